Source: an optimization exercise on an open RTL-to-GDS flow (aim: small area). Production flows keep margins and buffers that such runs may drop.
RTL that was checked went through simulation tests only; none was proved equivalent to the original.
The runs stand in the order in which they began. Some may have run side by side, so a run need not build on the results above it, and the first need not be the original design.
The series may have gaps, and a smaller design here may also do less where the tests do not look.
For runs 3 and 4, only the layout was checked, not whether the RTL still works.
Power and IR drop assume default switching activity.

==> flow/design.v <==
`timescale 1ns/1ps
module alu (
    input wire [18:0] a,
    input wire [18:0] b,
    input wire [2:0] alu_op,
    output reg zero,
    output reg [18:0] result
);
localparam ADD=3'b000;
localparam SUB=3'b001;
localparam MUL=3'b010;
localparam DIV=3'b011;
localparam AND=3'b100;
localparam OR=3'b101;
localparam XOR=3'b110;
localparam NOT=3'b111;
always @(*) begin
    case (alu_op)
        ADD: result=a+b;
        SUB: result=a-b;
        MUL: result=a*b;
        DIV: result= (b==0) ?19'd0:(a/b);
        AND: result=a&b;
        OR: result =a|b;
        XOR: result =a^b;
        NOT: result=~a;
        default: result = 19'd0;
    endcase
    zero=(result==19'd0);
end
endmodule  
`timescale 1ns/1ps
module alu_control (
    input wire [1:0] types,
    input wire [2:0] alu_type,
    input wire [1:0] funct2,
    output reg [2:0] alu_op
);
localparam ADD=3'b000;
localparam SUB=3'b001;
localparam MUL=3'b010;
localparam DIV=3'b011;
localparam AND=3'b100;
localparam OR=3'b101;
localparam XOR=3'b110;
localparam NOT=3'b111;
always @(*) begin
    case (types)
        2'b00: begin   
            case (alu_type)
                ADD: alu_op=ADD;
                SUB: alu_op=SUB;
                MUL: alu_op=MUL;
                DIV: alu_op=DIV;
                AND:alu_op=AND;
                OR:alu_op=OR;
                XOR:alu_op=XOR;
                NOT:alu_op=NOT;
                default:alu_op=ADD;
            endcase
        end
        2'b01: begin
            case (funct2)
                2'b00: alu_op = ADD; 
                2'b01: alu_op = SUB; 
                2'b10: alu_op = NOT;
                2'b11: alu_op = ADD;
                default: alu_op = ADD;
            endcase
        end
default: alu_op = ADD; 
    endcase
end
endmodule 
`timescale 1ns/1ps
module branch (
    input wire [1:0] types,
    input wire [3:0] opcode,
    input wire [18:0] readdata1,
    input wire [18:0] readdata2,
    input wire [18:0] pc_current,
    input wire [10:0] jump_addr,
    input wire [7:0] branch_addr,
    input wire [18:0] subroutine_pc_next,
    input wire subroutine_pc_src,
    input wire program_end,
    output reg [18:0] pc_next,
    output reg pc_src
);
always @(*) begin
    pc_src=1'b0;
    pc_next=pc_current+19'd1;
    if(!program_end) begin
    if(subroutine_pc_src)begin  
    pc_src=1'b1;
    pc_next=subroutine_pc_next;
    end
    else
        begin
case (types)
    2'b10:begin  
    if(opcode==4'b0011) begin
        pc_src=1'b1;
        pc_next={8'd0,jump_addr};
    end
    end
    2'b11: begin  
        if(opcode==4'b0100) begin
            if(branch_addr[0]==1'b0) begin
                if(readdata1==readdata2) begin
                    pc_src=1'b1;
                    pc_next={12'd0,branch_addr[7:1]};
                end
            end else if(branch_addr[0]==1'b1) begin
                if(readdata1!=readdata2) begin
                    pc_src=1'b1;
                    pc_next={12'd0,branch_addr[7:1]};
                end
            end
        end
    end
    default: begin
        pc_src=1'b0;
    end
endcase
        end
    end
    else
        begin
            pc_src=1'b0;
            pc_next=pc_current;  
        end
end
endmodule  
`timescale 1ns/1ps
module control (
    input wire [3:0] opcode,
    input wire program_end,
 output reg alu_use,
    output reg regwrite,
    output reg jump_en,
    output reg branch_en,
    output reg call_en,
    output reg ret_en,
    output reg mem_read,
    output reg mem_write,
    output reg encr_en,
    output reg decr_en,
    output reg fft_en
);
always @(*) begin
regwrite = 1'b0;
 alu_use=1'b0;
jump_en=1'b0;
branch_en=1'b0;
ret_en=1'b0;
call_en=1'b0;
mem_read=1'b0;
mem_write=1'b0;
encr_en=1'b0;
decr_en=1'b0;
fft_en=1'b0;
if(!program_end) begin
    case (opcode)
        4'b0001: begin  
            regwrite=1'b1;
            alu_use=1'b1;
        end
        4'b0010: begin  
            regwrite=1'b1;
            alu_use=1'b1;
        end
        4'b0011: begin  
            jump_en=1'b1;
        end
        4'b0100: begin  
            branch_en=1'b1;
        end
        4'b0101: begin  
            regwrite=1'b1;  
            mem_read=1'b1;
        end
        4'b0110: begin  
            mem_write=1'b1;
        end
        4'b0111: begin  
            call_en=1'b1;
        end
        4'b1000: begin  
           ret_en=1'b1;
        end
    4'b1001: begin  
        mem_read=1'b1;
        mem_write=1'b1;
        encr_en=1'b1;
    end
    4'b1010: begin  
        mem_read=1'b1;
        mem_write=1'b1;
        decr_en=1'b1;
    end
    4'b1011: begin  
        mem_read=1'b1;
        mem_write=1'b1;
        fft_en=1'b1;
    end
         default: begin
            regwrite = 1'b0;
            alu_use  = 1'b0;
        end
    endcase
end
end
endmodule  
`timescale 1ns/1ps
module data_memory (
    input wire clk,
    input wire reset,
    input wire [3:0] addr,
    input wire [18:0] write_data,
    input wire mem_write,
    input wire mem_read,
    output reg [18:0] read_data
);
reg [18:0] data_mem [0:15];
integer i;
always @(posedge clk or posedge reset) begin
    if (reset) begin
        for (i = 0; i < 16; i = i + 1) begin
            data_mem[i] <= 19'd0;
        end
        data_mem[0] <= 19'd5;
        data_mem[1] <= 19'b0011010001010110110;
        data_mem[2] <= 19'd0;
        data_mem[3] <= 19'd0;
        data_mem[4] <= 19'd3;
    end else if (mem_write) begin
        data_mem[addr] <= write_data;
    end
end
always @(*) begin
    if (mem_read) begin
        read_data = data_mem[addr];
    end else begin
        read_data = 19'd0;
    end
end
endmodule
`timescale 1ns/1ps
module encrdecr (
    input wire [18:0] a,
    input wire encr_en,
    input wire decr_en,
    output reg [18:0] result
);
parameter [18:0] key = 19'h1A2B3;
always @(*) begin
    result = 19'd0; 
    if (encr_en) begin
        result = a ^ key;
    end
    else if (decr_en) begin
        result = a ^ key; 
    end
end
endmodule
`timescale 1ns/1ps
module fft (
    input wire [18:0] a,
    input wire fft_en,
    output reg [18:0] fft_result
);
reg signed [18:0] real_part;
reg signed [18:0] temp_calc;
reg [2:0] freq_bin;
always @(*) begin
    fft_result = 19'd0;
    real_part = 19'd0;
    temp_calc = 19'd0;
    freq_bin = 3'd0;
    if(fft_en) begin
        real_part = $signed(a);
        freq_bin = real_part[2:0];
        case (freq_bin)
            3'b000: begin
                fft_result = real_part;
            end
            3'b001: begin
                temp_calc = (real_part * 707) / 1000;
                fft_result = temp_calc[18:0];
            end
            3'b010: begin
                fft_result = real_part;
            end
            3'b011: begin
                temp_calc = (real_part * 707) / 1000;
                fft_result = temp_calc[18:0];
            end
            3'b100: begin
                fft_result = ~real_part;
            end
            3'b101: begin
                temp_calc = (real_part * 707) / 1000;
                fft_result = ~temp_calc[18:0];
            end
            3'b110: begin
                fft_result = real_part;
            end
            3'b111: begin
                temp_calc = (real_part * 707) / 1000;
                fft_result = ~temp_calc[18:0];
            end
            default: begin
                fft_result = real_part;
            end
        endcase
        if(fft_result[18] == 1'b1) begin
            fft_result = ~fft_result + 1'b1;
        end
    end
    else begin
        fft_result = 19'd1;
    end
end
endmodule  
`timescale 1ns/1ps
module instr_parser (
    input wire [18:0] instr,
    output reg [3:0] opcode,
    output reg  [3:0] rs1,
    output reg  [3:0] rs2,
    output reg  [3:0] rd,
    output reg [1:0] funct2,
    output reg [2:0] alu_type,
    output reg [10:0] jump_addr,
    output reg [7:0] branch_addr,
    output reg [7:0] mem_addr,
    output reg [10:0] call_addr
);
always @(*) begin
    opcode =instr[18:15];
rs1=4'd0;
rs2=4'd0;
rd=4'd0;
alu_type=3'd0;
funct2=2'd0;
jump_addr=11'd0;
call_addr=11'd0;
branch_addr=8'd0;
mem_addr=8'd0;
case (opcode)
    4'b0001: begin  
rs1=instr[14:11];
rs2=instr[10:7];
rd=instr[6:3];
alu_type=instr[2:0];
    end
    4'b0010: begin 
rs1=instr[14:11];
funct2=instr[10:9];
rd=instr[6:3];
    end
    4'b0011: begin 
    jump_addr=instr[10:0];
    end
    4'b0100: begin 
rs1=instr[14:11];
rs2=instr[10:7];
branch_addr=instr[7:0];
    end
    4'b0101: begin  
rd=instr[14:11];
mem_addr=instr[7:0];
    end
     4'b0110: begin  
rs1=instr[14:11];
mem_addr=instr[7:0];
    end
     4'b0111: begin  
        call_addr=instr[10:0];
    end
    4'b1000: begin  
    end
    4'b1001: begin  
        rs1=instr[14:11];
mem_addr=instr[7:0];
    end
    4'b1010: begin  
rs1=instr[14:11];
mem_addr=instr[7:0];
    end
    4'b1011: begin  
       rs1=instr[14:11];
mem_addr=instr[7:0]; 
    end
    default: begin
rs1=instr[14:11];
rs2=instr[10:7];
rd=instr[6:3];
alu_type=instr[2:0];
    end
endcase
end
endmodule  
`timescale 1ns/1ps
module pc (
    input wire clk,
    input wire reset,
    input wire [18:0] pc_in,
    output reg [18:0] pc_out
);
always @(posedge clk or posedge reset) begin
    if (reset) begin
        pc_out <= 19'd0;
    end else begin
        pc_out <= pc_in;
    end
end
endmodule
`timescale 1ns/1ps
module register_file (
    input wire clk,
    input wire reset,
    input wire [3:0] rs1,
    input wire [3:0] rs2,
    input wire [3:0] rd,
    input wire [18:0] write_data,
    input wire regwrite,
    output wire [18:0] readdata1,
    output wire [18:0] readdata2
);
reg [18:0] mem [0:15];
integer i;
always @(posedge clk or posedge reset) begin
    if (reset) begin
        for (i = 0; i < 16; i = i + 1) begin
            mem[i] <= 19'd0;
        end
    end else if (regwrite) begin
        if (rd != 4'd0) begin  
            mem[rd] <= write_data;
        end
    end
end
assign readdata1 = (rs1 == 4'd0) ? 19'd0 : mem[rs1];
assign readdata2 = (rs2 == 4'd0) ? 19'd0 : mem[rs2];
endmodule
`timescale 1ns/1ps
module stack (
    input wire clk,
    input wire reset,
    input wire [18:0] push_data,
    input wire push,
    input wire pop,
    output reg [18:0] pop_data,
    output reg [3:0] sp,
    output wire stack_empty,
    output wire stack_full
);
integer i;
reg [18:0] stack_mem [0:15];
always @(posedge clk or posedge reset) begin
    if(reset) begin
        sp <= 4'd15;
        for(i = 0; i < 16; i = i + 1) begin
            stack_mem[i] <= 19'd0;
        end
    end
    else begin
        if(push && !stack_full) begin
            sp <= sp - 4'd1;
            stack_mem[sp - 4'd1] <= push_data;
        end
        else if(pop && !stack_empty) begin
            sp <= sp + 4'd1;
        end
    end
end
always @(*) begin
    if (!stack_empty) begin
        pop_data = stack_mem[sp];
    end
    else
        pop_data = 19'd0;
end
assign stack_empty = (sp >= 4'd15);
assign stack_full = (sp == 4'd0);
endmodule
`timescale 1ns/1ps
module subroutine (
    input wire clk,
    input wire reset,
    input wire [3:0] opcode,
    input wire [18:0] pc_current,
    input wire [10:0] call_addr,
    input wire call_en,
    input wire ret_en,
    input wire program_end,
    output reg [18:0] pc_next,
    output reg pc_src,   
    output wire [18:0] stack_top,   
    output wire [3:0] sp_out,       
    output wire stack_empty,
    output wire stack_full
);
wire [18:0] pop_data;
reg [18:0] push_data;
reg push, pop;
stack stack_inst (
    .clk(clk),
    .reset(reset),
    .push_data(push_data),
    .push(push),
    .pop(pop),
    .pop_data(pop_data),
    .sp(sp_out),
    .stack_empty(stack_empty),
    .stack_full(stack_full)
);
assign stack_top = pop_data;
always @(*) begin
    pc_src = 1'b0;
    pc_next = pc_current + 19'd1;
    push = 1'b0;
    pop = 1'b0;
    push_data = 19'd0;
    if (!program_end) begin
        if (opcode == 4'b0111 && call_en) begin 
            if (!stack_full) begin
                pc_src = 1'b1;
                pc_next = {8'd0, call_addr}; 
                push = 1'b1;
                push_data = pc_current + 19'd1; 
            end
        end else if (opcode == 4'b1000 && ret_en) begin 
            if (!stack_empty) begin
                pc_src = 1'b1;
                pc_next = pop_data;  
                pop = 1'b1;
            end
        end
    end else begin
        pc_next = pc_current;
    end
end
endmodule
`timescale 1ns/1ps
module type_decode (
    input wire [3:0] opcode,
    output reg [1:0] types
);
always @(*) begin
    case (opcode)
        4'b0001: types = 2'b00;   
        4'b0101: types = 2'b00;   
        4'b0110: types = 2'b00;   
4'b1001: types=2'b00;
4'b1010: types=2'b00;
4'b1011: types=2'b00;
        4'b0010: types = 2'b01;  
        4'b0011: types=2'b10;  
        4'b0111: types=2'b10;  
        4'b1000: types=2'b10;  
        4'b0100:types=2'b11;  
        default: types = 2'b00; 
    endcase
end
endmodule  
`timescale 1ns/1ps
module cpu (
    input wire clk,
    input wire reset,
    input wire [18:0] instr,
    output wire [18:0] pc,
    output wire halted,
    output wire rf_we,
    output wire [3:0] rf_waddr,
    output wire [18:0] rf_wdata,
    output wire dm_we,
    output wire [3:0] dm_waddr,
    output wire [18:0] dm_wdata
);
    wire [18:0] instruction;
    wire [3:0]  opcode, rs1, rs2, rd;
    wire [2:0]  alu_type, alu_op;
    wire [1:0]  funct2, types;
    wire [10:0] jump_addr, call_addr;
    wire [7:0]  branch_addr, mem_addr;
    wire [18:0] readdata1, readdata2, result, alu_b, mem_data, write_data;
    wire regwrite, alu_use, branch_en, jump_en, mem_read, mem_write, call_en, ret_en, pc_src, zero;
    wire [18:0] pc_out_internal, pc_next, pc_in;
    wire [18:0] subroutine_pc_next;
    wire subroutine_pc_src;
    wire [18:0] encr_result,fft_result;
    wire encr_en_out, decr_en_out, fft_en_out;
    wire [18:0] stack_top_out;
    wire [3:0] sp_out;
    wire stack_empty_out, stack_full_out;
    wire [18:0] dm_write_data;
    assign dm_write_data = (encr_en_out || decr_en_out) ? encr_result : ((fft_en_out) ? fft_result : readdata1);
    reg program_end;
pc p1 (
        .clk(clk),
        .reset(reset),
        .pc_in(pc_in),
        .pc_out(pc_out_internal)
    );
    always @(*) begin
        program_end = (pc_out_internal > 19'd31);
    end
    assign instruction = instr;
instr_parser instr_parser1 (
        .instr(instruction),
        .opcode(opcode),
        .rs1(rs1),
        .rs2(rs2),
        .rd(rd),
        .alu_type(alu_type),
        .funct2(funct2),
        .jump_addr(jump_addr),
        .branch_addr(branch_addr),
        .mem_addr(mem_addr),
        .call_addr(call_addr)
    );
    type_decode type_decoder1 (
        .opcode(opcode),
        .types(types)
    );
    alu_control alu_control1 (
        .types(types),
        .alu_type(alu_type),
        .funct2(funct2),
        .alu_op(alu_op)
    );
    register_file register_file1 (
        .clk(clk),
        .reset(reset),
        .rs1(rs1),
        .rs2(rs2),
        .rd(rd),
        .write_data(write_data),
        .regwrite(regwrite && !program_end),
        .readdata1(readdata1),
        .readdata2(readdata2)
    );
    data_memory data_mem1 (
        .clk(clk),
        .reset(reset),
        .addr(mem_addr[3:0]), 
        .write_data(dm_write_data),
        .mem_write(mem_write && !program_end),  
        .mem_read(mem_read),   
        .read_data(mem_data)   
    );
    subroutine subroutine1 (
        .clk(clk),
        .reset(reset),
        .opcode(opcode),
        .pc_current(pc_out_internal),
        .call_addr(call_addr),
        .call_en(call_en),
        .ret_en(ret_en),
        .program_end(program_end),
        .pc_next(subroutine_pc_next),
        .pc_src(subroutine_pc_src),
        .stack_top(stack_top_out),
        .sp_out(sp_out),
        .stack_empty(stack_empty_out),
        .stack_full(stack_full_out)
    );
    assign alu_b = (types == 2'b01 && (funct2 == 2'b00 || funct2 == 2'b01)) ? 19'd1 : readdata2;
    alu alu1 (
        .alu_op(alu_op),
        .a(readdata1),
        .b(alu_b),
        .result(result),
        .zero(zero)
    );
    branch branch1 (
        .types(types),
        .opcode(opcode),
        .readdata1(readdata1),
        .readdata2(readdata2),
        .pc_current(pc_out_internal),
        .jump_addr(jump_addr),
        .branch_addr(branch_addr),
        .subroutine_pc_next(subroutine_pc_next),
        .subroutine_pc_src(subroutine_pc_src),
        .pc_next(pc_next),
        .pc_src(pc_src),
        .program_end(program_end)
    );
    control control1 (
        .opcode(opcode),
        .regwrite(regwrite),
        .alu_use(alu_use),
        .branch_en(branch_en),
        .jump_en(jump_en),
        .mem_read(mem_read),
        .mem_write(mem_write),
        .call_en(call_en),
        .ret_en(ret_en),
        .program_end(program_end),
        .encr_en(encr_en_out),
        .decr_en(decr_en_out),
        .fft_en(fft_en_out)
    );
   encrdecr encrdecr1(
        .a(mem_data),
        .encr_en(encr_en_out),
        .decr_en(decr_en_out),
        .result(encr_result)
    );
fft fft1(
    .a(mem_data),
    .fft_en(fft_en_out),
    .fft_result(fft_result)
);
    assign write_data = (opcode == 4'b0101) ? mem_data : 
                       ((encr_en_out || decr_en_out) ? encr_result : ((fft_en_out) ? fft_result : result));
    assign pc_in = program_end ? pc_out_internal : (pc_src ? pc_next : (pc_out_internal + 19'd1));
    assign pc = pc_out_internal;
    assign halted = program_end;
    assign rf_we = regwrite && !program_end && (rd != 4'd0);
    assign rf_waddr = rd;
    assign rf_wdata = write_data;
    assign dm_we = mem_write && !program_end;
    assign dm_waddr = mem_addr[3:0];
    assign dm_wdata = dm_write_data;
endmodule
==> flow/run.sh <==
#!/bin/bash
# synth_recipe.tcl (not shown) runs the flow's synth.tcl, then flattens the netlist and writes it again
# the make line also repeats each setting of config.mk as NAME=value (left out here)
make -C /OpenROAD-flow-scripts/flow DESIGN_CONFIG=/design/flow/config.mk WORK_HOME=/design/flow/orfs CLKGATE_MAP_FILE= SYNTH_SCRIPT=/design/flow/synth_recipe.tcl finish
==> flow/config.mk <==
export PLATFORM = sky130hd
export DESIGN_NAME = cpu
export DESIGN_NICKNAME = cpu
export VERILOG_FILES = /design/flow/design.v
export SDC_FILE = /design/flow/constraint.sdc
export NUM_CORES = 4
export LEC_CHECK = 0
export CAP_MARGIN = 20
export CORE_MARGIN = 2
export CORE_UTILIZATION = 40
export SLEW_MARGIN = 20
==> flow/constraint.sdc <==
create_clock -name core_clock -period 250.0 [get_ports {clk}]
set_input_delay 50.0000 -clock core_clock [delete_from_list [all_inputs] [get_ports {clk}]]
set_output_delay 50.0000 -clock core_clock [all_outputs]
set_load 0.01 [all_outputs]
==> impl_metrics.py, run 1 <==
metrics = {
    "status": {
        "status": "finished clean",
    },
    "cts": {
        "cts_made_buffers": 96,
        "cts_buffer_depth": 3,
        "cts_tree": "done",
        "postCtsSetupRepairBufs": 0,
        "h-tree-depth": 3,
        "cts_sinks": 915,
        "hold_buffers": 0,
        "insertion_delay_ns": 0.76,
        "clkTransAtPathRegs_ns": 0.06,
        "cts_root_buf": "clkbuf_16",
        "cts_resized": 0,
    },
    "floorplan": {
        "design.die.area_sq_um": 177000,
        "rows": 152,
        "initial_utilization": 0.404,
        "ioPinCount": 89,
        "dieHeight_microns": 421,
        "core_sq_um": 172000,
        "die_w_microns": 421,
    },
    "drt": {
        "drtIter0Drc": 7049,
        "wl_met1_microns": 108000,
        "wire_per_inst_microns": 24.7,
        "detail-route-antenna-nets": 0,
        "drc": 0,
        "wl_microns": 257000,
        "firstDrtPassIters": 10,
        "wl_met2_microns": 115000,
        "via_per_inst": 6.15,
        "dr_wl_met3_microns": 21800,
        "via_count": 64000,
        "highest_layer": "met5",
    },
    "sta": {
        "max_freq_mhz": 6.53,
        "rsz0062_at_grt": "false",
        "fin_crit_sh": 0.612,
        "fin_skew_ns": 0.0686,
        "max_slew_margin": 0.178,
        "setup-violations-final": 0,
        "hold_viol": 0,
        "timing.final.crit_period_ns": 153.04,
        "tightest_slew_ns": 1.22,
        "report.final.slew_viol_count": 0,
        "tns_ns": 0,
    },
    "flow_run": {
        "drv_cap": 0,
    },
    "placed_design": {
        "placedInstanceArea_sq_um": 73400,
        "port_buffers": 88,
        "dpl.hpwl_microns": 181000,
        "place_congestion": 0.986,
    },
    "logic_synthesis": {
        "async_reset_ff_frac": 1.00,
        "synth_xor_area_frac": 0.0362,
        "netlist_instances": 8058,
        "yosys-mux-area-fraction": 0.0328,
        "yosys_warnings": 17,
        "synthAdderAreaFrac": 0.124,
        "syn_avg_cell_area_sq_um": 8.62,
        "synth-edff-count": 0,
        "synth_ff_type": "dfrtp_1",
        "synthSimpleGateAreaFrac": 0.177,
        "synth_top_family_by_area": "compound AO/OA/AOI/OAI gates",
        "synth_area_sq_um": 69500,
        "synth_cell_types": 132,
        "seq_area_frac_synth": 0.330,
        "synth-compound-area-share": 0.248,
        "synth-seq-cells": 915,
    },
    "grt": {
        "grt_max_degree": 177,
        "grt_pass1_wl_microns": 391000,
        "antenna_found_initial": 9,
        "grt_pass1_vias": 61900,
        "grt_overflow": 0,
        "grt_usage": 0.287,
    },
    "final_layout": {
        "fin_nets": 8624,
        "stdcell_area_sq_um": 76900,
        "seq_area_sq_um": 22900,
        "multiInputGateArea_sq_um": 43200,
        "area_growth_pct": 10.7,
        "nFillCells": 16900,
        "drive_gt1_frac": 0.0852,
        "final_util": 0.447,
    },
    "setup_path": {
        "start_kind": "input port",
        "cp_max_fo": 34,
        "crit_top_cell": "o21a_1",
        "required_ns": 200.00,
        "rr_worst_depth": 239,
        "crit_path_end_kind": "primary output",
        "crit_slowest_cell": "a21oi_1",
        "critPathKind": "in -> out",
        "r2r-start": "register_file1.mem[13][12]$_DFFE_PP0P_",
        "crit_arrival_ns": 103.04,
        "reg2reg_to": "register_file1.mem[5][0]$_DFFE_PP0P_",
        "max_stage_delay_ns": 0.80,
        "rrSetupSlack_ns": 198.63,
    },
    "worst_hold_path": {
        "holdPathEnd": "data_mem1.data_mem[1][7]$_DFFE_PP1P_",
        "hp-class": "reg -> reg",
        "holdPathStages": 2,
        "hold_start": "data_mem1.data_mem[1][7]$_DFFE_PP1P_",
    },
}
-- per-stage QoR --
| step | setup WS, ns | hold WS [ns] | std cells |
|---|---|---|---|
| floorplan | 104.20 | 0.442 | 8058 |
| global placement | 99.23 | 0.454 | 10200 |
| detailed placement | 97.81 | 0.457 | 10200 |
| CTS | 97.58 | 0.466 | 10400 |
| global route | 93.09 | 0.486 | 10400 |
| finish | 96.96 | 0.463 | 10400 |
-- state kept, by name, summed over array words and instances, names as in the netlist --
signal and cells:
data_mem1.data_mem 304, subroutine1.stack_inst.stack_mem 303, register_file1.mem 285, p1.pc_out 19
subroutine1.stack_inst.sp 4
-- cell type report --
cell class | count | share of cell area
Timing Repair Buffer | 327 | 0.0359
Tap cell | 2310 | 0.0376
Inverter | 454 | 0.0223
Clock buffer | 142 | 0.0359
Multi-Input combinational cell | 6229 | 0.562
Antenna cell | 3 | 0.0000976
Clock inverter | 36 | 0.00860
Sequential cell | 915 | 0.298
-- routing by layer --
metal  GRT usage  up-vias
met5           0        -
met1       0.384    31500
li1            -    29100
met4       0.127        8
met3      0.0553      652
met2       0.452     2806
-- cell usage after synthesis, drive strengths merged (125+ instances only) --
cell type  number  area (sq um)
nor2          576          2170
a21oi         285          1450
a22oi         252          1910
inv           451          1690
a31oi         140           903
o21a          160          1200
nand3         125           626
o21ai         784          3940
nand2        1089          4090
dfrtp         898         22500
xnor2         217          1930
ha            407          5090
clkbuf        350          1320
and2          268          1680
nor3          200          1020
fa            173          3460
-- layout by cell type (no fill, tap or decap), types with 183 or more instances in the layout --
cell | Yosys | routed
nand2_1 | 1089 | 1083
dfrtp_1 | 898 | 898
o21ai_0 | 632 | 631
nor2_1 | 574 | 566
inv_1 | 446 | 445
ha_1 | 407 | 407
a21oi_1 | 280 | 279
and2_1 | 266 | 265
a22oi_1 | 250 | 250
buf_4 | 23 | 231
xnor2_1 | 213 | 210
nor3_1 | 196 | 183
-- critical path: cells and delay by family --
| family | cells | cell delay, ns |
|---|---|---|
| compound gates | 156 | 29.52 |
| simple gates | 47 | 9.91 |
| fa+ha+maj | 19 | 6.07 |
| mux | 13 | 3.95 |
| buf+inv | 12 | 3.45 |
| xor+xnor | 1 | 0.07 |
-- cell families after synthesis --
| family | after synthesis |
|---|---|
| simple gates | 2658 |
| flops | 915 |
| fa+ha+maj | 584 |
| compound gates | 2510 |
| xor+xnor | 284 |
| mux | 193 |
| buf+inv | 914 |
-- how the worst max path moves through the flow --
stage,startpoint,endpoint,slack [ns]
floorplan,instr[16],rf_wdata[0],104.20
global placement,instr[15],rf_wdata[0],99.23
detailed placement,instr[16],rf_wdata[0],97.81
CTS,instr[16],rf_wdata[0],97.58
global route,instr[16],rf_wdata[0],93.09
finish,instr[16],rf_wdata[0],96.96
Power of run 1 is not shown: default switching activity piles up to over one toggle a cycle in this logic, so the estimate is an artifact.
==> run 2: changes to the inputs <==
==> flow/design.v (replaced) <==
module muldiv(input [18:0] a, input [18:0] b, input div, input mul, output [18:0] p, output [18:0] q);
  wire [18:0] bx = b ^ {19{div}};
  wire [18:0] hz;   
  assign hz[18] = ~b[18];
  assign hz[17] = hz[18] & ~b[17];
  assign hz[16] = hz[17] & ~b[16];
  assign hz[15] = hz[16] & ~b[15];
  assign hz[14] = hz[15] & ~b[14];
  assign hz[13] = hz[14] & ~b[13];
  assign hz[12] = hz[13] & ~b[12];
  assign hz[11] = hz[12] & ~b[11];
  assign hz[10] = hz[11] & ~b[10];
  assign hz[9] = hz[10] & ~b[9];
  assign hz[8] = hz[9] & ~b[8];
  assign hz[7] = hz[8] & ~b[7];
  assign hz[6] = hz[7] & ~b[6];
  assign hz[5] = hz[6] & ~b[5];
  assign hz[4] = hz[5] & ~b[4];
  assign hz[3] = hz[4] & ~b[3];
  assign hz[2] = hz[3] & ~b[2];
  assign hz[1] = hz[2] & ~b[1];
  assign hz[0] = 1'b0;
  wire [0:0] x18, y18, s18, r18; wire [1:0] c18; wire g18 = div | a[18];
  assign x18 = div & a[18];
  assign y18 = bx[0:0] & {1{g18}};
  assign c18[0] = div;
  assign s18[0] = x18[0] ^ y18[0] ^ c18[0];
  assign c18[1] = (x18[0] & y18[0]) | (c18[0] & (x18[0] ^ y18[0]));
  assign q[18] = c18[1] & hz[1];
  assign r18 = (mul | q[18]) ? s18 : x18;
  wire [1:0] x17, y17, s17, r17; wire [2:0] c17; wire g17 = div | a[17];
  assign x17 = {r18[0:0], div & a[17]};
  assign y17 = bx[1:0] & {2{g17}};
  assign c17[0] = div;
  assign s17[0] = x17[0] ^ y17[0] ^ c17[0];
  assign c17[1] = (x17[0] & y17[0]) | (c17[0] & (x17[0] ^ y17[0]));
  assign s17[1] = x17[1] ^ y17[1] ^ c17[1];
  assign c17[2] = (x17[1] & y17[1]) | (c17[1] & (x17[1] ^ y17[1]));
  assign q[17] = c17[2] & hz[2];
  assign r17 = (mul | q[17]) ? s17 : x17;
  wire [2:0] x16, y16, s16, r16; wire [3:0] c16; wire g16 = div | a[16];
  assign x16 = {r17[1:0], div & a[16]};
  assign y16 = bx[2:0] & {3{g16}};
  assign c16[0] = div;
  assign s16[0] = x16[0] ^ y16[0] ^ c16[0];
  assign c16[1] = (x16[0] & y16[0]) | (c16[0] & (x16[0] ^ y16[0]));
  assign s16[1] = x16[1] ^ y16[1] ^ c16[1];
  assign c16[2] = (x16[1] & y16[1]) | (c16[1] & (x16[1] ^ y16[1]));
  assign s16[2] = x16[2] ^ y16[2] ^ c16[2];
  assign c16[3] = (x16[2] & y16[2]) | (c16[2] & (x16[2] ^ y16[2]));
  assign q[16] = c16[3] & hz[3];
  assign r16 = (mul | q[16]) ? s16 : x16;
  wire [3:0] x15, y15, s15, r15; wire [4:0] c15; wire g15 = div | a[15];
  assign x15 = {r16[2:0], div & a[15]};
  assign y15 = bx[3:0] & {4{g15}};
  assign c15[0] = div;
  assign s15[0] = x15[0] ^ y15[0] ^ c15[0];
  assign c15[1] = (x15[0] & y15[0]) | (c15[0] & (x15[0] ^ y15[0]));
  assign s15[1] = x15[1] ^ y15[1] ^ c15[1];
  assign c15[2] = (x15[1] & y15[1]) | (c15[1] & (x15[1] ^ y15[1]));
  assign s15[2] = x15[2] ^ y15[2] ^ c15[2];
  assign c15[3] = (x15[2] & y15[2]) | (c15[2] & (x15[2] ^ y15[2]));
  assign s15[3] = x15[3] ^ y15[3] ^ c15[3];
  assign c15[4] = (x15[3] & y15[3]) | (c15[3] & (x15[3] ^ y15[3]));
  assign q[15] = c15[4] & hz[4];
  assign r15 = (mul | q[15]) ? s15 : x15;
  wire [4:0] x14, y14, s14, r14; wire [5:0] c14; wire g14 = div | a[14];
  assign x14 = {r15[3:0], div & a[14]};
  assign y14 = bx[4:0] & {5{g14}};
  assign c14[0] = div;
  assign s14[0] = x14[0] ^ y14[0] ^ c14[0];
  assign c14[1] = (x14[0] & y14[0]) | (c14[0] & (x14[0] ^ y14[0]));
  assign s14[1] = x14[1] ^ y14[1] ^ c14[1];
  assign c14[2] = (x14[1] & y14[1]) | (c14[1] & (x14[1] ^ y14[1]));
  assign s14[2] = x14[2] ^ y14[2] ^ c14[2];
  assign c14[3] = (x14[2] & y14[2]) | (c14[2] & (x14[2] ^ y14[2]));
  assign s14[3] = x14[3] ^ y14[3] ^ c14[3];
  assign c14[4] = (x14[3] & y14[3]) | (c14[3] & (x14[3] ^ y14[3]));
  assign s14[4] = x14[4] ^ y14[4] ^ c14[4];
  assign c14[5] = (x14[4] & y14[4]) | (c14[4] & (x14[4] ^ y14[4]));
  assign q[14] = c14[5] & hz[5];
  assign r14 = (mul | q[14]) ? s14 : x14;
  wire [5:0] x13, y13, s13, r13; wire [6:0] c13; wire g13 = div | a[13];
  assign x13 = {r14[4:0], div & a[13]};
  assign y13 = bx[5:0] & {6{g13}};
  assign c13[0] = div;
  assign s13[0] = x13[0] ^ y13[0] ^ c13[0];
  assign c13[1] = (x13[0] & y13[0]) | (c13[0] & (x13[0] ^ y13[0]));
  assign s13[1] = x13[1] ^ y13[1] ^ c13[1];
  assign c13[2] = (x13[1] & y13[1]) | (c13[1] & (x13[1] ^ y13[1]));
  assign s13[2] = x13[2] ^ y13[2] ^ c13[2];
  assign c13[3] = (x13[2] & y13[2]) | (c13[2] & (x13[2] ^ y13[2]));
  assign s13[3] = x13[3] ^ y13[3] ^ c13[3];
  assign c13[4] = (x13[3] & y13[3]) | (c13[3] & (x13[3] ^ y13[3]));
  assign s13[4] = x13[4] ^ y13[4] ^ c13[4];
  assign c13[5] = (x13[4] & y13[4]) | (c13[4] & (x13[4] ^ y13[4]));
  assign s13[5] = x13[5] ^ y13[5] ^ c13[5];
  assign c13[6] = (x13[5] & y13[5]) | (c13[5] & (x13[5] ^ y13[5]));
  assign q[13] = c13[6] & hz[6];
  assign r13 = (mul | q[13]) ? s13 : x13;
  wire [6:0] x12, y12, s12, r12; wire [7:0] c12; wire g12 = div | a[12];
  assign x12 = {r13[5:0], div & a[12]};
  assign y12 = bx[6:0] & {7{g12}};
  assign c12[0] = div;
  assign s12[0] = x12[0] ^ y12[0] ^ c12[0];
  assign c12[1] = (x12[0] & y12[0]) | (c12[0] & (x12[0] ^ y12[0]));
  assign s12[1] = x12[1] ^ y12[1] ^ c12[1];
  assign c12[2] = (x12[1] & y12[1]) | (c12[1] & (x12[1] ^ y12[1]));
  assign s12[2] = x12[2] ^ y12[2] ^ c12[2];
  assign c12[3] = (x12[2] & y12[2]) | (c12[2] & (x12[2] ^ y12[2]));
  assign s12[3] = x12[3] ^ y12[3] ^ c12[3];
  assign c12[4] = (x12[3] & y12[3]) | (c12[3] & (x12[3] ^ y12[3]));
  assign s12[4] = x12[4] ^ y12[4] ^ c12[4];
  assign c12[5] = (x12[4] & y12[4]) | (c12[4] & (x12[4] ^ y12[4]));
  assign s12[5] = x12[5] ^ y12[5] ^ c12[5];
  assign c12[6] = (x12[5] & y12[5]) | (c12[5] & (x12[5] ^ y12[5]));
  assign s12[6] = x12[6] ^ y12[6] ^ c12[6];
  assign c12[7] = (x12[6] & y12[6]) | (c12[6] & (x12[6] ^ y12[6]));
  assign q[12] = c12[7] & hz[7];
  assign r12 = (mul | q[12]) ? s12 : x12;
  wire [7:0] x11, y11, s11, r11; wire [8:0] c11; wire g11 = div | a[11];
  assign x11 = {r12[6:0], div & a[11]};
  assign y11 = bx[7:0] & {8{g11}};
  assign c11[0] = div;
  assign s11[0] = x11[0] ^ y11[0] ^ c11[0];
  assign c11[1] = (x11[0] & y11[0]) | (c11[0] & (x11[0] ^ y11[0]));
  assign s11[1] = x11[1] ^ y11[1] ^ c11[1];
  assign c11[2] = (x11[1] & y11[1]) | (c11[1] & (x11[1] ^ y11[1]));
  assign s11[2] = x11[2] ^ y11[2] ^ c11[2];
  assign c11[3] = (x11[2] & y11[2]) | (c11[2] & (x11[2] ^ y11[2]));
  assign s11[3] = x11[3] ^ y11[3] ^ c11[3];
  assign c11[4] = (x11[3] & y11[3]) | (c11[3] & (x11[3] ^ y11[3]));
  assign s11[4] = x11[4] ^ y11[4] ^ c11[4];
  assign c11[5] = (x11[4] & y11[4]) | (c11[4] & (x11[4] ^ y11[4]));
  assign s11[5] = x11[5] ^ y11[5] ^ c11[5];
  assign c11[6] = (x11[5] & y11[5]) | (c11[5] & (x11[5] ^ y11[5]));
  assign s11[6] = x11[6] ^ y11[6] ^ c11[6];
  assign c11[7] = (x11[6] & y11[6]) | (c11[6] & (x11[6] ^ y11[6]));
  assign s11[7] = x11[7] ^ y11[7] ^ c11[7];
  assign c11[8] = (x11[7] & y11[7]) | (c11[7] & (x11[7] ^ y11[7]));
  assign q[11] = c11[8] & hz[8];
  assign r11 = (mul | q[11]) ? s11 : x11;
  wire [8:0] x10, y10, s10, r10; wire [9:0] c10; wire g10 = div | a[10];
  assign x10 = {r11[7:0], div & a[10]};
  assign y10 = bx[8:0] & {9{g10}};
  assign c10[0] = div;
  assign s10[0] = x10[0] ^ y10[0] ^ c10[0];
  assign c10[1] = (x10[0] & y10[0]) | (c10[0] & (x10[0] ^ y10[0]));
  assign s10[1] = x10[1] ^ y10[1] ^ c10[1];
  assign c10[2] = (x10[1] & y10[1]) | (c10[1] & (x10[1] ^ y10[1]));
  assign s10[2] = x10[2] ^ y10[2] ^ c10[2];
  assign c10[3] = (x10[2] & y10[2]) | (c10[2] & (x10[2] ^ y10[2]));
  assign s10[3] = x10[3] ^ y10[3] ^ c10[3];
  assign c10[4] = (x10[3] & y10[3]) | (c10[3] & (x10[3] ^ y10[3]));
  assign s10[4] = x10[4] ^ y10[4] ^ c10[4];
  assign c10[5] = (x10[4] & y10[4]) | (c10[4] & (x10[4] ^ y10[4]));
  assign s10[5] = x10[5] ^ y10[5] ^ c10[5];
  assign c10[6] = (x10[5] & y10[5]) | (c10[5] & (x10[5] ^ y10[5]));
  assign s10[6] = x10[6] ^ y10[6] ^ c10[6];
  assign c10[7] = (x10[6] & y10[6]) | (c10[6] & (x10[6] ^ y10[6]));
  assign s10[7] = x10[7] ^ y10[7] ^ c10[7];
  assign c10[8] = (x10[7] & y10[7]) | (c10[7] & (x10[7] ^ y10[7]));
  assign s10[8] = x10[8] ^ y10[8] ^ c10[8];
  assign c10[9] = (x10[8] & y10[8]) | (c10[8] & (x10[8] ^ y10[8]));
  assign q[10] = c10[9] & hz[9];
  assign r10 = (mul | q[10]) ? s10 : x10;
  wire [9:0] x9, y9, s9, r9; wire [10:0] c9; wire g9 = div | a[9];
  assign x9 = {r10[8:0], div & a[9]};
  assign y9 = bx[9:0] & {10{g9}};
  assign c9[0] = div;
  assign s9[0] = x9[0] ^ y9[0] ^ c9[0];
  assign c9[1] = (x9[0] & y9[0]) | (c9[0] & (x9[0] ^ y9[0]));
  assign s9[1] = x9[1] ^ y9[1] ^ c9[1];
  assign c9[2] = (x9[1] & y9[1]) | (c9[1] & (x9[1] ^ y9[1]));
  assign s9[2] = x9[2] ^ y9[2] ^ c9[2];
  assign c9[3] = (x9[2] & y9[2]) | (c9[2] & (x9[2] ^ y9[2]));
  assign s9[3] = x9[3] ^ y9[3] ^ c9[3];
  assign c9[4] = (x9[3] & y9[3]) | (c9[3] & (x9[3] ^ y9[3]));
  assign s9[4] = x9[4] ^ y9[4] ^ c9[4];
  assign c9[5] = (x9[4] & y9[4]) | (c9[4] & (x9[4] ^ y9[4]));
  assign s9[5] = x9[5] ^ y9[5] ^ c9[5];
  assign c9[6] = (x9[5] & y9[5]) | (c9[5] & (x9[5] ^ y9[5]));
  assign s9[6] = x9[6] ^ y9[6] ^ c9[6];
  assign c9[7] = (x9[6] & y9[6]) | (c9[6] & (x9[6] ^ y9[6]));
  assign s9[7] = x9[7] ^ y9[7] ^ c9[7];
  assign c9[8] = (x9[7] & y9[7]) | (c9[7] & (x9[7] ^ y9[7]));
  assign s9[8] = x9[8] ^ y9[8] ^ c9[8];
  assign c9[9] = (x9[8] & y9[8]) | (c9[8] & (x9[8] ^ y9[8]));
  assign s9[9] = x9[9] ^ y9[9] ^ c9[9];
  assign c9[10] = (x9[9] & y9[9]) | (c9[9] & (x9[9] ^ y9[9]));
  assign q[9] = c9[10] & hz[10];
  assign r9 = (mul | q[9]) ? s9 : x9;
  wire [10:0] x8, y8, s8, r8; wire [11:0] c8; wire g8 = div | a[8];
  assign x8 = {r9[9:0], div & a[8]};
  assign y8 = bx[10:0] & {11{g8}};
  assign c8[0] = div;
  assign s8[0] = x8[0] ^ y8[0] ^ c8[0];
  assign c8[1] = (x8[0] & y8[0]) | (c8[0] & (x8[0] ^ y8[0]));
  assign s8[1] = x8[1] ^ y8[1] ^ c8[1];
  assign c8[2] = (x8[1] & y8[1]) | (c8[1] & (x8[1] ^ y8[1]));
  assign s8[2] = x8[2] ^ y8[2] ^ c8[2];
  assign c8[3] = (x8[2] & y8[2]) | (c8[2] & (x8[2] ^ y8[2]));
  assign s8[3] = x8[3] ^ y8[3] ^ c8[3];
  assign c8[4] = (x8[3] & y8[3]) | (c8[3] & (x8[3] ^ y8[3]));
  assign s8[4] = x8[4] ^ y8[4] ^ c8[4];
  assign c8[5] = (x8[4] & y8[4]) | (c8[4] & (x8[4] ^ y8[4]));
  assign s8[5] = x8[5] ^ y8[5] ^ c8[5];
  assign c8[6] = (x8[5] & y8[5]) | (c8[5] & (x8[5] ^ y8[5]));
  assign s8[6] = x8[6] ^ y8[6] ^ c8[6];
  assign c8[7] = (x8[6] & y8[6]) | (c8[6] & (x8[6] ^ y8[6]));
  assign s8[7] = x8[7] ^ y8[7] ^ c8[7];
  assign c8[8] = (x8[7] & y8[7]) | (c8[7] & (x8[7] ^ y8[7]));
  assign s8[8] = x8[8] ^ y8[8] ^ c8[8];
  assign c8[9] = (x8[8] & y8[8]) | (c8[8] & (x8[8] ^ y8[8]));
  assign s8[9] = x8[9] ^ y8[9] ^ c8[9];
  assign c8[10] = (x8[9] & y8[9]) | (c8[9] & (x8[9] ^ y8[9]));
  assign s8[10] = x8[10] ^ y8[10] ^ c8[10];
  assign c8[11] = (x8[10] & y8[10]) | (c8[10] & (x8[10] ^ y8[10]));
  assign q[8] = c8[11] & hz[11];
  assign r8 = (mul | q[8]) ? s8 : x8;
  wire [11:0] x7, y7, s7, r7; wire [12:0] c7; wire g7 = div | a[7];
  assign x7 = {r8[10:0], div & a[7]};
  assign y7 = bx[11:0] & {12{g7}};
  assign c7[0] = div;
  assign s7[0] = x7[0] ^ y7[0] ^ c7[0];
  assign c7[1] = (x7[0] & y7[0]) | (c7[0] & (x7[0] ^ y7[0]));
  assign s7[1] = x7[1] ^ y7[1] ^ c7[1];
  assign c7[2] = (x7[1] & y7[1]) | (c7[1] & (x7[1] ^ y7[1]));
  assign s7[2] = x7[2] ^ y7[2] ^ c7[2];
  assign c7[3] = (x7[2] & y7[2]) | (c7[2] & (x7[2] ^ y7[2]));
  assign s7[3] = x7[3] ^ y7[3] ^ c7[3];
  assign c7[4] = (x7[3] & y7[3]) | (c7[3] & (x7[3] ^ y7[3]));
  assign s7[4] = x7[4] ^ y7[4] ^ c7[4];
  assign c7[5] = (x7[4] & y7[4]) | (c7[4] & (x7[4] ^ y7[4]));
  assign s7[5] = x7[5] ^ y7[5] ^ c7[5];
  assign c7[6] = (x7[5] & y7[5]) | (c7[5] & (x7[5] ^ y7[5]));
  assign s7[6] = x7[6] ^ y7[6] ^ c7[6];
  assign c7[7] = (x7[6] & y7[6]) | (c7[6] & (x7[6] ^ y7[6]));
  assign s7[7] = x7[7] ^ y7[7] ^ c7[7];
  assign c7[8] = (x7[7] & y7[7]) | (c7[7] & (x7[7] ^ y7[7]));
  assign s7[8] = x7[8] ^ y7[8] ^ c7[8];
  assign c7[9] = (x7[8] & y7[8]) | (c7[8] & (x7[8] ^ y7[8]));
  assign s7[9] = x7[9] ^ y7[9] ^ c7[9];
  assign c7[10] = (x7[9] & y7[9]) | (c7[9] & (x7[9] ^ y7[9]));
  assign s7[10] = x7[10] ^ y7[10] ^ c7[10];
  assign c7[11] = (x7[10] & y7[10]) | (c7[10] & (x7[10] ^ y7[10]));
  assign s7[11] = x7[11] ^ y7[11] ^ c7[11];
  assign c7[12] = (x7[11] & y7[11]) | (c7[11] & (x7[11] ^ y7[11]));
  assign q[7] = c7[12] & hz[12];
  assign r7 = (mul | q[7]) ? s7 : x7;
  wire [12:0] x6, y6, s6, r6; wire [13:0] c6; wire g6 = div | a[6];
  assign x6 = {r7[11:0], div & a[6]};
  assign y6 = bx[12:0] & {13{g6}};
  assign c6[0] = div;
  assign s6[0] = x6[0] ^ y6[0] ^ c6[0];
  assign c6[1] = (x6[0] & y6[0]) | (c6[0] & (x6[0] ^ y6[0]));
  assign s6[1] = x6[1] ^ y6[1] ^ c6[1];
  assign c6[2] = (x6[1] & y6[1]) | (c6[1] & (x6[1] ^ y6[1]));
  assign s6[2] = x6[2] ^ y6[2] ^ c6[2];
  assign c6[3] = (x6[2] & y6[2]) | (c6[2] & (x6[2] ^ y6[2]));
  assign s6[3] = x6[3] ^ y6[3] ^ c6[3];
  assign c6[4] = (x6[3] & y6[3]) | (c6[3] & (x6[3] ^ y6[3]));
  assign s6[4] = x6[4] ^ y6[4] ^ c6[4];
  assign c6[5] = (x6[4] & y6[4]) | (c6[4] & (x6[4] ^ y6[4]));
  assign s6[5] = x6[5] ^ y6[5] ^ c6[5];
  assign c6[6] = (x6[5] & y6[5]) | (c6[5] & (x6[5] ^ y6[5]));
  assign s6[6] = x6[6] ^ y6[6] ^ c6[6];
  assign c6[7] = (x6[6] & y6[6]) | (c6[6] & (x6[6] ^ y6[6]));
  assign s6[7] = x6[7] ^ y6[7] ^ c6[7];
  assign c6[8] = (x6[7] & y6[7]) | (c6[7] & (x6[7] ^ y6[7]));
  assign s6[8] = x6[8] ^ y6[8] ^ c6[8];
  assign c6[9] = (x6[8] & y6[8]) | (c6[8] & (x6[8] ^ y6[8]));
  assign s6[9] = x6[9] ^ y6[9] ^ c6[9];
  assign c6[10] = (x6[9] & y6[9]) | (c6[9] & (x6[9] ^ y6[9]));
  assign s6[10] = x6[10] ^ y6[10] ^ c6[10];
  assign c6[11] = (x6[10] & y6[10]) | (c6[10] & (x6[10] ^ y6[10]));
  assign s6[11] = x6[11] ^ y6[11] ^ c6[11];
  assign c6[12] = (x6[11] & y6[11]) | (c6[11] & (x6[11] ^ y6[11]));
  assign s6[12] = x6[12] ^ y6[12] ^ c6[12];
  assign c6[13] = (x6[12] & y6[12]) | (c6[12] & (x6[12] ^ y6[12]));
  assign q[6] = c6[13] & hz[13];
  assign r6 = (mul | q[6]) ? s6 : x6;
  wire [13:0] x5, y5, s5, r5; wire [14:0] c5; wire g5 = div | a[5];
  assign x5 = {r6[12:0], div & a[5]};
  assign y5 = bx[13:0] & {14{g5}};
  assign c5[0] = div;
  assign s5[0] = x5[0] ^ y5[0] ^ c5[0];
  assign c5[1] = (x5[0] & y5[0]) | (c5[0] & (x5[0] ^ y5[0]));
  assign s5[1] = x5[1] ^ y5[1] ^ c5[1];
  assign c5[2] = (x5[1] & y5[1]) | (c5[1] & (x5[1] ^ y5[1]));
  assign s5[2] = x5[2] ^ y5[2] ^ c5[2];
  assign c5[3] = (x5[2] & y5[2]) | (c5[2] & (x5[2] ^ y5[2]));
  assign s5[3] = x5[3] ^ y5[3] ^ c5[3];
  assign c5[4] = (x5[3] & y5[3]) | (c5[3] & (x5[3] ^ y5[3]));
  assign s5[4] = x5[4] ^ y5[4] ^ c5[4];
  assign c5[5] = (x5[4] & y5[4]) | (c5[4] & (x5[4] ^ y5[4]));
  assign s5[5] = x5[5] ^ y5[5] ^ c5[5];
  assign c5[6] = (x5[5] & y5[5]) | (c5[5] & (x5[5] ^ y5[5]));
  assign s5[6] = x5[6] ^ y5[6] ^ c5[6];
  assign c5[7] = (x5[6] & y5[6]) | (c5[6] & (x5[6] ^ y5[6]));
  assign s5[7] = x5[7] ^ y5[7] ^ c5[7];
  assign c5[8] = (x5[7] & y5[7]) | (c5[7] & (x5[7] ^ y5[7]));
  assign s5[8] = x5[8] ^ y5[8] ^ c5[8];
  assign c5[9] = (x5[8] & y5[8]) | (c5[8] & (x5[8] ^ y5[8]));
  assign s5[9] = x5[9] ^ y5[9] ^ c5[9];
  assign c5[10] = (x5[9] & y5[9]) | (c5[9] & (x5[9] ^ y5[9]));
  assign s5[10] = x5[10] ^ y5[10] ^ c5[10];
  assign c5[11] = (x5[10] & y5[10]) | (c5[10] & (x5[10] ^ y5[10]));
  assign s5[11] = x5[11] ^ y5[11] ^ c5[11];
  assign c5[12] = (x5[11] & y5[11]) | (c5[11] & (x5[11] ^ y5[11]));
  assign s5[12] = x5[12] ^ y5[12] ^ c5[12];
  assign c5[13] = (x5[12] & y5[12]) | (c5[12] & (x5[12] ^ y5[12]));
  assign s5[13] = x5[13] ^ y5[13] ^ c5[13];
  assign c5[14] = (x5[13] & y5[13]) | (c5[13] & (x5[13] ^ y5[13]));
  assign q[5] = c5[14] & hz[14];
  assign r5 = (mul | q[5]) ? s5 : x5;
  wire [14:0] x4, y4, s4, r4; wire [15:0] c4; wire g4 = div | a[4];
  assign x4 = {r5[13:0], div & a[4]};
  assign y4 = bx[14:0] & {15{g4}};
  assign c4[0] = div;
  assign s4[0] = x4[0] ^ y4[0] ^ c4[0];
  assign c4[1] = (x4[0] & y4[0]) | (c4[0] & (x4[0] ^ y4[0]));
  assign s4[1] = x4[1] ^ y4[1] ^ c4[1];
  assign c4[2] = (x4[1] & y4[1]) | (c4[1] & (x4[1] ^ y4[1]));
  assign s4[2] = x4[2] ^ y4[2] ^ c4[2];
  assign c4[3] = (x4[2] & y4[2]) | (c4[2] & (x4[2] ^ y4[2]));
  assign s4[3] = x4[3] ^ y4[3] ^ c4[3];
  assign c4[4] = (x4[3] & y4[3]) | (c4[3] & (x4[3] ^ y4[3]));
  assign s4[4] = x4[4] ^ y4[4] ^ c4[4];
  assign c4[5] = (x4[4] & y4[4]) | (c4[4] & (x4[4] ^ y4[4]));
  assign s4[5] = x4[5] ^ y4[5] ^ c4[5];
  assign c4[6] = (x4[5] & y4[5]) | (c4[5] & (x4[5] ^ y4[5]));
  assign s4[6] = x4[6] ^ y4[6] ^ c4[6];
  assign c4[7] = (x4[6] & y4[6]) | (c4[6] & (x4[6] ^ y4[6]));
  assign s4[7] = x4[7] ^ y4[7] ^ c4[7];
  assign c4[8] = (x4[7] & y4[7]) | (c4[7] & (x4[7] ^ y4[7]));
  assign s4[8] = x4[8] ^ y4[8] ^ c4[8];
  assign c4[9] = (x4[8] & y4[8]) | (c4[8] & (x4[8] ^ y4[8]));
  assign s4[9] = x4[9] ^ y4[9] ^ c4[9];
  assign c4[10] = (x4[9] & y4[9]) | (c4[9] & (x4[9] ^ y4[9]));
  assign s4[10] = x4[10] ^ y4[10] ^ c4[10];
  assign c4[11] = (x4[10] & y4[10]) | (c4[10] & (x4[10] ^ y4[10]));
  assign s4[11] = x4[11] ^ y4[11] ^ c4[11];
  assign c4[12] = (x4[11] & y4[11]) | (c4[11] & (x4[11] ^ y4[11]));
  assign s4[12] = x4[12] ^ y4[12] ^ c4[12];
  assign c4[13] = (x4[12] & y4[12]) | (c4[12] & (x4[12] ^ y4[12]));
  assign s4[13] = x4[13] ^ y4[13] ^ c4[13];
  assign c4[14] = (x4[13] & y4[13]) | (c4[13] & (x4[13] ^ y4[13]));
  assign s4[14] = x4[14] ^ y4[14] ^ c4[14];
  assign c4[15] = (x4[14] & y4[14]) | (c4[14] & (x4[14] ^ y4[14]));
  assign q[4] = c4[15] & hz[15];
  assign r4 = (mul | q[4]) ? s4 : x4;
  wire [15:0] x3, y3, s3, r3; wire [16:0] c3; wire g3 = div | a[3];
  assign x3 = {r4[14:0], div & a[3]};
  assign y3 = bx[15:0] & {16{g3}};
  assign c3[0] = div;
  assign s3[0] = x3[0] ^ y3[0] ^ c3[0];
  assign c3[1] = (x3[0] & y3[0]) | (c3[0] & (x3[0] ^ y3[0]));
  assign s3[1] = x3[1] ^ y3[1] ^ c3[1];
  assign c3[2] = (x3[1] & y3[1]) | (c3[1] & (x3[1] ^ y3[1]));
  assign s3[2] = x3[2] ^ y3[2] ^ c3[2];
  assign c3[3] = (x3[2] & y3[2]) | (c3[2] & (x3[2] ^ y3[2]));
  assign s3[3] = x3[3] ^ y3[3] ^ c3[3];
  assign c3[4] = (x3[3] & y3[3]) | (c3[3] & (x3[3] ^ y3[3]));
  assign s3[4] = x3[4] ^ y3[4] ^ c3[4];
  assign c3[5] = (x3[4] & y3[4]) | (c3[4] & (x3[4] ^ y3[4]));
  assign s3[5] = x3[5] ^ y3[5] ^ c3[5];
  assign c3[6] = (x3[5] & y3[5]) | (c3[5] & (x3[5] ^ y3[5]));
  assign s3[6] = x3[6] ^ y3[6] ^ c3[6];
  assign c3[7] = (x3[6] & y3[6]) | (c3[6] & (x3[6] ^ y3[6]));
  assign s3[7] = x3[7] ^ y3[7] ^ c3[7];
  assign c3[8] = (x3[7] & y3[7]) | (c3[7] & (x3[7] ^ y3[7]));
  assign s3[8] = x3[8] ^ y3[8] ^ c3[8];
  assign c3[9] = (x3[8] & y3[8]) | (c3[8] & (x3[8] ^ y3[8]));
  assign s3[9] = x3[9] ^ y3[9] ^ c3[9];
  assign c3[10] = (x3[9] & y3[9]) | (c3[9] & (x3[9] ^ y3[9]));
  assign s3[10] = x3[10] ^ y3[10] ^ c3[10];
  assign c3[11] = (x3[10] & y3[10]) | (c3[10] & (x3[10] ^ y3[10]));
  assign s3[11] = x3[11] ^ y3[11] ^ c3[11];
  assign c3[12] = (x3[11] & y3[11]) | (c3[11] & (x3[11] ^ y3[11]));
  assign s3[12] = x3[12] ^ y3[12] ^ c3[12];
  assign c3[13] = (x3[12] & y3[12]) | (c3[12] & (x3[12] ^ y3[12]));
  assign s3[13] = x3[13] ^ y3[13] ^ c3[13];
  assign c3[14] = (x3[13] & y3[13]) | (c3[13] & (x3[13] ^ y3[13]));
  assign s3[14] = x3[14] ^ y3[14] ^ c3[14];
  assign c3[15] = (x3[14] & y3[14]) | (c3[14] & (x3[14] ^ y3[14]));
  assign s3[15] = x3[15] ^ y3[15] ^ c3[15];
  assign c3[16] = (x3[15] & y3[15]) | (c3[15] & (x3[15] ^ y3[15]));
  assign q[3] = c3[16] & hz[16];
  assign r3 = (mul | q[3]) ? s3 : x3;
  wire [16:0] x2, y2, s2, r2; wire [17:0] c2; wire g2 = div | a[2];
  assign x2 = {r3[15:0], div & a[2]};
  assign y2 = bx[16:0] & {17{g2}};
  assign c2[0] = div;
  assign s2[0] = x2[0] ^ y2[0] ^ c2[0];
  assign c2[1] = (x2[0] & y2[0]) | (c2[0] & (x2[0] ^ y2[0]));
  assign s2[1] = x2[1] ^ y2[1] ^ c2[1];
  assign c2[2] = (x2[1] & y2[1]) | (c2[1] & (x2[1] ^ y2[1]));
  assign s2[2] = x2[2] ^ y2[2] ^ c2[2];
  assign c2[3] = (x2[2] & y2[2]) | (c2[2] & (x2[2] ^ y2[2]));
  assign s2[3] = x2[3] ^ y2[3] ^ c2[3];
  assign c2[4] = (x2[3] & y2[3]) | (c2[3] & (x2[3] ^ y2[3]));
  assign s2[4] = x2[4] ^ y2[4] ^ c2[4];
  assign c2[5] = (x2[4] & y2[4]) | (c2[4] & (x2[4] ^ y2[4]));
  assign s2[5] = x2[5] ^ y2[5] ^ c2[5];
  assign c2[6] = (x2[5] & y2[5]) | (c2[5] & (x2[5] ^ y2[5]));
  assign s2[6] = x2[6] ^ y2[6] ^ c2[6];
  assign c2[7] = (x2[6] & y2[6]) | (c2[6] & (x2[6] ^ y2[6]));
  assign s2[7] = x2[7] ^ y2[7] ^ c2[7];
  assign c2[8] = (x2[7] & y2[7]) | (c2[7] & (x2[7] ^ y2[7]));
  assign s2[8] = x2[8] ^ y2[8] ^ c2[8];
  assign c2[9] = (x2[8] & y2[8]) | (c2[8] & (x2[8] ^ y2[8]));
  assign s2[9] = x2[9] ^ y2[9] ^ c2[9];
  assign c2[10] = (x2[9] & y2[9]) | (c2[9] & (x2[9] ^ y2[9]));
  assign s2[10] = x2[10] ^ y2[10] ^ c2[10];
  assign c2[11] = (x2[10] & y2[10]) | (c2[10] & (x2[10] ^ y2[10]));
  assign s2[11] = x2[11] ^ y2[11] ^ c2[11];
  assign c2[12] = (x2[11] & y2[11]) | (c2[11] & (x2[11] ^ y2[11]));
  assign s2[12] = x2[12] ^ y2[12] ^ c2[12];
  assign c2[13] = (x2[12] & y2[12]) | (c2[12] & (x2[12] ^ y2[12]));
  assign s2[13] = x2[13] ^ y2[13] ^ c2[13];
  assign c2[14] = (x2[13] & y2[13]) | (c2[13] & (x2[13] ^ y2[13]));
  assign s2[14] = x2[14] ^ y2[14] ^ c2[14];
  assign c2[15] = (x2[14] & y2[14]) | (c2[14] & (x2[14] ^ y2[14]));
  assign s2[15] = x2[15] ^ y2[15] ^ c2[15];
  assign c2[16] = (x2[15] & y2[15]) | (c2[15] & (x2[15] ^ y2[15]));
  assign s2[16] = x2[16] ^ y2[16] ^ c2[16];
  assign c2[17] = (x2[16] & y2[16]) | (c2[16] & (x2[16] ^ y2[16]));
  assign q[2] = c2[17] & hz[17];
  assign r2 = (mul | q[2]) ? s2 : x2;
  wire [17:0] x1, y1, s1, r1; wire [18:0] c1; wire g1 = div | a[1];
  assign x1 = {r2[16:0], div & a[1]};
  assign y1 = bx[17:0] & {18{g1}};
  assign c1[0] = div;
  assign s1[0] = x1[0] ^ y1[0] ^ c1[0];
  assign c1[1] = (x1[0] & y1[0]) | (c1[0] & (x1[0] ^ y1[0]));
  assign s1[1] = x1[1] ^ y1[1] ^ c1[1];
  assign c1[2] = (x1[1] & y1[1]) | (c1[1] & (x1[1] ^ y1[1]));
  assign s1[2] = x1[2] ^ y1[2] ^ c1[2];
  assign c1[3] = (x1[2] & y1[2]) | (c1[2] & (x1[2] ^ y1[2]));
  assign s1[3] = x1[3] ^ y1[3] ^ c1[3];
  assign c1[4] = (x1[3] & y1[3]) | (c1[3] & (x1[3] ^ y1[3]));
  assign s1[4] = x1[4] ^ y1[4] ^ c1[4];
  assign c1[5] = (x1[4] & y1[4]) | (c1[4] & (x1[4] ^ y1[4]));
  assign s1[5] = x1[5] ^ y1[5] ^ c1[5];
  assign c1[6] = (x1[5] & y1[5]) | (c1[5] & (x1[5] ^ y1[5]));
  assign s1[6] = x1[6] ^ y1[6] ^ c1[6];
  assign c1[7] = (x1[6] & y1[6]) | (c1[6] & (x1[6] ^ y1[6]));
  assign s1[7] = x1[7] ^ y1[7] ^ c1[7];
  assign c1[8] = (x1[7] & y1[7]) | (c1[7] & (x1[7] ^ y1[7]));
  assign s1[8] = x1[8] ^ y1[8] ^ c1[8];
  assign c1[9] = (x1[8] & y1[8]) | (c1[8] & (x1[8] ^ y1[8]));
  assign s1[9] = x1[9] ^ y1[9] ^ c1[9];
  assign c1[10] = (x1[9] & y1[9]) | (c1[9] & (x1[9] ^ y1[9]));
  assign s1[10] = x1[10] ^ y1[10] ^ c1[10];
  assign c1[11] = (x1[10] & y1[10]) | (c1[10] & (x1[10] ^ y1[10]));
  assign s1[11] = x1[11] ^ y1[11] ^ c1[11];
  assign c1[12] = (x1[11] & y1[11]) | (c1[11] & (x1[11] ^ y1[11]));
  assign s1[12] = x1[12] ^ y1[12] ^ c1[12];
  assign c1[13] = (x1[12] & y1[12]) | (c1[12] & (x1[12] ^ y1[12]));
  assign s1[13] = x1[13] ^ y1[13] ^ c1[13];
  assign c1[14] = (x1[13] & y1[13]) | (c1[13] & (x1[13] ^ y1[13]));
  assign s1[14] = x1[14] ^ y1[14] ^ c1[14];
  assign c1[15] = (x1[14] & y1[14]) | (c1[14] & (x1[14] ^ y1[14]));
  assign s1[15] = x1[15] ^ y1[15] ^ c1[15];
  assign c1[16] = (x1[15] & y1[15]) | (c1[15] & (x1[15] ^ y1[15]));
  assign s1[16] = x1[16] ^ y1[16] ^ c1[16];
  assign c1[17] = (x1[16] & y1[16]) | (c1[16] & (x1[16] ^ y1[16]));
  assign s1[17] = x1[17] ^ y1[17] ^ c1[17];
  assign c1[18] = (x1[17] & y1[17]) | (c1[17] & (x1[17] ^ y1[17]));
  assign q[1] = c1[18] & hz[18];
  assign r1 = (mul | q[1]) ? s1 : x1;
  wire [18:0] x0, y0, s0, r0; wire [19:0] c0; wire g0 = div | a[0];
  assign x0 = {r1[17:0], div & a[0]};
  assign y0 = bx[18:0] & {19{g0}};
  assign c0[0] = div;
  assign s0[0] = x0[0] ^ y0[0] ^ c0[0];
  assign c0[1] = (x0[0] & y0[0]) | (c0[0] & (x0[0] ^ y0[0]));
  assign s0[1] = x0[1] ^ y0[1] ^ c0[1];
  assign c0[2] = (x0[1] & y0[1]) | (c0[1] & (x0[1] ^ y0[1]));
  assign s0[2] = x0[2] ^ y0[2] ^ c0[2];
  assign c0[3] = (x0[2] & y0[2]) | (c0[2] & (x0[2] ^ y0[2]));
  assign s0[3] = x0[3] ^ y0[3] ^ c0[3];
  assign c0[4] = (x0[3] & y0[3]) | (c0[3] & (x0[3] ^ y0[3]));
  assign s0[4] = x0[4] ^ y0[4] ^ c0[4];
  assign c0[5] = (x0[4] & y0[4]) | (c0[4] & (x0[4] ^ y0[4]));
  assign s0[5] = x0[5] ^ y0[5] ^ c0[5];
  assign c0[6] = (x0[5] & y0[5]) | (c0[5] & (x0[5] ^ y0[5]));
  assign s0[6] = x0[6] ^ y0[6] ^ c0[6];
  assign c0[7] = (x0[6] & y0[6]) | (c0[6] & (x0[6] ^ y0[6]));
  assign s0[7] = x0[7] ^ y0[7] ^ c0[7];
  assign c0[8] = (x0[7] & y0[7]) | (c0[7] & (x0[7] ^ y0[7]));
  assign s0[8] = x0[8] ^ y0[8] ^ c0[8];
  assign c0[9] = (x0[8] & y0[8]) | (c0[8] & (x0[8] ^ y0[8]));
  assign s0[9] = x0[9] ^ y0[9] ^ c0[9];
  assign c0[10] = (x0[9] & y0[9]) | (c0[9] & (x0[9] ^ y0[9]));
  assign s0[10] = x0[10] ^ y0[10] ^ c0[10];
  assign c0[11] = (x0[10] & y0[10]) | (c0[10] & (x0[10] ^ y0[10]));
  assign s0[11] = x0[11] ^ y0[11] ^ c0[11];
  assign c0[12] = (x0[11] & y0[11]) | (c0[11] & (x0[11] ^ y0[11]));
  assign s0[12] = x0[12] ^ y0[12] ^ c0[12];
  assign c0[13] = (x0[12] & y0[12]) | (c0[12] & (x0[12] ^ y0[12]));
  assign s0[13] = x0[13] ^ y0[13] ^ c0[13];
  assign c0[14] = (x0[13] & y0[13]) | (c0[13] & (x0[13] ^ y0[13]));
  assign s0[14] = x0[14] ^ y0[14] ^ c0[14];
  assign c0[15] = (x0[14] & y0[14]) | (c0[14] & (x0[14] ^ y0[14]));
  assign s0[15] = x0[15] ^ y0[15] ^ c0[15];
  assign c0[16] = (x0[15] & y0[15]) | (c0[15] & (x0[15] ^ y0[15]));
  assign s0[16] = x0[16] ^ y0[16] ^ c0[16];
  assign c0[17] = (x0[16] & y0[16]) | (c0[16] & (x0[16] ^ y0[16]));
  assign s0[17] = x0[17] ^ y0[17] ^ c0[17];
  assign c0[18] = (x0[17] & y0[17]) | (c0[17] & (x0[17] ^ y0[17]));
  assign s0[18] = x0[18] ^ y0[18] ^ c0[18];
  assign c0[19] = (x0[18] & y0[18]) | (c0[18] & (x0[18] ^ y0[18]));
  assign q[0] = c0[19] & 1'b1;
  assign r0 = (mul | q[0]) ? s0 : x0;
  assign p = r0;
endmodule
module fftq(input [17:0] m, output [17:0] q);
wire fq1;
wire fq2;
wire fq3;
wire fq4;
wire fq5;
wire fq6;
wire fq7;
wire fq8;
wire fq9;
wire fq10;
wire fq11;
wire fq12;
wire fq13;
wire fq14;
wire fq15;
wire fq16;
wire fq17;
wire fq18;
wire fq19;
wire fq20;
wire fq21;
wire fq22;
wire fq23;
wire fq24;
wire fq25;
wire fq26;
wire fq27;
wire fq28;
wire fq29;
wire fq30;
wire fq31;
wire fq32;
wire fq33;
wire fq34;
wire fq35;
wire fq36;
wire fq37;
wire fq38;
wire fq39;
wire fq40;
wire fq41;
wire fq42;
wire fq43;
wire fq44;
wire fq45;
wire fq46;
wire fq47;
wire fq48;
wire fq49;
wire fq50;
wire fq51;
wire fq52;
wire fq53;
wire fq54;
wire fq55;
wire fq56;
wire fq57;
wire fq58;
wire fq59;
wire fq60;
wire fq61;
wire fq62;
wire fq63;
wire fq64;
wire fq65;
wire fq66;
wire fq67;
wire fq68;
wire fq69;
wire fq70;
wire fq71;
wire fq72;
wire fq73;
wire fq74;
wire fq75;
wire fq76;
wire fq77;
wire fq78;
wire fq79;
wire fq80;
wire fq81;
wire fq82;
wire fq83;
wire fq84;
wire fq85;
wire fq86;
wire fq87;
wire fq88;
wire fq89;
wire fq90;
wire fq91;
wire fq92;
wire fq93;
wire fq94;
wire fq95;
wire fq96;
wire fq97;
wire fq98;
wire fq99;
wire fq100;
wire fq101;
wire fq102;
wire fq103;
wire fq104;
wire fq105;
wire fq106;
wire fq107;
wire fq108;
wire fq109;
wire fq110;
wire fq111;
wire fq112;
wire fq113;
wire fq114;
wire fq115;
wire fq116;
wire fq117;
wire fq118;
wire fq119;
wire fq120;
wire fq121;
wire fq122;
wire fq123;
wire fq124;
wire fq125;
wire fq126;
wire fq127;
wire fq128;
wire fq129;
wire fq130;
wire fq131;
wire fq132;
wire fq133;
wire fq134;
wire fq135;
wire fq136;
wire fq137;
wire fq138;
wire fq139;
wire fq140;
wire fq141;
wire fq142;
wire fq143;
wire fq144;
wire fq145;
wire fq146;
wire fq147;
wire fq148;
wire fq149;
wire fq150;
wire fq151;
wire fq152;
wire fq153;
wire fq154;
wire fq155;
wire fq156;
wire fq157;
wire fq158;
wire fq159;
wire fq160;
wire fq161;
wire fq162;
wire fq163;
wire fq164;
wire fq165;
wire fq166;
wire fq167;
wire fq168;
wire fq169;
wire fq170;
wire fq171;
wire fq172;
wire fq173;
wire fq174;
wire fq175;
wire fq176;
wire fq177;
wire fq178;
wire fq179;
wire fq180;
wire fq181;
wire fq182;
wire fq183;
wire fq184;
wire fq185;
wire fq186;
wire fq187;
wire fq188;
wire fq189;
wire fq190;
wire fq191;
wire fq192;
wire fq193;
wire fq194;
wire fq195;
wire fq196;
wire fq197;
wire fq198;
wire fq199;
wire fq200;
wire fq201;
wire fq202;
wire fq203;
wire fq204;
wire fq205;
wire fq206;
wire fq207;
wire fq208;
wire fq209;
wire fq210;
wire fq211;
wire fq212;
wire fq213;
wire fq214;
wire fq215;
wire fq216;
wire fq217;
wire fq218;
wire fq219;
wire fq220;
wire fq221;
wire fq222;
wire fq223;
wire fq224;
wire fq225;
wire fq226;
wire fq227;
wire fq228;
wire fq229;
wire fq230;
wire fq231;
wire fq232;
wire fq233;
wire fq234;
wire fq235;
wire fq236;
wire fq237;
wire fq238;
wire fq239;
wire fq240;
wire fq241;
wire fq242;
wire fq243;
wire fq244;
wire fq245;
wire fq246;
wire fq247;
wire fq248;
assign fq1 = ~m[15] ^ m[11] ^ ~m[9];
assign fq2 = (~m[15] & m[11]) | (~m[9] & (~m[15] ^ m[11]));
assign fq3 = ~m[16] ^ m[12] ^ ~m[10];
assign fq4 = (~m[16] & m[12]) | (~m[10] & (~m[16] ^ m[12]));
assign fq5 = ~m[17] ^ m[13] ^ ~m[11];
assign fq6 = (~m[17] & m[13]) | (~m[11] & (~m[17] ^ m[13]));
assign fq7 = m[14] ^ ~m[12] ^ ~m[7];
assign fq8 = (m[14] & ~m[12]) | (~m[7] & (m[14] ^ ~m[12]));
assign fq9 = m[15] ^ ~m[13] ^ ~m[8];
assign fq10 = (m[15] & ~m[13]) | (~m[8] & (m[15] ^ ~m[13]));
assign fq11 = m[16] ^ ~m[14] ^ ~m[9];
assign fq12 = (m[16] & ~m[14]) | (~m[9] & (m[16] ^ ~m[14]));
assign fq13 = m[2] ^ m[0] ^ 1'b1;
assign fq14 = (m[2] & m[0]) | (1'b1 & (m[2] ^ m[0]));
assign fq15 = m[17] ^ ~m[15] ^ ~m[10];
assign fq16 = (m[17] & ~m[15]) | (~m[10] & (m[17] ^ ~m[15]));
assign fq17 = m[3] ^ m[1] ^ 1'b1;
assign fq18 = (m[3] & m[1]) | (1'b1 & (m[3] ^ m[1]));
assign fq19 = ~m[16] ^ ~m[11] ^ m[4];
assign fq20 = (~m[16] & ~m[11]) | (m[4] & (~m[16] ^ ~m[11]));
assign fq21 = ~m[17] ^ ~m[12] ^ m[5];
assign fq22 = (~m[17] & ~m[12]) | (m[5] & (~m[17] ^ ~m[12]));
assign fq23 = ~m[13] ^ m[6] ^ m[4];
assign fq24 = (~m[13] & m[6]) | (m[4] & (~m[13] ^ m[6]));
assign fq25 = ~m[14] ^ m[7] ^ m[5];
assign fq26 = (~m[14] & m[7]) | (m[5] & (~m[14] ^ m[7]));
assign fq27 = ~m[15] ^ m[8] ^ m[6];
assign fq28 = (~m[15] & m[8]) | (m[6] & (~m[15] ^ m[8]));
assign fq29 = ~m[4] ^ ~m[2] ^ m[0];
assign fq30 = (~m[4] & ~m[2]) | (m[0] & (~m[4] ^ ~m[2]));
assign fq31 = ~m[16] ^ m[9] ^ m[7];
assign fq32 = (~m[16] & m[9]) | (m[7] & (~m[16] ^ m[9]));
assign fq33 = ~m[5] ^ ~m[3] ^ m[1];
assign fq34 = (~m[5] & ~m[3]) | (m[1] & (~m[5] ^ ~m[3]));
assign fq35 = ~m[17] ^ m[10] ^ m[8];
assign fq36 = (~m[17] & m[10]) | (m[8] & (~m[17] ^ m[10]));
assign fq37 = ~m[6] ^ ~m[4] ^ m[2];
assign fq38 = (~m[6] & ~m[4]) | (m[2] & (~m[6] ^ ~m[4]));
assign fq39 = m[11] ^ m[9] ^ ~m[7];
assign fq40 = (m[11] & m[9]) | (~m[7] & (m[11] ^ m[9]));
assign fq41 = ~m[5] ^ m[3] ^ 1'b1;
assign fq42 = (~m[5] & m[3]) | (1'b1 & (~m[5] ^ m[3]));
assign fq43 = m[12] ^ m[10] ^ ~m[8];
assign fq44 = (m[12] & m[10]) | (~m[8] & (m[12] ^ m[10]));
assign fq45 = ~m[6] ^ m[4] ^ 1'b1;
assign fq46 = (~m[6] & m[4]) | (1'b1 & (~m[6] ^ m[4]));
assign fq47 = m[13] ^ m[11] ^ ~m[9];
assign fq48 = (m[13] & m[11]) | (~m[9] & (m[13] ^ m[11]));
assign fq49 = ~m[7] ^ m[5] ^ 1'b1;
assign fq50 = (~m[7] & m[5]) | (1'b1 & (~m[7] ^ m[5]));
assign fq51 = m[14] ^ m[12] ^ ~m[10];
assign fq52 = (m[14] & m[12]) | (~m[10] & (m[14] ^ m[12]));
assign fq53 = ~m[8] ^ m[6] ^ 1'b1;
assign fq54 = (~m[8] & m[6]) | (1'b1 & (~m[8] ^ m[6]));
assign fq55 = m[15] ^ m[13] ^ ~m[11];
assign fq56 = (m[15] & m[13]) | (~m[11] & (m[15] ^ m[13]));
assign fq57 = ~m[9] ^ m[7] ^ 1'b1;
assign fq58 = (~m[9] & m[7]) | (1'b1 & (~m[9] ^ m[7]));
assign fq59 = m[16] ^ m[14] ^ ~m[12];
assign fq60 = (m[16] & m[14]) | (~m[12] & (m[16] ^ m[14]));
assign fq61 = ~m[10] ^ m[8] ^ 1'b1;
assign fq62 = (~m[10] & m[8]) | (1'b1 & (~m[10] ^ m[8]));
assign fq63 = m[17] ^ m[15] ^ ~m[13];
assign fq64 = (m[17] & m[15]) | (~m[13] & (m[17] ^ m[15]));
assign fq65 = ~m[11] ^ m[9] ^ 1'b1;
assign fq66 = (~m[11] & m[9]) | (1'b1 & (~m[11] ^ m[9]));
assign fq67 = m[16] ^ ~m[14] ^ ~m[12];
assign fq68 = (m[16] & ~m[14]) | (~m[12] & (m[16] ^ ~m[14]));
assign fq69 = m[17] ^ ~m[15] ^ ~m[13];
assign fq70 = (m[17] & ~m[15]) | (~m[13] & (m[17] ^ ~m[15]));
assign fq71 = ~m[16] ^ ~m[14] ^ m[12];
assign fq72 = (~m[16] & ~m[14]) | (m[12] & (~m[16] ^ ~m[14]));
assign fq73 = ~m[17] ^ ~m[15] ^ m[13];
assign fq74 = (~m[17] & ~m[15]) | (m[13] & (~m[17] ^ ~m[15]));
assign fq75 = ~m[17] ^ m[15] ^ 1'b1;
assign fq76 = (~m[17] & m[15]) | (1'b1 & (~m[17] ^ m[15]));
assign fq77 = fq1 ^ ~m[4] ^ 1'b1;
assign fq78 = (fq1 & ~m[4]) | (1'b1 & (fq1 ^ ~m[4]));
assign fq79 = fq2 ^ fq3 ^ ~m[5];
assign fq80 = (fq2 & fq3) | (~m[5] & (fq2 ^ fq3));
assign fq81 = fq4 ^ fq5 ^ ~m[6];
assign fq82 = (fq4 & fq5) | (~m[6] & (fq4 ^ fq5));
assign fq83 = fq6 ^ fq7 ^ m[0];
assign fq84 = (fq6 & fq7) | (m[0] & (fq6 ^ fq7));
assign fq85 = fq8 ^ fq9 ^ m[1];
assign fq86 = (fq8 & fq9) | (m[1] & (fq8 ^ fq9));
assign fq87 = fq10 ^ fq11 ^ fq13;
assign fq88 = (fq10 & fq11) | (fq13 & (fq10 ^ fq11));
assign fq89 = fq12 ^ fq14 ^ fq15;
assign fq90 = (fq12 & fq14) | (fq15 & (fq12 ^ fq14));
assign fq91 = fq16 ^ fq18 ^ fq19;
assign fq92 = (fq16 & fq18) | (fq19 & (fq16 ^ fq18));
assign fq93 = fq20 ^ fq21 ^ m[3];
assign fq94 = (fq20 & fq21) | (m[3] & (fq20 ^ fq21));
assign fq95 = fq22 ^ fq23 ^ ~m[2];
assign fq96 = (fq22 & fq23) | (~m[2] & (fq22 ^ fq23));
assign fq97 = fq24 ^ fq25 ^ ~m[3];
assign fq98 = (fq24 & fq25) | (~m[3] & (fq24 ^ fq25));
assign fq99 = fq26 ^ fq27 ^ fq29;
assign fq100 = (fq26 & fq27) | (fq29 & (fq26 ^ fq27));
assign fq101 = fq28 ^ fq30 ^ fq31;
assign fq102 = (fq28 & fq30) | (fq31 & (fq28 ^ fq30));
assign fq103 = fq32 ^ fq34 ^ fq35;
assign fq104 = (fq32 & fq34) | (fq35 & (fq32 ^ fq34));
assign fq105 = fq36 ^ fq38 ^ fq39;
assign fq106 = (fq36 & fq38) | (fq39 & (fq36 ^ fq38));
assign fq107 = fq40 ^ fq42 ^ fq43;
assign fq108 = (fq40 & fq42) | (fq43 & (fq40 ^ fq42));
assign fq109 = fq44 ^ fq46 ^ fq47;
assign fq110 = (fq44 & fq46) | (fq47 & (fq44 ^ fq46));
assign fq111 = fq48 ^ fq50 ^ fq51;
assign fq112 = (fq48 & fq50) | (fq51 & (fq48 ^ fq50));
assign fq113 = fq52 ^ fq54 ^ fq55;
assign fq114 = (fq52 & fq54) | (fq55 & (fq52 ^ fq54));
assign fq115 = fq56 ^ fq58 ^ fq59;
assign fq116 = (fq56 & fq58) | (fq59 & (fq56 ^ fq58));
assign fq117 = fq60 ^ fq62 ^ fq63;
assign fq118 = (fq60 & fq62) | (fq63 & (fq60 ^ fq62));
assign fq119 = fq64 ^ fq66 ^ fq67;
assign fq120 = (fq64 & fq66) | (fq67 & (fq64 ^ fq66));
assign fq121 = fq68 ^ fq69 ^ m[11];
assign fq122 = (fq68 & fq69) | (m[11] & (fq68 ^ fq69));
assign fq123 = fq70 ^ fq71 ^ 1'b1;
assign fq124 = (fq70 & fq71) | (1'b1 & (fq70 ^ fq71));
assign fq125 = fq72 ^ fq73 ^ 1'b1;
assign fq126 = (fq72 & fq73) | (1'b1 & (fq72 ^ fq73));
assign fq127 = fq74 ^ ~m[16] ^ m[14];
assign fq128 = (fq74 & ~m[16]) | (m[14] & (fq74 ^ ~m[16]));
assign fq129 = fq82 ^ fq83 ^ 1'b1;
assign fq130 = (fq82 & fq83) | (1'b1 & (fq82 ^ fq83));
assign fq131 = fq84 ^ fq85 ^ 1'b1;
assign fq132 = (fq84 & fq85) | (1'b1 & (fq84 ^ fq85));
assign fq133 = fq88 ^ fq89 ^ fq17;
assign fq134 = (fq88 & fq89) | (fq17 & (fq88 ^ fq89));
assign fq135 = fq90 ^ fq91 ^ m[2];
assign fq136 = (fq90 & fq91) | (m[2] & (fq90 ^ fq91));
assign fq137 = fq92 ^ fq93 ^ ~m[1];
assign fq138 = (fq92 & fq93) | (~m[1] & (fq92 ^ fq93));
assign fq139 = fq94 ^ fq95 ^ ~m[0];
assign fq140 = (fq94 & fq95) | (~m[0] & (fq94 ^ fq95));
assign fq141 = fq96 ^ fq97 ^ ~m[1];
assign fq142 = (fq96 & fq97) | (~m[1] & (fq96 ^ fq97));
assign fq143 = fq100 ^ fq101 ^ fq33;
assign fq144 = (fq100 & fq101) | (fq33 & (fq100 ^ fq101));
assign fq145 = fq102 ^ fq103 ^ fq37;
assign fq146 = (fq102 & fq103) | (fq37 & (fq102 ^ fq103));
assign fq147 = fq104 ^ fq105 ^ fq41;
assign fq148 = (fq104 & fq105) | (fq41 & (fq104 ^ fq105));
assign fq149 = fq106 ^ fq107 ^ fq45;
assign fq150 = (fq106 & fq107) | (fq45 & (fq106 ^ fq107));
assign fq151 = fq108 ^ fq109 ^ fq49;
assign fq152 = (fq108 & fq109) | (fq49 & (fq108 ^ fq109));
assign fq153 = fq110 ^ fq111 ^ fq53;
assign fq154 = (fq110 & fq111) | (fq53 & (fq110 ^ fq111));
assign fq155 = fq112 ^ fq113 ^ fq57;
assign fq156 = (fq112 & fq113) | (fq57 & (fq112 ^ fq113));
assign fq157 = fq114 ^ fq115 ^ fq61;
assign fq158 = (fq114 & fq115) | (fq61 & (fq114 ^ fq115));
assign fq159 = fq116 ^ fq117 ^ fq65;
assign fq160 = (fq116 & fq117) | (fq65 & (fq116 ^ fq117));
assign fq161 = fq118 ^ fq119 ^ m[10];
assign fq162 = (fq118 & fq119) | (m[10] & (fq118 ^ fq119));
assign fq163 = fq120 ^ fq121 ^ 1'b1;
assign fq164 = (fq120 & fq121) | (1'b1 & (fq120 ^ fq121));
assign fq165 = fq132 ^ fq86 ^ fq87;
assign fq166 = (fq132 & fq86) | (fq87 & (fq132 ^ fq86));
assign fq167 = fq134 ^ fq135 ^ ~m[0];
assign fq168 = (fq134 & fq135) | (~m[0] & (fq134 ^ fq135));
assign fq169 = fq142 ^ fq98 ^ fq99;
assign fq170 = (fq142 & fq98) | (fq99 & (fq142 ^ fq98));
assign fq171 = fq160 ^ fq161 ^ 1'b1;
assign fq172 = (fq160 & fq161) | (1'b1 & (fq160 ^ fq161));
assign fq173 = fq164 ^ fq122 ^ fq123;
assign fq174 = (fq164 & fq122) | (fq123 & (fq164 ^ fq122));
assign fq175 = fq168 ^ fq136 ^ fq137;
assign fq176 = (fq168 & fq136) | (fq137 & (fq168 ^ fq136));
assign fq177 = fq172 ^ fq162 ^ fq163;
assign fq178 = (fq172 & fq162) | (fq163 & (fq172 ^ fq162));
assign fq179 = fq174 ^ fq124 ^ fq125;
assign fq180 = (fq174 & fq124) | (fq125 & (fq174 ^ fq124));
assign fq181 = fq176 ^ fq138 ^ fq139;
assign fq182 = (fq176 & fq138) | (fq139 & (fq176 ^ fq138));
assign fq183 = fq180 ^ fq126 ^ fq127;
assign fq184 = (fq180 & fq126) | (fq127 & (fq180 ^ fq126));
assign fq185 = fq182 ^ fq140 ^ fq141;
assign fq186 = (fq182 & fq140) | (fq141 & (fq182 ^ fq140));
assign fq187 = fq184 ^ fq128 ^ fq75;
assign fq188 = (fq184 & fq128) | (fq75 & (fq184 ^ fq128));
assign fq189 = fq188 ^ fq76 ^ m[16];
assign fq190 = (fq188 & fq76) | (m[16] & (fq188 ^ fq76));
assign fq191 = fq190 ^ m[17] ^ 1'b1;
assign fq192 = (fq190 & m[17]) | (1'b1 & (fq190 ^ m[17]));
assign fq193 = fq78 ^ fq79;
assign fq194 = fq78 & fq79;
assign fq195 = fq80 ^ fq81 ^ fq194;
assign fq196 = (fq80 & fq81) | (fq194 & (fq80 ^ fq81));
assign fq197 = fq129 ^ fq196;
assign fq198 = fq129 & fq196;
assign fq199 = fq130 ^ fq131 ^ fq198;
assign fq200 = (fq130 & fq131) | (fq198 & (fq130 ^ fq131));
assign fq201 = fq165 ^ fq200;
assign fq202 = fq165 & fq200;
assign fq203 = fq166 ^ fq133 ^ fq202;
assign fq204 = (fq166 & fq133) | (fq202 & (fq166 ^ fq133));
assign fq205 = fq167 ^ fq204;
assign fq206 = fq167 & fq204;
assign fq207 = fq175 ^ fq206;
assign fq208 = fq175 & fq206;
assign fq209 = fq181 ^ fq208;
assign fq210 = fq181 & fq208;
assign fq211 = fq185 ^ fq210;
assign fq212 = fq185 & fq210;
assign fq213 = fq186 ^ fq169 ^ fq212;
assign fq214 = (fq186 & fq169) | (fq212 & (fq186 ^ fq169));
assign fq215 = fq170 ^ fq143 ^ fq214;
assign fq216 = (fq170 & fq143) | (fq214 & (fq170 ^ fq143));
assign fq217 = fq144 ^ fq145 ^ fq216;
assign fq218 = (fq144 & fq145) | (fq216 & (fq144 ^ fq145));
assign fq219 = fq146 ^ fq147 ^ fq218;
assign fq220 = (fq146 & fq147) | (fq218 & (fq146 ^ fq147));
assign fq221 = fq148 ^ fq149 ^ fq220;
assign fq222 = (fq148 & fq149) | (fq220 & (fq148 ^ fq149));
assign fq223 = fq150 ^ fq151 ^ fq222;
assign fq224 = (fq150 & fq151) | (fq222 & (fq150 ^ fq151));
assign fq225 = fq152 ^ fq153 ^ fq224;
assign fq226 = (fq152 & fq153) | (fq224 & (fq152 ^ fq153));
assign fq227 = fq154 ^ fq155 ^ fq226;
assign fq228 = (fq154 & fq155) | (fq226 & (fq154 ^ fq155));
assign fq229 = fq156 ^ fq157 ^ fq228;
assign fq230 = (fq156 & fq157) | (fq228 & (fq156 ^ fq157));
assign fq231 = fq158 ^ fq159 ^ fq230;
assign fq232 = (fq158 & fq159) | (fq230 & (fq158 ^ fq159));
assign fq233 = fq171 ^ fq232;
assign fq234 = fq171 & fq232;
assign fq235 = fq177 ^ fq234;
assign fq236 = fq177 & fq234;
assign fq237 = fq178 ^ fq173 ^ fq236;
assign fq238 = (fq178 & fq173) | (fq236 & (fq178 ^ fq173));
assign fq239 = fq179 ^ fq238;
assign fq240 = fq179 & fq238;
assign fq241 = fq183 ^ fq240;
assign fq242 = fq183 & fq240;
assign fq243 = fq187 ^ fq242;
assign fq244 = fq187 & fq242;
assign fq245 = fq189 ^ fq244;
assign fq246 = fq189 & fq244;
assign fq247 = fq191 ^ fq246;
assign fq248 = fq191 & fq246;
assign q = {fq247, fq245, fq243, fq241, fq239, fq237, fq235, fq233, fq231, fq229, fq227, fq225, fq223, fq221, fq219, fq217, fq215, fq213};
endmodule
`timescale 1ns/1ps
module cpu (
    input wire clk,
    input wire reset,
    input wire [18:0] instr,
    output wire [18:0] pc,
    output wire halted,
    output wire rf_we,
    output wire [3:0] rf_waddr,
    output wire [18:0] rf_wdata,
    output wire dm_we,
    output wire [3:0] dm_waddr,
    output wire [18:0] dm_wdata
);
    reg [10:0] pcr;
    wire halt = |pcr[10:5];
    wire run = ~halt;
    assign pc = {8'd0, pcr};
    assign halted = halt;
    wire [3:0] op = instr[18:15];
    wire op_r   = (op == 4'b0001);
    wire op_i   = (op == 4'b0010);
    wire op_j   = (op == 4'b0011);
    wire op_b   = (op == 4'b0100);
    wire op_ld  = (op == 4'b0101);
    wire op_st  = (op == 4'b0110);
    wire op_cal = (op == 4'b0111);
    wire op_ret = (op == 4'b1000);
    wire op_enc = (op == 4'b1001) | (op == 4'b1010);
    wire op_fft = (op == 4'b1011);
    wire [2:0] f  = instr[2:0];
    wire [1:0] f2 = instr[10:9];
    reg [18:0] rf [1:15];
    reg [15:1] rv;
    wire [3:0] ra1 = instr[14:11];
    wire [3:0] ra2 = instr[10:7];
    wire [3:0] wa  = op_ld ? instr[14:11] : instr[6:3];
    wire [15:0] rvx = {rv, 1'b0};
    wire [18:0] rd1 = rvx[ra1] ? rf[ra1] : 19'd0;
    wire [18:0] rd2 = rvx[ra2] ? rf[ra2] : 19'd0;
    wire rf_wen = run & (op_r | op_i | op_ld) & (wa != 4'd0);
    reg [18:0] dm [0:15];
    reg [15:0] dv;
    wire [3:0] da = instr[3:0];
    reg [18:0] dinit;
    always @(*) begin
        case (da)
            4'd0: dinit = 19'd5;
            4'd1: dinit = 19'h1A2B6;
            4'd4: dinit = 19'd3;
            default: dinit = 19'd0;
        endcase
    end
    wire [18:0] dmr = dv[da] ? dm[da] : dinit;
    wire dm_wen = run & (op_st | op_enc | op_fft);
    wire [18:0] ay = op_r ? (rd2 ^ {19{f[0]}}) : {19{f2 == 2'b01}};
    wire acin = op_r ? f[0] : (f2 == 2'b00);
    wire [19:0] ac;
    wire [18:0] asum;
    assign ac[0] = acin;
    genvar k;
    generate
        for (k = 0; k < 19; k = k + 1) begin : add
            assign asum[k] = rd1[k] ^ ay[k] ^ ac[k];
            assign ac[k+1] = (rd1[k] & ay[k]) | (ac[k] & (rd1[k] ^ ay[k]));
        end
    endgenerate
    wire [18:0] prod, quot;
    muldiv md (.a(rd1), .b(rd2), .div(f[0]), .mul(~f[0]), .p(prod), .q(quot));
    wire bnz = |rd2;
    reg [18:0] alu;
    always @(*) begin
        if (op_i) alu = (f2 == 2'b10) ? ~rd1 : asum;
        else case (f)
            3'b000, 3'b001: alu = asum;
            3'b010: alu = prod;
            3'b011: alu = bnz ? quot : 19'd0;
            3'b100: alu = rd1 & rd2;
            3'b101: alu = rd1 | rd2;
            3'b110: alu = rd1 ^ rd2;
            default: alu = ~rd1;
        endcase
    end
    wire fs = dmr[18];
    wire [18:0] fv = dmr ^ {19{fs}};           
    wire [17:0] fq;
    fftq fq0 (.m({fv[17:1], 1'b1}), .q(fq));   
    wire f_odd = dmr[0];
    wire f_inv = dmr[2] & (dmr[0] | ~dmr[1]);
    wire [18:0] fb = f_odd ? {1'b0, fq} : fv;
    wire f_m1 = &dmr;                           
    wire f_dec = f_odd & f_inv & fs & ~f_m1;
    wire f_inc = f_odd ? (f_inv & (~fs | f_m1)) : (fs ^ f_inv);
    wire [18:0] fres = f_dec ? (fb - 19'd1) : (fb + {18'd0, f_inc});
    reg [3:0] sp;
    reg [4:0] stk [0:14];
    wire s_full = (sp == 4'd0);
    wire s_empty = (sp == 4'd15);
    wire [4:0] stop = stk[sp];
    wire do_call = run & op_cal & ~s_full;
    wire do_ret  = run & op_ret & ~s_empty;
    wire eq = (rd1 == rd2);
    wire taken = op_b & (instr[0] ? ~eq : eq);
    wire [4:0] ib = (op_ret & ~s_empty) ? stop : pcr[4:0];
    wire [5:0] inc = {1'b0, ib} + 6'd1;
    wire [10:0] pnext = (op_j | (op_cal & ~s_full)) ? instr[10:0] :
                        taken ? {4'd0, instr[7:1]} : {5'd0, inc};
    always @(posedge clk or posedge reset) begin
        if (reset) pcr <= 11'd0;
        else if (run) pcr <= pnext;
    end
    always @(posedge clk or posedge reset) begin
        if (reset) sp <= 4'd15;
        else if (do_call) sp <= sp - 4'd1;
        else if (do_ret) sp <= sp + 4'd1;
    end
    always @(posedge clk) begin
        if (do_call) stk[sp - 4'd1] <= pcr[4:0];
    end
    always @(posedge clk or posedge reset) begin
        if (reset) rv <= 15'd0;
        else if (rf_wen) rv[wa] <= 1'b1;
    end
    always @(posedge clk) begin
        if (rf_wen) rf[wa] <= rf_wdata;
    end
    always @(posedge clk or posedge reset) begin
        if (reset) dv <= 16'd0;
        else if (dm_wen) dv[da] <= 1'b1;
    end
    always @(posedge clk) begin
        if (dm_wen) dm[da] <= dm_wdata;
    end
    assign rf_we = rf_wen;
    assign rf_waddr = wa;
    assign rf_wdata = op_ld ? dmr : alu;
    assign dm_we = dm_wen;
    assign dm_waddr = da;
    assign dm_wdata = op_enc ? (dmr ^ 19'h1A2B3) : op_fft ? fres : rd1;
endmodule
==> impl_metrics.py, run 2 <==
metrics = {
    "status": {
        "status": "finished clean",
    },
    "logic_synthesis": {
        "synth-edff-count": 664,
        "yosys.area.top_type": "edfxtp_1",
        "syn_avg_cell_area_sq_um": 12.8,
        "synth_area_sq_um": 46800,
        "synth_most_common_cell": "edfxtp_1",
        "synthAdderAreaFrac": 0.154,
        "synth-seq-cells": 710,
        "synth-compound-area-share": 0.0934,
        "seq_area_frac_synth": 0.451,
        "yosys-mux-area-fraction": 0.156,
        "async_reset_ff_frac": 0.0648,
        "synth_xor_area_frac": 0.0114,
        "yosys_warnings": 1,
        "synthTopCellsByArea": "edfxtp_1 43%, fa_1 12%, mux4_2 12%",
        "synthSimpleGateAreaFrac": 0.0951,
        "netlist_instances": 3646,
        "synth_cell_types": 110,
        "synth_top_family_by_area": "multiplexers",
        "synth_top_area_frac": 0.426,
        "synth_ff_type": "edfxtp_1",
        "ys_top_cells_by_count": "664 x edfxtp_1, 419 x nor2_1, 315 x nand2_1",
    },
    "floorplan": {
        "initial_utilization": 0.403,
        "ioPinCount": 89,
        "dieHeight_microns": 346,
        "core_sq_um": 116000,
        "design.die.area_sq_um": 120000,
        "die_w_microns": 346,
        "rows": 125,
    },
    "placed_design": {
        "port_buffers": 80,
        "dpl.hpwl_microns": 103000,
        "place_congestion": 1.00,
        "placedInstanceArea_sq_um": 49700,
    },
    "sta": {
        "fin_crit_sh": 0.734,
        "tns_ns": 0,
        "setup-violations-final": 0,
        "whs_ns": 0.453,
        "report.final.slew_viol_count": 0,
        "tightest_slew_ns": 1.14,
        "fin_skew_ns": 0.0394,
        "max_slew_margin": 0.236,
        "max_freq_mhz": 5.45,
        "hold_viol": 0,
        "timing.final.crit_period_ns": 183.59,
        "rsz0062_at_grt": "false",
    },
    "cts": {
        "cts_sinks": 710,
        "hold_buffers": 0,
        "clkTransAtPathRegs_ns": 0.06,
        "cts_buffer_depth": 3,
        "cts_made_buffers": 72,
        "insertion_delay_ns": 0.64,
        "cts_tree": "done",
        "postCtsSetupRepairBufs": 0,
        "cts_resized": 0,
        "h-tree-depth": 3,
        "cts_root_buf": "clkbuf_16",
    },
    "final_layout": {
        "largest_register_ffs": 304,
        "top_register": "dm",
        "area_growth_pct": 11.0,
        "mostFrequentLayoutCell": "edfxtp_1",
        "largestRegisters": "dm x304, rf x285, stk x75",
        "nFillCells": 10600,
        "final_cell_mix": "664 x edfxtp_1, 406 x nor2_1, 315 x nand2_1, 291 x fa_1, 252 x mux4_2",
        "antenna_cells": 0,
        "drive_gt1_frac": 0.187,
        "stdcell_area_sq_um": 52000,
        "fin_nets": 4160,
    },
    "setup_path": {
        "cp_max_fo": 46,
        "path_buf_inv": 40,
        "max_stage_delay_ns": 0.71,
        "rr_worst_depth": 278,
        "reg2reg_to": "rf[10][6]$_DFFE_PP_",
        "crit_top_cell": "fa_1",
        "crit_slowest_cell": "buf_4",
        "critPathKind": "in -> out",
        "crit_arrival_ns": 133.59,
        "start_kind": "input port",
        "crit_path_end_kind": "primary output",
        "rrSetupSlack_ns": 167.57,
        "r2r-start": "rv[6]$_DFFE_PP0P_",
        "path_delay_family": "adder cells",
        "required_ns": 200.00,
    },
    "drt": {
        "via_count": 32000,
        "drtIter0Drc": 3841,
        "via_per_inst": 6.02,
        "firstDrtPassIters": 6,
        "wl_microns": 146000,
        "drc": 0,
        "wire_per_inst_microns": 27.5,
        "detail-route-antenna-nets": 0,
    },
    "grt": {
        "grt_pass1_vias": 32200,
        "grt_max_degree": 55,
        "grt_overflow": 0,
        "grt_usage": 0.243,
        "antenna_found_initial": 1,
        "grt_pass1_wl_microns": 217000,
    },
    "flow_run": {
        "drv_cap": 0,
    },
    "worst_hold_path": {
        "holdPathEnd": "dv[5]$_DFFE_PP0P_",
        "hp-class": "reg -> reg",
        "holdPathStages": 1,
        "hold_start": "dv[5]$_DFFE_PP0P_",
    },
}
run 2: through the flow:
step                      worst slack, ns  cells  utilization
after floorplan                     73.54   3653            -
after global placement              68.17   5186        0.428
after detailed placement            66.73   5186        0.428
after CTS                           66.70   5316        0.447
after global routing                62.09   5316        0.447
final                               66.41   5316        0.447
run 2: kinds of logic (layout without fill, tap and decap cells):
logic type,Yosys count,in the layout
flip-flops,710,710
adder cells (fa/ha/maj),403,403
AND/OR/NAND/NOR,1007,1007
multiplexers,405,405
XOR/XNOR,61,61
buffers and inverters,432,571
other,1,8
AO/OA/AOI/OAI,627,627
run 2: worst max path at each step:
| stage | from | to | slack, ns | cells past startpoint |
|---|---|---|---|---|
| 4_1_cts | instr[7] | rf_wdata[6] | 66.70 | 281 |
| 3_5_place_dp | instr[7] | rf_wdata[15] | 66.73 | 281 |
| 6_report | instr[7] | rf_wdata[10] | 66.41 | 283 |
| 3_3_place_gp | instr[7] | rf_wdata[10] | 68.17 | 283 |
| 2_1_floorplan | instr[0] | rf_wdata[16] | 73.54 | 282 |
| 5_1_grt | instr[7] | rf_wdata[10] | 62.09 | 283 |
run 2: area by class of cell:
class / instances / area (sq um) / area share
Multi-Input combinational cell: 2511 / 24100 / 0.463
Clock buffer: 92 / 1910 / 0.0367
Sequential cell: 710 / 21100 / 0.406
Tap cell: 1524 / 1910 / 0.0367
Inverter: 219 / 822 / 0.0158
Clock inverter: 38 / 327 / 0.00628
Timing Repair Buffer: 222 / 1840 / 0.0354
run 2: per-layer routing:
metal	global-route usage	part of all wire
met5	0	0
met1	0.346	0.42
met3	0.0494	0.094
met2	0.372	0.45
met4	0.0836	0.036
Power of run 2 is left out for the same reason.
==> run 3: changes to the inputs <==
--- a/flow/design.v
+++ b/flow/design.v
@@ -514,7 +514,7 @@
   assign c0[19] = (x0[18] & y0[18]) | (c0[18] & (x0[18] ^ y0[18]));
   assign q[0] = c0[19] & 1'b1;
   assign r0 = (mul | q[0]) ? s0 : x0;
-  assign p = r0;
+  assign p = s0;
 endmodule
 module fftq(input [17:0] m, output [17:0] q);
 wire fq1;
@@ -1052,9 +1052,15 @@
     wire [3:0] ra1 = instr[14:11];
     wire [3:0] ra2 = instr[10:7];
     wire [3:0] wa  = op_ld ? instr[14:11] : instr[6:3];
-    wire [15:0] rvx = {rv, 1'b0};
-    wire [18:0] rd1 = rvx[ra1] ? rf[ra1] : 19'd0;
-    wire [18:0] rd2 = rvx[ra2] ? rf[ra2] : 19'd0;
+    reg [18:0] rd1, rd2;
+    integer j;
+    always @(*) begin
+        rd1 = 19'd0; rd2 = 19'd0;
+        for (j = 1; j < 16; j = j + 1) begin
+            rd1 = rd1 | (rf[j] & {19{rv[j] & (ra1 == j)}});
+            rd2 = rd2 | (rf[j] & {19{rv[j] & (ra2 == j)}});
+        end
+    end
     wire rf_wen = run & (op_r | op_i | op_ld) & (wa != 4'd0);
     reg [18:0] dm [0:15];
     reg [15:0] dv;
@@ -1068,10 +1074,17 @@
             default: dinit = 19'd0;
         endcase
     end
-    wire [18:0] dmr = dv[da] ? dm[da] : dinit;
+    reg [18:0] dmr;
+    integer m;
+    always @(*) begin
+        dmr = dinit & {19{~dv[da]}};
+        for (m = 0; m < 16; m = m + 1)
+            dmr = dmr | (dm[m] & {19{dv[m] & (da == m)}});
+    end
     wire dm_wen = run & (op_st | op_enc | op_fft);
-    wire [18:0] ay = op_r ? (rd2 ^ {19{f[0]}}) : {19{f2 == 2'b01}};
-    wire acin = op_r ? f[0] : (f2 == 2'b00);
+    wire a_sub = op_b | f[0];
+    wire [18:0] ay = op_i ? {19{f2 == 2'b01}} : (rd2 ^ {19{a_sub}});
+    wire acin = op_i ? (f2 == 2'b00) : a_sub;
     wire [19:0] ac;
     wire [18:0] asum;
     assign ac[0] = acin;
@@ -1108,7 +1121,15 @@
     wire f_m1 = &dmr;                           
     wire f_dec = f_odd & f_inv & fs & ~f_m1;
     wire f_inc = f_odd ? (f_inv & (~fs | f_m1)) : (fs ^ f_inv);
-    wire [18:0] fres = f_dec ? (fb - 19'd1) : (fb + {18'd0, f_inc});
+    wire [19:0] ft;
+    wire [18:0] fres;
+    assign ft[0] = f_inc | f_dec;
+    generate
+        for (k = 0; k < 19; k = k + 1) begin : fid
+            assign fres[k] = fb[k] ^ ft[k];
+            assign ft[k+1] = ft[k] & (fb[k] ^ f_dec);
+        end
+    endgenerate
     reg [3:0] sp;
     reg [4:0] stk [0:14];
     wire s_full = (sp == 4'd0);
@@ -1116,10 +1137,10 @@
     wire [4:0] stop = stk[sp];
     wire do_call = run & op_cal & ~s_full;
     wire do_ret  = run & op_ret & ~s_empty;
-    wire eq = (rd1 == rd2);
+    wire eq = ~|asum;
     wire taken = op_b & (instr[0] ? ~eq : eq);
     wire [4:0] ib = (op_ret & ~s_empty) ? stop : pcr[4:0];
-    wire [5:0] inc = {1'b0, ib} + 6'd1;
+    wire [5:0] inc = {&ib, ib[4:0] ^ {&ib[3:0], &ib[2:0], &ib[1:0], ib[0], 1'b1}};
     wire [10:0] pnext = (op_j | (op_cal & ~s_full)) ? instr[10:0] :
                         taken ? {4'd0, instr[7:1]} : {5'd0, inc};
     always @(posedge clk or posedge reset) begin
--- a/flow/config.mk
+++ b/flow/config.mk
@@ -7,5 +7,6 @@
 export LEC_CHECK = 0
 export CAP_MARGIN = 20
 export CORE_MARGIN = 2
-export CORE_UTILIZATION = 40
+export CORE_UTILIZATION = 65
+export CTS_BUF_LIST = sky130_fd_sc_hd__clkbuf_8
 export SLEW_MARGIN = 20
==> impl_metrics.py, run 3 <==
metrics = {
    "sta": {
        "whs_ns": 0.465,
        "hold_viol": 0,
        "setup-violations-final": 0,
        "report.final.slew_viol_count": 0,
        "fin_skew_ns": 0.0486,
        "rsz0062_at_grt": "false",
        "max_slew_margin": 0.156,
        "tns_ns": 0,
        "tightest_slew_ns": 1.26,
        "timing.final.crit_period_ns": 187.35,
        "fin_crit_sh": 0.749,
        "max_freq_mhz": 5.34,
    },
    "setup_path": {
        "crit_top_cell": "fa_1",
        "path_delay_family": "adder cells",
        "path_buf_inv": 46,
        "start_kind": "input port",
        "crit_path_end_kind": "primary output",
        "cp_max_fo": 32,
        "required_ns": 200.00,
        "crit_arrival_ns": 137.35,
        "crit_slowest_cell": "a31oi_1",
        "max_stage_delay_ns": 0.79,
        "critPathKind": "in -> out",
    },
    "drt": {
        "detail-route-antenna-nets": 0,
        "drc": 0,
        "wire_per_inst_microns": 33.4,
        "drtIter0Drc": 6958,
        "firstDrtPassIters": 13,
        "via_per_inst": 7.51,
        "wl_microns": 168000,
        "via_count": 37800,
    },
    "logic_synthesis": {
        "netlist_instances": 3948,
        "synth_area_sq_um": 44900,
        "synth_top_area_frac": 0.444,
        "synth_ff_type": "edfxtp_1",
        "synth-edff-count": 664,
        "async_reset_ff_frac": 0.0648,
        "synthTopCellsByArea": "edfxtp_1 44%, fa_1 13%, a22oi_1 3.6%",
        "seq_area_frac_synth": 0.470,
        "yosys_warnings": 1,
        "synth_cell_types": 109,
        "synth-seq-cells": 710,
        "syn_avg_cell_area_sq_um": 11.4,
        "synth_most_common_cell": "edfxtp_1",
        "yosys.area.top_type": "edfxtp_1",
        "ys_top_cells_by_count": "664 x edfxtp_1, 427 x nand2_1, 388 x nor2_1",
    },
    "placed_design": {
        "dpl.hpwl_microns": 110000,
        "port_buffers": 80,
        "place_congestion": 1.03,
        "dp_cells": 4846,
    },
    "grt": {
        "grt_overflow": 0,
        "met2_usage": 0.701,
        "grt_usage": 0.476,
        "globalRouteMet3Util": 0.177,
        "antenna_found_initial": 5,
        "grt_pass1_vias": 38200,
        "grt-busiest-layer": "met2",
        "use_met1": 0.590,
        "grt_max_degree": 65,
        "grt_pass1_wl_microns": 246000,
    },
    "cts": {
        "cts_root_buf": "clkbuf_8",
        "cts_tree": "done",
        "cts_buffer_depth": 3,
        "cts_made_buffers": 105,
        "h-tree-depth": 3,
        "clkTransAtPathRegs_ns": 0.06,
        "cts_sinks": 710,
        "insertion_delay_ns": 0.76,
        "hold_buffers": 0,
        "postCtsSetupRepairBufs": 0,
        "cts_resized": 0,
    },
    "final_layout": {
        "final_cell_mix": "664 x edfxtp_1, 427 x nand2_1, 367 x nor2_1, 291 x fa_1, 237 x inv_1",
        "fin_nets": 4479,
        "final_util": 0.723,
        "largest_register_ffs": 304,
        "final_cells": 5039,
        "area_growth_pct": 10.2,
        "top_register": "dm",
        "drive_gt1_frac": 0.124,
        "largestRegisters": "dm x304, rf x285, stk x75",
        "mostFrequentLayoutCell": "edfxtp_1",
    },
    "floorplan": {
        "design.die.area_sq_um": 71200,
        "initial_utilization": 0.656,
        "ioPinCount": 89,
        "die_w_microns": 267,
        "core_sq_um": 68500,
        "rows": 96,
        "dieHeight_microns": 267,
    },
    "status": {
        "status": "finished clean",
    },
    "flow_run": {
        "drv_cap": 0,
    },
    "worst_hold_path": {
        "hp-class": "reg -> reg",
    },
}
[run 3: changes by cell type in the layout (fill, tap and decap cells not counted), sizes merged, moves of 28 or more]
| cell | delta |
|---|---|
| nand2 | +113 |
| mux4 | -230 |
| nor2 | -33 |
| mux2i | -45 |
| and3 | +63 |
| nand4 | +33 |
| nand3 | +33 |
| a222oi | +61 |
| xnor2 | +28 |
| a22oi | +190 |
[run 3: metrics by stage]
| stage | setup slack [ns] | cell area (sq um) |
|---|---|---|
| final | 62.65 | 49500 |
| after global routing | 58.69 | 49500 |
| after CTS | 63.35 | 49500 |
| after detailed placement | 63.37 | 47400 |
| after global placement | 65.96 | 47400 |
| after floorplan | 72.43 | 45000 |
[run 3: path summary, 6_finish.rpt]
kind | end | from | cells past startpoint | slack [ns]
hold / removal | dv[15]$_DFFE_PP0P_ | dv[15]$_DFFE_PP0P_ | 1 | 0.47
setup / recovery | rf_wdata[18] | instr[10] | 283 | 62.65
min in group asynchronous | pcr[6]$_DFFE_PP0N_ | reset | 2 | 49.73
hold reg to reg | dv[15]$_DFFE_PP0P_ | dv[15]$_DFFE_PP0P_ | 1 | 0.47
setup reg to reg | rf[14][18]$_DFFE_PP_ | rv[13]$_DFFE_PP0P_ | 280 | 163.69
max in group asynchronous | dv[0]$_DFFE_PP0P_ | reset | 2 | 199.65
[run 3: area by class of cell]
| cell class | instances | area [sq um] |
|---|---|---|
| antenna | 5 | 12.5 |
| clock buffer | 106 | 1460 |
| clock inverter | 82 | 596 |
| fill | 4584 | 18900 |
| inverter | 222 | 835 |
| multi-input combinational | 2776 | 22300 |
| sequential | 710 | 21100 |
| tap | 882 | 1100 |
| timing repair buffer | 256 | 2110 |
[run 3: layer usage]
metal / wire (microns) / vias to the layer above / part of all wire
met5: 67 / - / 0.00040
met4: 13200 / 2 / 0.079
met3: 27700 / 985 / 0.16
met2: 72900 / 3731 / 0.43
met1: 54400 / 18200 / 0.32
li1: - / 14900 / -
[run 3: worst reg2reg max path, delay by kind of cell (launching register included)]
family                     cells  cell delay (ns)
DFF                            1             0.57
adders and majority gates    171            62.83
and+or+nand+nor               26             6.21
AOI/OAI and AO/OA             27             8.26
buffers and inverters         44             4.61
muxes                         12             3.45
[run 3: cells by family after synthesis]
family,after synthesis,synth area share
and+or+nand+nor,1302,0.139
AOI/OAI and AO/OA,874,0.142
DFF,710,0.470
buffers and inverters,469,0.0421
adders and majority gates,387,0.156
muxes,116,0.0334
xor gates and xnor gates,89,0.0174
other,1,0.0000835
Power of run 3 is not shown: the default activity estimate is doubtful for this run.
==> run 4: changes to the inputs <==
--- a/flow/config.mk
+++ b/flow/config.mk
@@ -8,5 +8,5 @@
 export CAP_MARGIN = 20
 export CORE_MARGIN = 2
 export CORE_UTILIZATION = 65
-export CTS_BUF_LIST = sky130_fd_sc_hd__clkbuf_8
+export CTS_BUF_LIST = sky130_fd_sc_hd__clkbuf_4
 export SLEW_MARGIN = 20
==> impl_metrics.py, run 4 <==
metrics = {
    "drt": {
        "via_per_inst": 7.45,
        "detail-route-antenna-nets": 0,
        "drtIter0Drc": 6799,
        "via_count": 38300,
        "drc": 0,
        "firstDrtPassIters": 14,
        "wire_per_inst_microns": 32.7,
        "wl_microns": 169000,
    },
    "final_layout": {
        "nFillCells": 4584,
        "fin_nets": 4542,
        "top_register": "dm",
        "mostFrequentLayoutCell": "edfxtp_1",
        "area_growth_pct": 10.7,
        "largest_register_ffs": 304,
        "final_cell_mix": "664 x edfxtp_1, 427 x nand2_1, 367 x nor2_1, 291 x fa_1, 233 x clkbuf_4",
        "drive_gt1_frac": 0.150,
        "multiInputGateArea_sq_um": 22300,
        "largestRegisters": "dm x304, rf x285, stk x75",
        "seq_area_sq_um": 21100,
    },
    "cts": {
        "clkTransAtPathRegs_ns": 0.08,
        "cts_tree": "done",
        "h-tree-depth": 4,
        "postCtsSetupRepairBufs": 0,
        "cts_buffer_depth": 3,
        "hold_buffers": 0,
        "cts_made_buffers": 168,
        "insertion_delay_ns": 1.10,
        "cts_resized": 0,
        "cts_root_buf": "clkbuf_4",
        "cts_sinks": 710,
    },
    "floorplan": {
        "core_sq_um": 68500,
        "dieHeight_microns": 267,
        "design.die.area_sq_um": 71200,
        "rows": 96,
        "ioPinCount": 89,
        "die_w_microns": 267,
        "initial_utilization": 0.656,
    },
    "sta": {
        "max_slew_margin": 0.215,
        "tns_ns": 0,
        "rsz0062_at_grt": "false",
        "tightest_slew_ns": 1.17,
        "report.final.slew_viol_count": 0,
        "hold_viol": 0,
        "max_freq_mhz": 5.34,
        "fin_crit_sh": 0.750,
        "fin_skew_ns": 0.130,
        "timing.final.crit_period_ns": 187.38,
        "setup-violations-final": 0,
    },
    "setup_path": {
        "critPathKind": "in -> out",
        "crit_slowest_cell": "clkdlybuf4s50_1",
        "max_stage_delay_ns": 1.00,
        "required_ns": 200.00,
        "rrSetupSlack_ns": 163.59,
        "crit_top_cell": "fa_1",
        "cp_max_fo": 32,
        "crit_arrival_ns": 137.38,
        "crit_path_end_kind": "primary output",
        "start_kind": "input port",
        "rr_worst_depth": 278,
    },
    "logic_synthesis": {
        "yosys_warnings": 1,
        "synth-edff-count": 664,
        "synth_area_sq_um": 44900,
        "async_reset_ff_frac": 0.0648,
        "synth_most_common_cell": "edfxtp_1",
        "synth_ff_type": "edfxtp_1",
        "synth_top_area_frac": 0.444,
        "netlist_instances": 3948,
        "synthTopCellsByArea": "edfxtp_1 44%, fa_1 13%, a22oi_1 3.6%",
        "ys_top_cells_by_count": "664 x edfxtp_1, 427 x nand2_1, 388 x nor2_1",
        "syn_avg_cell_area_sq_um": 11.4,
        "synth-seq-cells": 710,
        "yosys.area.top_type": "edfxtp_1",
        "seq_area_frac_synth": 0.470,
        "synth_cell_types": 109,
    },
    "grt": {
        "grt_max_degree": 65,
        "grt_pass1_wl_microns": 246000,
        "grt_pass1_vias": 38700,
        "antenna_found_initial": 7,
        "grt_overflow": 0,
        "grt_usage": 0.476,
    },
    "worst_hold_path": {
        "holdPathStages": 1,
        "hp-class": "reg -> reg",
    },
    "flow_run": {
        "drv_cap": 0,
    },
    "status": {
        "status": "finished clean",
    },
    "placed_design": {
        "place_congestion": 1.03,
        "dpl.hpwl_microns": 110000,
        "port_buffers": 80,
    },
}
==> run 4: area by class of cell <==
type	count	area share
multi-input combinational	2776	0.449
inverter	222	0.0168
antenna	6	0.000302
tap	882	0.0222
clock buffer	233	0.0352
sequential	710	0.424
clock inverter	63	0.0101
timing repair buffer	256	0.0424
==> run 4: kinds of logic (layout without fill, tap and decap cells) <==
| group | after synthesis | after routing | share of synthesized area |
|---|---|---|---|
| xor gates and xnor gates | 89 | 89 | 0.0174 |
| muxes | 116 | 116 | 0.0334 |
| AOI/OAI and AO/OA | 874 | 874 | 0.142 |
| adders and majority gates | 387 | 387 | 0.156 |
| DFF | 710 | 710 | 0.470 |
| buffers and inverters | 469 | 774 | 0.0421 |
| other | 1 | 14 | 0.0000835 |
| and+or+nand+nor | 1302 | 1302 | 0.139 |
==> run 4: metrics by stage <==
| stage | hold WS, ns | setup slack [ns] | instance area, sq um | instances | util |
|---|---|---|---|---|---|
| 2_1_floorplan | 0.430 | 72.43 | 45000 | 3955 | - |
| 3_3_place_gp | 0.447 | 65.96 | 47400 | 4846 | 0.693 |
| 3_5_place_dp | 0.448 | 63.37 | 47400 | 4846 | 0.693 |
| 4_1_cts | 0.465 | 63.36 | 49700 | 5142 | 0.726 |
| 5_1_grt | 0.485 | 58.76 | 49700 | 5146 | 0.726 |
| 6_report | 0.465 | 62.62 | 49700 | 5148 | 0.726 |
==> run 4: worst max-delay path: cells and delay by family <==
kind | cells | cell delay (ns)
adder cells (fa/ha/maj) | 171 | 63.12
buffers and inverters | 44 | 5.78
AO/OA/AOI/OAI | 27 | 7.83
AND/OR/NAND/NOR | 27 | 7.07
multiplexers | 12 | 3.41
==> run 4: final timing paths <==
check,from,to
worst max-delay path,instr[9],rf_wdata[18]
worst min-delay path,dv[15]$_DFFE_PP0P_,dv[15]$_DFFE_PP0P_
worst max register to register,rv[1]$_DFFE_PP0P_,rf[12][18]$_DFFE_PP_
worst min register to register,dv[15]$_DFFE_PP0P_,dv[15]$_DFFE_PP0P_
max in group asynchronous,reset,pcr[7]$_DFFE_PP0N_
min in group asynchronous,reset,pcr[6]$_DFFE_PP0N_
==> run 4: metal layers <==
| metal | wire (microns) | GRT usage | vias to the layer above |
|---|---|---|---|
| met5 | 43 | 0 | - |
| met2 | 73300 | 0.708 | 3835 |
| met4 | 13200 | 0.309 | 6 |
| li1 | - | - | 15100 |
| met1 | 54600 | 0.588 | 18300 |
| met3 | 27400 | 0.177 | 1029 |
Power of run 4 is not shown: the default activity estimate is doubtful for this run.
==> run 5: changes to the inputs <==
==> flow/design.v (replaced) <==
module muldiv(input [18:0] a, input [18:0] b, input div, input add, input inv, input cin,
              output [18:0] p, output [18:0] q, output [18:0] s);
  wire [18:0] bx = b ^ {19{inv}};
  wire [18:0] hz;   
  assign hz[18] = ~b[18];
  assign hz[17] = hz[18] & ~b[17];
  assign hz[16] = hz[17] & ~b[16];
  assign hz[15] = hz[16] & ~b[15];
  assign hz[14] = hz[15] & ~b[14];
  assign hz[13] = hz[14] & ~b[13];
  assign hz[12] = hz[13] & ~b[12];
  assign hz[11] = hz[12] & ~b[11];
  assign hz[10] = hz[11] & ~b[10];
  assign hz[9] = hz[10] & ~b[9];
  assign hz[8] = hz[9] & ~b[8];
  assign hz[7] = hz[8] & ~b[7];
  assign hz[6] = hz[7] & ~b[6];
  assign hz[5] = hz[6] & ~b[5];
  assign hz[4] = hz[5] & ~b[4];
  assign hz[3] = hz[4] & ~b[3];
  assign hz[2] = hz[3] & ~b[2];
  assign hz[1] = hz[2] & ~b[1];
  assign hz[0] = 1'b0;
  wire [0:0] x18, s18, r18; wire [1:0] c18; wire e18;
  assign x18 = div & a[18];
  assign c18[0] = div;
  assign s18[0] = x18[0] ^ bx[0] ^ c18[0];
  assign c18[1] = (x18[0] & bx[0]) | (c18[0] & (x18[0] ^ bx[0]));
  assign q[18] = c18[1] & hz[1];
  assign e18 = div ? q[18] : a[18];
  assign r18 = e18 ? s18 : x18;
  wire [1:0] x17, s17, r17; wire [2:0] c17; wire e17;
  assign x17 = {r18[0:0], div & a[17]};
  assign c17[0] = div;
  assign s17[0] = x17[0] ^ bx[0] ^ c17[0];
  assign c17[1] = (x17[0] & bx[0]) | (c17[0] & (x17[0] ^ bx[0]));
  assign s17[1] = x17[1] ^ bx[1] ^ c17[1];
  assign c17[2] = (x17[1] & bx[1]) | (c17[1] & (x17[1] ^ bx[1]));
  assign q[17] = c17[2] & hz[2];
  assign e17 = div ? q[17] : a[17];
  assign r17 = e17 ? s17 : x17;
  wire [2:0] x16, s16, r16; wire [3:0] c16; wire e16;
  assign x16 = {r17[1:0], div & a[16]};
  assign c16[0] = div;
  assign s16[0] = x16[0] ^ bx[0] ^ c16[0];
  assign c16[1] = (x16[0] & bx[0]) | (c16[0] & (x16[0] ^ bx[0]));
  assign s16[1] = x16[1] ^ bx[1] ^ c16[1];
  assign c16[2] = (x16[1] & bx[1]) | (c16[1] & (x16[1] ^ bx[1]));
  assign s16[2] = x16[2] ^ bx[2] ^ c16[2];
  assign c16[3] = (x16[2] & bx[2]) | (c16[2] & (x16[2] ^ bx[2]));
  assign q[16] = c16[3] & hz[3];
  assign e16 = div ? q[16] : a[16];
  assign r16 = e16 ? s16 : x16;
  wire [3:0] x15, s15, r15; wire [4:0] c15; wire e15;
  assign x15 = {r16[2:0], div & a[15]};
  assign c15[0] = div;
  assign s15[0] = x15[0] ^ bx[0] ^ c15[0];
  assign c15[1] = (x15[0] & bx[0]) | (c15[0] & (x15[0] ^ bx[0]));
  assign s15[1] = x15[1] ^ bx[1] ^ c15[1];
  assign c15[2] = (x15[1] & bx[1]) | (c15[1] & (x15[1] ^ bx[1]));
  assign s15[2] = x15[2] ^ bx[2] ^ c15[2];
  assign c15[3] = (x15[2] & bx[2]) | (c15[2] & (x15[2] ^ bx[2]));
  assign s15[3] = x15[3] ^ bx[3] ^ c15[3];
  assign c15[4] = (x15[3] & bx[3]) | (c15[3] & (x15[3] ^ bx[3]));
  assign q[15] = c15[4] & hz[4];
  assign e15 = div ? q[15] : a[15];
  assign r15 = e15 ? s15 : x15;
  wire [4:0] x14, s14, r14; wire [5:0] c14; wire e14;
  assign x14 = {r15[3:0], div & a[14]};
  assign c14[0] = div;
  assign s14[0] = x14[0] ^ bx[0] ^ c14[0];
  assign c14[1] = (x14[0] & bx[0]) | (c14[0] & (x14[0] ^ bx[0]));
  assign s14[1] = x14[1] ^ bx[1] ^ c14[1];
  assign c14[2] = (x14[1] & bx[1]) | (c14[1] & (x14[1] ^ bx[1]));
  assign s14[2] = x14[2] ^ bx[2] ^ c14[2];
  assign c14[3] = (x14[2] & bx[2]) | (c14[2] & (x14[2] ^ bx[2]));
  assign s14[3] = x14[3] ^ bx[3] ^ c14[3];
  assign c14[4] = (x14[3] & bx[3]) | (c14[3] & (x14[3] ^ bx[3]));
  assign s14[4] = x14[4] ^ bx[4] ^ c14[4];
  assign c14[5] = (x14[4] & bx[4]) | (c14[4] & (x14[4] ^ bx[4]));
  assign q[14] = c14[5] & hz[5];
  assign e14 = div ? q[14] : a[14];
  assign r14 = e14 ? s14 : x14;
  wire [5:0] x13, s13, r13; wire [6:0] c13; wire e13;
  assign x13 = {r14[4:0], div & a[13]};
  assign c13[0] = div;
  assign s13[0] = x13[0] ^ bx[0] ^ c13[0];
  assign c13[1] = (x13[0] & bx[0]) | (c13[0] & (x13[0] ^ bx[0]));
  assign s13[1] = x13[1] ^ bx[1] ^ c13[1];
  assign c13[2] = (x13[1] & bx[1]) | (c13[1] & (x13[1] ^ bx[1]));
  assign s13[2] = x13[2] ^ bx[2] ^ c13[2];
  assign c13[3] = (x13[2] & bx[2]) | (c13[2] & (x13[2] ^ bx[2]));
  assign s13[3] = x13[3] ^ bx[3] ^ c13[3];
  assign c13[4] = (x13[3] & bx[3]) | (c13[3] & (x13[3] ^ bx[3]));
  assign s13[4] = x13[4] ^ bx[4] ^ c13[4];
  assign c13[5] = (x13[4] & bx[4]) | (c13[4] & (x13[4] ^ bx[4]));
  assign s13[5] = x13[5] ^ bx[5] ^ c13[5];
  assign c13[6] = (x13[5] & bx[5]) | (c13[5] & (x13[5] ^ bx[5]));
  assign q[13] = c13[6] & hz[6];
  assign e13 = div ? q[13] : a[13];
  assign r13 = e13 ? s13 : x13;
  wire [6:0] x12, s12, r12; wire [7:0] c12; wire e12;
  assign x12 = {r13[5:0], div & a[12]};
  assign c12[0] = div;
  assign s12[0] = x12[0] ^ bx[0] ^ c12[0];
  assign c12[1] = (x12[0] & bx[0]) | (c12[0] & (x12[0] ^ bx[0]));
  assign s12[1] = x12[1] ^ bx[1] ^ c12[1];
  assign c12[2] = (x12[1] & bx[1]) | (c12[1] & (x12[1] ^ bx[1]));
  assign s12[2] = x12[2] ^ bx[2] ^ c12[2];
  assign c12[3] = (x12[2] & bx[2]) | (c12[2] & (x12[2] ^ bx[2]));
  assign s12[3] = x12[3] ^ bx[3] ^ c12[3];
  assign c12[4] = (x12[3] & bx[3]) | (c12[3] & (x12[3] ^ bx[3]));
  assign s12[4] = x12[4] ^ bx[4] ^ c12[4];
  assign c12[5] = (x12[4] & bx[4]) | (c12[4] & (x12[4] ^ bx[4]));
  assign s12[5] = x12[5] ^ bx[5] ^ c12[5];
  assign c12[6] = (x12[5] & bx[5]) | (c12[5] & (x12[5] ^ bx[5]));
  assign s12[6] = x12[6] ^ bx[6] ^ c12[6];
  assign c12[7] = (x12[6] & bx[6]) | (c12[6] & (x12[6] ^ bx[6]));
  assign q[12] = c12[7] & hz[7];
  assign e12 = div ? q[12] : a[12];
  assign r12 = e12 ? s12 : x12;
  wire [7:0] x11, s11, r11; wire [8:0] c11; wire e11;
  assign x11 = {r12[6:0], div & a[11]};
  assign c11[0] = div;
  assign s11[0] = x11[0] ^ bx[0] ^ c11[0];
  assign c11[1] = (x11[0] & bx[0]) | (c11[0] & (x11[0] ^ bx[0]));
  assign s11[1] = x11[1] ^ bx[1] ^ c11[1];
  assign c11[2] = (x11[1] & bx[1]) | (c11[1] & (x11[1] ^ bx[1]));
  assign s11[2] = x11[2] ^ bx[2] ^ c11[2];
  assign c11[3] = (x11[2] & bx[2]) | (c11[2] & (x11[2] ^ bx[2]));
  assign s11[3] = x11[3] ^ bx[3] ^ c11[3];
  assign c11[4] = (x11[3] & bx[3]) | (c11[3] & (x11[3] ^ bx[3]));
  assign s11[4] = x11[4] ^ bx[4] ^ c11[4];
  assign c11[5] = (x11[4] & bx[4]) | (c11[4] & (x11[4] ^ bx[4]));
  assign s11[5] = x11[5] ^ bx[5] ^ c11[5];
  assign c11[6] = (x11[5] & bx[5]) | (c11[5] & (x11[5] ^ bx[5]));
  assign s11[6] = x11[6] ^ bx[6] ^ c11[6];
  assign c11[7] = (x11[6] & bx[6]) | (c11[6] & (x11[6] ^ bx[6]));
  assign s11[7] = x11[7] ^ bx[7] ^ c11[7];
  assign c11[8] = (x11[7] & bx[7]) | (c11[7] & (x11[7] ^ bx[7]));
  assign q[11] = c11[8] & hz[8];
  assign e11 = div ? q[11] : a[11];
  assign r11 = e11 ? s11 : x11;
  wire [8:0] x10, s10, r10; wire [9:0] c10; wire e10;
  assign x10 = {r11[7:0], div & a[10]};
  assign c10[0] = div;
  assign s10[0] = x10[0] ^ bx[0] ^ c10[0];
  assign c10[1] = (x10[0] & bx[0]) | (c10[0] & (x10[0] ^ bx[0]));
  assign s10[1] = x10[1] ^ bx[1] ^ c10[1];
  assign c10[2] = (x10[1] & bx[1]) | (c10[1] & (x10[1] ^ bx[1]));
  assign s10[2] = x10[2] ^ bx[2] ^ c10[2];
  assign c10[3] = (x10[2] & bx[2]) | (c10[2] & (x10[2] ^ bx[2]));
  assign s10[3] = x10[3] ^ bx[3] ^ c10[3];
  assign c10[4] = (x10[3] & bx[3]) | (c10[3] & (x10[3] ^ bx[3]));
  assign s10[4] = x10[4] ^ bx[4] ^ c10[4];
  assign c10[5] = (x10[4] & bx[4]) | (c10[4] & (x10[4] ^ bx[4]));
  assign s10[5] = x10[5] ^ bx[5] ^ c10[5];
  assign c10[6] = (x10[5] & bx[5]) | (c10[5] & (x10[5] ^ bx[5]));
  assign s10[6] = x10[6] ^ bx[6] ^ c10[6];
  assign c10[7] = (x10[6] & bx[6]) | (c10[6] & (x10[6] ^ bx[6]));
  assign s10[7] = x10[7] ^ bx[7] ^ c10[7];
  assign c10[8] = (x10[7] & bx[7]) | (c10[7] & (x10[7] ^ bx[7]));
  assign s10[8] = x10[8] ^ bx[8] ^ c10[8];
  assign c10[9] = (x10[8] & bx[8]) | (c10[8] & (x10[8] ^ bx[8]));
  assign q[10] = c10[9] & hz[9];
  assign e10 = div ? q[10] : a[10];
  assign r10 = e10 ? s10 : x10;
  wire [9:0] x9, s9, r9; wire [10:0] c9; wire e9;
  assign x9 = {r10[8:0], div & a[9]};
  assign c9[0] = div;
  assign s9[0] = x9[0] ^ bx[0] ^ c9[0];
  assign c9[1] = (x9[0] & bx[0]) | (c9[0] & (x9[0] ^ bx[0]));
  assign s9[1] = x9[1] ^ bx[1] ^ c9[1];
  assign c9[2] = (x9[1] & bx[1]) | (c9[1] & (x9[1] ^ bx[1]));
  assign s9[2] = x9[2] ^ bx[2] ^ c9[2];
  assign c9[3] = (x9[2] & bx[2]) | (c9[2] & (x9[2] ^ bx[2]));
  assign s9[3] = x9[3] ^ bx[3] ^ c9[3];
  assign c9[4] = (x9[3] & bx[3]) | (c9[3] & (x9[3] ^ bx[3]));
  assign s9[4] = x9[4] ^ bx[4] ^ c9[4];
  assign c9[5] = (x9[4] & bx[4]) | (c9[4] & (x9[4] ^ bx[4]));
  assign s9[5] = x9[5] ^ bx[5] ^ c9[5];
  assign c9[6] = (x9[5] & bx[5]) | (c9[5] & (x9[5] ^ bx[5]));
  assign s9[6] = x9[6] ^ bx[6] ^ c9[6];
  assign c9[7] = (x9[6] & bx[6]) | (c9[6] & (x9[6] ^ bx[6]));
  assign s9[7] = x9[7] ^ bx[7] ^ c9[7];
  assign c9[8] = (x9[7] & bx[7]) | (c9[7] & (x9[7] ^ bx[7]));
  assign s9[8] = x9[8] ^ bx[8] ^ c9[8];
  assign c9[9] = (x9[8] & bx[8]) | (c9[8] & (x9[8] ^ bx[8]));
  assign s9[9] = x9[9] ^ bx[9] ^ c9[9];
  assign c9[10] = (x9[9] & bx[9]) | (c9[9] & (x9[9] ^ bx[9]));
  assign q[9] = c9[10] & hz[10];
  assign e9 = div ? q[9] : a[9];
  assign r9 = e9 ? s9 : x9;
  wire [10:0] x8, s8, r8; wire [11:0] c8; wire e8;
  assign x8 = {r9[9:0], div & a[8]};
  assign c8[0] = div;
  assign s8[0] = x8[0] ^ bx[0] ^ c8[0];
  assign c8[1] = (x8[0] & bx[0]) | (c8[0] & (x8[0] ^ bx[0]));
  assign s8[1] = x8[1] ^ bx[1] ^ c8[1];
  assign c8[2] = (x8[1] & bx[1]) | (c8[1] & (x8[1] ^ bx[1]));
  assign s8[2] = x8[2] ^ bx[2] ^ c8[2];
  assign c8[3] = (x8[2] & bx[2]) | (c8[2] & (x8[2] ^ bx[2]));
  assign s8[3] = x8[3] ^ bx[3] ^ c8[3];
  assign c8[4] = (x8[3] & bx[3]) | (c8[3] & (x8[3] ^ bx[3]));
  assign s8[4] = x8[4] ^ bx[4] ^ c8[4];
  assign c8[5] = (x8[4] & bx[4]) | (c8[4] & (x8[4] ^ bx[4]));
  assign s8[5] = x8[5] ^ bx[5] ^ c8[5];
  assign c8[6] = (x8[5] & bx[5]) | (c8[5] & (x8[5] ^ bx[5]));
  assign s8[6] = x8[6] ^ bx[6] ^ c8[6];
  assign c8[7] = (x8[6] & bx[6]) | (c8[6] & (x8[6] ^ bx[6]));
  assign s8[7] = x8[7] ^ bx[7] ^ c8[7];
  assign c8[8] = (x8[7] & bx[7]) | (c8[7] & (x8[7] ^ bx[7]));
  assign s8[8] = x8[8] ^ bx[8] ^ c8[8];
  assign c8[9] = (x8[8] & bx[8]) | (c8[8] & (x8[8] ^ bx[8]));
  assign s8[9] = x8[9] ^ bx[9] ^ c8[9];
  assign c8[10] = (x8[9] & bx[9]) | (c8[9] & (x8[9] ^ bx[9]));
  assign s8[10] = x8[10] ^ bx[10] ^ c8[10];
  assign c8[11] = (x8[10] & bx[10]) | (c8[10] & (x8[10] ^ bx[10]));
  assign q[8] = c8[11] & hz[11];
  assign e8 = div ? q[8] : a[8];
  assign r8 = e8 ? s8 : x8;
  wire [11:0] x7, s7, r7; wire [12:0] c7; wire e7;
  assign x7 = {r8[10:0], div & a[7]};
  assign c7[0] = div;
  assign s7[0] = x7[0] ^ bx[0] ^ c7[0];
  assign c7[1] = (x7[0] & bx[0]) | (c7[0] & (x7[0] ^ bx[0]));
  assign s7[1] = x7[1] ^ bx[1] ^ c7[1];
  assign c7[2] = (x7[1] & bx[1]) | (c7[1] & (x7[1] ^ bx[1]));
  assign s7[2] = x7[2] ^ bx[2] ^ c7[2];
  assign c7[3] = (x7[2] & bx[2]) | (c7[2] & (x7[2] ^ bx[2]));
  assign s7[3] = x7[3] ^ bx[3] ^ c7[3];
  assign c7[4] = (x7[3] & bx[3]) | (c7[3] & (x7[3] ^ bx[3]));
  assign s7[4] = x7[4] ^ bx[4] ^ c7[4];
  assign c7[5] = (x7[4] & bx[4]) | (c7[4] & (x7[4] ^ bx[4]));
  assign s7[5] = x7[5] ^ bx[5] ^ c7[5];
  assign c7[6] = (x7[5] & bx[5]) | (c7[5] & (x7[5] ^ bx[5]));
  assign s7[6] = x7[6] ^ bx[6] ^ c7[6];
  assign c7[7] = (x7[6] & bx[6]) | (c7[6] & (x7[6] ^ bx[6]));
  assign s7[7] = x7[7] ^ bx[7] ^ c7[7];
  assign c7[8] = (x7[7] & bx[7]) | (c7[7] & (x7[7] ^ bx[7]));
  assign s7[8] = x7[8] ^ bx[8] ^ c7[8];
  assign c7[9] = (x7[8] & bx[8]) | (c7[8] & (x7[8] ^ bx[8]));
  assign s7[9] = x7[9] ^ bx[9] ^ c7[9];
  assign c7[10] = (x7[9] & bx[9]) | (c7[9] & (x7[9] ^ bx[9]));
  assign s7[10] = x7[10] ^ bx[10] ^ c7[10];
  assign c7[11] = (x7[10] & bx[10]) | (c7[10] & (x7[10] ^ bx[10]));
  assign s7[11] = x7[11] ^ bx[11] ^ c7[11];
  assign c7[12] = (x7[11] & bx[11]) | (c7[11] & (x7[11] ^ bx[11]));
  assign q[7] = c7[12] & hz[12];
  assign e7 = div ? q[7] : a[7];
  assign r7 = e7 ? s7 : x7;
  wire [12:0] x6, s6, r6; wire [13:0] c6; wire e6;
  assign x6 = {r7[11:0], div & a[6]};
  assign c6[0] = div;
  assign s6[0] = x6[0] ^ bx[0] ^ c6[0];
  assign c6[1] = (x6[0] & bx[0]) | (c6[0] & (x6[0] ^ bx[0]));
  assign s6[1] = x6[1] ^ bx[1] ^ c6[1];
  assign c6[2] = (x6[1] & bx[1]) | (c6[1] & (x6[1] ^ bx[1]));
  assign s6[2] = x6[2] ^ bx[2] ^ c6[2];
  assign c6[3] = (x6[2] & bx[2]) | (c6[2] & (x6[2] ^ bx[2]));
  assign s6[3] = x6[3] ^ bx[3] ^ c6[3];
  assign c6[4] = (x6[3] & bx[3]) | (c6[3] & (x6[3] ^ bx[3]));
  assign s6[4] = x6[4] ^ bx[4] ^ c6[4];
  assign c6[5] = (x6[4] & bx[4]) | (c6[4] & (x6[4] ^ bx[4]));
  assign s6[5] = x6[5] ^ bx[5] ^ c6[5];
  assign c6[6] = (x6[5] & bx[5]) | (c6[5] & (x6[5] ^ bx[5]));
  assign s6[6] = x6[6] ^ bx[6] ^ c6[6];
  assign c6[7] = (x6[6] & bx[6]) | (c6[6] & (x6[6] ^ bx[6]));
  assign s6[7] = x6[7] ^ bx[7] ^ c6[7];
  assign c6[8] = (x6[7] & bx[7]) | (c6[7] & (x6[7] ^ bx[7]));
  assign s6[8] = x6[8] ^ bx[8] ^ c6[8];
  assign c6[9] = (x6[8] & bx[8]) | (c6[8] & (x6[8] ^ bx[8]));
  assign s6[9] = x6[9] ^ bx[9] ^ c6[9];
  assign c6[10] = (x6[9] & bx[9]) | (c6[9] & (x6[9] ^ bx[9]));
  assign s6[10] = x6[10] ^ bx[10] ^ c6[10];
  assign c6[11] = (x6[10] & bx[10]) | (c6[10] & (x6[10] ^ bx[10]));
  assign s6[11] = x6[11] ^ bx[11] ^ c6[11];
  assign c6[12] = (x6[11] & bx[11]) | (c6[11] & (x6[11] ^ bx[11]));
  assign s6[12] = x6[12] ^ bx[12] ^ c6[12];
  assign c6[13] = (x6[12] & bx[12]) | (c6[12] & (x6[12] ^ bx[12]));
  assign q[6] = c6[13] & hz[13];
  assign e6 = div ? q[6] : a[6];
  assign r6 = e6 ? s6 : x6;
  wire [13:0] x5, s5, r5; wire [14:0] c5; wire e5;
  assign x5 = {r6[12:0], div & a[5]};
  assign c5[0] = div;
  assign s5[0] = x5[0] ^ bx[0] ^ c5[0];
  assign c5[1] = (x5[0] & bx[0]) | (c5[0] & (x5[0] ^ bx[0]));
  assign s5[1] = x5[1] ^ bx[1] ^ c5[1];
  assign c5[2] = (x5[1] & bx[1]) | (c5[1] & (x5[1] ^ bx[1]));
  assign s5[2] = x5[2] ^ bx[2] ^ c5[2];
  assign c5[3] = (x5[2] & bx[2]) | (c5[2] & (x5[2] ^ bx[2]));
  assign s5[3] = x5[3] ^ bx[3] ^ c5[3];
  assign c5[4] = (x5[3] & bx[3]) | (c5[3] & (x5[3] ^ bx[3]));
  assign s5[4] = x5[4] ^ bx[4] ^ c5[4];
  assign c5[5] = (x5[4] & bx[4]) | (c5[4] & (x5[4] ^ bx[4]));
  assign s5[5] = x5[5] ^ bx[5] ^ c5[5];
  assign c5[6] = (x5[5] & bx[5]) | (c5[5] & (x5[5] ^ bx[5]));
  assign s5[6] = x5[6] ^ bx[6] ^ c5[6];
  assign c5[7] = (x5[6] & bx[6]) | (c5[6] & (x5[6] ^ bx[6]));
  assign s5[7] = x5[7] ^ bx[7] ^ c5[7];
  assign c5[8] = (x5[7] & bx[7]) | (c5[7] & (x5[7] ^ bx[7]));
  assign s5[8] = x5[8] ^ bx[8] ^ c5[8];
  assign c5[9] = (x5[8] & bx[8]) | (c5[8] & (x5[8] ^ bx[8]));
  assign s5[9] = x5[9] ^ bx[9] ^ c5[9];
  assign c5[10] = (x5[9] & bx[9]) | (c5[9] & (x5[9] ^ bx[9]));
  assign s5[10] = x5[10] ^ bx[10] ^ c5[10];
  assign c5[11] = (x5[10] & bx[10]) | (c5[10] & (x5[10] ^ bx[10]));
  assign s5[11] = x5[11] ^ bx[11] ^ c5[11];
  assign c5[12] = (x5[11] & bx[11]) | (c5[11] & (x5[11] ^ bx[11]));
  assign s5[12] = x5[12] ^ bx[12] ^ c5[12];
  assign c5[13] = (x5[12] & bx[12]) | (c5[12] & (x5[12] ^ bx[12]));
  assign s5[13] = x5[13] ^ bx[13] ^ c5[13];
  assign c5[14] = (x5[13] & bx[13]) | (c5[13] & (x5[13] ^ bx[13]));
  assign q[5] = c5[14] & hz[14];
  assign e5 = div ? q[5] : a[5];
  assign r5 = e5 ? s5 : x5;
  wire [14:0] x4, s4, r4; wire [15:0] c4; wire e4;
  assign x4 = {r5[13:0], div & a[4]};
  assign c4[0] = div;
  assign s4[0] = x4[0] ^ bx[0] ^ c4[0];
  assign c4[1] = (x4[0] & bx[0]) | (c4[0] & (x4[0] ^ bx[0]));
  assign s4[1] = x4[1] ^ bx[1] ^ c4[1];
  assign c4[2] = (x4[1] & bx[1]) | (c4[1] & (x4[1] ^ bx[1]));
  assign s4[2] = x4[2] ^ bx[2] ^ c4[2];
  assign c4[3] = (x4[2] & bx[2]) | (c4[2] & (x4[2] ^ bx[2]));
  assign s4[3] = x4[3] ^ bx[3] ^ c4[3];
  assign c4[4] = (x4[3] & bx[3]) | (c4[3] & (x4[3] ^ bx[3]));
  assign s4[4] = x4[4] ^ bx[4] ^ c4[4];
  assign c4[5] = (x4[4] & bx[4]) | (c4[4] & (x4[4] ^ bx[4]));
  assign s4[5] = x4[5] ^ bx[5] ^ c4[5];
  assign c4[6] = (x4[5] & bx[5]) | (c4[5] & (x4[5] ^ bx[5]));
  assign s4[6] = x4[6] ^ bx[6] ^ c4[6];
  assign c4[7] = (x4[6] & bx[6]) | (c4[6] & (x4[6] ^ bx[6]));
  assign s4[7] = x4[7] ^ bx[7] ^ c4[7];
  assign c4[8] = (x4[7] & bx[7]) | (c4[7] & (x4[7] ^ bx[7]));
  assign s4[8] = x4[8] ^ bx[8] ^ c4[8];
  assign c4[9] = (x4[8] & bx[8]) | (c4[8] & (x4[8] ^ bx[8]));
  assign s4[9] = x4[9] ^ bx[9] ^ c4[9];
  assign c4[10] = (x4[9] & bx[9]) | (c4[9] & (x4[9] ^ bx[9]));
  assign s4[10] = x4[10] ^ bx[10] ^ c4[10];
  assign c4[11] = (x4[10] & bx[10]) | (c4[10] & (x4[10] ^ bx[10]));
  assign s4[11] = x4[11] ^ bx[11] ^ c4[11];
  assign c4[12] = (x4[11] & bx[11]) | (c4[11] & (x4[11] ^ bx[11]));
  assign s4[12] = x4[12] ^ bx[12] ^ c4[12];
  assign c4[13] = (x4[12] & bx[12]) | (c4[12] & (x4[12] ^ bx[12]));
  assign s4[13] = x4[13] ^ bx[13] ^ c4[13];
  assign c4[14] = (x4[13] & bx[13]) | (c4[13] & (x4[13] ^ bx[13]));
  assign s4[14] = x4[14] ^ bx[14] ^ c4[14];
  assign c4[15] = (x4[14] & bx[14]) | (c4[14] & (x4[14] ^ bx[14]));
  assign q[4] = c4[15] & hz[15];
  assign e4 = div ? q[4] : a[4];
  assign r4 = e4 ? s4 : x4;
  wire [15:0] x3, s3, r3; wire [16:0] c3; wire e3;
  assign x3 = {r4[14:0], div & a[3]};
  assign c3[0] = div;
  assign s3[0] = x3[0] ^ bx[0] ^ c3[0];
  assign c3[1] = (x3[0] & bx[0]) | (c3[0] & (x3[0] ^ bx[0]));
  assign s3[1] = x3[1] ^ bx[1] ^ c3[1];
  assign c3[2] = (x3[1] & bx[1]) | (c3[1] & (x3[1] ^ bx[1]));
  assign s3[2] = x3[2] ^ bx[2] ^ c3[2];
  assign c3[3] = (x3[2] & bx[2]) | (c3[2] & (x3[2] ^ bx[2]));
  assign s3[3] = x3[3] ^ bx[3] ^ c3[3];
  assign c3[4] = (x3[3] & bx[3]) | (c3[3] & (x3[3] ^ bx[3]));
  assign s3[4] = x3[4] ^ bx[4] ^ c3[4];
  assign c3[5] = (x3[4] & bx[4]) | (c3[4] & (x3[4] ^ bx[4]));
  assign s3[5] = x3[5] ^ bx[5] ^ c3[5];
  assign c3[6] = (x3[5] & bx[5]) | (c3[5] & (x3[5] ^ bx[5]));
  assign s3[6] = x3[6] ^ bx[6] ^ c3[6];
  assign c3[7] = (x3[6] & bx[6]) | (c3[6] & (x3[6] ^ bx[6]));
  assign s3[7] = x3[7] ^ bx[7] ^ c3[7];
  assign c3[8] = (x3[7] & bx[7]) | (c3[7] & (x3[7] ^ bx[7]));
  assign s3[8] = x3[8] ^ bx[8] ^ c3[8];
  assign c3[9] = (x3[8] & bx[8]) | (c3[8] & (x3[8] ^ bx[8]));
  assign s3[9] = x3[9] ^ bx[9] ^ c3[9];
  assign c3[10] = (x3[9] & bx[9]) | (c3[9] & (x3[9] ^ bx[9]));
  assign s3[10] = x3[10] ^ bx[10] ^ c3[10];
  assign c3[11] = (x3[10] & bx[10]) | (c3[10] & (x3[10] ^ bx[10]));
  assign s3[11] = x3[11] ^ bx[11] ^ c3[11];
  assign c3[12] = (x3[11] & bx[11]) | (c3[11] & (x3[11] ^ bx[11]));
  assign s3[12] = x3[12] ^ bx[12] ^ c3[12];
  assign c3[13] = (x3[12] & bx[12]) | (c3[12] & (x3[12] ^ bx[12]));
  assign s3[13] = x3[13] ^ bx[13] ^ c3[13];
  assign c3[14] = (x3[13] & bx[13]) | (c3[13] & (x3[13] ^ bx[13]));
  assign s3[14] = x3[14] ^ bx[14] ^ c3[14];
  assign c3[15] = (x3[14] & bx[14]) | (c3[14] & (x3[14] ^ bx[14]));
  assign s3[15] = x3[15] ^ bx[15] ^ c3[15];
  assign c3[16] = (x3[15] & bx[15]) | (c3[15] & (x3[15] ^ bx[15]));
  assign q[3] = c3[16] & hz[16];
  assign e3 = div ? q[3] : a[3];
  assign r3 = e3 ? s3 : x3;
  wire [16:0] x2, s2, r2; wire [17:0] c2; wire e2;
  assign x2 = {r3[15:0], div & a[2]};
  assign c2[0] = div;
  assign s2[0] = x2[0] ^ bx[0] ^ c2[0];
  assign c2[1] = (x2[0] & bx[0]) | (c2[0] & (x2[0] ^ bx[0]));
  assign s2[1] = x2[1] ^ bx[1] ^ c2[1];
  assign c2[2] = (x2[1] & bx[1]) | (c2[1] & (x2[1] ^ bx[1]));
  assign s2[2] = x2[2] ^ bx[2] ^ c2[2];
  assign c2[3] = (x2[2] & bx[2]) | (c2[2] & (x2[2] ^ bx[2]));
  assign s2[3] = x2[3] ^ bx[3] ^ c2[3];
  assign c2[4] = (x2[3] & bx[3]) | (c2[3] & (x2[3] ^ bx[3]));
  assign s2[4] = x2[4] ^ bx[4] ^ c2[4];
  assign c2[5] = (x2[4] & bx[4]) | (c2[4] & (x2[4] ^ bx[4]));
  assign s2[5] = x2[5] ^ bx[5] ^ c2[5];
  assign c2[6] = (x2[5] & bx[5]) | (c2[5] & (x2[5] ^ bx[5]));
  assign s2[6] = x2[6] ^ bx[6] ^ c2[6];
  assign c2[7] = (x2[6] & bx[6]) | (c2[6] & (x2[6] ^ bx[6]));
  assign s2[7] = x2[7] ^ bx[7] ^ c2[7];
  assign c2[8] = (x2[7] & bx[7]) | (c2[7] & (x2[7] ^ bx[7]));
  assign s2[8] = x2[8] ^ bx[8] ^ c2[8];
  assign c2[9] = (x2[8] & bx[8]) | (c2[8] & (x2[8] ^ bx[8]));
  assign s2[9] = x2[9] ^ bx[9] ^ c2[9];
  assign c2[10] = (x2[9] & bx[9]) | (c2[9] & (x2[9] ^ bx[9]));
  assign s2[10] = x2[10] ^ bx[10] ^ c2[10];
  assign c2[11] = (x2[10] & bx[10]) | (c2[10] & (x2[10] ^ bx[10]));
  assign s2[11] = x2[11] ^ bx[11] ^ c2[11];
  assign c2[12] = (x2[11] & bx[11]) | (c2[11] & (x2[11] ^ bx[11]));
  assign s2[12] = x2[12] ^ bx[12] ^ c2[12];
  assign c2[13] = (x2[12] & bx[12]) | (c2[12] & (x2[12] ^ bx[12]));
  assign s2[13] = x2[13] ^ bx[13] ^ c2[13];
  assign c2[14] = (x2[13] & bx[13]) | (c2[13] & (x2[13] ^ bx[13]));
  assign s2[14] = x2[14] ^ bx[14] ^ c2[14];
  assign c2[15] = (x2[14] & bx[14]) | (c2[14] & (x2[14] ^ bx[14]));
  assign s2[15] = x2[15] ^ bx[15] ^ c2[15];
  assign c2[16] = (x2[15] & bx[15]) | (c2[15] & (x2[15] ^ bx[15]));
  assign s2[16] = x2[16] ^ bx[16] ^ c2[16];
  assign c2[17] = (x2[16] & bx[16]) | (c2[16] & (x2[16] ^ bx[16]));
  assign q[2] = c2[17] & hz[17];
  assign e2 = div ? q[2] : a[2];
  assign r2 = e2 ? s2 : x2;
  wire [17:0] x1, s1, r1; wire [18:0] c1; wire e1;
  assign x1 = {r2[16:0], div & a[1]};
  assign c1[0] = div;
  assign s1[0] = x1[0] ^ bx[0] ^ c1[0];
  assign c1[1] = (x1[0] & bx[0]) | (c1[0] & (x1[0] ^ bx[0]));
  assign s1[1] = x1[1] ^ bx[1] ^ c1[1];
  assign c1[2] = (x1[1] & bx[1]) | (c1[1] & (x1[1] ^ bx[1]));
  assign s1[2] = x1[2] ^ bx[2] ^ c1[2];
  assign c1[3] = (x1[2] & bx[2]) | (c1[2] & (x1[2] ^ bx[2]));
  assign s1[3] = x1[3] ^ bx[3] ^ c1[3];
  assign c1[4] = (x1[3] & bx[3]) | (c1[3] & (x1[3] ^ bx[3]));
  assign s1[4] = x1[4] ^ bx[4] ^ c1[4];
  assign c1[5] = (x1[4] & bx[4]) | (c1[4] & (x1[4] ^ bx[4]));
  assign s1[5] = x1[5] ^ bx[5] ^ c1[5];
  assign c1[6] = (x1[5] & bx[5]) | (c1[5] & (x1[5] ^ bx[5]));
  assign s1[6] = x1[6] ^ bx[6] ^ c1[6];
  assign c1[7] = (x1[6] & bx[6]) | (c1[6] & (x1[6] ^ bx[6]));
  assign s1[7] = x1[7] ^ bx[7] ^ c1[7];
  assign c1[8] = (x1[7] & bx[7]) | (c1[7] & (x1[7] ^ bx[7]));
  assign s1[8] = x1[8] ^ bx[8] ^ c1[8];
  assign c1[9] = (x1[8] & bx[8]) | (c1[8] & (x1[8] ^ bx[8]));
  assign s1[9] = x1[9] ^ bx[9] ^ c1[9];
  assign c1[10] = (x1[9] & bx[9]) | (c1[9] & (x1[9] ^ bx[9]));
  assign s1[10] = x1[10] ^ bx[10] ^ c1[10];
  assign c1[11] = (x1[10] & bx[10]) | (c1[10] & (x1[10] ^ bx[10]));
  assign s1[11] = x1[11] ^ bx[11] ^ c1[11];
  assign c1[12] = (x1[11] & bx[11]) | (c1[11] & (x1[11] ^ bx[11]));
  assign s1[12] = x1[12] ^ bx[12] ^ c1[12];
  assign c1[13] = (x1[12] & bx[12]) | (c1[12] & (x1[12] ^ bx[12]));
  assign s1[13] = x1[13] ^ bx[13] ^ c1[13];
  assign c1[14] = (x1[13] & bx[13]) | (c1[13] & (x1[13] ^ bx[13]));
  assign s1[14] = x1[14] ^ bx[14] ^ c1[14];
  assign c1[15] = (x1[14] & bx[14]) | (c1[14] & (x1[14] ^ bx[14]));
  assign s1[15] = x1[15] ^ bx[15] ^ c1[15];
  assign c1[16] = (x1[15] & bx[15]) | (c1[15] & (x1[15] ^ bx[15]));
  assign s1[16] = x1[16] ^ bx[16] ^ c1[16];
  assign c1[17] = (x1[16] & bx[16]) | (c1[16] & (x1[16] ^ bx[16]));
  assign s1[17] = x1[17] ^ bx[17] ^ c1[17];
  assign c1[18] = (x1[17] & bx[17]) | (c1[17] & (x1[17] ^ bx[17]));
  assign q[1] = c1[18] & hz[18];
  assign e1 = div ? q[1] : a[1];
  assign r1 = e1 ? s1 : x1;
  wire [18:0] x0, s0, r0; wire [19:0] c0; wire e0;
  assign x0 = add ? a : {r1[17:0], div & a[0]};
  assign c0[0] = cin;
  assign s0[0] = x0[0] ^ bx[0] ^ c0[0];
  assign c0[1] = (x0[0] & bx[0]) | (c0[0] & (x0[0] ^ bx[0]));
  assign s0[1] = x0[1] ^ bx[1] ^ c0[1];
  assign c0[2] = (x0[1] & bx[1]) | (c0[1] & (x0[1] ^ bx[1]));
  assign s0[2] = x0[2] ^ bx[2] ^ c0[2];
  assign c0[3] = (x0[2] & bx[2]) | (c0[2] & (x0[2] ^ bx[2]));
  assign s0[3] = x0[3] ^ bx[3] ^ c0[3];
  assign c0[4] = (x0[3] & bx[3]) | (c0[3] & (x0[3] ^ bx[3]));
  assign s0[4] = x0[4] ^ bx[4] ^ c0[4];
  assign c0[5] = (x0[4] & bx[4]) | (c0[4] & (x0[4] ^ bx[4]));
  assign s0[5] = x0[5] ^ bx[5] ^ c0[5];
  assign c0[6] = (x0[5] & bx[5]) | (c0[5] & (x0[5] ^ bx[5]));
  assign s0[6] = x0[6] ^ bx[6] ^ c0[6];
  assign c0[7] = (x0[6] & bx[6]) | (c0[6] & (x0[6] ^ bx[6]));
  assign s0[7] = x0[7] ^ bx[7] ^ c0[7];
  assign c0[8] = (x0[7] & bx[7]) | (c0[7] & (x0[7] ^ bx[7]));
  assign s0[8] = x0[8] ^ bx[8] ^ c0[8];
  assign c0[9] = (x0[8] & bx[8]) | (c0[8] & (x0[8] ^ bx[8]));
  assign s0[9] = x0[9] ^ bx[9] ^ c0[9];
  assign c0[10] = (x0[9] & bx[9]) | (c0[9] & (x0[9] ^ bx[9]));
  assign s0[10] = x0[10] ^ bx[10] ^ c0[10];
  assign c0[11] = (x0[10] & bx[10]) | (c0[10] & (x0[10] ^ bx[10]));
  assign s0[11] = x0[11] ^ bx[11] ^ c0[11];
  assign c0[12] = (x0[11] & bx[11]) | (c0[11] & (x0[11] ^ bx[11]));
  assign s0[12] = x0[12] ^ bx[12] ^ c0[12];
  assign c0[13] = (x0[12] & bx[12]) | (c0[12] & (x0[12] ^ bx[12]));
  assign s0[13] = x0[13] ^ bx[13] ^ c0[13];
  assign c0[14] = (x0[13] & bx[13]) | (c0[13] & (x0[13] ^ bx[13]));
  assign s0[14] = x0[14] ^ bx[14] ^ c0[14];
  assign c0[15] = (x0[14] & bx[14]) | (c0[14] & (x0[14] ^ bx[14]));
  assign s0[15] = x0[15] ^ bx[15] ^ c0[15];
  assign c0[16] = (x0[15] & bx[15]) | (c0[15] & (x0[15] ^ bx[15]));
  assign s0[16] = x0[16] ^ bx[16] ^ c0[16];
  assign c0[17] = (x0[16] & bx[16]) | (c0[16] & (x0[16] ^ bx[16]));
  assign s0[17] = x0[17] ^ bx[17] ^ c0[17];
  assign c0[18] = (x0[17] & bx[17]) | (c0[17] & (x0[17] ^ bx[17]));
  assign s0[18] = x0[18] ^ bx[18] ^ c0[18];
  assign c0[19] = (x0[18] & bx[18]) | (c0[18] & (x0[18] ^ bx[18]));
  assign q[0] = c0[19] & 1'b1;
  assign p = a[0] ? s0 : x0;
  assign s = s0;
endmodule
module fftq(input [17:0] m, output [17:0] q);
wire fq1;
wire fq2;
wire fq3;
wire fq4;
wire fq5;
wire fq6;
wire fq7;
wire fq8;
wire fq9;
wire fq10;
wire fq11;
wire fq12;
wire fq13;
wire fq14;
wire fq15;
wire fq16;
wire fq17;
wire fq18;
wire fq19;
wire fq20;
wire fq21;
wire fq22;
wire fq23;
wire fq24;
wire fq25;
wire fq26;
wire fq27;
wire fq28;
wire fq29;
wire fq30;
wire fq31;
wire fq32;
wire fq33;
wire fq34;
wire fq35;
wire fq36;
wire fq37;
wire fq38;
wire fq39;
wire fq40;
wire fq41;
wire fq42;
wire fq43;
wire fq44;
wire fq45;
wire fq46;
wire fq47;
wire fq48;
wire fq49;
wire fq50;
wire fq51;
wire fq52;
wire fq53;
wire fq54;
wire fq55;
wire fq56;
wire fq57;
wire fq58;
wire fq59;
wire fq60;
wire fq61;
wire fq62;
wire fq63;
wire fq64;
wire fq65;
wire fq66;
wire fq67;
wire fq68;
wire fq69;
wire fq70;
wire fq71;
wire fq72;
wire fq73;
wire fq74;
wire fq75;
wire fq76;
wire fq77;
wire fq78;
wire fq79;
wire fq80;
wire fq81;
wire fq82;
wire fq83;
wire fq84;
wire fq85;
wire fq86;
wire fq87;
wire fq88;
wire fq89;
wire fq90;
wire fq91;
wire fq92;
wire fq93;
wire fq94;
wire fq95;
wire fq96;
wire fq97;
wire fq98;
wire fq99;
wire fq100;
wire fq101;
wire fq102;
wire fq103;
wire fq104;
wire fq105;
wire fq106;
wire fq107;
wire fq108;
wire fq109;
wire fq110;
wire fq111;
wire fq112;
wire fq113;
wire fq114;
wire fq115;
wire fq116;
wire fq117;
wire fq118;
wire fq119;
wire fq120;
wire fq121;
wire fq122;
wire fq123;
wire fq124;
wire fq125;
wire fq126;
wire fq127;
wire fq128;
wire fq129;
wire fq130;
wire fq131;
wire fq132;
wire fq133;
wire fq134;
wire fq135;
wire fq136;
wire fq137;
wire fq138;
wire fq139;
wire fq140;
wire fq141;
wire fq142;
wire fq143;
wire fq144;
wire fq145;
wire fq146;
wire fq147;
wire fq148;
wire fq149;
wire fq150;
wire fq151;
wire fq152;
wire fq153;
wire fq154;
wire fq155;
wire fq156;
wire fq157;
wire fq158;
wire fq159;
wire fq160;
wire fq161;
wire fq162;
wire fq163;
wire fq164;
wire fq165;
wire fq166;
wire fq167;
wire fq168;
wire fq169;
wire fq170;
wire fq171;
wire fq172;
wire fq173;
wire fq174;
wire fq175;
wire fq176;
wire fq177;
wire fq178;
wire fq179;
wire fq180;
wire fq181;
wire fq182;
wire fq183;
wire fq184;
wire fq185;
wire fq186;
wire fq187;
wire fq188;
wire fq189;
wire fq190;
wire fq191;
wire fq192;
wire fq193;
wire fq194;
wire fq195;
wire fq196;
wire fq197;
wire fq198;
wire fq199;
wire fq200;
wire fq201;
wire fq202;
wire fq203;
wire fq204;
wire fq205;
wire fq206;
wire fq207;
wire fq208;
wire fq209;
wire fq210;
wire fq211;
wire fq212;
wire fq213;
wire fq214;
wire fq215;
wire fq216;
wire fq217;
wire fq218;
wire fq219;
wire fq220;
wire fq221;
wire fq222;
wire fq223;
wire fq224;
wire fq225;
wire fq226;
wire fq227;
wire fq228;
wire fq229;
wire fq230;
wire fq231;
wire fq232;
wire fq233;
wire fq234;
wire fq235;
wire fq236;
wire fq237;
wire fq238;
wire fq239;
wire fq240;
wire fq241;
wire fq242;
wire fq243;
wire fq244;
wire fq245;
wire fq246;
wire fq247;
wire fq248;
assign fq1 = ~m[15] ^ m[11] ^ ~m[9];
assign fq2 = (~m[15] & m[11]) | (~m[9] & (~m[15] ^ m[11]));
assign fq3 = ~m[16] ^ m[12] ^ ~m[10];
assign fq4 = (~m[16] & m[12]) | (~m[10] & (~m[16] ^ m[12]));
assign fq5 = ~m[17] ^ m[13] ^ ~m[11];
assign fq6 = (~m[17] & m[13]) | (~m[11] & (~m[17] ^ m[13]));
assign fq7 = m[14] ^ ~m[12] ^ ~m[7];
assign fq8 = (m[14] & ~m[12]) | (~m[7] & (m[14] ^ ~m[12]));
assign fq9 = m[15] ^ ~m[13] ^ ~m[8];
assign fq10 = (m[15] & ~m[13]) | (~m[8] & (m[15] ^ ~m[13]));
assign fq11 = m[16] ^ ~m[14] ^ ~m[9];
assign fq12 = (m[16] & ~m[14]) | (~m[9] & (m[16] ^ ~m[14]));
assign fq13 = m[2] ^ m[0] ^ 1'b1;
assign fq14 = (m[2] & m[0]) | (1'b1 & (m[2] ^ m[0]));
assign fq15 = m[17] ^ ~m[15] ^ ~m[10];
assign fq16 = (m[17] & ~m[15]) | (~m[10] & (m[17] ^ ~m[15]));
assign fq17 = m[3] ^ m[1] ^ 1'b1;
assign fq18 = (m[3] & m[1]) | (1'b1 & (m[3] ^ m[1]));
assign fq19 = ~m[16] ^ ~m[11] ^ m[4];
assign fq20 = (~m[16] & ~m[11]) | (m[4] & (~m[16] ^ ~m[11]));
assign fq21 = ~m[17] ^ ~m[12] ^ m[5];
assign fq22 = (~m[17] & ~m[12]) | (m[5] & (~m[17] ^ ~m[12]));
assign fq23 = ~m[13] ^ m[6] ^ m[4];
assign fq24 = (~m[13] & m[6]) | (m[4] & (~m[13] ^ m[6]));
assign fq25 = ~m[14] ^ m[7] ^ m[5];
assign fq26 = (~m[14] & m[7]) | (m[5] & (~m[14] ^ m[7]));
assign fq27 = ~m[15] ^ m[8] ^ m[6];
assign fq28 = (~m[15] & m[8]) | (m[6] & (~m[15] ^ m[8]));
assign fq29 = ~m[4] ^ ~m[2] ^ m[0];
assign fq30 = (~m[4] & ~m[2]) | (m[0] & (~m[4] ^ ~m[2]));
assign fq31 = ~m[16] ^ m[9] ^ m[7];
assign fq32 = (~m[16] & m[9]) | (m[7] & (~m[16] ^ m[9]));
assign fq33 = ~m[5] ^ ~m[3] ^ m[1];
assign fq34 = (~m[5] & ~m[3]) | (m[1] & (~m[5] ^ ~m[3]));
assign fq35 = ~m[17] ^ m[10] ^ m[8];
assign fq36 = (~m[17] & m[10]) | (m[8] & (~m[17] ^ m[10]));
assign fq37 = ~m[6] ^ ~m[4] ^ m[2];
assign fq38 = (~m[6] & ~m[4]) | (m[2] & (~m[6] ^ ~m[4]));
assign fq39 = m[11] ^ m[9] ^ ~m[7];
assign fq40 = (m[11] & m[9]) | (~m[7] & (m[11] ^ m[9]));
assign fq41 = ~m[5] ^ m[3] ^ 1'b1;
assign fq42 = (~m[5] & m[3]) | (1'b1 & (~m[5] ^ m[3]));
assign fq43 = m[12] ^ m[10] ^ ~m[8];
assign fq44 = (m[12] & m[10]) | (~m[8] & (m[12] ^ m[10]));
assign fq45 = ~m[6] ^ m[4] ^ 1'b1;
assign fq46 = (~m[6] & m[4]) | (1'b1 & (~m[6] ^ m[4]));
assign fq47 = m[13] ^ m[11] ^ ~m[9];
assign fq48 = (m[13] & m[11]) | (~m[9] & (m[13] ^ m[11]));
assign fq49 = ~m[7] ^ m[5] ^ 1'b1;
assign fq50 = (~m[7] & m[5]) | (1'b1 & (~m[7] ^ m[5]));
assign fq51 = m[14] ^ m[12] ^ ~m[10];
assign fq52 = (m[14] & m[12]) | (~m[10] & (m[14] ^ m[12]));
assign fq53 = ~m[8] ^ m[6] ^ 1'b1;
assign fq54 = (~m[8] & m[6]) | (1'b1 & (~m[8] ^ m[6]));
assign fq55 = m[15] ^ m[13] ^ ~m[11];
assign fq56 = (m[15] & m[13]) | (~m[11] & (m[15] ^ m[13]));
assign fq57 = ~m[9] ^ m[7] ^ 1'b1;
assign fq58 = (~m[9] & m[7]) | (1'b1 & (~m[9] ^ m[7]));
assign fq59 = m[16] ^ m[14] ^ ~m[12];
assign fq60 = (m[16] & m[14]) | (~m[12] & (m[16] ^ m[14]));
assign fq61 = ~m[10] ^ m[8] ^ 1'b1;
assign fq62 = (~m[10] & m[8]) | (1'b1 & (~m[10] ^ m[8]));
assign fq63 = m[17] ^ m[15] ^ ~m[13];
assign fq64 = (m[17] & m[15]) | (~m[13] & (m[17] ^ m[15]));
assign fq65 = ~m[11] ^ m[9] ^ 1'b1;
assign fq66 = (~m[11] & m[9]) | (1'b1 & (~m[11] ^ m[9]));
assign fq67 = m[16] ^ ~m[14] ^ ~m[12];
assign fq68 = (m[16] & ~m[14]) | (~m[12] & (m[16] ^ ~m[14]));
assign fq69 = m[17] ^ ~m[15] ^ ~m[13];
assign fq70 = (m[17] & ~m[15]) | (~m[13] & (m[17] ^ ~m[15]));
assign fq71 = ~m[16] ^ ~m[14] ^ m[12];
assign fq72 = (~m[16] & ~m[14]) | (m[12] & (~m[16] ^ ~m[14]));
assign fq73 = ~m[17] ^ ~m[15] ^ m[13];
assign fq74 = (~m[17] & ~m[15]) | (m[13] & (~m[17] ^ ~m[15]));
assign fq75 = ~m[17] ^ m[15] ^ 1'b1;
assign fq76 = (~m[17] & m[15]) | (1'b1 & (~m[17] ^ m[15]));
assign fq77 = fq1 ^ ~m[4] ^ 1'b1;
assign fq78 = (fq1 & ~m[4]) | (1'b1 & (fq1 ^ ~m[4]));
assign fq79 = fq2 ^ fq3 ^ ~m[5];
assign fq80 = (fq2 & fq3) | (~m[5] & (fq2 ^ fq3));
assign fq81 = fq4 ^ fq5 ^ ~m[6];
assign fq82 = (fq4 & fq5) | (~m[6] & (fq4 ^ fq5));
assign fq83 = fq6 ^ fq7 ^ m[0];
assign fq84 = (fq6 & fq7) | (m[0] & (fq6 ^ fq7));
assign fq85 = fq8 ^ fq9 ^ m[1];
assign fq86 = (fq8 & fq9) | (m[1] & (fq8 ^ fq9));
assign fq87 = fq10 ^ fq11 ^ fq13;
assign fq88 = (fq10 & fq11) | (fq13 & (fq10 ^ fq11));
assign fq89 = fq12 ^ fq14 ^ fq15;
assign fq90 = (fq12 & fq14) | (fq15 & (fq12 ^ fq14));
assign fq91 = fq16 ^ fq18 ^ fq19;
assign fq92 = (fq16 & fq18) | (fq19 & (fq16 ^ fq18));
assign fq93 = fq20 ^ fq21 ^ m[3];
assign fq94 = (fq20 & fq21) | (m[3] & (fq20 ^ fq21));
assign fq95 = fq22 ^ fq23 ^ ~m[2];
assign fq96 = (fq22 & fq23) | (~m[2] & (fq22 ^ fq23));
assign fq97 = fq24 ^ fq25 ^ ~m[3];
assign fq98 = (fq24 & fq25) | (~m[3] & (fq24 ^ fq25));
assign fq99 = fq26 ^ fq27 ^ fq29;
assign fq100 = (fq26 & fq27) | (fq29 & (fq26 ^ fq27));
assign fq101 = fq28 ^ fq30 ^ fq31;
assign fq102 = (fq28 & fq30) | (fq31 & (fq28 ^ fq30));
assign fq103 = fq32 ^ fq34 ^ fq35;
assign fq104 = (fq32 & fq34) | (fq35 & (fq32 ^ fq34));
assign fq105 = fq36 ^ fq38 ^ fq39;
assign fq106 = (fq36 & fq38) | (fq39 & (fq36 ^ fq38));
assign fq107 = fq40 ^ fq42 ^ fq43;
assign fq108 = (fq40 & fq42) | (fq43 & (fq40 ^ fq42));
assign fq109 = fq44 ^ fq46 ^ fq47;
assign fq110 = (fq44 & fq46) | (fq47 & (fq44 ^ fq46));
assign fq111 = fq48 ^ fq50 ^ fq51;
assign fq112 = (fq48 & fq50) | (fq51 & (fq48 ^ fq50));
assign fq113 = fq52 ^ fq54 ^ fq55;
assign fq114 = (fq52 & fq54) | (fq55 & (fq52 ^ fq54));
assign fq115 = fq56 ^ fq58 ^ fq59;
assign fq116 = (fq56 & fq58) | (fq59 & (fq56 ^ fq58));
assign fq117 = fq60 ^ fq62 ^ fq63;
assign fq118 = (fq60 & fq62) | (fq63 & (fq60 ^ fq62));
assign fq119 = fq64 ^ fq66 ^ fq67;
assign fq120 = (fq64 & fq66) | (fq67 & (fq64 ^ fq66));
assign fq121 = fq68 ^ fq69 ^ m[11];
assign fq122 = (fq68 & fq69) | (m[11] & (fq68 ^ fq69));
assign fq123 = fq70 ^ fq71 ^ 1'b1;
assign fq124 = (fq70 & fq71) | (1'b1 & (fq70 ^ fq71));
assign fq125 = fq72 ^ fq73 ^ 1'b1;
assign fq126 = (fq72 & fq73) | (1'b1 & (fq72 ^ fq73));
assign fq127 = fq74 ^ ~m[16] ^ m[14];
assign fq128 = (fq74 & ~m[16]) | (m[14] & (fq74 ^ ~m[16]));
assign fq129 = fq82 ^ fq83 ^ 1'b1;
assign fq130 = (fq82 & fq83) | (1'b1 & (fq82 ^ fq83));
assign fq131 = fq84 ^ fq85 ^ 1'b1;
assign fq132 = (fq84 & fq85) | (1'b1 & (fq84 ^ fq85));
assign fq133 = fq88 ^ fq89 ^ fq17;
assign fq134 = (fq88 & fq89) | (fq17 & (fq88 ^ fq89));
assign fq135 = fq90 ^ fq91 ^ m[2];
assign fq136 = (fq90 & fq91) | (m[2] & (fq90 ^ fq91));
assign fq137 = fq92 ^ fq93 ^ ~m[1];
assign fq138 = (fq92 & fq93) | (~m[1] & (fq92 ^ fq93));
assign fq139 = fq94 ^ fq95 ^ ~m[0];
assign fq140 = (fq94 & fq95) | (~m[0] & (fq94 ^ fq95));
assign fq141 = fq96 ^ fq97 ^ ~m[1];
assign fq142 = (fq96 & fq97) | (~m[1] & (fq96 ^ fq97));
assign fq143 = fq100 ^ fq101 ^ fq33;
assign fq144 = (fq100 & fq101) | (fq33 & (fq100 ^ fq101));
assign fq145 = fq102 ^ fq103 ^ fq37;
assign fq146 = (fq102 & fq103) | (fq37 & (fq102 ^ fq103));
assign fq147 = fq104 ^ fq105 ^ fq41;
assign fq148 = (fq104 & fq105) | (fq41 & (fq104 ^ fq105));
assign fq149 = fq106 ^ fq107 ^ fq45;
assign fq150 = (fq106 & fq107) | (fq45 & (fq106 ^ fq107));
assign fq151 = fq108 ^ fq109 ^ fq49;
assign fq152 = (fq108 & fq109) | (fq49 & (fq108 ^ fq109));
assign fq153 = fq110 ^ fq111 ^ fq53;
assign fq154 = (fq110 & fq111) | (fq53 & (fq110 ^ fq111));
assign fq155 = fq112 ^ fq113 ^ fq57;
assign fq156 = (fq112 & fq113) | (fq57 & (fq112 ^ fq113));
assign fq157 = fq114 ^ fq115 ^ fq61;
assign fq158 = (fq114 & fq115) | (fq61 & (fq114 ^ fq115));
assign fq159 = fq116 ^ fq117 ^ fq65;
assign fq160 = (fq116 & fq117) | (fq65 & (fq116 ^ fq117));
assign fq161 = fq118 ^ fq119 ^ m[10];
assign fq162 = (fq118 & fq119) | (m[10] & (fq118 ^ fq119));
assign fq163 = fq120 ^ fq121 ^ 1'b1;
assign fq164 = (fq120 & fq121) | (1'b1 & (fq120 ^ fq121));
assign fq165 = fq132 ^ fq86 ^ fq87;
assign fq166 = (fq132 & fq86) | (fq87 & (fq132 ^ fq86));
assign fq167 = fq134 ^ fq135 ^ ~m[0];
assign fq168 = (fq134 & fq135) | (~m[0] & (fq134 ^ fq135));
assign fq169 = fq142 ^ fq98 ^ fq99;
assign fq170 = (fq142 & fq98) | (fq99 & (fq142 ^ fq98));
assign fq171 = fq160 ^ fq161 ^ 1'b1;
assign fq172 = (fq160 & fq161) | (1'b1 & (fq160 ^ fq161));
assign fq173 = fq164 ^ fq122 ^ fq123;
assign fq174 = (fq164 & fq122) | (fq123 & (fq164 ^ fq122));
assign fq175 = fq168 ^ fq136 ^ fq137;
assign fq176 = (fq168 & fq136) | (fq137 & (fq168 ^ fq136));
assign fq177 = fq172 ^ fq162 ^ fq163;
assign fq178 = (fq172 & fq162) | (fq163 & (fq172 ^ fq162));
assign fq179 = fq174 ^ fq124 ^ fq125;
assign fq180 = (fq174 & fq124) | (fq125 & (fq174 ^ fq124));
assign fq181 = fq176 ^ fq138 ^ fq139;
assign fq182 = (fq176 & fq138) | (fq139 & (fq176 ^ fq138));
assign fq183 = fq180 ^ fq126 ^ fq127;
assign fq184 = (fq180 & fq126) | (fq127 & (fq180 ^ fq126));
assign fq185 = fq182 ^ fq140 ^ fq141;
assign fq186 = (fq182 & fq140) | (fq141 & (fq182 ^ fq140));
assign fq187 = fq184 ^ fq128 ^ fq75;
assign fq188 = (fq184 & fq128) | (fq75 & (fq184 ^ fq128));
assign fq189 = fq188 ^ fq76 ^ m[16];
assign fq190 = (fq188 & fq76) | (m[16] & (fq188 ^ fq76));
assign fq191 = fq190 ^ m[17] ^ 1'b1;
assign fq192 = (fq190 & m[17]) | (1'b1 & (fq190 ^ m[17]));
assign fq193 = fq78 ^ fq79;
assign fq194 = fq78 & fq79;
assign fq195 = fq80 ^ fq81 ^ fq194;
assign fq196 = (fq80 & fq81) | (fq194 & (fq80 ^ fq81));
assign fq197 = fq129 ^ fq196;
assign fq198 = fq129 & fq196;
assign fq199 = fq130 ^ fq131 ^ fq198;
assign fq200 = (fq130 & fq131) | (fq198 & (fq130 ^ fq131));
assign fq201 = fq165 ^ fq200;
assign fq202 = fq165 & fq200;
assign fq203 = fq166 ^ fq133 ^ fq202;
assign fq204 = (fq166 & fq133) | (fq202 & (fq166 ^ fq133));
assign fq205 = fq167 ^ fq204;
assign fq206 = fq167 & fq204;
assign fq207 = fq175 ^ fq206;
assign fq208 = fq175 & fq206;
assign fq209 = fq181 ^ fq208;
assign fq210 = fq181 & fq208;
assign fq211 = fq185 ^ fq210;
assign fq212 = fq185 & fq210;
assign fq213 = fq186 ^ fq169 ^ fq212;
assign fq214 = (fq186 & fq169) | (fq212 & (fq186 ^ fq169));
assign fq215 = fq170 ^ fq143 ^ fq214;
assign fq216 = (fq170 & fq143) | (fq214 & (fq170 ^ fq143));
assign fq217 = fq144 ^ fq145 ^ fq216;
assign fq218 = (fq144 & fq145) | (fq216 & (fq144 ^ fq145));
assign fq219 = fq146 ^ fq147 ^ fq218;
assign fq220 = (fq146 & fq147) | (fq218 & (fq146 ^ fq147));
assign fq221 = fq148 ^ fq149 ^ fq220;
assign fq222 = (fq148 & fq149) | (fq220 & (fq148 ^ fq149));
assign fq223 = fq150 ^ fq151 ^ fq222;
assign fq224 = (fq150 & fq151) | (fq222 & (fq150 ^ fq151));
assign fq225 = fq152 ^ fq153 ^ fq224;
assign fq226 = (fq152 & fq153) | (fq224 & (fq152 ^ fq153));
assign fq227 = fq154 ^ fq155 ^ fq226;
assign fq228 = (fq154 & fq155) | (fq226 & (fq154 ^ fq155));
assign fq229 = fq156 ^ fq157 ^ fq228;
assign fq230 = (fq156 & fq157) | (fq228 & (fq156 ^ fq157));
assign fq231 = fq158 ^ fq159 ^ fq230;
assign fq232 = (fq158 & fq159) | (fq230 & (fq158 ^ fq159));
assign fq233 = fq171 ^ fq232;
assign fq234 = fq171 & fq232;
assign fq235 = fq177 ^ fq234;
assign fq236 = fq177 & fq234;
assign fq237 = fq178 ^ fq173 ^ fq236;
assign fq238 = (fq178 & fq173) | (fq236 & (fq178 ^ fq173));
assign fq239 = fq179 ^ fq238;
assign fq240 = fq179 & fq238;
assign fq241 = fq183 ^ fq240;
assign fq242 = fq183 & fq240;
assign fq243 = fq187 ^ fq242;
assign fq244 = fq187 & fq242;
assign fq245 = fq189 ^ fq244;
assign fq246 = fq189 & fq244;
assign fq247 = fq191 ^ fq246;
assign fq248 = fq191 & fq246;
assign q = {fq247, fq245, fq243, fq241, fq239, fq237, fq235, fq233, fq231, fq229, fq227, fq225, fq223, fq221, fq219, fq217, fq215, fq213};
endmodule
`timescale 1ns/1ps
module cpu (
    input wire clk,
    input wire reset,
    input wire [18:0] instr,
    output wire [18:0] pc,
    output wire halted,
    output wire rf_we,
    output wire [3:0] rf_waddr,
    output wire [18:0] rf_wdata,
    output wire dm_we,
    output wire [3:0] dm_waddr,
    output wire [18:0] dm_wdata
);
    reg [10:0] pcr;
    wire halt = |pcr[10:5];
    wire run = ~halt;
    assign pc = {8'd0, pcr};
    assign halted = halt;
    wire [3:0] op = instr[18:15];
    wire op_r   = (op == 4'b0001);
    wire op_i   = (op == 4'b0010);
    wire op_j   = (op == 4'b0011);
    wire op_b   = (op == 4'b0100);
    wire op_ld  = (op == 4'b0101);
    wire op_st  = (op == 4'b0110);
    wire op_cal = (op == 4'b0111);
    wire op_ret = (op == 4'b1000);
    wire op_enc = (op == 4'b1001) | (op == 4'b1010);
    wire op_fft = (op == 4'b1011);
    wire [2:0] f  = instr[2:0];
    wire [1:0] f2 = instr[10:9];
    reg [18:0] rf [1:15];
    reg [15:1] rv;
    wire [3:0] ra1 = instr[14:11];
    wire [3:0] ra2 = instr[10:7] & {4{~op_i}};    
    wire [3:0] wa  = op_ld ? instr[14:11] : instr[6:3];
    reg [15:1] s1, s2;
    reg [18:0] t1 [0:4];
    reg [18:0] t2 [0:4];
    reg [18:0] rd1, rd2;
    integer j;
    always @(*) begin
        for (j = 1; j < 16; j = j + 1) begin
            s1[j] = rv[j] & (ra1 == j);
            s2[j] = rv[j] & (ra2 == j);
        end
        for (j = 0; j < 5; j = j + 1) begin
            t1[j] = ~((rf[3*j+1] & {19{s1[3*j+1]}}) | (rf[3*j+2] & {19{s1[3*j+2]}}) | (rf[3*j+3] & {19{s1[3*j+3]}}));
            t2[j] = ~((rf[3*j+1] & {19{s2[3*j+1]}}) | (rf[3*j+2] & {19{s2[3*j+2]}}) | (rf[3*j+3] & {19{s2[3*j+3]}}));
        end
        rd1 = ~(t1[0] & t1[1] & t1[2] & t1[3] & t1[4]);
        rd2 = ~(t2[0] & t2[1] & t2[2] & t2[3] & t2[4]);
    end
    wire rf_wen = run & (op_r | op_i | op_ld) & (wa != 4'd0);
    reg [18:0] dm [0:15];
    reg [15:0] dv;
    wire [3:0] da = instr[3:0];
    reg [18:0] dinit;
    always @(*) begin
        case (da)
            4'd0: dinit = 19'd5;
            4'd1: dinit = 19'h1A2B6;
            4'd4: dinit = 19'd3;
            default: dinit = 19'd0;
        endcase
    end
    reg [18:0] dmr;
    integer m;
    always @(*) begin
        dmr = dinit & {19{~dv[da]}};
        for (m = 0; m < 16; m = m + 1)
            dmr = dmr | (dm[m] & {19{dv[m] & (da == m)}});
    end
    wire dm_wen = run & (op_st | op_enc | op_fft);
    genvar k;
    wire a_inv = op_i ? (f2 == 2'b01) : (op_b | f[0]);
    wire a_cin = op_i ? (f2 == 2'b00) : (op_b | f[0]);
    wire a_add = ~(op_r & f[1] & ~f[2]);
    wire [18:0] prod, quot, asum;
    muldiv md (.a(rd1), .b(rd2), .div(f[0]), .add(a_add), .inv(a_inv), .cin(a_cin),
               .p(prod), .q(quot), .s(asum));
    wire bnz = |rd2;
    reg [18:0] alu;
    always @(*) begin
        if (op_i) alu = (f2 == 2'b10) ? ~rd1 : asum;
        else case (f)
            3'b000, 3'b001: alu = asum;
            3'b010: alu = prod;
            3'b011: alu = bnz ? quot : 19'd0;
            3'b100: alu = rd1 & rd2;
            3'b101: alu = rd1 | rd2;
            3'b110: alu = rd1 ^ rd2;
            default: alu = ~rd1;
        endcase
    end
    wire fs = dmr[18];
    wire [18:0] fv = dmr ^ {19{fs}};           
    wire [17:0] fq;
    fftq fq0 (.m({fv[17:1], 1'b1}), .q(fq));   
    wire f_odd = dmr[0];
    wire f_inv = dmr[2] & (dmr[0] | ~dmr[1]);
    wire [18:0] fb = f_odd ? {1'b0, fq} : fv;
    wire f_m1 = &dmr;                           
    wire f_dec = f_odd & f_inv & fs & ~f_m1;
    wire f_inc = f_odd ? (f_inv & (~fs | f_m1)) : (fs ^ f_inv);
    wire [19:0] ft;
    wire [18:0] fres;
    assign ft[0] = f_inc | f_dec;
    generate
        for (k = 0; k < 19; k = k + 1) begin : fid
            assign fres[k] = fb[k] ^ ft[k];
            assign ft[k+1] = ft[k] & (fb[k] ^ f_dec);
        end
    endgenerate
    reg [3:0] sp;
    reg [4:0] stk [0:14];
    wire s_full = (sp == 4'd0);
    wire s_empty = (sp == 4'd15);
    wire [4:0] stop = stk[sp];
    wire do_call = run & op_cal & ~s_full;
    wire do_ret  = run & op_ret & ~s_empty;
    wire eq = ~|asum;
    wire taken = op_b & (instr[0] ? ~eq : eq);
    wire [4:0] ib = (op_ret & ~s_empty) ? stop : pcr[4:0];
    wire [5:0] inc = {&ib, ib[4:0] ^ {&ib[3:0], &ib[2:0], &ib[1:0], ib[0], 1'b1}};
    wire [10:0] pnext = (op_j | (op_cal & ~s_full)) ? instr[10:0] :
                        taken ? {4'd0, instr[7:1]} : {5'd0, inc};
    always @(posedge clk or posedge reset) begin
        if (reset) pcr <= 11'd0;
        else if (run) pcr <= pnext;
    end
    always @(posedge clk or posedge reset) begin
        if (reset) sp <= 4'd15;
        else if (do_call) sp <= sp - 4'd1;
        else if (do_ret) sp <= sp + 4'd1;
    end
    always @(posedge clk) begin
        if (do_call) stk[sp - 4'd1] <= pcr[4:0];
    end
    always @(posedge clk or posedge reset) begin
        if (reset) rv <= 15'd0;
        else if (rf_wen) rv[wa] <= 1'b1;
    end
    always @(posedge clk) begin
        if (rf_wen) rf[wa] <= rf_wdata;
    end
    always @(posedge clk or posedge reset) begin
        if (reset) dv <= 16'd0;
        else if (dm_wen) dv[da] <= 1'b1;
    end
    always @(posedge clk) begin
        if (dm_wen) dm[da] <= dm_wdata;
    end
    assign rf_we = rf_wen;
    assign rf_waddr = wa;
    assign rf_wdata = op_ld ? dmr : alu;
    assign dm_we = dm_wen;
    assign dm_waddr = da;
    assign dm_wdata = op_enc ? (dmr ^ 19'h1A2B3) : op_fft ? fres : rd1;
endmodule
--- a/flow/config.mk
+++ b/flow/config.mk
@@ -7,6 +7,5 @@
 export LEC_CHECK = 0
 export CAP_MARGIN = 20
 export CORE_MARGIN = 2
-export CORE_UTILIZATION = 65
-export CTS_BUF_LIST = sky130_fd_sc_hd__clkbuf_4
+export CORE_UTILIZATION = 40
 export SLEW_MARGIN = 20
==> impl_metrics.py, run 5 <==
metrics = {
    "status": {
        "status": "finished clean",
    },
    "drt": {
        "wire_per_inst_microns": 31.4,
        "via_per_inst": 6.55,
        "wl_microns": 166000,
        "drc": 0,
        "drtIter0Drc": 5525,
        "detail-route-antenna-nets": 0,
        "firstDrtPassIters": 10,
        "via_count": 34600,
    },
    "final_layout": {
        "final_cell_mix": "664 x edfxtp_1, 315 x nand2_1, 272 x fa_1, 231 x nor2_1, 203 x inv_1",
        "largestRegisters": "dm x304, rf x285, stk x75",
        "drive_gt1_frac": 0.135,
        "multiInputGateArea_sq_um": 21400,
        "largest_register_ffs": 304,
        "mostFrequentLayoutCell": "edfxtp_1",
        "seq_area_sq_um": 21100,
        "top_register": "dm",
        "area_growth_pct": 13.4,
        "fin_nets": 4200,
        "nFillCells": 9891,
    },
    "sta": {
        "setup-violations-final": 0,
        "rsz0062_at_grt": "false",
        "hold_viol": 0,
        "max_freq_mhz": 5.40,
        "fin_skew_ns": 0.0440,
        "timing.final.crit_period_ns": 185.04,
        "tightest_slew_ns": 1.08,
        "fin_crit_sh": 0.740,
        "tns_ns": 0,
        "max_slew_margin": 0.276,
        "report.final.slew_viol_count": 0,
    },
    "logic_synthesis": {
        "synth_area_sq_um": 44100,
        "seq_area_frac_synth": 0.479,
        "netlist_instances": 3703,
        "synth_most_common_cell": "edfxtp_1",
        "async_reset_ff_frac": 0.0648,
        "yosys_warnings": 3,
        "synth_top_area_frac": 0.453,
        "synth_ff_type": "edfxtp_1",
        "syn_avg_cell_area_sq_um": 11.9,
        "yosys.area.top_type": "edfxtp_1",
        "synth-seq-cells": 710,
        "synth-edff-count": 664,
        "ys_top_cells_by_count": "664 x edfxtp_1, 315 x nand2_1, 272 x fa_1",
        "synthTopCellsByArea": "edfxtp_1 45%, fa_1 12%, a22oi_1 3.2%",
        "synth_cell_types": 121,
    },
    "floorplan": {
        "initial_utilization": 0.404,
        "die_w_microns": 336,
        "dieHeight_microns": 336,
        "ioPinCount": 89,
        "design.die.area_sq_um": 113000,
        "core_sq_um": 109000,
        "rows": 121,
    },
    "flow_run": {
        "drv_cap": 0,
    },
    "cts": {
        "clkTransAtPathRegs_ns": 0.06,
        "cts_root_buf": "clkbuf_16",
        "postCtsSetupRepairBufs": 0,
        "cts_made_buffers": 75,
        "insertion_delay_ns": 0.67,
        "cts_resized": 0,
        "cts_sinks": 710,
        "cts_tree": "done",
        "h-tree-depth": 3,
        "hold_buffers": 0,
        "cts_buffer_depth": 3,
    },
    "placed_design": {
        "dpl.hpwl_microns": 109000,
        "place_congestion": 0.987,
        "port_buffers": 80,
    },
    "grt": {
        "antenna_found_initial": 6,
        "grt_pass1_wl_microns": 239000,
        "grt_pass1_vias": 33700,
        "grt_usage": 0.291,
        "grt_overflow": 0,
        "grt_max_degree": 52,
    },
    "setup_path": {
        "crit_top_cell": "fa_1",
        "crit_slowest_cell": "or4b_4",
        "crit_path_end_kind": "primary output",
        "path_buf_inv": 25,
        "crit_arrival_ns": 135.04,
        "cp_max_fo": 42,
        "required_ns": 200.00,
        "critPathKind": "in -> out",
        "start_kind": "input port",
        "max_stage_delay_ns": 0.94,
        "path_delay_family": "adder cells",
    },
    "worst_hold_path": {
        "hp-class": "reg -> reg",
    },
}
run 5: routing by layer:
layer / up-vias / global-route usage / share of wire / wire, microns
li1: 14300 / - / - / -
met1: 17300 / 0.396 / 0.39 / 64800
met2: 2466 / 0.429 / 0.43 / 71000
met3: 608 / 0.0802 / 0.12 / 20200
met4: 6 / 0.145 / 0.059 / 9720
met5: - / 0 / 0.00021 / 35
run 5: through the flow:
stage               setup WS (ns)  utilization  area (sq um)  hold slack, ns  cells
floorplan                   71.42            -         44100           0.429   3710
global placement            66.90        0.434         47300           0.441   5146
detailed placement          65.21        0.434         47300           0.451   5146
CTS                         65.09        0.458         50000           0.467   5285
global route                60.61        0.458         50000           0.474   5285
finish                      64.96        0.458         50000           0.467   5287
run 5: path summary, 6_finish.rpt:
check	from	to	slack, ns	depth (start not counted)
worst min register to register	dv[14]$_DFFE_PP0P_	dv[14]$_DFFE_PP0P_	0.47	1
min in group asynchronous	reset	pcr[5]$_DFFE_PP0N_	49.85	3
worst max-delay path	instr[17]	rf_wdata[18]	64.96	262
max in group asynchronous	reset	dv[15]$_DFFE_PP0P_	199.65	3
worst min-delay path	dv[14]$_DFFE_PP0P_	dv[14]$_DFFE_PP0P_	0.47	1
worst max register to register	rv[10]$_DFFE_PP0P_	pcr[2]$_DFFE_PP0N_	164.45	264
run 5: kinds of logic after synthesis:
| group | share of synthesized area |
|---|---|
| simple gates | 0.121 |
| mux | 0.0344 |
| compound gates | 0.158 |
| flops | 0.479 |
| buf+inv | 0.0432 |
| xor+xnor | 0.0139 |
| other cells | 0.0000851 |
| fa+ha+maj | 0.151 |
run 5: layout make-up:
class	count	area share
diodes	2	0.000100
clock buffers	91	0.0396
clock inverters	48	0.0131
inverters	210	0.0158
multi-input cells	2533	0.428
flip-flops and latches	710	0.422
well taps	1414	0.0354
repair buffers	279	0.0455
run 5: worst register-to-register path, delay by kind of cell, from the launching register on:
family                   cells  cell delay (ns)
adder cells (fa/ha/maj)    164            62.61
buffers and inverters       23             2.56
flip-flops                   1             0.70
AO/OA/AOI/OAI               32             8.10
AND/OR/NAND/NOR             35             8.62
multiplexers                 7             2.32
XOR/XNOR                     3             0.56
Power of run 5 is not shown: default switching activity piles up to over one toggle a cycle in this logic, so the estimate is an artifact.
==> run 6: changes to the inputs <==
--- a/flow/design.v
+++ b/flow/design.v
@@ -1,4 +1,4 @@
-module muldiv(input [18:0] a, input [18:0] b, input div, input add, input inv, input cin,
+module muldiv(input [18:0] a, input [18:0] ax, input [18:0] b, input div, input add, input inv, input cin,
               output [18:0] p, output [18:0] q, output [18:0] s);
   wire [18:0] bx = b ^ {19{inv}};
   wire [18:0] hz;   
@@ -472,7 +472,7 @@
   assign e1 = div ? q[1] : a[1];
   assign r1 = e1 ? s1 : x1;
   wire [18:0] x0, s0, r0; wire [19:0] c0; wire e0;
-  assign x0 = add ? a : {r1[17:0], div & a[0]};
+  assign x0 = add ? ax : {r1[17:0], div & a[0]};
   assign c0[0] = cin;
   assign s0[0] = x0[0] ^ bx[0] ^ c0[0];
   assign c0[1] = (x0[0] & bx[0]) | (c0[0] & (x0[0] ^ bx[0]));
@@ -1050,7 +1050,7 @@
     reg [18:0] rf [1:15];
     reg [15:1] rv;
     wire [3:0] ra1 = instr[14:11];
-    wire [3:0] ra2 = instr[10:7] & {4{~op_i}};    
+    wire [3:0] ra2 = instr[10:7] & {4{~(op_i | op_fft)}};    
     wire [3:0] wa  = op_ld ? instr[14:11] : instr[6:3];
     reg [15:1] s1, s2;
     reg [18:0] t1 [0:4];
@@ -1090,12 +1090,22 @@
             dmr = dmr | (dm[m] & {19{dv[m] & (da == m)}});
     end
     wire dm_wen = run & (op_st | op_enc | op_fft);
+    wire fs = dmr[18];
+    wire [18:0] fv = dmr ^ {19{fs}};           
+    wire [17:0] fq;
+    fftq fq0 (.m({fv[17:1], 1'b1}), .q(fq));   
+    wire f_odd = dmr[0];
+    wire f_inv = dmr[2] & (dmr[0] | ~dmr[1]);
+    wire [18:0] fb = f_odd ? {1'b0, fq} : fv;
+    wire f_m1 = &dmr;                           
+    wire f_dec = f_odd & f_inv & fs & ~f_m1;
+    wire f_inc = f_odd ? (f_inv & (~fs | f_m1)) : (fs ^ f_inv);
     genvar k;
-    wire a_inv = op_i ? (f2 == 2'b01) : (op_b | f[0]);
-    wire a_cin = op_i ? (f2 == 2'b00) : (op_b | f[0]);
+    wire a_inv = op_fft ? f_dec : op_i ? (f2 == 2'b01) : (op_b | f[0]);
+    wire a_cin = op_fft ? f_inc : op_i ? (f2 == 2'b00) : (op_b | f[0]);
     wire a_add = ~(op_r & f[1] & ~f[2]);
     wire [18:0] prod, quot, asum;
-    muldiv md (.a(rd1), .b(rd2), .div(f[0]), .add(a_add), .inv(a_inv), .cin(a_cin),
+    muldiv md (.a(rd1), .ax(op_fft ? fb : rd1), .b(rd2), .div(f[0]), .add(a_add), .inv(a_inv), .cin(a_cin),
                .p(prod), .q(quot), .s(asum));
     wire bnz = |rd2;
     reg [18:0] alu;
@@ -1111,25 +1121,6 @@
             default: alu = ~rd1;
         endcase
     end
-    wire fs = dmr[18];
-    wire [18:0] fv = dmr ^ {19{fs}};           
-    wire [17:0] fq;
-    fftq fq0 (.m({fv[17:1], 1'b1}), .q(fq));   
-    wire f_odd = dmr[0];
-    wire f_inv = dmr[2] & (dmr[0] | ~dmr[1]);
-    wire [18:0] fb = f_odd ? {1'b0, fq} : fv;
-    wire f_m1 = &dmr;                           
-    wire f_dec = f_odd & f_inv & fs & ~f_m1;
-    wire f_inc = f_odd ? (f_inv & (~fs | f_m1)) : (fs ^ f_inv);
-    wire [19:0] ft;
-    wire [18:0] fres;
-    assign ft[0] = f_inc | f_dec;
-    generate
-        for (k = 0; k < 19; k = k + 1) begin : fid
-            assign fres[k] = fb[k] ^ ft[k];
-            assign ft[k+1] = ft[k] & (fb[k] ^ f_dec);
-        end
-    endgenerate
     reg [3:0] sp;
     reg [4:0] stk [0:14];
     wire s_full = (sp == 4'd0);
@@ -1174,5 +1165,5 @@
     assign rf_wdata = op_ld ? dmr : alu;
     assign dm_we = dm_wen;
     assign dm_waddr = da;
-    assign dm_wdata = op_enc ? (dmr ^ 19'h1A2B3) : op_fft ? fres : rd1;
+    assign dm_wdata = op_enc ? (dmr ^ 19'h1A2B3) : op_fft ? asum : rd1;
 endmodule
--- a/flow/config.mk
+++ b/flow/config.mk
@@ -5,6 +5,7 @@
 export SDC_FILE = /design/flow/constraint.sdc
 export NUM_CORES = 4
 export LEC_CHECK = 0
+export ABC_AREA = 1
 export CAP_MARGIN = 20
 export CORE_MARGIN = 2
 export CORE_UTILIZATION = 40
==> impl_metrics.py, run 6 <==
metrics = {
    "sta": {
        "report.final.slew_viol_count": 0,
        "max_slew_margin": 0.207,
        "tns_ns": 0,
        "whs_ns": 0.487,
        "max_freq_mhz": 5.43,
        "timing.final.crit_period_ns": 184.29,
        "tightest_slew_ns": 1.18,
        "fin_crit_sh": 0.737,
        "fin_skew_ns": 0.0661,
        "hold_viol": 0,
        "rsz0062_at_grt": "false",
        "setup-violations-final": 0,
    },
    "floorplan": {
        "rows": 121,
        "dieHeight_microns": 334,
        "core_sq_um": 109000,
        "die_w_microns": 334,
        "design.die.area_sq_um": 112000,
        "ioPinCount": 89,
        "initial_utilization": 0.402,
    },
    "logic_synthesis": {
        "netlist_instances": 4352,
        "synth_cell_types": 79,
        "synth_ff_type": "edfxtp_1",
        "synthSimpleGateAreaFrac": 0.178,
        "yosys.area.top_type": "edfxtp_1",
        "seq_area_frac_synth": 0.483,
        "yosys-mux-area-fraction": 0.000229,
        "synth_most_common_cell": "nand2_1",
        "ys_top_cells_by_count": "956 x nand2_1, 664 x edfxtp_1, 504 x inv_1",
        "synth-seq-cells": 710,
        "synthAdderAreaFrac": 0.153,
        "synth_top_area_frac": 0.457,
        "synth_xor_area_frac": 0.00903,
        "synth-edff-count": 664,
        "async_reset_ff_frac": 0.0648,
        "yosys_warnings": 3,
        "syn_avg_cell_area_sq_um": 10.0,
        "synthTopCellsByArea": "edfxtp_1 46%, fa_1 12%, nand2_1 8.2%",
        "synth_top_family_by_area": "simple AND/OR/NAND/NOR gates",
        "synth_area_sq_um": 43600,
        "synth-compound-area-share": 0.114,
    },
    "power": {
        "power_mw": 0.495,
        "vdd_ir_drop_max_v": 0.00000733,
        "p_per_area_nw_per_um2": 9.98,
        "power_leakage_nw": 19.7,
    },
    "drt": {
        "drc": 0,
        "firstDrtPassIters": 9,
        "wl_microns": 158000,
        "via_count": 34900,
        "detail-route-antenna-nets": 0,
        "via_per_inst": 5.83,
        "wire_per_inst_microns": 26.4,
        "drtIter0Drc": 4591,
    },
    "cts": {
        "cts_made_buffers": 77,
        "cts_tree": "done",
        "h-tree-depth": 3,
        "postCtsSetupRepairBufs": 0,
        "insertion_delay_ns": 0.70,
        "cts_sinks": 710,
        "hold_buffers": 0,
        "cts_buffer_depth": 3,
        "cts_root_buf": "clkbuf_16",
        "cts_resized": 0,
        "clkTransAtPathRegs_ns": 0.06,
    },
    "grt": {
        "grt_usage": 0.280,
        "grt_max_degree": 47,
        "grt_overflow": 0,
        "antenna_found_initial": 4,
        "grt_pass1_vias": 34000,
        "grt_pass1_wl_microns": 230000,
    },
    "status": {
        "status": "finished clean",
    },
    "placed_design": {
        "place_congestion": 1.01,
        "port_buffers": 80,
        "dpl.hpwl_microns": 109000,
    },
    "setup_path": {
        "required_ns": 200.00,
        "cp_max_fo": 22,
        "rr_worst_depth": 290,
        "r2r-start": "dv[7]$_DFFE_PP0P_",
        "crit_slowest_cell": "clkdlybuf4s50_1",
        "reg2reg_to": "pcr[1]$_DFFE_PP0N_",
        "critPathKind": "in -> out",
        "crit_arrival_ns": 134.29,
        "cp-startpoint": "instr[1]",
        "rrSetupSlack_ns": 166.45,
        "crit_end": "rf_wdata[18]",
        "start_kind": "input port",
        "crit_path_end_kind": "primary output",
        "crit_top_cell": "fa_1",
        "max_stage_delay_ns": 0.83,
    },
    "final_layout": {
        "final_cell_mix": "956 x nand2_1, 664 x edfxtp_1, 502 x inv_1, 338 x nor2_1, 272 x fa_1",
        "nFillCells": 10200,
        "seq_area_sq_um": 21100,
        "drive_gt1_frac": 0.107,
        "largestRegisters": "dm x304, rf x285, stk x75",
        "area_growth_pct": 13.5,
        "mostFrequentLayoutCell": "nand2_1",
        "fin_nets": 4893,
        "largest_register_ffs": 304,
        "top_register": "dm",
        "multiInputGateArea_sq_um": 20100,
    },
    "worst_hold_path": {
        "hp-class": "reg -> reg",
        "hold_start": "pcr[10]$_DFFE_PP0N_",
    },
    "flow_run": {
        "drv_cap": 0,
    },
}
==> run 6: cell type report <==
| class | count | share of cell area |
|---|---|---|
| Sequential cell | 710 | 0.426 |
| Multi-Input combinational cell | 2963 | 0.406 |
| Inverter | 533 | 0.0404 |
| Clock buffer | 90 | 0.0401 |
| Timing Repair Buffer | 218 | 0.0370 |
| Tap cell | 1414 | 0.0357 |
| Clock inverter | 52 | 0.0146 |
| Antenna cell | 1 | 0.0000505 |
==> run 6: worst min-delay path by stage <==
stage,end,cells after the start
final,pcr[10]$_DFFE_PP0N_,2
after global routing,pcr[10]$_DFFE_PP0N_,2
after detailed placement,pcr[10]$_DFFE_PP0N_,2
after global placement,dv[4]$_DFFE_PP0P_,2
after floorplan,rv[12]$_DFFE_PP0P_,2
after CTS,pcr[10]$_DFFE_PP0N_,2
==> run 6: layer usage <==
layer | up-vias | wire length, microns | global-route usage
met3 | 504 | 15900 | 0.0544
met5 | - | 13 | 0
met2 | 2107 | 71000 | 0.439
met1 | 17100 | 62300 | 0.374
met4 | 2 | 8470 | 0.133
li1 | 15200 | - | -
==> run 6: power breakdown <==
group | total (mW) | internal, mW | switching, mW
combinational | 0.237 | 0.0894 | 0.148
sequential | 0.136 | 0.136 | 0.000101
clock | 0.121 | 0.0707 | 0.0507
==> run 6: cells by family (layout without fill, tap and decap cells) <==
group | Yosys count | count (layout)
XOR/XNOR | 45 | 45
other | 1 | 9
AO/OA/AOI/OAI | 755 | 755
AND/OR/NAND/NOR | 1785 | 1785
adder cells (fa/ha/maj) | 369 | 369
flip-flops | 710 | 710
buffers and inverters | 686 | 893
multiplexers | 1 | 1
==> run 6: metrics by stage <==
stage                     setup WS [ns]  instances  utilization  cell area (sq um)
final                             65.71       5981        0.456              49600
after CTS                         65.53       5980        0.456              49500
after global routing              60.38       5980        0.456              49500
after floorplan                   70.90       4359            -              43700
after detailed placement          65.63       5838        0.431              46800
after global placement            67.14       5838        0.431              46800
==> run 6: critical path: cells and delay by family <==
kind	cells	cell delay (ns)
adder cells (fa/ha/maj)	168	63.15
AND/OR/NAND/NOR	69	11.04
buffers and inverters	34	5.27
XOR/XNOR	1	0.18
AO/OA/AOI/OAI	25	4.62
==> run 7: changes to the inputs <==
--- a/flow/design.v
+++ b/flow/design.v
@@ -1,6 +1,6 @@
 module muldiv(input [18:0] a, input [18:0] ax, input [18:0] b, input div, input add, input inv, input cin,
-              output [18:0] p, output [18:0] q, output [18:0] s);
-  wire [18:0] bx = b ^ {19{inv}};
+              output [18:0] p, output [18:0] q, output [18:0] s, output [18:0] bx);
+  assign bx = b ^ {19{inv}};
   wire [18:0] hz;   
   assign hz[18] = ~b[18];
   assign hz[17] = hz[18] & ~b[17];
@@ -1050,7 +1050,7 @@
     reg [18:0] rf [1:15];
     reg [15:1] rv;
     wire [3:0] ra1 = instr[14:11];
-    wire [3:0] ra2 = instr[10:7] & {4{~(op_i | op_fft)}};    
+    wire [3:0] ra2 = instr[10:7] & {4{~(op_i | op_fft | (op_r & (f == 3'b111)))}};    
     wire [3:0] wa  = op_ld ? instr[14:11] : instr[6:3];
     reg [15:1] s1, s2;
     reg [18:0] t1 [0:4];
@@ -1101,24 +1101,23 @@
     wire f_dec = f_odd & f_inv & fs & ~f_m1;
     wire f_inc = f_odd ? (f_inv & (~fs | f_m1)) : (fs ^ f_inv);
     genvar k;
-    wire a_inv = op_fft ? f_dec : op_i ? (f2 == 2'b01) : (op_b | f[0]);
+    wire a_inv = op_fft ? f_dec : op_i ? (f2[0] ^ f2[1]) : (op_b | f[0]);
     wire a_cin = op_fft ? f_inc : op_i ? (f2 == 2'b00) : (op_b | f[0]);
     wire a_add = ~(op_r & f[1] & ~f[2]);
-    wire [18:0] prod, quot, asum;
+    wire [18:0] prod, quot, asum, bx;
     muldiv md (.a(rd1), .ax(op_fft ? fb : rd1), .b(rd2), .div(f[0]), .add(a_add), .inv(a_inv), .cin(a_cin),
-               .p(prod), .q(quot), .s(asum));
+               .p(prod), .q(quot), .s(asum), .bx(bx));
     wire bnz = |rd2;
     reg [18:0] alu;
     always @(*) begin
-        if (op_i) alu = (f2 == 2'b10) ? ~rd1 : asum;
+        if (op_i) alu = (f2 == 2'b10) ? (rd1 ^ bx) : asum;
         else case (f)
             3'b000, 3'b001: alu = asum;
             3'b010: alu = prod;
             3'b011: alu = bnz ? quot : 19'd0;
             3'b100: alu = rd1 & rd2;
             3'b101: alu = rd1 | rd2;
-            3'b110: alu = rd1 ^ rd2;
-            default: alu = ~rd1;
+            default: alu = rd1 ^ bx;
         endcase
     end
     reg [3:0] sp;
==> flow/flow/run.sh (new file) <==
#!/bin/bash
# The standard ORFS flow (standard.sh), with three changes to how the layout is made:
#  - port buffers use the smallest buffer (sky130_fd_sc_hd__buf_1);
#  - clock-tree sink clusters of up to 30 flip-flops within 70 um;
#  - no CTS dummy loads.
# make's output goes to standard.log; ORFS's per-step logs stay under orfs/logs.
set -e
cat >> config.mk <<'EOC'
export BUFFER_PORTS_ARGS = -buffer_cell sky130_fd_sc_hd__buf_1
export CTS_ARGS = -sink_clustering_enable -repair_clock_nets -dont_use_dummy_load -sink_clustering_size 30 -sink_clustering_max_diameter 70
EOC
bash standard.sh > standard.log 2>&1
==> flow/standard.sh (new file) <==
#!/bin/bash
# synth_recipe.tcl (not shown) runs the flow's synth.tcl, then flattens the netlist and writes it again
# the make line also repeats each setting of config.mk as NAME=value (left out here)
make -C /OpenROAD-flow-scripts/flow DESIGN_CONFIG=/design/flow/config.mk WORK_HOME=/design/flow/orfs CLKGATE_MAP_FILE= SYNTH_SCRIPT=/design/flow/synth_recipe.tcl "${@:-finish}"
--- a/flow/config.mk
+++ b/flow/config.mk
@@ -5,8 +5,9 @@
 export SDC_FILE = /design/flow/constraint.sdc
 export NUM_CORES = 4
 export LEC_CHECK = 0
-export ABC_AREA = 1
 export CAP_MARGIN = 20
 export CORE_MARGIN = 2
 export CORE_UTILIZATION = 40
 export SLEW_MARGIN = 20
+export BUFFER_PORTS_ARGS = -buffer_cell sky130_fd_sc_hd__buf_1
+export CTS_ARGS = -sink_clustering_enable -repair_clock_nets -dont_use_dummy_load -sink_clustering_size 30 -sink_clustering_max_diameter 70
removed: flow/run.sh
==> impl_metrics.py, run 7 <==
metrics = {
    "status": {
        "status": "finished clean",
    },
    "final_layout": {
        "multiInputGateArea_sq_um": 20800,
        "final_cell_mix": "664 x edfxtp_1, 273 x nand2_1, 272 x fa_1, 217 x nor2_1, 184 x a22oi_1",
        "seq_area_sq_um": 21100,
        "nFillCells": 9916,
        "final_cells": 5068,
        "drive_gt1_frac": 0.107,
        "top_register": "dm",
        "largest_register_ffs": 304,
        "mostFrequentLayoutCell": "edfxtp_1",
        "area_growth_pct": 8.90,
        "stdcell_area_sq_um": 47200,
        "largestRegisters": "dm x304, rf x285, stk x75",
        "fin_nets": 4020,
    },
    "cts": {
        "cts_sinks": 710,
        "h-tree-depth": 2,
        "insertion_delay_ns": 0.71,
        "cts_made_buffers": 47,
        "cts_tree": "done",
        "cts_resized": 0,
        "cts_buffer_depth": 3,
        "cts_root_buf": "clkbuf_16",
        "hold_buffers": 0,
        "postCtsSetupRepairBufs": 0,
        "clkTransAtPathRegs_ns": 0.04,
    },
    "setup_path": {
        "required_ns": 200.00,
        "max_stage_delay_ns": 0.79,
        "crit_arrival_ns": 136.43,
        "critPathKind": "in -> out",
        "rr_worst_depth": 270,
        "crit_end": "rf_wdata[17]",
        "start_kind": "input port",
        "cp_max_fo": 45,
        "cp-startpoint": "instr[0]",
        "r2r-start": "dv[3]$_DFFE_PP0P_",
        "crit_path_end_kind": "primary output",
        "rrSetupSlack_ns": 162.73,
        "reg2reg_to": "pcr[4]$_DFFE_PP0N_",
        "crit_top_cell": "fa_1",
        "crit_slowest_cell": "nor4_1",
    },
    "drt": {
        "firstDrtPassIters": 13,
        "drtIter0Drc": 5522,
        "wl_microns": 165000,
        "wire_per_inst_microns": 32.6,
        "detail-route-antenna-nets": 0,
        "via_count": 33400,
        "via_per_inst": 6.59,
        "drc": 0,
    },
    "logic_synthesis": {
        "synth-seq-cells": 710,
        "synth_cell_types": 104,
        "synth_most_common_cell": "edfxtp_1",
        "synth_ff_type": "edfxtp_1",
        "synth_area_sq_um": 43300,
        "yosys.area.top_type": "edfxtp_1",
        "synth_top_area_frac": 0.461,
        "synth-edff-count": 664,
        "synthTopCellsByArea": "edfxtp_1 46%, fa_1 13%, a22oi_1 3.2%",
        "syn_avg_cell_area_sq_um": 12.0,
        "netlist_instances": 3595,
        "seq_area_frac_synth": 0.487,
        "async_reset_ff_frac": 0.0648,
        "yosys_warnings": 3,
        "ys_top_cells_by_count": "664 x edfxtp_1, 273 x nand2_1, 272 x fa_1",
    },
    "floorplan": {
        "rows": 120,
        "dieHeight_microns": 333,
        "design.die.area_sq_um": 111000,
        "die_w_microns": 333,
        "initial_utilization": 0.404,
        "core_sq_um": 107000,
        "ioPinCount": 89,
    },
    "grt": {
        "grt_pass1_wl_microns": 238000,
        "antenna_found_initial": 5,
        "grt_usage": 0.294,
        "grt_pass1_vias": 32800,
        "grt_max_degree": 73,
        "grt_overflow": 0,
    },
    "placed_design": {
        "placedInstanceArea_sq_um": 45900,
        "port_buffers": 80,
        "dp_cells": 5019,
        "dpl.hpwl_microns": 112000,
        "place_congestion": 1.00,
    },
    "sta": {
        "tightest_slew_ns": 1.22,
        "max_freq_mhz": 5.36,
        "report.final.slew_viol_count": 0,
        "setup-violations-final": 0,
        "fin_skew_ns": 0.153,
        "timing.final.crit_period_ns": 186.43,
        "whs_ns": 0.468,
        "tns_ns": 0,
        "fin_crit_sh": 0.746,
        "hold_viol": 0,
        "rsz0062_at_grt": "false",
        "max_slew_margin": 0.178,
    },
    "flow_run": {
        "drv_cap": 0,
    },
    "power": {
        "p_per_area_nw_per_um2": 9.94,
        "power_leakage_nw": 16.4,
        "vdd_ir_drop_max_v": 0.0000122,
        "power_mw": 0.469,
    },
    "worst_hold_path": {
        "hp-class": "reg -> reg",
        "hold_start": "dv[11]$_DFFE_PP0P_",
    },
}
run 7: cell families after synthesis:
family	count (synthesis)	synth area share
simple gates	996	0.119
xor+xnor	70	0.0142
fa+ha+maj	333	0.143
other cells	1	0.0000866
buf+inv	420	0.0399
mux	119	0.0354
flops	710	0.487
compound gates	946	0.161
run 7: stage by stage:
step	utilization	worst slack [ns]
final	0.440	63.57
after floorplan	-	68.88
after CTS	0.440	63.61
after global routing	0.440	59.25
after global placement	0.429	65.27
after detailed placement	0.429	63.91
run 7: worst max-delay path, delay by kind of cell:
kind            cells  cell delay [ns]
simple gates       33             8.00
fa+ha+maj         169            65.67
xor+xnor            2             0.31
buf+inv            27             3.83
compound gates     29             5.55
mux                11             2.93
run 7: cell type report:
| cell class | instances | area share |
|---|---|---|
| Timing Repair Buffer | 250 | 0.0337 |
| Clock buffer | 47 | 0.0249 |
| Antenna cell | 1 | 0.0000531 |
| Inverter | 185 | 0.0148 |
| Multi-Input combinational cell | 2472 | 0.442 |
| Tap cell | 1403 | 0.0372 |
| Sequential cell | 710 | 0.447 |
run 7: report_power, final:
group,internal (mW),switching [mW]
sequential,0.137,0.00593
clock,0.0332,0.0389
combinational,0.101,0.152
total,0.271,0.197
run 7: per-layer routing:
| layer | up-vias | track usage | routed length (microns) |
|---|---|---|---|
| li1 | 13800 | - | - |
| met3 | 486 | 0.0727 | 18300 |
| met2 | 2274 | 0.450 | 73700 |
| met1 | 16800 | 0.389 | 63400 |
| met5 | - | 0 | 40 |
| met4 | 6 | 0.147 | 9540 |
run 7: worst min-delay path by stage:
stage	endpoint	slack (ns)	cells past startpoint
final	dv[11]$_DFFE_PP0P_	0.47	1
after CTS	dv[11]$_DFFE_PP0P_	0.48	1
after floorplan	dv[12]$_DFFE_PP0P_	0.44	1
after global placement	dv[13]$_DFFE_PP0P_	0.45	1
after detailed placement	dv[11]$_DFFE_PP0P_	0.46	1
after global routing	dv[14]$_DFFE_PP0P_	0.49	1
==> run 8: changes to the inputs <==
--- a/flow/config.mk
+++ b/flow/config.mk
@@ -7,7 +7,7 @@
 export LEC_CHECK = 0
 export CAP_MARGIN = 20
 export CORE_MARGIN = 2
-export CORE_UTILIZATION = 40
+export CORE_UTILIZATION = 50
 export SLEW_MARGIN = 20
 export BUFFER_PORTS_ARGS = -buffer_cell sky130_fd_sc_hd__buf_1
 export CTS_ARGS = -sink_clustering_enable -repair_clock_nets -dont_use_dummy_load -sink_clustering_size 30 -sink_clustering_max_diameter 70
==> impl_metrics.py, run 8 <==
metrics = {
    "cts": {
        "cts_made_buffers": 36,
        "hold_buffers": 0,
        "cts_sinks": 710,
        "insertion_delay_ns": 0.63,
        "cts_root_buf": "clkbuf_16",
        "clkTransAtPathRegs_ns": 0.11,
        "cts_tree": "done",
        "cts_buffer_depth": 3,
        "postCtsSetupRepairBufs": 0,
        "h-tree-depth": 2,
        "cts_resized": 0,
    },
    "logic_synthesis": {
        "synth-seq-cells": 710,
        "synth-edff-count": 664,
        "yosys.area.top_type": "edfxtp_1",
        "synthTopCellsByArea": "edfxtp_1 46%, fa_1 13%, a22oi_1 3.2%",
        "netlist_instances": 3595,
        "syn_avg_cell_area_sq_um": 12.0,
        "async_reset_ff_frac": 0.0648,
        "seq_area_frac_synth": 0.487,
        "synth_top_area_frac": 0.461,
        "synth_area_sq_um": 43300,
        "ys_top_cells_by_count": "664 x edfxtp_1, 273 x nand2_1, 272 x fa_1",
        "synth_most_common_cell": "edfxtp_1",
        "synth_ff_type": "edfxtp_1",
        "yosys_warnings": 3,
        "synth_cell_types": 104,
    },
    "setup_path": {
        "crit_path_end_kind": "primary output",
        "worst-path-stages": 272,
        "path_buf_inv": 28,
        "critPathKind": "in -> out",
        "reg2reg_to": "pcr[5]$_DFFE_PP0N_",
        "rrSetupSlack_ns": 161.72,
        "path_delay_family": "adder cells",
        "r2r-start": "dv[3]$_DFFE_PP0P_",
        "crit_top_cell": "fa_1",
        "crit_slowest_cell": "nor4_1",
        "required_ns": 200.00,
        "crit_arrival_ns": 137.22,
        "start_kind": "input port",
        "cp-startpoint": "instr[0]",
        "cp_max_fo": 29,
        "rr_worst_depth": 271,
        "max_stage_delay_ns": 0.93,
        "crit_end": "rf_wdata[16]",
    },
    "floorplan": {
        "rows": 107,
        "die_w_microns": 298,
        "design.die.area_sq_um": 89000,
        "initial_utilization": 0.506,
        "core_sq_um": 85500,
        "dieHeight_microns": 298,
        "ioPinCount": 89,
    },
    "sta": {
        "rsz0062_at_grt": "false",
        "tightest_slew_ns": 1.14,
        "setup_ws_ns": 62.78,
        "report.final.slew_viol_count": 0,
        "fin_crit_sh": 0.749,
        "setup-violations-final": 0,
        "tns_ns": 0,
        "max_slew_margin": 0.231,
        "hold_viol": 0,
        "max_freq_mhz": 5.34,
        "fin_skew_ns": 0.123,
        "timing.final.crit_period_ns": 187.22,
    },
    "final_layout": {
        "nFillCells": 7247,
        "largest_register_ffs": 304,
        "largestRegisters": "dm x304, rf x285, stk x75",
        "area_growth_pct": 7.76,
        "top_register": "dm",
        "fin_nets": 4027,
        "mostFrequentLayoutCell": "edfxtp_1",
        "drive_gt1_frac": 0.108,
        "final_cell_mix": "664 x edfxtp_1, 273 x nand2_1, 272 x fa_1, 217 x nor2_1, 188 x buf_4",
        "final_cells": 4819,
    },
    "power": {
        "power_leakage_nw": 16.4,
        "p_int_mw": 0.263,
        "p_sw_frac": 0.420,
        "p_per_area_nw_per_um2": 9.74,
        "power_mw": 0.454,
        "seq_power_share": 0.313,
        "power_frac_comb": 0.552,
        "vdd_ir_drop_max_v": 0.0000108,
        "power.switching_mw": 0.191,
        "power.clock.fraction": 0.135,
    },
    "drt": {
        "firstDrtPassIters": 9,
        "via_count": 34200,
        "wl_microns": 169000,
        "wire_per_inst_microns": 35.0,
        "drtIter0Drc": 5317,
        "via_per_inst": 7.10,
        "drc": 0,
        "detail-route-antenna-nets": 0,
    },
    "status": {
        "status": "finished clean",
    },
    "flow_run": {
        "drv_cap": 0,
    },
    "placed_design": {
        "pre_cts_ws_ns": 63.46,
        "place_congestion": 1.03,
        "dpl.hpwl_microns": 115000,
        "dp_cells": 4778,
        "port_buffers": 80,
    },
    "grt": {
        "grt_usage": 0.377,
        "grt_pass1_wl_microns": 242000,
        "grt_pass1_vias": 33600,
        "antenna_found_initial": 4,
        "grt_overflow": 0,
        "grt_max_degree": 66,
    },
    "worst_hold_path": {
        "hp-class": "reg -> reg",
        "holdPathStages": 1,
    },
}
==> run 8: per-layer routing <==
layer / vias to the layer above / wire [microns] / global-route usage
met5: - / 13 / 0
met4: 2 / 10600 / 0.191
met3: 576 / 19700 / 0.0901
met2: 2505 / 75400 / 0.576
met1: 17300 / 63000 / 0.504
li1: 13800 / - / -
==> run 8: cells by family after synthesis <==
logic type                 after synthesis  share of synthesized area
and+or+nand+nor                        996                      0.119
AOI/OAI and AO/OA                      946                      0.161
DFF                                    710                      0.487
buffers and inverters                  420                     0.0399
adders and majority gates              333                      0.143
muxes                                  119                     0.0354
xor gates and xnor gates                70                     0.0142
other                                    1                  0.0000866
==> run 8: cell type report <==
class	count	area [sq um]	share of cell area
repair buffers	268	1720	0.0369
flip-flops and latches	710	21100	0.452
diodes	4	10.0	0.000215
multi-input cells	2472	20800	0.446
inverters	185	696	0.0149
well taps	1144	1430	0.0307
clock buffers	36	901	0.0193
==> run 8: worst min-delay path by stage <==
stage                             startpoint            endpoint  slack, ns
after floorplan           dv[12]$_DFFE_PP0P_  dv[12]$_DFFE_PP0P_       0.44
after global placement    dv[13]$_DFFE_PP0P_  dv[13]$_DFFE_PP0P_       0.45
after detailed placement  dv[11]$_DFFE_PP0P_  dv[11]$_DFFE_PP0P_       0.46
after CTS                 dv[11]$_DFFE_PP0P_  dv[11]$_DFFE_PP0P_       0.48
after global routing       dv[9]$_DFFE_PP0P_   dv[9]$_DFFE_PP0P_       0.51
final                     dv[11]$_DFFE_PP0P_  dv[11]$_DFFE_PP0P_       0.48
==> run 8: through the flow <==
step | area [sq um] | utilization | hold slack, ns
6_report | 46700 | 0.545 | 0.483
3_3_place_gp | 45700 | 0.535 | 0.453
2_1_floorplan | 43300 | - | 0.435
3_5_place_dp | 45700 | 0.535 | 0.458
5_1_grt | 46700 | 0.545 | 0.512
4_1_cts | 46600 | 0.545 | 0.481
==> run 8: worst reg2reg max path: cells and delay by family, from the launching register on <==
family / cells / cell delay, ns
and+or+nand+nor: 36 / 9.83
DFF: 1 / 0.42
adders and majority gates: 169 / 65.70
xor gates and xnor gates: 3 / 0.59
AOI/OAI and AO/OA: 27 / 5.39
buffers and inverters: 23 / 2.54
muxes: 13 / 3.72
==> run 8: power by group through the flow <==
stage | clock (mW) | sequential [mW] | combinational, mW
2_1_floorplan | 0 | 0.142 | 0.170
4_1_cts | 0.0619 | 0.142 | 0.250
3_3_place_gp | 0 | 0.145 | 0.240
5_1_grt | 0.0654 | 0.143 | 0.282
3_5_place_dp | 0 | 0.145 | 0.247
6_report | 0.0613 | 0.142 | 0.251
==> run 9: changes to the inputs <==
--- a/flow/config.mk
+++ b/flow/config.mk
@@ -8,6 +8,7 @@
 export CAP_MARGIN = 20
 export CORE_MARGIN = 2
 export CORE_UTILIZATION = 50
+export PLACE_DENSITY = 0.75
 export SLEW_MARGIN = 20
 export BUFFER_PORTS_ARGS = -buffer_cell sky130_fd_sc_hd__buf_1
 export CTS_ARGS = -sink_clustering_enable -repair_clock_nets -dont_use_dummy_load -sink_clustering_size 30 -sink_clustering_max_diameter 70
==> impl_metrics.py, run 9 <==
metrics = {
    "logic_synthesis": {
        "synth_area_sq_um": 43300,
        "synthTopCellsByArea": "edfxtp_1 46%, fa_1 13%, a22oi_1 3.2%",
        "yosys-mux-area-fraction": 0.0354,
        "netlist_instances": 3595,
        "synth-seq-cells": 710,
        "synth_most_common_cell": "edfxtp_1",
        "seq_area_frac_synth": 0.487,
        "async_reset_ff_frac": 0.0648,
        "synthSimpleGateAreaFrac": 0.119,
        "synth_cell_types": 104,
        "yosys.area.top_type": "edfxtp_1",
        "synth_xor_area_frac": 0.0142,
        "synth_ff_type": "edfxtp_1",
        "synth-compound-area-share": 0.161,
        "synth_top_area_frac": 0.461,
        "synth-edff-count": 664,
        "syn_avg_cell_area_sq_um": 12.0,
        "synth_top_family_by_area": "compound AO/OA/AOI/OAI gates",
        "yosys_warnings": 3,
        "synthAdderAreaFrac": 0.143,
        "ys_top_cells_by_count": "664 x edfxtp_1, 273 x nand2_1, 272 x fa_1",
    },
    "setup_path": {
        "max_stage_delay_ns": 1.09,
        "path_delay_family": "adder cells",
        "crit_top_cell": "fa_1",
        "crit_slowest_cell": "and4_1",
        "start_kind": "input port",
        "path_buf_inv": 25,
        "rrSetupSlack_ns": 162.84,
        "required_ns": 200.00,
        "crit_path_end_kind": "primary output",
        "critPathKind": "in -> out",
        "rr_worst_depth": 274,
        "r2r-start": "dv[4]$_DFFE_PP0P_",
        "reg2reg_to": "pcr[4]$_DFFE_PP0N_",
        "crit_arrival_ns": 136.99,
        "cp_max_fo": 37,
    },
    "floorplan": {
        "core_sq_um": 85500,
        "rows": 107,
        "dieHeight_microns": 298,
        "ioPinCount": 89,
        "die_w_microns": 298,
        "initial_utilization": 0.506,
        "design.die.area_sq_um": 89000,
    },
    "final_layout": {
        "largest_register_ffs": 304,
        "largestRegisters": "dm x304, rf x285, stk x75",
        "final_cell_mix": "664 x edfxtp_1, 273 x nand2_1, 272 x fa_1, 217 x nor2_1, 184 x a22oi_1",
        "mostFrequentLayoutCell": "edfxtp_1",
        "seq_area_sq_um": 21100,
        "area_growth_pct": 7.44,
        "final_cells": 4805,
        "multiInputGateArea_sq_um": 20800,
        "nFillCells": 7065,
        "top_register": "dm",
        "drive_gt1_frac": 0.102,
        "fin_nets": 4009,
    },
    "sta": {
        "whs_ns": 0.474,
        "setup_ws_ns": 63.01,
        "max_freq_mhz": 5.35,
        "hold_viol": 0,
        "fin_skew_ns": 0.120,
        "fin_crit_sh": 0.748,
        "tightest_slew_ns": 1.29,
        "tns_ns": 0,
        "timing.final.crit_period_ns": 186.99,
        "report.final.slew_viol_count": 0,
        "rsz0062_at_grt": "false",
        "setup-violations-final": 0,
        "max_slew_margin": 0.137,
    },
    "drt": {
        "detail-route-antenna-nets": 0,
        "via_count": 34300,
        "drtIter0Drc": 6793,
        "wire_per_inst_microns": 33.0,
        "via_per_inst": 7.14,
        "drc": 0,
        "firstDrtPassIters": 9,
        "wl_microns": 158000,
    },
    "cts": {
        "hold_buffers": 0,
        "cts_made_buffers": 35,
        "cts_root_buf": "clkbuf_16",
        "cts_buffer_depth": 3,
        "clkTransAtPathRegs_ns": 0.08,
        "cts_resized": 0,
        "cts_tree": "done",
        "postCtsSetupRepairBufs": 0,
        "cts_sinks": 710,
        "h-tree-depth": 2,
        "insertion_delay_ns": 0.64,
    },
    "worst_hold_path": {
        "hp-class": "reg -> reg",
        "holdPathEnd": "dv[12]$_DFFE_PP0P_",
        "holdPathStages": 1,
        "hold_start": "dv[12]$_DFFE_PP0P_",
    },
    "placed_design": {
        "dpl.hpwl_microns": 108000,
        "dp_cells": 4762,
        "place_congestion": 0.993,
        "port_buffers": 80,
        "pre_cts_ws_ns": 63.66,
    },
    "grt": {
        "antenna_found_initial": 10,
        "grt_usage": 0.352,
        "grt_pass1_wl_microns": 230000,
        "grt_pass1_vias": 33700,
        "grt_overflow": 0,
        "grt_max_degree": 73,
    },
    "flow_run": {
        "drv_cap": 0,
    },
    "power": {
        "vdd_ir_drop_max_v": 0.0000103,
        "p_per_area_nw_per_um2": 9.80,
        "power_leakage_nw": 16.3,
    },
    "status": {
        "status": "finished clean",
    },
}
run 9: area by class of cell:
cell class	count	share of cell area
multi-input combinational	2472	0.447
inverter	185	0.0149
antenna	8	0.000430
sequential	710	0.453
tap	1144	0.0308
timing repair buffer	251	0.0343
clock buffer	35	0.0188
run 9: power by group:
part | internal [mW] | switching, mW | leakage [nW] | total [mW]
clock | 0.0252 | 0.0351 | 0.431 | 0.0603
combinational | 0.101 | 0.152 | 9.22 | 0.253
sequential | 0.137 | 0.00583 | 6.66 | 0.143
run 9: cells by family (layout without fill, tap and decap cells):
family	count (synthesis)	after routing
AOI/OAI and AO/OA	946	946
xor gates and xnor gates	70	70
adders and majority gates	333	333
buffers and inverters	420	471
DFF	710	710
muxes	119	119
other	1	16
and+or+nand+nor	996	996
run 9: how the worst max path moves through the flow:
stage | from | to | slack (ns) | cells after the start
2_1_floorplan | instr[0] | rf_wdata[18] | 68.88 | 276
3_3_place_gp | instr[0] | rf_wdata[18] | 65.18 | 273
3_5_place_dp | instr[0] | rf_wdata[18] | 63.66 | 273
4_1_cts | instr[0] | rf_wdata[18] | 63.27 | 273
5_1_grt | instr[0] | rf_wdata[18] | 58.87 | 276
6_report | instr[0] | rf_wdata[18] | 63.01 | 273
run 9: metrics by stage:
stage                     utilization  total power, mW  instance area [sq um]
final                           0.544            0.456                  46500
after global routing            0.544            0.490                  46500
after CTS                       0.543            0.454                  46500
after detailed placement        0.533            0.395                  45600
after global placement          0.533            0.389                  45600
after floorplan                     -            0.313                  43300
run 9: routing by layer:
| layer | GRT usage | wire, microns | vias to the layer above |
|---|---|---|---|
| li1 | - | - | 13800 |
| met1 | 0.469 | 57000 | 16800 |
| met2 | 0.519 | 68200 | 3015 |
| met3 | 0.100 | 22200 | 674 |
| met4 | 0.195 | 10900 | 6 |
| met5 | 0 | 40 | - |
run 9: worst register-to-register path, delay by kind of cell (launching register included):
family,cells,cell delay (ns)
DFF,1,0.41
buffers and inverters,24,2.75
xor gates and xnor gates,3,0.55
adders and majority gates,170,66.37
muxes,12,2.87
and+or+nand+nor,37,9.19
AOI/OAI and AO/OA,28,5.01

[afterwards: timing with drivers on the ports]
How much do the figures lean on ideal ports? The routed layouts below were timed once more, with nothing changed but the port constraints.
Step 1 (the two cells are an assumption about what drives the block):
set clk [get_ports {clk}]
set_driving_cell -lib_cell sky130_fd_sc_hd__clkbuf_16 $clk
set_driving_cell -lib_cell sky130_fd_sc_hd__buf_2 [delete_from_list [all_inputs] $clk]
Step 2 adds t to the input delays and takes it off the output delays; t is the mean of the earliest and latest rising clock arrival at the registers after step 1. Input paths then give back, and output paths get back, about the clock's delay inside the block.
Three values: ideal, step 1, step 2; two values: the first two.
run | t (ns) | slack for setup (ns) | hold slack, ns
run 1 | 0.807 | 96.963 / 96.838 / 96.838 | 0.463 / 0.463 / 0.463
run 2 | 0.684 | 66.413 / 66.369 / 66.369 | 0.453 / 0.453 / 0.453
run 3 | 0.804 | 62.649 / 62.628 / 62.628 | 0.465 / 0.465 / 0.465
run 4 | 1.096 | 62.621 / 62.594 / 62.594 | 0.465 / 0.465 / 0.465
run 5 | 0.716 | 64.960 / 64.925 / 64.925 | 0.467 / 0.467 / 0.467
run 6 | 0.739 | 65.712 / 65.648 / 65.648 | 0.487 / 0.487 / 0.487
run 7 | 0.701 | 63.571 / 63.543 / 63.543 | 0.468 / 0.468 / 0.468
run 8 | 0.639 | 62.778 / 62.750 / 62.750 | 0.483 / 0.483 / 0.483
run 9 | 0.654 | 63.012 / 62.989 / 62.989 | 0.474 / 0.474 / 0.474
After both steps setup and hold are still met in every run listed. The setup slack of run 1, which loses most, moves by -0.125 ns with the drivers and by -0.125 ns with both steps.
